This design comes from an exercise in tuning for small area, a short achievable clock period and few clock cycles per item on the open sky130 flow, not from production work.
RTL that was checked went through simulation tests only; none was proved equivalent to the original.
The runs stand in the order in which they began. Some may have run side by side, so a run need not build on the results above it, and the first need not be the original design.
Not every run is shown, and edits may drop behaviour that the tests do not exercise.
Only the layout flow was run in runs 2 to 5, 9, 13, 16 and 19; the RTL was not checked for function there.

## run.sh

```bash
#!/bin/bash
# synth_recipe.tcl (not shown) runs the flow's synth.tcl, then flattens the netlist and writes it again
# the make line also repeats each setting of config.mk as NAME=value (left out here)
make -C /OpenROAD-flow-scripts/flow DESIGN_CONFIG=/design/flow/config.mk WORK_HOME=/design/flow/orfs CLKGATE_MAP_FILE= SYNTH_SCRIPT=/design/flow/synth_recipe.tcl finish
```

## config.mk

```make
export PLATFORM = sky130hd
export DESIGN_NAME = hw3_0516310
export DESIGN_NICKNAME = hw3_0516310
export VERILOG_FILES = /design/flow/design.v
export SDC_FILE = /design/flow/constraint.sdc
export NUM_CORES = 4
export LEC_CHECK = 0
export CAP_MARGIN = 20
export CORE_MARGIN = 2
export CORE_UTILIZATION = 40
export SLEW_MARGIN = 20
```

## constraint.sdc

```tcl
create_clock -name core_clock -period 5.0 [get_ports {clk}]
set_input_delay 1.0000 -clock core_clock [delete_from_list [all_inputs] [get_ports {clk}]]
set_output_delay 1.0000 -clock core_clock [all_outputs]
set_load 0.01 [all_outputs]
```

## design.v

```verilog
`timescale 1ns / 1ps
module hw3_0516310(
   input clk,
	input enable,
	input [79:0] inbits,
	output reg [34:0] out_text,
	output reg valid);
	reg [12:0] cnt;
	reg [2:0] num;
	localparam [6:0] A = 7'd65;
	reg [79:0] in_bits;
	reg start, Include;
	always @(posedge clk) begin
		if(enable) begin
			if(~valid) begin
				if(Include) begin in_bits = inbits; Include = 0; end
				if(start) begin
					if(in_bits[79]) start = 0;
					else in_bits = in_bits << 1;
				end
				if(in_bits[79:77] == 0 && ~Include && ~start) begin
					out_text  = out_text << 7;
					case(cnt)
						13'b10111 : out_text[6:0] = A;
						13'b111010101 : out_text[6:0] = A+1;
						13'b11101011101 : out_text[6:0] = A+2;
						13'b1110101 : out_text[6:0] = A+3;
						13'b1 : out_text[6:0] = A+4;
						13'b101011101 : out_text[6:0] = A+5;
						13'b111011101 :out_text[6:0] = A+6;
						13'b1010101 : out_text[6:0] = A+7;
						13'b101 : out_text[6:0] = A+8;
						13'b1011101110111 : out_text[6:0] = A+9;
						13'b111010111 : out_text[6:0] = A+10;
						13'b101110101 : out_text[6:0] = A+11;
						13'b1110111 : out_text[6:0] = A+12;
						13'b11101 : out_text[6:0] = A+13;
						13'b11101110111 : out_text[6:0] = A+14;
						13'b10111011101 : out_text[6:0] = A+15;
						13'b1110111010111 : out_text[6:0] = A+16;
						13'b1011101 : out_text[6:0] = A+17;
						13'b10101 : out_text[6:0] = A+18;
						13'b111 : out_text[6:0] = A+19;
						13'b1010111 : out_text[6:0] = A+20;
						13'b101010111 : out_text[6:0] = A+21;
						13'b101110111 : out_text[6:0] = A+22;
						13'b11101010111 : out_text[6:0] = A+23;
						13'b1110101110111 : out_text[6:0] = A+24;
						13'b11101110101 : out_text[6:0] = A+25;
					endcase
					num = num+1;
					cnt = 0;
					in_bits = in_bits << 3;
					end
					else if(~Include && ~start){cnt, in_bits} = {cnt, in_bits} << 1;
					if(num == 5) valid = 1;
			end
		end
		else begin 
			num = 0;
			cnt = 0;
			Include = 1;
			start = 1;
			valid = 0;
			out_text = 0;
		end
	end
endmodule
```

==> summary.txt, run 1 <==
Logic synthesis
  • Sequential share of the synthesized area: 0.504
  • Yosys cell types: 56
  • Yosys warns: 1
  • Syn Inst Count: 669
  • EDFF count, synth: 80
  • FF+latch count, synth: 129
  • Mapped Avg Cell Area: 10.0 µm²
  • Ys async rst share: 0
  • Top_reg_cell synth: edfxtp_1
  • Synthesized area: 6710 µm²

STA
  • Min cycle time layout: 3240 ps
  • Pins Over Slew Limit: 0
  • Slew @ Worst Pin: 1010 ps
  • Final setup fails: 0
  • Final Skew: 7.79 ps
  • Setup TNS: 0 ps
  • Post-route clock period utilization: 0.649
  • Final Hold Viols: 0
  • Slew margin rel.: 0.325
  • RSZ-0062 raised after global routing: false
  • Max Freq: 308 MHz

Placed design
  • DP HPWL: 10.9 mm
  • Port-buffer cells: 112
  • RePlAce Congestion: 0.855

Critical path
  • Worst-path fanout max: 57
  • Setup Crit Path Kind: primary input to flop
  • Worst r2r src: Include
  • Worst Setup End Kind: flop
  • Worst Path Arrival: 3390 ps
  • Critical path launch point: inbits[79]
  • CP startpoint kind: primary input
  • CP required: 5150 ps

Detailed routing
  • Routed WL per cell: 16.7 µm
  • Final WL: 16.3 mm
  • DR DRC count: 0
  • Routed vias: 5292
  • 1st-iter DRT viols: 322
  • Drt first pass iters: 7
  • DRT antenna net count: 0
  • Avg Vias per Cell: 5.39

Min path
  • Worst min path class: flop to flop
  • Critical hold path startpoint: out_text[32]

Final layout
  • Synth-to-layout area growth: 27.1%
  • Antenna cells: 0
  • Fraction of layout cells with a size suffix above 1: 0.0762
  • Most frequent cells in the layout: 114 x a21oi_1, 112 x clkdlybuf4s50_1, 80 x edfxtp_1
  • Nets: 831
  • Fillers: 1518
  • Commonest non-fill, non-tap cell in the layout: a21oi_1

Die
  • Die area: 17800 µm²
  • Initial Util: 0.408
  • Die Ht: 134 µm
  • Die W: 134 µm
  • Ports: 118
  • Core Region: 16500 µm²
  • Number of core rows: 47

Clock tree
  • TritonCTS sink count: 129
  • Hold-fix buffers, CTS: 0
  • H-Tree Depth: 4
  • Post-CTS setup buffers: 0
  • Root Driver: clkbuf_16
  • Clock Latency Late Sink: 410 ps
  • Worst-path clk slew: 60 ps
  • CTS tree: yes
  • Buffer levels on the longest clock path: 2
  • CTS buffer count: 17
  • Cts repair resizes: 0

Global route
  • First-pass GRT wire length: 26.4 mm
  • GRT Overall Usage: 0.185
  • Maximum number of pins on one net before global-route repair: 81
  • Gr ovfl total: 0
  • Initial antenna violation count: 0
  • Vias in the first global route: 5263

Status
  • Status: complete, no violations

Job
  • Max-Cap Viols: 0
sequential cells by signal (all words and copies together), names as in the netlist:
| register | flops |
|---|---|
| in_bits | 80 |
| out_text | 30 |
| cnt | 13 |
| num | 3 |
| Include | 1 |
| start | 1 |
| valid | 1 |
routing by layer:
layer  vias to the layer above  routed length, µm  GRT usage  part of all wire
met4                         0                158     0.0585            0.0097
met3                        14                601     0.0381             0.037
met2                       108               7970      0.305              0.49
met1                      2549               7620      0.244              0.47
met5                         -                  0          0                 0
li1                       2621                  -          -                 -
worst paths after layout:
path	end	depth (start not counted)	slack, ps
worst max-delay path	in_bits[51]	7	1760
worst min-delay path	out_text[32]	2	460
worst max register to register	in_bits[51]	5	2040
worst min register to register	out_text[32]	2	460
logic make-up (layout without fill, tap and decap cells):
family / count (synthesis) / count (layout) / synth area share
AO/OA/AOI/OAI: 161 / 161 / 0.134
flip-flops: 129 / 129 / 0.504
buffers and inverters: 68 / 155 / 0.0528
other: 1 / 6 / 0.000559
XOR/XNOR: 3 / 3 / 0.00392
AND/OR/NAND/NOR: 228 / 228 / 0.184
adder cells (fa/ha/maj): 1 / 1 / 0.00186
multiplexers: 78 / 78 / 0.118
through the flow:
stage	cell area (µm²)	util	instances	hold slack, ps	worst slack [ps]
after floorplan	6730	-	674	454	1210
after global placement	7890	0.479	948	442	1390
after detailed placement	7890	0.479	948	452	1360
after CTS	8510	0.517	980	460	1800
after global routing	8530	0.518	981	471	1560
final	8530	0.518	981	457	1760
Yosys cell counts, types with 2 or more instances:
library cell | n | area (µm²)
and3_1 | 75 | 469
nor3b_1 | 3 | 22.5
nor2b_1 | 5 | 31.3
nand4b_1 | 4 | 35.0
nor3_1 | 6 | 30.0
nor2_1 | 14 | 52.6
nor2_4 | 2 | 22.5
a31oi_1 | 7 | 43.8
nand4_1 | 3 | 18.8
a41oi_1 | 2 | 17.5
nand2_1 | 73 | 274
nand3_1 | 18 | 90.1
dfxtp_1 | 49 | 981
edfxtp_1 | 80 | 2400
nand2b_1 | 2 | 12.5
nor4_1 | 7 | 43.8
o22ai_1 | 2 | 12.5
buf_6 | 3 | 33.8
and2_1 | 3 | 18.8
buf_4 | 5 | 37.5
clkbuf_1 | 36 | 135
o21ai_0 | 14 | 70.1
or2_2 | 3 | 18.8
buf_2 | 17 | 85.1
mux2i_1 | 77 | 771
a21oi_1 | 114 | 571
xnor2_1 | 3 | 26.3
a211oi_1 | 4 | 30.0
clkbuf_8 | 2 | 27.5
o211ai_1 | 2 | 15.0
a21boi_0 | 7 | 52.6
inv_1 | 3 | 11.3
worst max-delay path, stage by stage:
cell and delay (ps):
clkdlybuf4s50_1 450, nor3_1 240, a21oi_1 240, nor2_4 820, buf_4 390, and3_1 190
a21oi_1 40
cell type report:
class | count | area (µm²) | share of cell area
multi-input combinational | 477 | 3020 | 0.353
clock inverter | 9 | 60.1 | 0.00704
tap | 220 | 275 | 0.0323
sequential | 129 | 3390 | 0.397
clock buffer | 23 | 564 | 0.0661
timing repair buffer | 120 | 1220 | 0.143
inverter | 3 | 11.3 | 0.00132
Testbench counts, summed over its fixed seeds: cycles 236,023, items 4,000.
Power of run 1 is not shown: the default activity estimate is doubtful for this run.
==> run 2, diff against run 1 <==
==> design.v (replaced) <==
module hw3_0516310(
	input clk,
	input enable,
	input [79:0] inbits,
	output reg [34:0] out_text,
	output reg valid);
	reg [79:0] sr;        
	reg loaded;           
	reg started;          
	reg [2:0] n;          
	wire [15:0] s = sr[79:64];    
	reg [13:0] gap;
	reg seen;
	integer i;
	always @* begin
		seen = started;
		for (i = 0; i < 14; i = i + 1) begin
			gap[i] = seen & ~(s[15-i] | s[14-i] | s[13-i]);
			seen = seen | s[15-i];
		end
	end
	reg found, one;
	reg [3:0] b, f;
	always @* begin
		found = 1'b0; b = 4'd0;
		for (i = 13; i >= 0; i = i - 1)
			if (gap[i]) begin found = 1'b1; b = i; end
		one = 1'b0; f = 4'd14;
		for (i = 13; i >= 0; i = i - 1)
			if (s[15-i]) begin one = 1'b1; f = i; end
	end
	wire [3:0] am1 = found ? b + 4'd2 : (f == 4'd0 ? 4'd0 : f - 4'd1);
	wire [79:0] nxt = {sr[78:0], 1'b0} << am1;
	wire [12:0] code = s[15:3] >> (4'd13 - b);
	reg [6:0] letter;
	always @* begin
		case (code)
			13'b10111         : letter = 7'd65;
			13'b111010101     : letter = 7'd66;
			13'b11101011101   : letter = 7'd67;
			13'b1110101       : letter = 7'd68;
			13'b1             : letter = 7'd69;
			13'b101011101     : letter = 7'd70;
			13'b111011101     : letter = 7'd71;
			13'b1010101       : letter = 7'd72;
			13'b101           : letter = 7'd73;
			13'b1011101110111 : letter = 7'd74;
			13'b111010111     : letter = 7'd75;
			13'b101110101     : letter = 7'd76;
			13'b1110111       : letter = 7'd77;
			13'b11101         : letter = 7'd78;
			13'b11101110111   : letter = 7'd79;
			13'b10111011101   : letter = 7'd80;
			13'b1110111010111 : letter = 7'd81;
			13'b1011101       : letter = 7'd82;
			13'b10101         : letter = 7'd83;
			13'b111           : letter = 7'd84;
			13'b1010111       : letter = 7'd85;
			13'b101010111     : letter = 7'd86;
			13'b101110111     : letter = 7'd87;
			13'b11101010111   : letter = 7'd88;
			13'b1110101110111 : letter = 7'd89;
			13'b11101110101   : letter = 7'd90;
			default           : letter = 7'd0;
		endcase
	end
	wire emit = loaded & ~valid & found;
	always @(posedge clk) begin
		sr <= loaded ? nxt : inbits;
		if (emit) out_text <= {out_text[27:0], letter};
		if (!enable) begin
			loaded <= 1'b0;
			started <= 1'b0;
			n <= 3'd0;
			valid <= 1'b0;
		end else begin
			loaded <= 1'b1;
			if (loaded) started <= started | found | s[15];
			if (emit) begin
				n <= n + 3'd1;
				if (n == 3'd4) valid <= 1'b1;
			end
		end
	end
endmodule
==> run 2 against run 1 <==
Still clean. Clock skew grew 1.3 ps. Area after synthesis grew 43%. Global-route usage grew 4.0 points. Critical endpoint is now out_text[6].
==> summary.txt, run 2 <==
Critical path
  • CP required: 5150 ps (about the same)
  • Worst-path fanout max: 5 (-91%)
  • Critical path's slowest cell: or4_4
  • Worst Setup End Kind: flop
  • Worst Path Arrival: 4990 ps (+1600 ps)
  • CP cell instances: or4_1 -> or4_4 -> a21oi_4 -> or2b_1 -> a31oi_1 -> nor2_1 -> nor2_2 -> buf_4 -> ha_1 -> clkinv_1 -> o31ai_2 -> o21ai_0 -> and3_1 -> a22o_1 -> a2111oi_4 -> nand4_1
  • Setup Crit Path Kind: flop to flop
  • CP startpoint kind: flop
  • CP max stage delay: 570 ps (-250 ps)
  • FF-to-FF path depth: 16 (+11)

Detailed routing
  • Top Layer Used: met4
  • WL met3: 1.34 mm (+120%)
  • 1st-iter DRT viols: 589 (+83%)
  • Met2 Wirelength: 13.9 mm (+74%)
  • Routed WL per cell: 19.5 µm (+17%)
  • Final WL: 28.9 mm (+77%)
  • DR DRC count: 0 (unchanged)
  • Drt first pass iters: 5 (-2)
  • Avg Vias per Cell: 5.71 (+5.8%)
  • Length of routed wiring on met1: 13.2 mm (+73%)
  • DRT antenna net count: 0 (unchanged)
  • Routed vias: 8437 (+59%)

Clock tree
  • CTS buffer count: 17 (unchanged)
  • TritonCTS sink count: 116 (-10%)
  • Root Driver: clkbuf_16
  • Worst-path clk slew: 60 ps (about the same)
  • Buffer levels on the longest clock path: 2 (unchanged)
  • CTS tree: yes
  • Hold-fix buffers, CTS: 0 (unchanged)
  • Clock Latency Late Sink: 420 ps (about the same)
  • H-Tree Depth: 4 (unchanged)

Final layout
  • Max FFs per register: 80 (unchanged)
  • Antenna cells: 0 (unchanged)
  • Synth-to-layout area growth: 25.0%
  • Final design utilization: 0.510 (-0.00801)
  • Fraction of layout cells with a size suffix above 1: 0.194 (+0.118)
  • Most frequent cells in the layout: 274 x mux2i_1, 112 x clkdlybuf4s50_1, 85 x dfxtp_1
  • Commonest non-fill, non-tap cell in the layout: mux2i_1
  • Nets: 1233 (+48%)

Die
  • Number of core rows: 56 (+19%)
  • Initial Util: 0.408 (+0.000640)
  • Core Region: 23500 µm² (+43%)
  • Ports: 118 (unchanged)
  • Die area: 25300 µm² (+42%)
  • Die Ht: 159 µm (+19%)
  • Die W: 159 µm (+19%)

Logic synthesis
  • Top_reg_cell synth: dfxtp_1
  • Synth area leaders: mux2i_1 29%, dfxtp_1 18%, edfxtp_1 9.4%, mux2_2 8.2%, nand2_1 2.7%
  • Top-count cell post-synth: mux2i_1
  • Syn Inst Count: 1031 (+54%)
  • Yosys cell types: 95 (+70%)
  • FF+latch count, synth: 116 (-10%)
  • Mapped Avg Cell Area: 9.32 µm² (-7.1%)
  • Synth area leader: mux2i_1
  • Yosys warns: 1 (unchanged)
  • Ys async rst share: 0 (unchanged)
  • EDFF count, synth: 30 (-63%)
  • Most frequent cells after synthesis: 275 x mux2i_1, 86 x dfxtp_1, 70 x mux2_2, 68 x nand2_1, 46 x nor2_1
  • Synthesized area: 9610 µm² (+43%)
  • Sequential share of the synthesized area: 0.273 (-0.231)
  • Top cell type's share of synthesized area: 0.286 (-0.0716)

Min path
  • WHS Path Cells: 0 (-2)
  • Worst min path class: flop to flop

STA
  • Slew margin rel.: 0.310 (-0.0152)
  • Slew @ Worst Pin: 1030 ps (+26.0 ps)
  • Post-route clock period utilization: 0.969 (+0.321)
  • Pins Over Slew Limit: 0 (unchanged)
  • Max Freq: 206 MHz (-33%)
  • Final Hold Viols: 0 (unchanged)
  • Final Skew: 9.13 ps (+1.34 ps)
  • Final setup fails: 0 (unchanged)
  • Min cycle time layout: 4850 ps (+1600 ps)

Global route
  • Initial antenna violation count: 0 (unchanged)
  • GRT Overall Usage: 0.225 (+0.0405)
  • Maximum number of pins on one net before global-route repair: 81 (unchanged)
  • Vias in the first global route: 8342 (+59%)
  • First-pass GRT wire length: 46.2 mm (+75%)
  • Gr ovfl total: 0 (unchanged)

Placed design
  • DP HPWL: 21.5 mm (+98%)
  • Port-buffer cells: 112 (unchanged)
  • RePlAce Congestion: 0.949 (+11%)

Status
  • Status: complete, no violations

Job
  • Max-Cap Viols: 0 (unchanged)
==> run 2: cell count changes in the layout (fill, tap and decap cells not counted), moves of 37 or more <==
cell	before	now
a21oi_1	114	39
dfxtp_1	48	85
edfxtp_1	80	30
and3_1	75	7
mux2i_1	77	274
mux2_2	0	70
buf_4	5	55
==> run 2: critical path: cells and delay by family (launching register included) <==
kind,cells,cell delay (ps)
AO/OA/AOI/OAI,6,1700
AND/OR/NAND/NOR,7,2060
flip-flops,1,310
buffers and inverters,2,350
adder cells (fa/ha/maj),1,150
==> run 2: logic make-up (layout without fill, tap and decap cells) <==
logic type	after synthesis	after routing	share of synthesized area
AND/OR/NAND/NOR	237	237	0.129
flip-flops	116	116	0.273
multiplexers	346	346	0.370
buffers and inverters	110	234	0.0501
AO/OA/AOI/OAI	213	213	0.168
XOR/XNOR	3	3	0.00273
other	1	5	0.000390
adder cells (fa/ha/maj)	5	5	0.00651
==> run 2: cell type report <==
| class | instances | area [µm²] |
|---|---|---|
| Multi-Input combinational cell | 809 | 6660 |
| Tap cell | 319 | 399 |
| Sequential cell | 116 | 2630 |
| Fill cell | 2248 | 11500 |
| Clock inverter | 15 | 164 |
| Timing Repair Buffer | 171 | 1610 |
| Clock buffer | 17 | 425 |
| Inverter | 31 | 118 |
==> run 2: repair_timing <==
action / CTS / global route
resized for setup: 1 / 19
pin swaps: 0 / 9
setup buffers: 0 / 5
endpoints found under the hold margin: 0 / 0
setup endpoints to repair: 3 / 6
==> run 2: worst paths after layout <==
kind / from / end / slack, ps
max: started / out_text[6] / 150
max reg2reg: started / out_text[6] / 150
min reg2reg: out_text[2] / out_text[9] / 440
min: out_text[2] / out_text[9] / 440
==> run 2: stage by stage <==
stage          cell area (µm²)  setup slack [ps]  instances  hold slack [ps]  setup TNS (ps)
2_1_floorplan             9620               310       1035              499               0
3_3_place_gp             11300               104       1441              428               0
3_5_place_dp             11300             -8.89       1441              430           -8.89
4_1_cts                  11900               110       1473              444               0
5_1_grt                  12000             -36.4       1478              454           -36.4
6_report                 12000               154       1478              442               0
==> run 2: per-layer routing <==
layer	global-route usage	up-vias
met1	0.304	4032
met2	0.381	260
met5	0	-
met4	0.0566	0
li1	-	4109
met3	0.0300	36
Power of run 2 is left out: the tool's default activity adds up to more than one toggle a clock period on the data nets, which glitch-free logic cannot reach.
==> run 3, diff against run 2 <==
--- a/design.v
+++ b/design.v
@@ -9,5 +9,6 @@
 	reg started;          
+	reg [1:0] ph;         
 	reg [2:0] n;          
-	wire [15:0] s = sr[79:64];    
-	reg [13:0] gap;
+	wire [18:0] s = sr[79:61];    
+	reg [16:0] gap;
 	reg seen;
@@ -16,20 +17,29 @@
 		seen = started;
-		for (i = 0; i < 14; i = i + 1) begin
-			gap[i] = seen & ~(s[15-i] | s[14-i] | s[13-i]);
-			seen = seen | s[15-i];
+		for (i = 0; i < 17; i = i + 1) begin
+			gap[i] = seen & (i >= ph) & ~(s[18-i] | s[17-i] | s[16-i]);
+			seen = seen | s[18-i];
 		end
 	end
-	reg found, one;
-	reg [3:0] b, f;
+	reg found;
+	reg [4:0] b, f;
 	always @* begin
-		found = 1'b0; b = 4'd0;
-		for (i = 13; i >= 0; i = i - 1)
+		found = 1'b0; b = 5'd0;
+		for (i = 16; i >= 0; i = i - 1)
 			if (gap[i]) begin found = 1'b1; b = i; end
-		one = 1'b0; f = 4'd14;
-		for (i = 13; i >= 0; i = i - 1)
-			if (s[15-i]) begin one = 1'b1; f = i; end
+		f = 5'd16;
+		for (i = 15; i >= 0; i = i - 1)
+			if (s[18-i]) f = i;
 	end
-	wire [3:0] am1 = found ? b + 4'd2 : (f == 4'd0 ? 4'd0 : f - 4'd1);
-	wire [79:0] nxt = {sr[78:0], 1'b0} << am1;
-	wire [12:0] code = s[15:3] >> (4'd13 - b);
+	wire [4:0] e = b + 5'd3;
+	wire [2:0] q = found ? e[4:2] : (f[4:2] == 3'd0 ? 3'd1 : f[4:2]);
+	wire ld = ~loaded;
+	wire [4:0] sel = {5{loaded}} & {q == 3'd4, q == 3'd3, q == 3'd2, q == 3'd1, q == 3'd0};
+	wire [79:0] nxt = ({80{ld}} & inbits)
+	                | ({80{sel[0]}} & sr)
+	                | ({80{sel[1]}} & {sr[75:0], 4'b0})
+	                | ({80{sel[2]}} & {sr[71:0], 8'b0})
+	                | ({80{sel[3]}} & {sr[67:0], 12'b0})
+	                | ({80{sel[4]}} & {sr[63:0], 16'b0});
+	wire [15:0] w = s[18:3];
+	wire [12:0] code = w >> (5'd16 - b);
 	reg [6:0] letter;
@@ -68,3 +78,3 @@
 	always @(posedge clk) begin
-		sr <= loaded ? nxt : inbits;
+		sr <= nxt;
 		if (emit) out_text <= {out_text[27:0], letter};
@@ -73,2 +83,3 @@
 			started <= 1'b0;
+			ph <= 2'd0;
 			n <= 3'd0;
@@ -77,3 +88,6 @@
 			loaded <= 1'b1;
-			if (loaded) started <= started | found | s[15];
+			if (loaded) begin
+				started <= started | found | (|s[18:15]);
+				ph <= found ? e[1:0] : 2'd0;
+			end
 			if (emit) begin
==> run 3 against run 2 <==
Largest cell class unchanged. Still clean. Synthesized cell count down 16%. Non-clock buffer count up 12. Sequential share of layout area up 3.9 points. Clock skew up 0.90 ps. Core utilization up 2.5 points. Critical path depth up 2. Clock-buffer cell count unchanged. Hold slack worse by 1.4 ps. First-iteration DRC count down 4.9%. Design area down 14%.
==> summary.txt, run 3 <==
Detailed routing
  • Avg Vias per Cell: 5.79 (+1.3%)
  • 1st-iter DRT viols: 560 (-4.9%)
  • Routed vias: 7440 (-12%)
  • Drt first pass iters: 5 (unchanged)
  • DRT antenna net count: 0 (unchanged)
  • DR DRC count: 0 (unchanged)
  • Final WL: 22.9 mm (-21%)
  • Routed WL per cell: 17.8 µm (-8.7%)

Die
  • Die area: 20700 µm² (-18%)
  • Initial Util: 0.404 (-0.00391)
  • Die W: 144 µm (-9.6%)
  • Number of core rows: 51 (-8.9%)
  • Ports: 118 (unchanged)
  • Die Ht: 144 µm (-9.6%)
  • Core Region: 19300 µm² (-18%)

Final layout
  • Post-route insts no fill: 1286 (-13%)
  • Fillers: 1793 (-20%)
  • Synth-to-layout area growth: 32.3%
  • Antenna cells: 0 (unchanged)
  • Design area: 10300 µm² (-14%)
  • Footprint of the multi-input gates: 5000 µm² (-25%)
  • Most frequent cells in the layout: 112 x clkdlybuf4s50_1, 94 x a21oi_1, 86 x mux2i_1
  • Final design utilization: 0.535 (+0.0246)
  • Fraction of layout cells with a size suffix above 1: 0.184 (-0.0100)
  • Max FFs per register: 80 (unchanged)
  • Nets: 1093 (-11%)
  • Register area: 2670 µm² (+1.6%)
  • Commonest non-fill, non-tap cell in the layout: clkdlybuf4s50_1

Critical path
  • Critical path's slowest cell: or4_1
  • Reg2Reg Setup Slack: 90 ps (-70 ps)
  • Worst path top cell family by delay: simple AND/OR/NAND/NOR gates
  • CP required: 5140 ps (about the same)
  • WP buf/inv: 3 (+1)
  • CP max stage delay: 540 ps (-30 ps)
  • Crit path top cell by count: buf_4
  • CP startpoint kind: flop
  • CP cell instances: buf_4 -> or4_4 -> o22ai_4 -> a211oi_2 -> or2_4 -> nor3_4 -> inv_4 -> ha_4 -> buf_4 -> a31oi_1 -> a2bb2oi_1 -> nand2_1 -> mux2i_4 -> xor2_1 -> o22ai_1 -> a22o_1 -> a211o_1 -> or4_1
  • Setup Crit Path Kind: flop to flop
  • Critical R2R Capture: out_text[6]
  • Worst Path Arrival: 5050 ps (+60 ps)
  • FF-to-FF path depth: 18 (+2)
  • Worst Setup End Kind: flop
  • Worst r2r src: sr[76]
  • Worst-path fanout max: 10 (+5)

STA
  • Final Hold Viols: 0 (unchanged)
  • Post-route clock period utilization: 0.982 (+0.0131)
  • Pins Over Slew Limit: 0 (unchanged)
  • Final setup fails: 0 (unchanged)
  • Slew margin rel.: 0.368 (+0.0578)
  • Slew @ Worst Pin: 944 ps (-90.2 ps)
  • Min cycle time layout: 4910 ps (+65.4 ps)
  • Max Freq: 204 MHz (-1.3%)
  • RSZ-0062 raised after global routing: true
  • Final Skew: 10.0 ps (+0.901 ps)

Clock tree
  • H-Tree Depth: 4 (unchanged)
  • CTS buffer count: 17 (unchanged)
  • CTS tree: yes
  • Worst-path clk slew: 60 ps (about the same)
  • Hold-fix buffers, CTS: 0 (unchanged)
  • TritonCTS sink count: 118 (+1.7%)
  • Root Driver: clkbuf_16
  • Clock Latency Late Sink: 420 ps (about the same)
  • Buffer levels on the longest clock path: 2 (unchanged)

Logic synthesis
  • Synth area leaders: dfxtp_1 23%, edfxtp_1 12%, mux2i_1 11%, o221ai_1 7.3%, nor2b_1 6.2%
  • FF+latch count, synth: 118 (+1.7%)
  • Most frequent cells after synthesis: 94 x a21oi_1, 88 x dfxtp_1, 86 x mux2i_1, 78 x nor2b_1, 65 x o221ai_1
  • Top cell type's share of synthesized area: 0.225 (-0.0611)
  • Yosys warns: 1 (unchanged)
  • EDFF count, synth: 30 (unchanged)
  • Sequential share of the synthesized area: 0.341 (+0.0677)
  • Synthesized area: 7820 µm² (-19%)
  • Ys async rst share: 0 (unchanged)
  • Top_reg_cell synth: dfxtp_1
  • Mapped Avg Cell Area: 8.97 µm² (-3.7%)
  • Yosys cell types: 96 (+1.1%)
  • Synth area leader: dfxtp_1
  • Top-count cell post-synth: a21oi_1
  • Syn Inst Count: 871 (-16%)

Min path
  • WHS Path Cells: 0 (unchanged)
  • Hold Path Sink: out_text[20]
  • Worst min path class: flop to flop
  • Critical hold path startpoint: out_text[13]

Placed design
  • Port-buffer cells: 112 (unchanged)
  • RePlAce Congestion: 0.996 (+5.0%)
  • Area after DPL: 9550 µm² (-15%)
  • DP HPWL: 16.6 mm (-23%)
  • Post-Place Cells: 1250 (-13%)

Global route
  • Initial antenna violation count: 0 (unchanged)
  • Vias in the first global route: 6977 (-16%)
  • GRT Overall Usage: 0.219 (-0.00621)
  • First-pass GRT wire length: 36.0 mm (-22%)
  • Gr ovfl total: 0 (unchanged)
  • Maximum number of pins on one net before global-route repair: 65 (-20%)

Job
  • Max-Cap Viols: 0 (unchanged)

Status
  • Status: complete, no violations
run 3: worst max-delay path by stage:
stage                       from     endpoint  cells after the start
final                     sr[76]  out_text[6]                     18
after global routing      sr[76]  out_text[6]                     19
after CTS                 sr[77]  out_text[6]                     17
after detailed placement  sr[76]  out_text[6]                     19
after global placement    sr[75]  out_text[6]                     17
after floorplan           sr[71]         n[2]                     11
run 3: layout make-up:
type,instances,area share
multi-input cells,670,0.483
flip-flops and latches,118,0.258
repair buffers,183,0.164
clock buffers,17,0.0411
well taps,265,0.0321
clock inverters,15,0.0138
inverters,18,0.00714
run 3: cell families after synthesis:
kind of cell / count (synthesis) / share of synthesized area
other cells: 1 / 0.000480
buf+inv: 87 / 0.0480
compound gates: 285 / 0.258
simple gates: 271 / 0.204
mux: 103 / 0.140
fa+ha+maj: 3 / 0.00480
flops: 118 / 0.341
xor+xnor: 3 / 0.00336
run 3: metrics by stage:
| step | worst slack (ps) | hold slack, ps | TNS, ps |
|---|---|---|---|
| 3_5_place_dp | -36.8 | 434 | -36.8 |
| 4_1_cts | 14.9 | 436 | 0 |
| 6_report | 88.9 | 441 | 0 |
| 5_1_grt | -106 | 448 | -184 |
| 3_3_place_gp | 61.8 | 429 | 0 |
| 2_1_floorplan | 23.4 | 465 | 0 |
run 3: routing by layer:
metal / routed length [µm] / vias up / GRT usage
met5: 0 / - / 0
met4: 408 / 0 / 0.0738
met3: 1040 / 33 / 0.0367
met2: 10900 / 243 / 0.354
met1: 10500 / 3543 / 0.297
li1: - / 3621 / -
run 3: what timing repair did:
action,in CTS,in global routing
pin swaps,0,6
gates resized for setup,5,32
buffers inserted,0,4
hold endpoints to repair,0,0
setup endpoints to repair,2,5
run 3: worst register-to-register path: stages, from the launching register on:
cell       delay (ps)
dfxtp_2           360
buf_4             180
or4_4             470
o22ai_4           220
a211oi_2          100
or2_4             270
nor3_4            230
inv_4              60
ha_4              300
buf_4             170
a31oi_1            60
a2bb2oi_1         490
nand2_1           220
mux2i_4           280
xor2_1            170
o22ai_1            90
a22o_1            210
a211o_1           220
or4_1             540
Power of run 3 is left out for the same reason.
==> run 4, diff against run 3 <==
==> design.v (replaced) <==
module hw3_0516310(
	input clk,
	input enable,
	input [79:0] inbits,
	output reg [34:0] out_text,
	output reg valid);
	reg [79:0] sr;        
	reg loaded;           
	reg started;          
	reg [2:0] ph;         
	reg [2:0] n;          
	reg [12:0] code_r;    
	reg emit_r;           
	wire [22:0] s;
	genvar k;
	generate for (k = 0; k < 23; k = k + 1) begin : g_s
		assign s[k] = sr[79-k];
	end endgenerate
	integer i, j;
	reg [19:0] m;         
	reg [7:0] live;
	always @* begin
		for (i = 0; i < 8; i = i + 1) live[i] = (i >= ph);
		for (i = 0; i < 20; i = i + 1) m[i] = s[i] & (i >= 8 || live[i]);
	end
	reg [20:0] gap, first;
	reg seen, any;
	always @* begin
		seen = started;
		for (i = 0; i <= 20; i = i + 1) begin
			gap[i] = seen & ~(s[i] | s[i+1] | s[i+2]);
			if (i < 8) gap[i] = gap[i] & live[i];
			seen = seen | s[i];
		end
		any = 1'b0;
		for (i = 0; i <= 20; i = i + 1) begin
			first[i] = gap[i] & ~any;
			any = any | gap[i];
		end
	end
	wire found = |gap;
	reg [12:0] code;
	always @* begin
		code = 13'd0;
		for (i = 1; i <= 20; i = i + 1)
			for (j = 0; j < 13; j = j + 1)
				if (j < i) code[j] = code[j] | (first[i] & m[i-1-j]);
	end
	wire st0 = |gap[4:0];
	wire st16 = found ? ~(|gap[12:0]) : ~started & ~(|s[15:0]);
	wire st8 = ~st0 & ~st16;
	reg [2:0] phn;
	always @* begin
		phn = 3'd0;
		for (i = 0; i <= 20; i = i + 1)
			if (first[i]) phn = phn | ((i + 3) % 8);
	end
	wire [79:0] nxt = ({80{~loaded}} & inbits)
	                | ({80{loaded & st0}} & sr)
	                | ({80{loaded & st8}} & {sr[71:0], 8'b0})
	                | ({80{loaded & st16}} & {sr[63:0], 16'b0});
	reg [6:0] letter;
	always @* begin
		case (code_r)
			13'b10111         : letter = 7'd65;
			13'b111010101     : letter = 7'd66;
			13'b11101011101   : letter = 7'd67;
			13'b1110101       : letter = 7'd68;
			13'b1             : letter = 7'd69;
			13'b101011101     : letter = 7'd70;
			13'b111011101     : letter = 7'd71;
			13'b1010101       : letter = 7'd72;
			13'b101           : letter = 7'd73;
			13'b1011101110111 : letter = 7'd74;
			13'b111010111     : letter = 7'd75;
			13'b101110101     : letter = 7'd76;
			13'b1110111       : letter = 7'd77;
			13'b11101         : letter = 7'd78;
			13'b11101110111   : letter = 7'd79;
			13'b10111011101   : letter = 7'd80;
			13'b1110111010111 : letter = 7'd81;
			13'b1011101       : letter = 7'd82;
			13'b10101         : letter = 7'd83;
			13'b111           : letter = 7'd84;
			13'b1010111       : letter = 7'd85;
			13'b101010111     : letter = 7'd86;
			13'b101110111     : letter = 7'd87;
			13'b11101010111   : letter = 7'd88;
			13'b1110101110111 : letter = 7'd89;
			13'b11101110101   : letter = 7'd90;
			default           : letter = 7'd0;
		endcase
	end
	wire emit = loaded & found & (n != 3'd5);
	always @(posedge clk) begin
		sr <= nxt;
		code_r <= code;
		if (emit_r) out_text <= {out_text[27:0], letter};
		if (!enable) begin
			loaded <= 1'b0;
			started <= 1'b0;
			ph <= 3'd0;
			n <= 3'd0;
			emit_r <= 1'b0;
			valid <= 1'b0;
		end else begin
			loaded <= 1'b1;
			if (loaded) begin
				started <= started | found | (|s[7:0]);
				ph <= phn;
			end
			emit_r <= emit;
			if (emit) n <= n + 3'd1;
			if (emit_r && n == 3'd5) valid <= 1'b1;
		end
	end
endmodule
==> run 4 against run 3 <==
Design area down 3.6%. Sequential share of layout area is 4.0 points higher. Flip-flop and latch count up 15. Core utilization fell by 3.9 points. Cell count increased by 3.0%. Global-route usage up 4.8 points. Critical endpoint is now sr[67]. Still clean. Critical path depth down 10. Clock-buffer cell count unchanged.
==> summary.txt, run 4 <==
Detailed routing
  • Routed WL per cell: 22.4 µm (+26%)
  • DR DRC count: 0 (unchanged)
  • DRT antenna net count: 0 (unchanged)
  • Avg Vias per Cell: 6.70 (+16%)
  • 1st-iter DRT viols: 1215 (+120%)
  • Routed vias: 8869 (+19%)
  • Drt first pass iters: 9 (+4)
  • Final WL: 29.7 mm (+29%)

Final layout
  • Commonest non-fill, non-tap cell in the layout: nor2_1
  • Final design utilization: 0.496 (-0.0390)
  • Register area: 2970 µm² (+11%)
  • Fillers: 1896 (+5.7%)
  • Fraction of layout cells with a size suffix above 1: 0.0693 (-0.115)
  • Max FFs per register: 80 (unchanged)
  • Nets: 1125 (+2.9%)
  • Most frequent cells in the layout: 116 x nor2_1, 112 x clkdlybuf4s50_1, 102 x dfxtp_1
  • Antenna cells: 0 (unchanged)
  • Design area: 9970 µm² (-3.6%)
  • Footprint of the multi-input gates: 4710 µm² (-5.8%)
  • Synth-to-layout area growth: 22.0%

Clock tree
  • CTS buffer count: 17 (unchanged)
  • Post-CTS setup buffers: 0 (unchanged)
  • Clock Latency Late Sink: 430 ps (about the same)
  • Root Driver: clkbuf_16
  • Hold-fix buffers, CTS: 0 (unchanged)
  • CTS tree: yes
  • H-Tree Depth: 4 (unchanged)
  • Worst-path clk slew: 70 ps (about the same)
  • TritonCTS sink count: 133 (+13%)
  • Buffer levels on the longest clock path: 2 (unchanged)
  • Cts repair resizes: 0 (-5)

Placed design
  • Area after DPL: 9380 µm² (-1.7%)
  • Port-buffer cells: 112 (unchanged)
  • RePlAce Congestion: 1.00 (+0.34%)
  • DP HPWL: 19.9 mm (+20%)

Die
  • Ports: 118 (unchanged)
  • Number of core rows: 52 (+2.0%)
  • Initial Util: 0.406 (+0.00195)
  • Die area: 21600 µm² (+4.4%)
  • Core Region: 20100 µm² (+4.0%)
  • Die Ht: 147 µm (+2.2%)
  • Die W: 147 µm (+2.2%)

Logic synthesis
  • Ys async rst share: 0 (unchanged)
  • Sequential share of the synthesized area: 0.363 (+0.0222)
  • Synth area leaders: dfxtp_1 25%, edfxtp_1 11%, a221o_1 8.1%, a32oi_1 6.8%, a21oi_1 5.6%
  • Synth area leader: dfxtp_1
  • FF+latch count, synth: 133 (+13%)
  • Synthesized area: 8170 µm² (+4.5%)
  • Mapped Avg Cell Area: 8.26 µm² (-8.0%)
  • Syn Inst Count: 989 (+14%)
  • Most frequent cells after synthesis: 116 x nor2_1, 103 x dfxtp_1, 92 x a21oi_1, 77 x clkbuf_1
  • Top_reg_cell synth: dfxtp_1
  • EDFF count, synth: 30 (unchanged)
  • Top-count cell post-synth: nor2_1
  • Yosys warns: 13 (+12)
  • Yosys cell types: 71 (-26%)
  • Top cell type's share of synthesized area: 0.252 (+0.0271)

Critical path
  • Setup Crit Path Kind: flop to flop
  • Worst Path Arrival: 4370 ps (-680 ps)
  • Worst r2r src: sr[70]
  • Critical path launch point: sr[70]
  • Worst Setup End Kind: flop
  • CP startpoint kind: flop
  • CP required: 5360 ps (+220 ps)
  • Worst-path fanout max: 54 (+44)

STA
  • Slew margin rel.: 0.345 (-0.0229)
  • Max Freq: 250 MHz (+23%)
  • Final Hold Viols: 0 (unchanged)
  • RSZ-0062 raised after global routing: false
  • Slew @ Worst Pin: 981 ps (+36.4 ps)
  • Final Skew: 15.6 ps (+5.62 ps)
  • Pins Over Slew Limit: 0 (unchanged)
  • Post-route clock period utilization: 0.801 (-0.181)
  • Setup TNS: 0 ps (unchanged)
  • Min cycle time layout: 4000 ps (-907 ps)
  • Final setup fails: 0 (unchanged)

Global route
  • Maximum number of pins on one net before global-route repair: 103 (+58%)
  • Vias in the first global route: 8039 (+15%)
  • GRT Overall Usage: 0.267 (+0.0478)
  • First-pass GRT wire length: 45.8 mm (+27%)
  • Gr ovfl total: 0 (unchanged)
  • Initial antenna violation count: 0 (unchanged)

Min path
  • Worst min path class: flop to flop
  • Critical hold path startpoint: out_text[11]

Status
  • Status: complete, no violations

Job
  • Max-Cap Viols: 0 (unchanged)
-- run 4: cell types whose count changed after synthesis, sizes merged, moves of 15 or more --
cell,previous run,this run
o221ai,65,1
nand3,12,36
nor2,43,117
a32oi,4,63
a31oi,5,20
clkbuf,46,77
dfxtp,88,103
mux2i,87,0
nand2,37,66
a221o,1,66
a22oi,9,30
nor2b,78,4
-- run 4: path summary, 6_finish.rpt --
kind / depth (start not counted) / endpoint / slack (ps)
min reg2reg: 0 / out_text[18] / 440
min: 0 / out_text[18] / 440
max: 8 / sr[67] / 1000
max reg2reg: 8 / sr[67] / 1000
-- run 4: final cells by class --
class,instances,share of cell area
multi-input combinational,739,0.472
tap,270,0.0339
timing repair buffer,134,0.132
inverter,16,0.00603
sequential,133,0.298
clock inverter,15,0.0157
clock buffer,17,0.0427
-- run 4: metrics by stage --
stage	instances	hold slack [ps]	setup slack (ps)
CTS	1324	447	1160
global route	1324	457	707
global placement	1292	427	1130
finish	1324	443	996
floorplan	993	477	2150
detailed placement	1292	433	1180
-- run 4: cells by family after synthesis --
kind of cell | synth area share
buffers and inverters | 0.0666
adders and majority gates | 0.00306
DFF | 0.363
xor gates and xnor gates | 0.00215
AOI/OAI and AO/OA | 0.359
other | 0.000459
and+or+nand+nor | 0.206
-- run 4: critical path: stages (launching register included) --
cell	delay (ps)
dfxtp_1	620
nor4_1	610
nand4_1	270
o21ai_1	480
nand2_1	440
o31ai_4	560
and3_2	410
buf_12	290
a221o_1	200
-- run 4: per-layer routing --
| metal | global-route usage | up-vias | share of wire |
|---|---|---|---|
| li1 | - | 4049 | - |
| met1 | 0.353 | 4118 | 0.40 |
| met2 | 0.418 | 599 | 0.46 |
| met3 | 0.0506 | 103 | 0.085 |
| met4 | 0.133 | 0 | 0.047 |
| met5 | 0 | - | 0 |
Power of run 4 is not shown: the default activity estimate is doubtful for this run.
==> run 5, diff against run 4 <==
==> design.v (replaced) <==
module hw3_0516310(
	input clk,
	input enable,
	input [79:0] inbits,
	output reg [34:0] out_text,
	output reg valid);
	reg [79:0] sr;        
	reg loaded;           
	reg started;          
	reg [2:0] ph;         
	reg [2:0] n;          
	wire [22:0] s = sr[79:57];    
	reg [7:0] live;
	integer i;
	always @*
		for (i = 0; i < 8; i = i + 1) live[i] = (i >= ph);
	reg [20:0] gap;
	reg seen;
	always @* begin
		seen = started;
		for (i = 0; i <= 20; i = i + 1) begin
			gap[i] = seen & ~(s[22-i] | s[21-i] | s[20-i]);
			if (i < 8) gap[i] = gap[i] & live[i];
			seen = seen | s[22-i];
		end
	end
	reg found;
	reg [4:0] b;
	reg [4:0] f;
	always @* begin
		found = 1'b0; b = 0;
		for (i = 20; i >= 0; i = i - 1)
			if (gap[i]) begin found = 1'b1; b = i; end
		f = 16;
		for (i = 15; i >= 0; i = i - 1)
			if (s[22-i]) f = i;
	end
	wire [4:0] e = b + 3;
	wire [4:0] fq = f / 8;
	wire [4:0] q = found ? e / 8 : (fq == 0 ? 1 : fq);
	wire [79:0] nxt = ({80{~loaded}} & inbits)
	                | ({80{loaded & (q == 0)}} & sr)
	                | ({80{loaded & (q == 1)}} & {sr[71:0], 8'b0})
	                | ({80{loaded & (q == 2)}} & {sr[63:0], 16'b0});
	reg [19:0] m;
	always @*
		for (i = 0; i < 20; i = i + 1)
			m[19-i] = s[22-i] & (i >= 8 || live[i]);
	wire [19:0] msh = m >> (20 - b);
	wire [12:0] code = msh[12:0];
	reg [6:0] letter;
	always @* begin
		case (code)
			13'b10111         : letter = 7'd65;
			13'b111010101     : letter = 7'd66;
			13'b11101011101   : letter = 7'd67;
			13'b1110101       : letter = 7'd68;
			13'b1             : letter = 7'd69;
			13'b101011101     : letter = 7'd70;
			13'b111011101     : letter = 7'd71;
			13'b1010101       : letter = 7'd72;
			13'b101           : letter = 7'd73;
			13'b1011101110111 : letter = 7'd74;
			13'b111010111     : letter = 7'd75;
			13'b101110101     : letter = 7'd76;
			13'b1110111       : letter = 7'd77;
			13'b11101         : letter = 7'd78;
			13'b11101110111   : letter = 7'd79;
			13'b10111011101   : letter = 7'd80;
			13'b1110111010111 : letter = 7'd81;
			13'b1011101       : letter = 7'd82;
			13'b10101         : letter = 7'd83;
			13'b111           : letter = 7'd84;
			13'b1010111       : letter = 7'd85;
			13'b101010111     : letter = 7'd86;
			13'b101110111     : letter = 7'd87;
			13'b11101010111   : letter = 7'd88;
			13'b1110101110111 : letter = 7'd89;
			13'b11101110101   : letter = 7'd90;
			default           : letter = 7'd0;
		endcase
	end
	wire emit = loaded & ~valid & found;
	always @(posedge clk) begin
		sr <= nxt;
		if (emit) out_text <= {out_text[27:0], letter};
		if (!enable) begin
			loaded <= 1'b0;
			started <= 1'b0;
			ph <= 0;
			n <= 3'd0;
			valid <= 1'b0;
		end else begin
			loaded <= 1'b1;
			if (loaded) begin
				started <= started | found | (|s[22:15]);
				ph <= found ? e % 8 : 0;
			end
			if (emit) begin
				n <= n + 3'd1;
				if (n == 3'd4) valid <= 1'b1;
			end
		end
	end
endmodule
==> run 5 against run 4 <==
Critical path depth up 17. Cell count down 5.7%. Die area down 9.5%. Non-clock buffer count up 68. Area after synthesis down 9.8%. Wire length down 14%. Sequential share of layout area down 3.1 points. Largest cell class unchanged. Highest routed layer unchanged.
==> summary.txt, run 5 <==
Status
  • Status: complete, no violations

Detailed routing
  • Final WL: 25.5 mm (-14%)
  • Drt first pass iters: 13 (+4)
  • Avg Vias per Cell: 6.21 (-7.3%)
  • DR DRC count: 0 (unchanged)
  • Routed WL per cell: 20.5 µm (-8.7%)
  • DRT antenna net count: 0 (unchanged)
  • 1st-iter DRT viols: 1270 (+4.5%)
  • Routed vias: 7749 (-13%)

Logic synthesis
  • Compound-Gate Fraction of Synth Area: 0.278 (-0.0803)
  • Most frequent cells after synthesis: 178 x nand2_1, 89 x dfxtp_1, 64 x a222oi_1, 56 x clkbuf_1, 35 x nor2_1
  • Synth Area in Adders: 0.00510 (+0.00203)
  • Synthesized area: 7370 µm² (-9.8%)
  • Syn Inst Count: 854 (-14%)
  • Yosys warns: 13 (unchanged)
  • EDFF count, synth: 30 (unchanged)
  • Sequential share of the synthesized area: 0.364 (+0.00139)
  • Main combinational cell family by area after synthesis: compound AO/OA/AOI/OAI gates
  • FF+latch count, synth: 119 (-11%)
  • Simple-Gate Fraction of Synth Area: 0.225 (+0.0183)
  • Mapped Avg Cell Area: 8.63 µm² (+4.5%)
  • Xor and xnor area share after synthesis: 0.00238 (+0.000233)
  • Yosys cell types: 89 (+25%)
  • Synth area leader: dfxtp_1
  • Top_reg_cell synth: dfxtp_1
  • Top-count cell post-synth: nand2_1
  • Synth area leaders: dfxtp_1 24%, edfxtp_1 12%, nand2_1 9.1%, a222oi_1 8.7%, mux2i_1 3.1%
  • Ys async rst share: 0 (unchanged)
  • Top cell type's share of synthesized area: 0.242 (-0.0106)
  • Post-synthesis mux area share: 0.0695 (+0.0695)

Clock tree
  • CTS buffer count: 17 (unchanged)
  • TritonCTS sink count: 119 (-11%)
  • CTS tree: yes
  • Root Driver: clkbuf_16
  • H-Tree Depth: 4 (unchanged)
  • Hold-fix buffers, CTS: 0 (unchanged)
  • Worst-path clk slew: 60 ps (about the same)
  • Clock Latency Late Sink: 430 ps (about the same)
  • Buffer levels on the longest clock path: 2 (unchanged)

Critical path
  • Reg2Reg Setup Slack: 90 ps (-910 ps)
  • Worst r2r src: started
  • Crit path top cell by count: buf_4
  • Setup Crit Path Kind: flop to flop
  • Worst-path fanout max: 21 (-61%)
  • CP startpoint kind: flop
  • Critical R2R Capture: out_text[3]
  • Critical path's slowest cell: o32ai_4
  • Worst Path Arrival: 5080 ps (+710 ps)
  • Worst Setup End Kind: flop
  • CP max stage delay: 340 ps (-280 ps)
  • FF-to-FF path depth: 25 (+17)
  • CP required: 5170 ps (-190 ps)

Die
  • Die Ht: 140 µm (-4.9%)
  • Ports: 118 (unchanged)
  • Core Region: 18000 µm² (-10%)
  • Die area: 19500 µm² (-9.5%)
  • Initial Util: 0.409 (+0.00244)
  • Number of core rows: 49 (-5.8%)
  • Die W: 140 µm (-4.9%)

Job
  • Max-Cap Viols: 0 (unchanged)

Min path
  • Worst min path class: flop to flop
  • Critical hold path startpoint: out_text[25]
  • Hold Path Sink: out_text[32]
  • WHS Path Cells: 0 (unchanged)

Global route
  • First-pass GRT wire length: 39.8 mm (-13%)
  • Gr ovfl total: 0 (unchanged)
  • Maximum number of pins on one net before global-route repair: 81 (-21%)
  • GRT Overall Usage: 0.255 (-0.0119)
  • Vias in the first global route: 7052 (-12%)
  • Initial antenna violation count: 0 (unchanged)

STA
  • Final Hold Viols: 0 (unchanged)
  • Pins Over Slew Limit: 0 (unchanged)
  • Setup TNS: 0 ps (unchanged)
  • Worst Hold Slack: 445 ps (+2.38 ps)
  • Slew margin rel.: 0.254 (-0.0915)
  • Max Freq: 204 MHz (-18%)
  • Final Skew: 15.8 ps (+0.186 ps)
  • Slew @ Worst Pin: 1120 ps (+139 ps)
  • Min cycle time layout: 4910 ps (+907 ps)
  • Final setup fails: 0 (unchanged)
  • Post-route clock period utilization: 0.982 (+0.181)

Final layout
  • Fillers: 1689 (-11%)
  • Most frequent cells in the layout: 178 x nand2_1, 112 x clkdlybuf4s50_1, 88 x dfxtp_1
  • Antenna cells: 0 (unchanged)
  • Post-route insts no fill: 1248 (-5.7%)
  • Nets: 1091 (-3.0%)
  • Max FFs per register: 80 (unchanged)
  • Fraction of layout cells with a size suffix above 1: 0.209 (+0.140)
  • Synth-to-layout area growth: 36.5%
  • Commonest non-fill, non-tap cell in the layout: nand2_1

Placed design
  • Port-buffer cells: 112 (unchanged)
  • DP HPWL: 18.1 mm (-9.0%)
  • Post-Place Cells: 1201 (-7.0%)
  • RePlAce Congestion: 0.923 (-7.7%)
-- run 5: changes by cell type after synthesis, moves of 13 or more --
cell      change
a31oi_1      -17
clkbuf_1     -21
a22oi_1      -20
nand2_1     +112
a221o_1      -64
a32oi_1      -63
mux2i_1      +23
nor2_1       -81
a222oi_1     +56
dfxtp_1      -14
a21oi_1      -72
nand3_1      -13
-- run 5: cell families after synthesis --
kind of cell,after synthesis
and+or+nand+nor,344
AOI/OAI and AO/OA,251
DFF,119
buffers and inverters,96
muxes,38
adders and majority gates,3
xor gates and xnor gates,2
other,1
-- run 5: worst max-delay path by stage --
stage	startpoint	to	slack, ps	cells after the start
2_1_floorplan	sr[79]	out_text[3]	20	24
3_3_place_gp	sr[77]	out_text[6]	110	16
3_5_place_dp	sr[77]	out_text[6]	80	16
4_1_cts	sr[77]	out_text[6]	60	16
5_1_grt	started	out_text[3]	-70	25
6_report	started	out_text[3]	90	25
-- run 5: repair_timing --
action                                  4_1_cts  5_1_grt
buffers inserted                              0       15
gates resized for setup                       0       44
endpoints found under the setup margin        0        6
-- run 5: final cells by class --
| cell class | instances | area (µm²) | share of cell area |
|---|---|---|---|
| multi-input cells | 643 | 4560 | 0.454 |
| repair buffers | 202 | 1850 | 0.184 |
| clock buffers | 21 | 493 | 0.0490 |
| clock inverters | 11 | 88.8 | 0.00884 |
| inverters | 23 | 86.3 | 0.00859 |
| well taps | 229 | 287 | 0.0285 |
| flip-flops and latches | 119 | 2680 | 0.267 |
-- run 5: worst max-delay path: cells and delay by family (launching register included) --
family,cells,cell delay (ps)
flip-flops,1,320
adder cells (fa/ha/maj),1,190
AND/OR/NAND/NOR,6,730
AO/OA/AOI/OAI,9,1800
multiplexers,2,450
buffers and inverters,7,1150
-- run 5: routing by layer --
layer,up-vias,GRT usage,part of all wire
met2,396,0.371,0.44
met4,0,0.0600,0.011
met3,25,0.0496,0.082
met5,-,0,0
li1,3609,-,-
met1,3719,0.387,0.47
-- run 5: stage by stage --
stage	util	area, µm²	worst slack (ps)
6_report	0.558	10100	89.4
5_1_grt	0.558	10100	-69.8
4_1_cts	0.540	9730	61.1
3_5_place_dp	0.507	9150	79.5
3_3_place_gp	0.507	9150	113
2_1_floorplan	-	7470	23.7
Power of run 5 is not shown: default switching activity piles up to over one toggle a cycle in this logic, so the estimate is an artifact.
==> run 6, diff against run 5 <==
==> design.v (replaced) <==
module hw3_0516310(
	input clk,
	input enable,
	input [79:0] inbits,
	output [34:0] out_text,
	output reg valid);
	reg [79:0] sr;        
	reg loaded;           
	reg started;          
	reg [2:0] ph;         
	reg [2:0] n;          
	reg [12:0] code_r;    
	reg [27:0] out_hi;    
	wire [22:0] s;
	genvar k;
	generate for (k = 0; k < 23; k = k + 1) begin : g_s
		assign s[k] = sr[79-k];
	end endgenerate
	integer i, j;
	reg [19:0] m;         
	reg [7:0] live;
	always @* begin
		for (i = 0; i < 8; i = i + 1) live[i] = (i >= ph);
		for (i = 0; i < 20; i = i + 1) m[i] = s[i] & (i >= 8 || live[i]);
	end
	reg [20:0] gap, first;
	reg seen, any;
	always @* begin
		seen = started;
		for (i = 0; i <= 20; i = i + 1) begin
			gap[i] = seen & ~(s[i] | s[i+1] | s[i+2]);
			if (i < 8) gap[i] = gap[i] & live[i];
			seen = seen | s[i];
		end
		any = 1'b0;
		for (i = 0; i <= 20; i = i + 1) begin
			first[i] = gap[i] & ~any;
			any = any | gap[i];
		end
	end
	wire found = |gap;
	reg [12:0] code;
	always @* begin
		code = 13'd0;
		for (i = 1; i <= 20; i = i + 1)
			for (j = 0; j < 13; j = j + 1)
				if (j < i) code[j] = code[j] | (first[i] & m[i-1-j]);
	end
	wire st0 = |gap[4:0];
	wire st16 = found ? ~(|gap[12:0]) : ~started & ~(|s[15:0]);
	wire st8 = ~st0 & ~st16;
	reg [2:0] phn;
	always @* begin
		phn = 3'd0;
		for (i = 0; i <= 20; i = i + 1)
			if (first[i]) phn = phn | ((i + 3) % 8);
	end
	wire [79:0] nxt = ({80{~loaded}} & inbits)
	                | ({80{loaded & st0}} & sr)
	                | ({80{loaded & st8}} & {sr[71:0], 8'b0})
	                | ({80{loaded & st16}} & {sr[63:0], 16'b0});
	reg [6:0] letter;
	always @* begin
		case (code_r)
			13'b10111         : letter = 7'd65;
			13'b111010101     : letter = 7'd66;
			13'b11101011101   : letter = 7'd67;
			13'b1110101       : letter = 7'd68;
			13'b1             : letter = 7'd69;
			13'b101011101     : letter = 7'd70;
			13'b111011101     : letter = 7'd71;
			13'b1010101       : letter = 7'd72;
			13'b101           : letter = 7'd73;
			13'b1011101110111 : letter = 7'd74;
			13'b111010111     : letter = 7'd75;
			13'b101110101     : letter = 7'd76;
			13'b1110111       : letter = 7'd77;
			13'b11101         : letter = 7'd78;
			13'b11101110111   : letter = 7'd79;
			13'b10111011101   : letter = 7'd80;
			13'b1110111010111 : letter = 7'd81;
			13'b1011101       : letter = 7'd82;
			13'b10101         : letter = 7'd83;
			13'b111           : letter = 7'd84;
			13'b1010111       : letter = 7'd85;
			13'b101010111     : letter = 7'd86;
			13'b101110111     : letter = 7'd87;
			13'b11101010111   : letter = 7'd88;
			13'b1110101110111 : letter = 7'd89;
			13'b11101110101   : letter = 7'd90;
			default           : letter = 7'd0;
		endcase
	end
	wire emit = loaded & found & (n != 3'd5);
	assign out_text = {out_hi, letter};
	always @(posedge clk) begin
		sr <= nxt;
		if (emit) begin
			code_r <= code;
			out_hi <= {out_hi[20:0], letter};
		end
		if (!enable) begin
			loaded <= 1'b0;
			started <= 1'b0;
			ph <= 3'd0;
			n <= 3'd0;
			valid <= 1'b0;
		end else begin
			loaded <= 1'b1;
			if (loaded) begin
				started <= started | found | (|s[7:0]);
				ph <= phn;
			end
			if (emit) n <= n + 3'd1;
			if (emit && n == 3'd4) valid <= 1'b1;
		end
	end
endmodule
--- a/config.mk
+++ b/config.mk
@@ -7,2 +7,3 @@
 export LEC_CHECK = 0
+export ABC_CLOCK_PERIOD_IN_PS = 3000
 export CAP_MARGIN = 20
@@ -10,2 +11,3 @@
 export CORE_UTILIZATION = 40
+export SETUP_SLACK_MARGIN = 1.5
 export SLEW_MARGIN = 20
==> run 6 against run 5 <==
Still clean on timing, DRC and antenna. Critical path depth down 18. Core utilization decreased by 5.1 points. Design area up 2.1%. Maximum frequency increased by 44%. First-iteration DRC count decreased by 28%. Register-to-register slack improved by 1500 ps. Sequential share of layout area increased by 1.6 points. Non-clock buffer count shrank 57. Critical endpoint is now out_text[1].
==> summary.txt, run 6 <==
Final layout
  • Post-route insts no fill: 1292 (+3.5%)
  • Nets: 1094 (+0.27%)
  • Fillers: 1885 (+12%)
  • Antenna cells: 0 (unchanged)
  • Synth-to-layout area growth: 24.1%
  • Register area: 2900 µm² (+8.0%)
  • Max FFs per register: 80 (unchanged)
  • Fraction of layout cells with a size suffix above 1: 0.155 (-0.0544)
  • Footprint of the multi-input gates: 5040 µm² (+10%)
  • Design area: 10300 µm² (+2.1%)
  • Most frequent cells in the layout: 115 x nand2_1, 106 x clkdlybuf4s50_1, 86 x dfxtp_1
  • Commonest non-fill, non-tap cell in the layout: nand2_1

Die
  • Ports: 118 (unchanged)
  • Die W: 148 µm (+5.8%)
  • Die area: 21800 µm² (+12%)
  • Die Ht: 148 µm (+5.8%)
  • Initial Util: 0.408 (about the same)
  • Number of core rows: 52 (+6.1%)
  • Core Region: 20200 µm² (+12%)

Detailed routing
  • Routed WL per cell: 20.8 µm (+1.5%)
  • Routed vias: 8102 (+4.6%)
  • Final WL: 26.8 mm (+5.0%)
  • 1st-iter DRT viols: 919 (-28%)
  • DRT antenna net count: 0 (unchanged)
  • Avg Vias per Cell: 6.27 (+0.99%)
  • DR DRC count: 0 (unchanged)
  • Drt first pass iters: 5 (-8)

STA
  • Max Freq: 293 MHz (+44%)
  • Pins Over Slew Limit: 0 (unchanged)
  • Final setup fails: 0 (unchanged)
  • Setup TNS: 0 ps (unchanged)
  • Slew @ Worst Pin: 963 ps (-156 ps)
  • Final Hold Viols: 0 (unchanged)
  • Slew margin rel.: 0.358 (+0.104)
  • RSZ-0062 raised after global routing: true
  • Min cycle time layout: 3410 ps (-1500 ps)
  • Post-route clock period utilization: 0.682 (-0.300)
  • Final Skew: 11.4 ps (-4.45 ps)

Min path
  • Worst min path class: flop to flop
  • Hold Path Sink: out_hi[15]
  • Critical hold path startpoint: out_hi[8]
  • WHS Path Cells: 0 (unchanged)

Clock tree
  • Clock Latency Late Sink: 430 ps (about the same)
  • CTS tree: yes
  • H-Tree Depth: 4 (unchanged)
  • Buffer levels on the longest clock path: 2 (unchanged)
  • TritonCTS sink count: 126 (+5.9%)
  • Root Driver: clkbuf_16
  • Worst-path clk slew: 60 ps (about the same)
  • Hold-fix buffers, CTS: 0 (unchanged)
  • CTS buffer count: 17 (unchanged)

Global route
  • Initial antenna violation count: 0 (unchanged)
  • First-pass GRT wire length: 42.5 mm (+6.8%)
  • GRT Overall Usage: 0.245 (-0.0102)
  • Gr ovfl total: 0 (unchanged)
  • Maximum number of pins on one net before global-route repair: 79 (-2.5%)
  • Vias in the first global route: 7691 (+9.1%)

Critical path
  • Critical path's slowest cell: edfxtp_1
  • Critical R2R Capture: code_r[0]
  • Worst Path Arrival: 2410 ps (-2670 ps)
  • CP required: 4000 ps (-1170 ps)
  • CP startpoint kind: flop
  • FF-to-FF path depth: 10 (-60%)
  • CP cell instances: nand2_2 -> nor3b_2 -> and2_1 -> a22o_1 -> nor4_1 -> nand2_1 -> dlygate4sd2_1
  • Reg2Reg Setup Slack: 1610 ps (+1520 ps)
  • Worst-path fanout max: 7 (-67%)
  • Worst r2r src: sr[70]
  • CP max stage delay: 500 ps (+160 ps)
  • Worst Setup End Kind: output pin
  • Setup Crit Path Kind: flop to output pin

Status
  • Status: complete, no violations

Logic synthesis
  • Synth area leaders: dfxtp_1 22%, edfxtp_1 13%, o221ai_2 9.1%, mux2i_1 7.6%, nand2_1 5.3%
  • Synthesized area: 8270 µm² (+12%)
  • Mapped Avg Cell Area: 8.83 µm² (+2.4%)
  • Top_reg_cell synth: dfxtp_1
  • Syn Inst Count: 936 (+9.6%)
  • Sequential share of the synthesized area: 0.350 (-0.0142)
  • Top-count cell post-synth: nand2_1
  • Top cell type's share of synthesized area: 0.216 (-0.0263)
  • Synth area leader: dfxtp_1
  • FF+latch count, synth: 126 (+5.9%)
  • Ys async rst share: 0 (unchanged)
  • EDFF count, synth: 37 (+23%)
  • Yosys cell types: 74 (-17%)
  • Most frequent cells after synthesis: 117 x nand2_1, 89 x dfxtp_1, 80 x o21ai_0, 66 x clkbuf_1, 63 x mux2i_1
  • Yosys warns: 13 (unchanged)

Placed design
  • RePlAce Congestion: 0.936 (+1.5%)
  • DP HPWL: 19.0 mm (+4.8%)
  • Post-Place Cells: 1244 (+3.6%)
  • Port-buffer cells: 112 (unchanged)
  • Area after DPL: 9460 µm² (+3.4%)

Job
  • Max-Cap Viols: 0 (unchanged)
==> run 6: logic make-up after synthesis <==
| group | after synthesis | share of synthesized area |
|---|---|---|
| compound gates | 322 | 0.316 |
| xor+xnor | 1 | 0.00106 |
| fa+ha+maj | 3 | 0.00454 |
| buf+inv | 106 | 0.0593 |
| flops | 126 | 0.350 |
| mux | 63 | 0.0763 |
| other cells | 1 | 0.000454 |
| simple gates | 314 | 0.192 |
==> run 6: how the worst max path moves through the flow <==
stage / startpoint / end / slack [ps]
global route: sr[74] / code_r[0] / 1420
detailed placement: code_r[8] / out_text[6] / 930
CTS: code_r[11] / out_text[6] / 1490
floorplan: sr[71] / code_r[0] / 1700
global placement: code_r[8] / out_text[4] / 930
finish: code_r[4] / out_text[1] / 1590
==> run 6: through the flow <==
stage / hold slack (ps) / utilization / setup WS [ps]
3_5_place_dp: 430 / 0.467 / 933
5_1_grt: 452 / 0.507 / 1420
2_1_floorplan: 442 / - / 1700
6_report: 444 / 0.507 / 1590
3_3_place_gp: 432 / 0.467 / 928
4_1_cts: 445 / 0.501 / 1490
==> run 6: final cells by class <==
cell class,count,share of cell area
Multi-Input combinational cell,708,0.491
Sequential cell,126,0.283
Timing Repair Buffer,145,0.133
Clock buffer,18,0.0439
Tap cell,270,0.0329
Clock inverter,14,0.0127
Inverter,11,0.00402
==> run 6: worst max-delay path: cells and delay by family, from the launching register on <==
kind            cells  cell delay, ps
flops               1             500
compound gates      1             200
simple gates        5             970
buf+inv             1             300
==> run 6: what timing repair did <==
action | 4_1_cts | 5_1_grt
resized for setup | 20 | 23
pin swaps | 2 | 3
setup buffers | 7 | 9
hold endpoints to repair | 0 | 0
endpoints found under the setup margin | 35 | 79
==> run 6: per-layer routing <==
metal	GRT usage	share of wire
met5	0	0
met3	0.0537	0.069
met1	0.323	0.43
met2	0.389	0.47
met4	0.0995	0.034
Testbench counts for the RTL of run 6, summed over its fixed seeds: cycles 29,937, items 4,000.
Power of run 6 is not shown: the default activity estimate is doubtful for this run.
==> run 7, diff against run 6 <==
--- a/config.mk
+++ b/config.mk
@@ -7,3 +7,3 @@
 export LEC_CHECK = 0
-export ABC_CLOCK_PERIOD_IN_PS = 3000
+export ABC_CLOCK_PERIOD_IN_PS = 2500
 export CAP_MARGIN = 20
@@ -11,3 +11,3 @@
 export CORE_UTILIZATION = 40
-export SETUP_SLACK_MARGIN = 1.5
+export SETUP_SLACK_MARGIN = 2.5
 export SLEW_MARGIN = 20
==> run 7 against run 6 <==
Still clean on timing, DRC and antenna. Clock-buffer cell count grew 4. Area after synthesis is the same. Non-clock buffer count grew 141. Sequential share of layout area shrank 6.0 points. Design area grew 29%. Largest cell class unchanged.
==> summary.txt, run 7 <==
Placed design
  • Post-Place Cells: 1237 (-0.56%)
  • RePlAce Congestion: 0.960 (+2.5%)
  • DP HPWL: 19.6 mm (+3.2%)
  • Port-buffer cells: 112 (unchanged)

Critical path
  • Worst Path Arrival: 2380 ps (-30 ps)
  • Critical path's slowest cell: edfxtp_1
  • CP max stage delay: 410 ps (-90 ps)
  • CP cell instances: buf_6 -> nor4_4 -> nor2b_4 -> nand3_2 -> nor2_2 -> buf_4 -> buf_4 -> buf_4 -> buf_6 -> a21boi_2 -> nand4_1 -> buf_2
  • Reg2Reg Setup Slack: 2090 ps (+480 ps)
  • CP startpoint kind: flop
  • Crit path top cell by count: buf_4
  • Critical R2R Capture: code_r[3]
  • Setup Crit Path Kind: flop to output pin
  • FF-to-FF path depth: 10 (unchanged)
  • CP required: 4000 ps (about the same)
  • Worst r2r src: sr[78]
  • Worst Setup End Kind: output pin
  • Worst-path fanout max: 2 (-5)

Logic synthesis
  • Top_reg_cell synth: dfxtp_1
  • Yosys cell types: 74 (unchanged)
  • EDFF count, synth: 37 (unchanged)
  • Ys async rst share: 0 (unchanged)
  • Mapped Avg Cell Area: 8.83 µm² (unchanged)
  • Synth area leader: dfxtp_1
  • Top cell type's share of synthesized area: 0.216 (unchanged)
  • Synthesized area: 8270 µm² (unchanged)
  • Top-count cell post-synth: nand2_1
  • Syn Inst Count: 936 (unchanged)
  • Yosys warns: 13 (unchanged)
  • Synth area leaders: dfxtp_1 22%, edfxtp_1 13%, o221ai_2 9.1%, mux2i_1 7.6%, nand2_1 5.3%
  • Sequential share of the synthesized area: 0.350 (unchanged)
  • FF+latch count, synth: 126 (unchanged)
  • Most frequent cells after synthesis: 117 x nand2_1, 89 x dfxtp_1, 80 x o21ai_0, 66 x clkbuf_1, 63 x mux2i_1

Min path
  • WHS Path Cells: 0 (unchanged)
  • Hold Path Sink: out_hi[27]
  • Critical hold path startpoint: out_hi[20]
  • Worst min path class: flop to flop

Final layout
  • Final design utilization: 0.654 (+0.147)
  • Antenna cells: 0 (unchanged)
  • Footprint of the multi-input gates: 6270 µm² (+24%)
  • Fraction of layout cells with a size suffix above 1: 0.424 (+0.269)
  • Fillers: 1559 (-17%)
  • Register area: 2950 µm² (+1.7%)
  • Commonest non-fill, non-tap cell in the layout: buf_4
  • Most frequent cells in the layout: 111 x buf_4, 106 x clkdlybuf4s50_1, 73 x o21ai_0
  • Nets: 1239 (+13%)
  • Synth-to-layout area growth: 60.2%
  • Max FFs per register: 80 (unchanged)
  • Post-route insts no fill: 1436 (+11%)

STA
  • RSZ-0062 raised after global routing: true
  • Final Skew: 14.1 ps (+2.76 ps)
  • Slew @ Worst Pin: 905 ps (-58.3 ps)
  • Min cycle time layout: 3380 ps (-34.3 ps)
  • Max Freq: 296 MHz (+1.0%)
  • Post-route clock period utilization: 0.675 (-0.00686)
  • Final Hold Viols: 0 (unchanged)
  • Slew margin rel.: 0.395 (+0.0366)
  • Pins Over Slew Limit: 0 (unchanged)
  • Final setup fails: 0 (unchanged)
  • Setup TNS: 0 ps (unchanged)

Clock tree
  • Worst-path clk slew: 60 ps (about the same)
  • Clock Latency Late Sink: 420 ps (about the same)
  • CTS tree: yes
  • H-Tree Depth: 4 (unchanged)
  • CTS buffer count: 17 (unchanged)
  • Root Driver: clkbuf_16
  • Hold-fix buffers, CTS: 0 (unchanged)
  • TritonCTS sink count: 126 (unchanged)
  • Buffer levels on the longest clock path: 2 (unchanged)

Die
  • Initial Util: 0.408 (unchanged)
  • Number of core rows: 52 (unchanged)
  • Die Ht: 148 µm (unchanged)
  • Core Region: 20200 µm² (unchanged)
  • Die W: 148 µm (unchanged)
  • Ports: 118 (unchanged)
  • Die area: 21800 µm² (unchanged)

Detailed routing
  • WL met3: 2.90 mm (+56%)
  • Avg Vias per Cell: 6.51 (+3.8%)
  • Drt first pass iters: 8 (+3)
  • Routed vias: 9347 (+15%)
  • 1st-iter DRT viols: 962 (+4.7%)
  • Top Layer Used: met5
  • Length of routed wiring on met1: 13.2 mm (+15%)
  • Met2 Wirelength: 15.8 mm (+25%)
  • DR DRC count: 0 (unchanged)
  • Routed WL per cell: 23.4 µm (+13%)
  • DRT antenna net count: 0 (unchanged)
  • Final WL: 33.6 mm (+25%)

Job
  • Max-Cap Viols: 0 (unchanged)

Global route
  • Initial antenna violation count: 2 (+2)
  • Vias in the first global route: 8995 (+17%)
  • GRT Overall Usage: 0.301 (+0.0566)
  • Maximum number of pins on one net before global-route repair: 94 (+19%)
  • First-pass GRT wire length: 51.3 mm (+21%)
  • Gr ovfl total: 0 (unchanged)

Status
  • Status: complete, no violations
==> run 7: cell counts after synthesis <==
No cell type changed its count.
==> run 7: logic make-up after synthesis <==
| kind of cell | Yosys count | share of synthesized area |
|---|---|---|
| flops | 126 | 0.350 |
| xor+xnor | 1 | 0.00106 |
| compound gates | 322 | 0.316 |
| mux | 63 | 0.0763 |
| fa+ha+maj | 3 | 0.00454 |
| simple gates | 314 | 0.192 |
| buf+inv | 106 | 0.0593 |
| other cells | 1 | 0.000454 |
==> run 7: per-stage QoR <==
step                cell area [µm²]  worst slack [ps]  hold WS (ps)
finish                        13200              1620           444
global route                  13200              1450           461
CTS                           12800              1620           446
detailed placement             9780              1210           434
global placement               9780              1300           431
floorplan                      8740              2030           442
==> run 7: layout make-up <==
class,instances,area share
Clock buffer,22,0.0390
Clock inverter,9,0.00870
Inverter,11,0.00340
Multi-Input combinational cell,711,0.474
Sequential cell,126,0.223
Tap cell,270,0.0255
Timing Repair Buffer,286,0.227
Timing Repair inverter,1,0.000378
==> run 7: per-layer routing <==
layer / track usage / vias up
met5: 0 / -
met4: 0.141 / 2
met3: 0.0664 / 153
met2: 0.485 / 553
met1: 0.386 / 4530
li1: - / 4109
==> run 7: worst max path at each step <==
stage / startpoint / endpoint / slack (ps) / depth (start not counted)
after floorplan: sr[70] / code_r[0] / 2030 / 7
after global placement: code_r[8] / out_text[6] / 1300 / 8
after detailed placement: sr[72] / sr[48] / 1210 / 10
after CTS: code_r[11] / out_text[6] / 1620 / 11
after global routing: code_r[10] / out_text[6] / 1450 / 12
final: code_r[10] / out_text[6] / 1620 / 12
==> run 7: critical path: cells and delay by family (launching register included) <==
family          cells  cell delay, ps
simple gates        5             830
buf+inv             6             660
flops               1             410
compound gates      1              40
==> run 7: what timing repair did <==
item / 4_1_cts / 5_1_grt
setup buffers: 127 / 23
endpoints found under the setup margin: 144 / 144
pin swaps: 70 / 48
cloned: 18 / 0
gates resized for setup: 262 / 62
Power of run 7 is not shown: the default activity estimate is doubtful for this run.
==> run 8, diff against run 7 <==
--- a/config.mk
+++ b/config.mk
@@ -7,3 +7,4 @@
 export LEC_CHECK = 0
-export ABC_CLOCK_PERIOD_IN_PS = 2500
+export ABC_AREA = 1
+export ABC_CLOCK_PERIOD_IN_PS = 3000
 export CAP_MARGIN = 20
@@ -11,3 +12,3 @@
 export CORE_UTILIZATION = 40
-export SETUP_SLACK_MARGIN = 2.5
+export SETUP_SLACK_MARGIN = 1.5
 export SLEW_MARGIN = 20
==> run 8 against run 7 <==
Global-route usage is 5.3 points lower. Synthesized cell count up 34%. Highest routed layer is now met4. Largest cell class unchanged. Core utilization shrank 15 points. Still clean. Clock skew decreased by 3.0 ps. Hold slack got worse by 2.1 ps.
==> summary.txt, run 8 <==
Status
  • Status: complete, no violations

Detailed routing
  • Avg Vias per Cell: 5.51 (-15%)
  • WL met3: 1.57 mm (-46%)
  • Top Layer Used: met4
  • Met2 Wirelength: 12.8 mm (-19%)
  • DR DRC count: 0 (unchanged)
  • DRT antenna net count: 0 (unchanged)
  • Length of routed wiring on met1: 12.6 mm (-4.2%)
  • Routed vias: 8848 (-5.3%)
  • Drt first pass iters: 6 (-2)
  • Final WL: 27.6 mm (-18%)
  • 1st-iter DRT viols: 694 (-28%)
  • Routed WL per cell: 17.2 µm (-27%)

Die
  • Die Ht: 148 µm (+0.40%)
  • Core Region: 20400 µm² (+0.64%)
  • Number of core rows: 52 (unchanged)
  • Initial Util: 0.409 (+0.000708)
  • Die area: 22000 µm² (+0.79%)
  • Ports: 118 (unchanged)
  • Die W: 148 µm (+0.40%)

Placed design
  • DP HPWL: 19.3 mm (-1.5%)
  • Port-buffer cells: 112 (unchanged)
  • RePlAce Congestion: 0.914 (-4.8%)

Clock tree
  • CTS tree: yes
  • TritonCTS sink count: 126 (unchanged)
  • Buffer levels on the longest clock path: 2 (unchanged)
  • Worst-path clk slew: 60 ps (about the same)
  • Root Driver: clkbuf_16
  • Hold-fix buffers, CTS: 0 (unchanged)
  • H-Tree Depth: 4 (unchanged)
  • Clock Latency Late Sink: 420 ps (about the same)
  • CTS buffer count: 17 (unchanged)

Logic synthesis
  • Top_reg_cell synth: dfxtp_1
  • Sequential share of the synthesized area: 0.347 (-0.00284)
  • Top-count cell post-synth: nand2_1
  • Top cell type's share of synthesized area: 0.214 (-0.00175)
  • Synth area leaders: dfxtp_1 21%, nand2_1 14%, edfxtp_1 13%, nand3_1 12%, nand4_1 8.3%
  • Synth area leader: dfxtp_1
  • Mapped Avg Cell Area: 6.67 µm² (-25%)
  • Ys async rst share: 0 (unchanged)
  • Synthesized area: 8330 µm² (+0.82%)
  • EDFF count, synth: 37 (unchanged)
  • Syn Inst Count: 1250 (+34%)
  • FF+latch count, synth: 126 (unchanged)
  • Yosys cell types: 43 (-42%)
  • Yosys warns: 13 (unchanged)
  • Most frequent cells after synthesis: 316 x nand2_1, 194 x nand3_1, 135 x nor2_1, 110 x nand4_1, 92 x inv_1

Final layout
  • Nets: 1409 (+14%)
  • Max FFs per register: 80 (unchanged)
  • Commonest non-fill, non-tap cell in the layout: nand2_1
  • Fraction of layout cells with a size suffix above 1: 0.0942 (-0.329)
  • Fillers: 2116 (+36%)
  • Synth-to-layout area growth: 23.0%
  • Most frequent cells in the layout: 314 x nand2_1, 194 x nand3_1, 123 x nor2_1
  • Antenna cells: 0 (unchanged)

STA
  • Setup TNS: 0 ps (unchanged)
  • Post-route clock period utilization: 0.709 (+0.0341)
  • Slew margin rel.: 0.297 (-0.0975)
  • Final Skew: 11.1 ps (-2.99 ps)
  • Min cycle time layout: 3550 ps (+171 ps)
  • Pins Over Slew Limit: 0 (unchanged)
  • Slew @ Worst Pin: 1050 ps (+146 ps)
  • Max Freq: 282 MHz (-4.8%)
  • Final Hold Viols: 0 (unchanged)
  • Final setup fails: 0 (unchanged)
  • RSZ-0062 raised after global routing: true

Job
  • Max-Cap Viols: 0 (unchanged)

Critical path
  • CP required: 4000 ps (about the same)
  • Worst Path Arrival: 2550 ps (+170 ps)
  • Setup Crit Path Kind: flop to output pin
  • Worst-path fanout max: 3 (+1)
  • Worst Setup End Kind: output pin
  • CP startpoint kind: flop

Global route
  • Vias in the first global route: 8265 (-8.1%)
  • Maximum number of pins on one net before global-route repair: 84 (-11%)
  • First-pass GRT wire length: 43.4 mm (-15%)
  • Gr ovfl total: 0 (unchanged)
  • GRT Overall Usage: 0.248 (-0.0527)
  • Initial antenna violation count: 0 (-2)

Min path
  • Worst min path class: flop to flop
[run 8: cell types whose count changed in the layout (fill, tap and decap cells not counted), moves of 42 or more]
| cell | before | now |
|---|---|---|
| buf_4 | 111 | 16 |
| inv_1 | 9 | 83 |
| mux2i_1 | 63 | 0 |
| nand2_1 | 53 | 314 |
| nand3_1 | 26 | 194 |
| nand3b_1 | 1 | 66 |
| nand4_1 | 12 | 110 |
| nor2_1 | 39 | 123 |
| o21ai_0 | 73 | 31 |
| o221ai_2 | 63 | 0 |
[run 8: routing by layer]
layer | track usage | vias to the layer above
li1 | - | 4372
met1 | 0.343 | 4122
met2 | 0.397 | 310
met3 | 0.0423 | 44
met4 | 0.0795 | 0
met5 | 0 | -
[run 8: cell families after synthesis]
| group | share of synthesized area |
|---|---|
| adder cells (fa/ha/maj) | 0.00450 |
| AND/OR/NAND/NOR | 0.504 |
| XOR/XNOR | 0.00105 |
| other | 0.000450 |
| AO/OA/AOI/OAI | 0.0395 |
| buffers and inverters | 0.103 |
| flip-flops | 0.347 |
[run 8: layout make-up]
cell class                 count  area [µm²]  share of cell area
tap                          270         338              0.0330
clock inverter                14         119              0.0116
inverter                     111         417              0.0406
timing repair buffer         130        1270               0.124
multi-input combinational    938        4760               0.465
clock buffer                  18         450              0.0439
sequential                   126        2900               0.283
[run 8: timing repair]
item	4_1_cts	5_1_grt
setup buffers	6	4
gates cloned	0	1
setup endpoints to repair	78	118
pin swaps	1	3
resized for setup	25	26
[run 8: worst paths after layout]
path / start / to / slack (ps) / cells after the start
max: code_r[11] / out_text[1] / 1450 / 9
min: out_hi[13] / out_hi[20] / 440 / 0
max reg2reg: sr[75] / code_r[10] / 1760 / 18
min reg2reg: out_hi[13] / out_hi[20] / 440 / 0
[run 8: metrics by stage]
step            util  hold slack, ps  area [µm²]  worst slack, ps  cells
3_5_place_dp   0.464             431        9450             1370   1564
6_report       0.503             442       10300             1450   1607
4_1_cts        0.498             445       10100             1470   1602
3_3_place_gp   0.464             427        9450             1250   1564
5_1_grt        0.503             455       10300             1350   1607
2_1_floorplan      -             460        8350             2230   1254
[run 8: critical path, cell delays in order, from the launching register on]
cell             delay [ps]
edfxtp_1                410
nor2_1                  120
inv_1                   100
nor4_4                  230
buf_4                   180
nand2_2                  80
o31ai_4                 260
nor4_1                   90
nand2_1                 100
clkdlybuf4s50_1         560
Power of run 8 is not shown: the default activity estimate is doubtful for this run.
==> run 9, diff against run 8 <==
--- a/design.v
+++ b/design.v
@@ -9,3 +9,3 @@
 	reg started;          
-	reg [2:0] ph;         
+	reg [3:0] ph;         
 	reg [2:0] n;          
@@ -13,5 +13,5 @@
 	reg [27:0] out_hi;    
-	wire [22:0] s;
+	wire [30:0] s;
 	genvar k;
-	generate for (k = 0; k < 23; k = k + 1) begin : g_s
+	generate for (k = 0; k < 31; k = k + 1) begin : g_s
 		assign s[k] = sr[79-k];
@@ -19,9 +19,9 @@
 	integer i, j;
-	reg [19:0] m;         
-	reg [7:0] live;
+	reg [27:0] m;         
+	reg [15:0] live;
 	always @* begin
-		for (i = 0; i < 8; i = i + 1) live[i] = (i >= ph);
-		for (i = 0; i < 20; i = i + 1) m[i] = s[i] & (i >= 8 || live[i]);
+		for (i = 0; i < 16; i = i + 1) live[i] = (i >= ph);
+		for (i = 0; i < 28; i = i + 1) m[i] = s[i] & (i >= 16 || live[i]);
 	end
-	reg [20:0] gap, first;
+	reg [28:0] gap, first;
 	reg seen, any;
@@ -29,5 +29,5 @@
 		seen = started;
-		for (i = 0; i <= 20; i = i + 1) begin
+		for (i = 0; i <= 28; i = i + 1) begin
 			gap[i] = seen & ~(s[i] | s[i+1] | s[i+2]);
-			if (i < 8) gap[i] = gap[i] & live[i];
+			if (i < 16) gap[i] = gap[i] & live[i];
 			seen = seen | s[i];
@@ -35,3 +35,3 @@
 		any = 1'b0;
-		for (i = 0; i <= 20; i = i + 1) begin
+		for (i = 0; i <= 28; i = i + 1) begin
 			first[i] = gap[i] & ~any;
@@ -44,3 +44,3 @@
 		code = 13'd0;
-		for (i = 1; i <= 20; i = i + 1)
+		for (i = 1; i <= 28; i = i + 1)
 			for (j = 0; j < 13; j = j + 1)
@@ -48,15 +48,12 @@
 	end
-	wire st0 = |gap[4:0];
-	wire st16 = found ? ~(|gap[12:0]) : ~started & ~(|s[15:0]);
-	wire st8 = ~st0 & ~st16;
-	reg [2:0] phn;
+	wire hold = |gap[12:0];
+	reg [3:0] phn;
 	always @* begin
-		phn = 3'd0;
-		for (i = 0; i <= 20; i = i + 1)
-			if (first[i]) phn = phn | ((i + 3) % 8);
+		phn = 4'd0;
+		for (i = 0; i <= 28; i = i + 1)
+			if (first[i]) phn = phn | ((i + 3) % 16);
 	end
 	wire [79:0] nxt = ({80{~loaded}} & inbits)
-	                | ({80{loaded & st0}} & sr)
-	                | ({80{loaded & st8}} & {sr[71:0], 8'b0})
-	                | ({80{loaded & st16}} & {sr[63:0], 16'b0});
+	                | ({80{loaded & hold}} & sr)
+	                | ({80{loaded & ~hold}} & {sr[63:0], 16'b0});
 	reg [6:0] letter;
@@ -104,3 +101,3 @@
 			started <= 1'b0;
-			ph <= 3'd0;
+			ph <= 4'd0;
 			n <= 3'd0;
@@ -110,3 +107,3 @@
 			if (loaded) begin
-				started <= started | found | (|s[7:0]);
+				started <= started | found | (|s[15:0]);
 				ph <= phn;
--- a/config.mk
+++ b/config.mk
@@ -7,3 +7,2 @@
 export LEC_CHECK = 0
-export ABC_AREA = 1
 export ABC_CLOCK_PERIOD_IN_PS = 3000
==> run 9 against run 8 <==
Flip-flop and latch count up 1. Die area increased by 4.2%. Clock skew is 18 ps higher. Via count rose by 9.6%. Critical path depth is 1 lower. Sequential share of layout area decreased by 2.3 points. Area after synthesis grew 4.3%. Worst setup slack worse by 94 ps. First-iteration DRC count is 130% higher. Core utilization is 2.8 points higher. Largest cell class unchanged.
==> summary.txt, run 9 <==
Status
  • Status: complete, no violations

Final layout
  • Antenna cells: 0 (unchanged)
  • Synth-to-layout area growth: 29.2%
  • Fraction of layout cells with a size suffix above 1: 0.155 (+0.0604)
  • Nets: 1275 (-9.5%)
  • Max FFs per register: 80 (unchanged)
  • Footprint of the multi-input gates: 5590 µm² (+17%)
  • Fillers: 2072 (-2.1%)
  • Register area: 2920 µm² (+0.86%)
  • Commonest non-fill, non-tap cell in the layout: nor2_1
  • Most frequent cells in the layout: 121 x nor2_1, 106 x clkdlybuf4s50_1, 97 x a21oi_1

Die
  • Die Ht: 151 µm (+2.1%)
  • Die area: 22900 µm² (+4.2%)
  • Ports: 118 (unchanged)
  • Core Region: 21200 µm² (+3.9%)
  • Die W: 151 µm (+2.1%)
  • Number of core rows: 53 (+1.9%)
  • Initial Util: 0.411 (+0.00182)

Logic synthesis
  • Yosys cell types: 81 (+88%)
  • Ys async rst share: 0 (unchanged)
  • Top cell type's share of synthesized area: 0.207 (-0.00659)
  • Synth area leader: dfxtp_1
  • Syn Inst Count: 1081 (-14%)
  • Most frequent cells after synthesis: 121 x nor2_1, 98 x a21oi_1, 90 x dfxtp_1, 87 x nand2_1, 74 x clkbuf_1
  • Top_reg_cell synth: dfxtp_1
  • EDFF count, synth: 37 (unchanged)
  • Sequential share of the synthesized area: 0.335 (-0.0121)
  • Synth area leaders: dfxtp_1 21%, edfxtp_1 13%, mux2i_1 7.5%, a21oi_1 5.6%, nor2_1 5.2%
  • Yosys warns: 13 (unchanged)
  • Mapped Avg Cell Area: 8.04 µm² (+21%)
  • Synthesized area: 8690 µm² (+4.3%)
  • Top-count cell post-synth: nor2_1
  • FF+latch count, synth: 127 (+0.79%)

Detailed routing
  • DR DRC count: 0 (unchanged)
  • Routed vias: 9695 (+9.6%)
  • 1st-iter DRT viols: 1574 (+130%)
  • Drt first pass iters: 8 (+2)
  • DRT antenna net count: 0 (unchanged)
  • Avg Vias per Cell: 6.56 (+19%)
  • Routed WL per cell: 24.8 µm (+44%)
  • Final WL: 36.6 mm (+32%)

Clock tree
  • TritonCTS sink count: 127 (+0.79%)
  • Worst-path clk slew: 60 ps (about the same)
  • CTS buffer count: 17 (unchanged)
  • Hold-fix buffers, CTS: 0 (unchanged)
  • Clock Latency Late Sink: 440 ps (+20 ps)
  • H-Tree Depth: 4 (unchanged)
  • Root Driver: clkbuf_16
  • CTS tree: yes
  • Buffer levels on the longest clock path: 2 (unchanged)

Global route
  • Initial antenna violation count: 1 (+1)
  • Gr ovfl total: 0 (unchanged)
  • GRT Overall Usage: 0.312 (+0.0634)
  • Maximum number of pins on one net before global-route repair: 119 (+42%)
  • First-pass GRT wire length: 53.4 mm (+23%)
  • Vias in the first global route: 8729 (+5.6%)

STA
  • Setup TNS: 0 ps (unchanged)
  • Final Hold Viols: 0 (unchanged)
  • Final setup fails: 0 (unchanged)
  • Final Skew: 29.0 ps (+17.9 ps)
  • Min cycle time layout: 3640 ps (+93.6 ps)
  • RSZ-0062 raised after global routing: true
  • Slew @ Worst Pin: 1040 ps (-8.08 ps)
  • Post-route clock period utilization: 0.728 (+0.0187)
  • Pins Over Slew Limit: 0 (unchanged)
  • Max Freq: 275 MHz (-2.6%)
  • Slew margin rel.: 0.305 (+0.00798)

Placed design
  • DP HPWL: 26.2 mm (+36%)
  • RePlAce Congestion: 1.05 (+15%)
  • Port-buffer cells: 112 (unchanged)

Critical path
  • CP required: 4000 ps (about the same)
  • Critical path's slowest cell: edfxtp_1
  • CP startpoint kind: flop
  • Worst path top cell family by delay: simple AND/OR/NAND/NOR gates
  • Setup Crit Path Kind: flop to output pin
  • Worst Setup End Kind: output pin
  • Worst Path Arrival: 2640 ps (+90 ps)
  • Crit path top cell by count: or3_4
  • CP max stage delay: 420 ps (-140 ps)
  • Worst-path fanout max: 5 (+2)
  • CP cell instances: or3_4 -> or3_4 -> o21bai_1 -> a31oi_1 -> or3_1 -> buf_4 -> nand3b_1 -> buf_2
  • WP buf/inv: 2 (-1)

Job
  • Max-Cap Viols: 0 (unchanged)

Min path
  • Worst min path class: flop to flop
[run 9: changes by cell type in the layout (fill, tap and decap cells not counted), moves of 60 or more]
| cell | delta |
|---|---|
| nand4_1 | -94 |
| a21oi_1 | +84 |
| mux2i_1 | +65 |
| nand2_1 | -231 |
| nand3b_1 | -60 |
| inv_1 | -62 |
| nand3_1 | -160 |
[run 9: layout make-up]
cell class,instances,area share
clock inverters,13,0.0126
inverters,21,0.00701
multi-input cells,839,0.498
repair buffers,184,0.150
clock buffers,19,0.0413
flip-flops and latches,127,0.260
well taps,275,0.0306
[run 9: timing repair]
item,4_1_cts,5_1_grt
setup buffers,13,20
gates cloned,2,2
endpoints found under the hold margin,0,0
resized for setup,53,33
endpoints found under the setup margin,133,120
pin swaps,13,14
[run 9: kinds of logic after synthesis]
logic type      synth area share
other cells             0.000431
buf+inv                   0.0617
fa+ha+maj                0.00432
flops                      0.335
compound gates             0.265
mux                       0.0761
xor+xnor                 0.00101
simple gates               0.256
[run 9: final timing paths]
check                  start          end  slack, ps  depth (start not counted)
setup / recovery  code_r[12]  out_text[2]       1360                          8
hold / removal     out_hi[9]   out_hi[16]        450                          0
setup reg to reg      sr[72]    code_r[5]       1430                          8
hold reg to reg    out_hi[9]   out_hi[16]        450                          0
[run 9: worst register-to-register path, delay by kind of cell (launching register included)]
| family | cells | cell delay [ps] |
|---|---|---|
| flops | 1 | 460 |
| compound gates | 3 | 870 |
| simple gates | 5 | 1940 |
[run 9: per-layer routing]
layer,routed length (µm),share of wire,track usage
met5,12,0.00033,0
met1,15000,0.41,0.421
met3,4640,0.13,0.103
met2,15500,0.42,0.459
met4,1500,0.041,0.122
[run 9: metrics by stage]
step,instances,instance area (µm²),hold WS [ps],utilization,worst slack [ps]
6_report,1478,11200,448,0.531,1360
5_1_grt,1478,11200,456,0.531,1260
4_1_cts,1456,10900,447,0.516,1270
3_5_place_dp,1409,10000,437,0.475,851
3_3_place_gp,1409,10000,428,0.475,907
2_1_floorplan,1085,8710,444,-,1610
Power of run 9 is not shown: the default activity estimate is doubtful for this run.
==> run 10, diff against run 9 <==
--- a/design.v
+++ b/design.v
@@ -9,3 +9,3 @@
 	reg started;          
-	reg [3:0] ph;         
+	reg [2:0] ph;         
 	reg [2:0] n;          
@@ -13,5 +13,5 @@
 	reg [27:0] out_hi;    
-	wire [30:0] s;
+	wire [22:0] s;
 	genvar k;
-	generate for (k = 0; k < 31; k = k + 1) begin : g_s
+	generate for (k = 0; k < 23; k = k + 1) begin : g_s
 		assign s[k] = sr[79-k];
@@ -19,9 +19,9 @@
 	integer i, j;
-	reg [27:0] m;         
-	reg [15:0] live;
+	reg [19:0] m;         
+	reg [7:0] live;
 	always @* begin
-		for (i = 0; i < 16; i = i + 1) live[i] = (i >= ph);
-		for (i = 0; i < 28; i = i + 1) m[i] = s[i] & (i >= 16 || live[i]);
+		for (i = 0; i < 8; i = i + 1) live[i] = (i >= ph);
+		for (i = 0; i < 20; i = i + 1) m[i] = s[i] & (i >= 8 || live[i]);
 	end
-	reg [28:0] gap, first;
+	reg [20:0] gap, first;
 	reg seen, any;
@@ -29,5 +29,5 @@
 		seen = started;
-		for (i = 0; i <= 28; i = i + 1) begin
+		for (i = 0; i <= 20; i = i + 1) begin
 			gap[i] = seen & ~(s[i] | s[i+1] | s[i+2]);
-			if (i < 16) gap[i] = gap[i] & live[i];
+			if (i < 8) gap[i] = gap[i] & live[i];
 			seen = seen | s[i];
@@ -35,3 +35,3 @@
 		any = 1'b0;
-		for (i = 0; i <= 28; i = i + 1) begin
+		for (i = 0; i <= 20; i = i + 1) begin
 			first[i] = gap[i] & ~any;
@@ -44,3 +44,3 @@
 		code = 13'd0;
-		for (i = 1; i <= 28; i = i + 1)
+		for (i = 1; i <= 20; i = i + 1)
 			for (j = 0; j < 13; j = j + 1)
@@ -48,12 +48,15 @@
 	end
-	wire hold = |gap[12:0];
-	reg [3:0] phn;
+	wire st0 = |gap[4:0];
+	wire st16 = found ? ~(|gap[12:0]) : ~started & ~(|s[15:0]);
+	wire st8 = ~st0 & ~st16;
+	reg [2:0] phn;
 	always @* begin
-		phn = 4'd0;
-		for (i = 0; i <= 28; i = i + 1)
-			if (first[i]) phn = phn | ((i + 3) % 16);
+		phn = 3'd0;
+		for (i = 0; i <= 20; i = i + 1)
+			if (first[i]) phn = phn | ((i + 3) % 8);
 	end
 	wire [79:0] nxt = ({80{~loaded}} & inbits)
-	                | ({80{loaded & hold}} & sr)
-	                | ({80{loaded & ~hold}} & {sr[63:0], 16'b0});
+	                | ({80{loaded & st0}} & sr)
+	                | ({80{loaded & st8}} & {sr[71:0], 8'b0})
+	                | ({80{loaded & st16}} & {sr[63:0], 16'b0});
 	reg [6:0] letter;
@@ -101,3 +104,3 @@
 			started <= 1'b0;
-			ph <= 4'd0;
+			ph <= 3'd0;
 			n <= 3'd0;
@@ -107,3 +110,3 @@
 			if (loaded) begin
-				started <= started | found | (|s[15:0]);
+				started <= started | found | (|s[7:0]);
 				ph <= phn;
==> flow/run.sh (new file) <==
#!/bin/bash
# The standard layout, with the port buffers made from the smallest buffer
# (buf_1) instead of the one buffer_ports picks by itself.
set -euo pipefail
bash standard.sh finish \
  "BUFFER_PORTS_ARGS=-buffer_cell sky130_fd_sc_hd__buf_1" \
  > standard.log 2>&1
==> standard.sh (new file) <==
#!/bin/bash
# synth_recipe.tcl (not shown) runs the flow's synth.tcl, then flattens the netlist and writes it again
# the make line also repeats each setting of config.mk as NAME=value (left out here)
make -C /OpenROAD-flow-scripts/flow DESIGN_CONFIG=/design/flow/config.mk WORK_HOME=/design/flow/orfs CLKGATE_MAP_FILE= SYNTH_SCRIPT=/design/flow/synth_recipe.tcl "${@:-finish}"
removed: run.sh
==> run 10 against run 9 <==
Still clean on timing, DRC and antenna. Register-to-register slack improved by 290 ps. Clock skew fell by 19 ps. Flip-flop and latch count fell by 1. Hold slack lost 3.4 ps. Global-route usage is 7.8 points lower. Sequential share of layout area up 4.5 points. Clock-buffer cell count shrank 1. Critical path type unchanged. Largest cell class unchanged.
==> summary.txt, run 10 <==
Logic synthesis
  • Mapped Avg Cell Area: 8.83 µm² (+9.8%)
  • Synthesized area: 8270 µm² (-4.9%)
  • Top_reg_cell synth: dfxtp_1
  • Yosys cell types: 74 (-8.6%)
  • Synth area leader: dfxtp_1
  • Yosys warns: 13 (unchanged)
  • FF+latch count, synth: 126 (-0.79%)
  • Most frequent cells after synthesis: 117 x nand2_1, 89 x dfxtp_1, 80 x o21ai_0, 66 x clkbuf_1, 63 x mux2i_1
  • EDFF count, synth: 37 (unchanged)
  • Top cell type's share of synthesized area: 0.216 (+0.00834)
  • Sequential share of the synthesized area: 0.350 (+0.0150)
  • Top-count cell post-synth: nand2_1
  • Synth area leaders: dfxtp_1 22%, edfxtp_1 13%, o221ai_2 9.1%, mux2i_1 7.6%, nand2_1 5.3%
  • Syn Inst Count: 936 (-13%)
  • Ys async rst share: 0 (unchanged)

Min path
  • Worst min path class: flop to flop
  • Critical hold path startpoint: out_hi[15]

Final layout
  • Max FFs per register: 80 (unchanged)
  • Synth-to-layout area growth: 15.0%
  • Fillers: 2006 (-3.2%)
  • Most frequent cells in the layout: 116 x nand2_1, 110 x buf_1, 87 x dfxtp_1
  • Commonest non-fill, non-tap cell in the layout: nand2_1
  • Fraction of layout cells with a size suffix above 1: 0.141 (-0.0134)
  • Nets: 1085 (-15%)

STA
  • Pins Over Slew Limit: 0 (unchanged)
  • Min cycle time layout: 3450 ps (-191 ps)
  • Setup TNS: 0 ps (unchanged)
  • Final Hold Viols: 0 (unchanged)
  • RSZ-0062 raised after global routing: true
  • Post-route clock period utilization: 0.690 (-0.0382)
  • Max Freq: 290 MHz (+5.5%)
  • Final Skew: 10.0 ps (-19.0 ps)
  • Slew margin rel.: 0.293 (-0.0118)
  • Slew @ Worst Pin: 1060 ps (+17.7 ps)
  • Final setup fails: 0 (unchanged)

Clock tree
  • Worst-path clk slew: 60 ps (about the same)
  • CTS tree: yes
  • Clock Latency Late Sink: 420 ps (-20 ps)
  • CTS buffer count: 17 (unchanged)
  • Root Driver: clkbuf_16
  • Buffer levels on the longest clock path: 2 (unchanged)
  • TritonCTS sink count: 126 (-0.79%)
  • H-Tree Depth: 4 (unchanged)

Critical path
  • Worst-path fanout max: 9 (+4)
  • Worst r2r src: sr[75]
  • CP startpoint kind: flop
  • Critical R2R Capture: code_r[5]
  • Worst Path Arrival: 2450 ps (-190 ps)
  • CP required: 4000 ps (about the same)
  • FF-to-FF path depth: 7 (-1)
  • Worst Setup End Kind: output pin
  • Setup Crit Path Kind: flop to output pin
  • Critical path launch point: code_r[6]
  • Crit path to: out_text[2]
  • Reg2Reg Setup Slack: 1720 ps (+290 ps)

Detailed routing
  • DRT antenna net count: 0 (unchanged)
  • 1st-iter DRT viols: 905 (-43%)
  • Drt first pass iters: 6 (-2)
  • Routed WL per cell: 20.4 µm (-18%)
  • Avg Vias per Cell: 6.26 (-4.6%)
  • Routed vias: 8038 (-17%)
  • DR DRC count: 0 (unchanged)
  • Final WL: 26.2 mm (-28%)

Placed design
  • RePlAce Congestion: 0.959 (-8.8%)
  • DP HPWL: 18.2 mm (-31%)
  • Port-buffer cells: 112 (unchanged)

Global route
  • Met3 Usage GRT: 0.0515 (-0.0515)
  • Initial antenna violation count: 1 (unchanged)
  • GRT Overall Usage: 0.233 (-0.0784)
  • Maximum number of pins on one net before global-route repair: 91 (-24%)
  • Most Crowded Layer GR: met2
  • M1 GR Usage: 0.302 (-0.119)
  • First-pass GRT wire length: 41.0 mm (-23%)
  • Gr ovfl total: 0 (unchanged)
  • Met2 Use GR: 0.386 (-0.0730)
  • Vias in the first global route: 7551 (-13%)

Die
  • Initial Util: 0.408 (-0.00253)
  • Die Ht: 148 µm (-2.4%)
  • Core Region: 20200 µm² (-4.3%)
  • Ports: 118 (unchanged)
  • Number of core rows: 52 (-1.9%)
  • Die W: 148 µm (-2.4%)
  • Die area: 21800 µm² (-4.8%)

Job
  • Max-Cap Viols: 0 (unchanged)

Status
  • Status: complete, no violations
## run 10: cells by family (layout without fill, tap and decap cells)
group | after synthesis | in the layout | share of synthesized area
mux | 63 | 63 | 0.0763
buf+inv | 106 | 179 | 0.0593
other cells | 1 | 6 | 0.000454
fa+ha+maj | 3 | 3 | 0.00454
simple gates | 314 | 314 | 0.192
flops | 126 | 126 | 0.350
xor+xnor | 1 | 1 | 0.00106
compound gates | 322 | 322 | 0.316
## run 10: layout make-up
| type | instances | area (µm²) | area share |
|---|---|---|---|
| antenna | 1 | 2.50 | 0.000263 |
| clock buffer | 18 | 439 | 0.0462 |
| clock inverter | 14 | 154 | 0.0162 |
| inverter | 11 | 41.3 | 0.00434 |
| multi-input combinational | 708 | 5000 | 0.526 |
| sequential | 126 | 2900 | 0.305 |
| tap | 270 | 338 | 0.0355 |
| timing repair buffer | 136 | 628 | 0.0661 |
## run 10: timing repair
action                                  4_1_cts  5_1_grt
cloned                                        0        1
pin swaps                                     1        0
hold buffers                                  0        0
resized for setup                             9       16
endpoints found under the setup margin       37       99
setup buffers                                 4        4
## run 10: how the worst min path moves through the flow
| stage | to | slack (ps) | depth (start not counted) |
|---|---|---|---|
| floorplan | sr[10] | 440 | 2 |
| global placement | out_hi[20] | 430 | 0 |
| detailed placement | out_hi[10] | 440 | 0 |
| CTS | out_hi[22] | 450 | 0 |
| global route | out_hi[27] | 460 | 0 |
| finish | out_hi[22] | 440 | 0 |
## run 10: critical path, cell delays in order, from the launching register on
cell,delay [ps]
edfxtp_1,550
nand2_2,210
nor3b_2,350
and2_1,250
a22o_1,170
a31oi_1,60
and3_1,180
nand2_1,100
buf_2,150
## run 10: through the flow
step                      area [µm²]  cells  utilization  hold WS, ps  setup slack, ps
after CTS                       9400   1278        0.465          446             1500
after floorplan                 8290    940            -          442             1700
after detailed placement        8740   1242        0.432          438             1320
final                           9500   1284        0.470          444             1550
after global placement          8740   1242        0.432          430             1420
after global routing            9500   1284        0.470          461             1440
## run 10: metal layers
layer,routed length [µm],vias to the layer above,share of wire
li1,-,3776,-
met1,11200,3855,0.43
met2,12500,342,0.48
met3,1780,65,0.068
met4,725,0,0.028
met5,0,-,0
Testbench counts for the RTL of run 10, summed over its fixed seeds: cycles 29,937, items 4,000.
Power of run 10 is not shown: the default activity estimate is doubtful for this run.
==> run 11, diff against run 10 <==
==> flow/run.sh (replaced) <==
#!/bin/bash
# The standard layout, with the port buffers made from the smallest buffer
# (buf_1) instead of the one buffer_ports picks by itself, and power
# recovery (downsizing cells off the critical paths) after global routing.
set -euo pipefail
bash standard.sh finish \
  "BUFFER_PORTS_ARGS=-buffer_cell sky130_fd_sc_hd__buf_1" \
  RECOVER_POWER=100 \
  > standard.log 2>&1
==> run 11 against run 10 <==
Maximum frequency decreased by 15%. Highest routed layer unchanged. Sequential share of layout area increased by 1.4 points. Worst setup slack got worse by 610 ps. Still clean. Die area unchanged. Clock skew about the same. Wire length about the same. Design area decreased by 4.3%.
==> summary.txt, run 11 <==
Status
  • Status: complete, no violations

Die
  • Die W: 148 µm (unchanged)
  • Die area: 21800 µm² (unchanged)
  • Initial Util: 0.408 (unchanged)
  • Ports: 118 (unchanged)
  • Number of core rows: 52 (unchanged)
  • Die Ht: 148 µm (unchanged)
  • Core Region: 20200 µm² (unchanged)

Min path
  • Worst min path class: flop to flop

Final layout
  • Synth-to-layout area growth: 10.1%
  • Most frequent cells in the layout: 117 x nand2_1, 109 x buf_1, 87 x dfxtp_1
  • Commonest non-fill, non-tap cell in the layout: nand2_1
  • Design area: 9100 µm² (-4.3%)
  • Fillers: 2083 (+3.8%)
  • Nets: 1085 (unchanged)
  • Max FFs per register: 80 (unchanged)
  • Fraction of layout cells with a size suffix above 1: 0.0809 (-0.0602)

Placed design
  • DP HPWL: 18.2 mm (unchanged)
  • Area after DPL: 8740 µm² (unchanged)
  • RePlAce Congestion: 0.959 (unchanged)
  • Port-buffer cells: 112 (unchanged)
  • Pre-CTS setup slack: 1320 ps (unchanged)

Critical path
  • Worst Path Arrival: 4370 ps (+1920 ps)
  • Setup Crit Path Kind: flop to flop
  • CP required: 5310 ps (+1310 ps)
  • Worst-path fanout max: 29 (+20)
  • Worst Setup End Kind: flop
  • CP startpoint kind: flop

Logic synthesis
  • Synth area leaders: dfxtp_1 22%, edfxtp_1 13%, o221ai_2 9.1%, mux2i_1 7.6%, nand2_1 5.3%
  • Top-count cell post-synth: nand2_1
  • Sequential share of the synthesized area: 0.350 (unchanged)
  • Mapped Avg Cell Area: 8.83 µm² (unchanged)
  • Xor and xnor area share after synthesis: 0.00106 (unchanged)
  • EDFF count, synth: 37 (unchanged)
  • Main combinational cell family by area after synthesis: compound AO/OA/AOI/OAI gates
  • Ys async rst share: 0 (unchanged)
  • Simple-Gate Fraction of Synth Area: 0.192 (unchanged)
  • Top cell type's share of synthesized area: 0.216 (unchanged)
  • Top_reg_cell synth: dfxtp_1
  • Yosys warns: 13 (unchanged)
  • FF+latch count, synth: 126 (unchanged)
  • Synth Area in Adders: 0.00454 (unchanged)
  • Yosys cell types: 74 (unchanged)
  • Most frequent cells after synthesis: 117 x nand2_1, 89 x dfxtp_1, 80 x o21ai_0, 66 x clkbuf_1, 63 x mux2i_1
  • Synth area leader: dfxtp_1
  • Synthesized area: 8270 µm² (unchanged)
  • Compound-Gate Fraction of Synth Area: 0.316 (unchanged)
  • Syn Inst Count: 936 (unchanged)
  • Post-synthesis mux area share: 0.0763 (unchanged)

Detailed routing
  • Avg Vias per Cell: 6.27 (+0.12%)
  • DR DRC count: 0 (unchanged)
  • Drt first pass iters: 7 (+1)
  • Routed WL per cell: 20.4 µm (about the same)
  • Routed vias: 8048 (+0.12%)
  • 1st-iter DRT viols: 906 (+0.11%)
  • Final WL: 26.2 mm (about the same)
  • DRT antenna net count: 0 (unchanged)

Global route
  • Vias in the first global route: 7551 (unchanged)
  • Initial antenna violation count: 1 (unchanged)
  • First-pass GRT wire length: 41.0 mm (unchanged)
  • Gr ovfl total: 0 (unchanged)
  • Maximum number of pins on one net before global-route repair: 91 (unchanged)
  • GRT Overall Usage: 0.233 (unchanged)

Clock tree
  • Worst-path clk slew: 60 ps (about the same)
  • Clock Latency Late Sink: 430 ps (about the same)
  • H-Tree Depth: 4 (unchanged)
  • Root Driver: clkbuf_16
  • Buffer levels on the longest clock path: 2 (unchanged)
  • CTS tree: yes
  • Hold-fix buffers, CTS: 0 (unchanged)
  • TritonCTS sink count: 126 (unchanged)
  • CTS buffer count: 17 (unchanged)

STA
  • Final Skew: 10.3 ps (+0.242 ps)
  • Post-route clock period utilization: 0.812 (+0.123)
  • Final setup fails: 0 (unchanged)
  • Final Hold Viols: 0 (unchanged)
  • Setup TNS: 0 ps (unchanged)
  • Slew @ Worst Pin: 1050 ps (-11.0 ps)
  • Min cycle time layout: 4060 ps (+613 ps)
  • PnR worst setup slack: 938 ps (-613 ps)
  • RSZ-0062 raised after global routing: true
  • Max Freq: 246 MHz (-15%)
  • Slew margin rel.: 0.301 (+0.00734)
  • Pins Over Slew Limit: 0 (unchanged)
  • Worst Hold Slack: 444 ps (-0.0420 ps)

Job
  • Max-Cap Viols: 0 (unchanged)
[run 11: path summary, 6_finish.rpt]
kind	endpoint	slack, ps	startpoint	cells past startpoint
worst min-delay path	out_hi[22]	440	out_hi[15]	0
worst max register to register	sr[72]	940	sr[70]	10
worst max-delay path	sr[72]	940	sr[70]	10
worst min register to register	out_hi[22]	440	out_hi[15]	0
[run 11: repair_timing]
item,in CTS,in global routing
gates resized for setup,9,16
endpoints found under the setup margin,37,99
hold endpoints to repair,0,0
gates cloned,0,1
pin swaps,1,0
setup buffers,4,4
[run 11: per-layer routing]
layer  GRT usage  vias to the layer above  part of all wire
met5           0                        -                 0
met4      0.0808                        0             0.023
met3      0.0515                       55             0.071
met2       0.386                      347              0.48
met1       0.302                     3875              0.43
li1            -                     3771                 -
[run 11: metrics by stage]
stage / utilization / instances
CTS: 0.465 / 1278
global route: 0.450 / 1284
detailed placement: 0.432 / 1242
global placement: 0.432 / 1242
finish: 0.450 / 1284
floorplan: - / 940
[run 11: cell type report]
class / count / area (µm²) / area share
antenna: 1 / 2.50 / 0.000275
clock buffer: 18 / 439 / 0.0483
clock inverter: 14 / 154 / 0.0169
inverter: 11 / 41.3 / 0.00454
multi-input combinational: 708 / 4610 / 0.507
sequential: 126 / 2900 / 0.318
tap: 270 / 338 / 0.0371
timing repair buffer: 136 / 614 / 0.0675
[run 11: kinds of logic after synthesis]
group / count (synthesis)
compound gates: 322
simple gates: 314
flops: 126
buf+inv: 106
mux: 63
fa+ha+maj: 3
other cells: 1
xor+xnor: 1
[run 11: critical path, stage by stage, from the launching register on]
cell and delay, ps:
dfxtp_1 430, clkbuf_1 280, or2_2 390, or3_1 330, a221oi_1 640, and2_0 280
nand4_1 400, o22ai_1 330, nor2_1 220, clkbuf_16 300, o221ai_1 300
Power of run 11 is not shown: the default activity estimate is doubtful for this run.
==> run 12, diff against run 11 <==
==> flow/run.sh (replaced) <==
#!/bin/bash
# The standard layout, with the port buffers made from the smallest buffer
# (buf_1) instead of the one buffer_ports picks by itself.
set -euo pipefail
bash standard.sh finish \
  "BUFFER_PORTS_ARGS=-buffer_cell sky130_fd_sc_hd__buf_1" \
  > standard.log 2>&1
--- a/config.mk
+++ b/config.mk
@@ -11,2 +11,4 @@
 export CORE_UTILIZATION = 40
+export CTS_BUF_LIST = sky130_fd_sc_hd__clkbuf_4 sky130_fd_sc_hd__clkbuf_8
+export CTS_CLUSTER_SIZE = 30
 export SETUP_SLACK_MARGIN = 1.5
==> run 12 against run 11 <==
Still clean. Global-route usage is essentially flat. Synthesized cell count unchanged. Hold slack better by 7.0 ps. Die area unchanged. Critical path depth stayed put. Clock-buffer cell count unchanged. Register-to-register slack better by 740 ps. Clock skew grew 9.4 ps. Area after synthesis stayed put. Flip-flop and latch count did not move. Cell count about the same. Critical path type is now flop to output pin.
==> summary.txt, run 12 <==
Detailed routing
  • Routed WL per cell: 20.5 µm (+0.23%)
  • Avg Vias per Cell: 6.32 (+0.87%)
  • 1st-iter DRT viols: 945 (+4.3%)
  • Drt first pass iters: 6 (-1)
  • Routed vias: 8124 (+0.94%)
  • DR DRC count: 0 (unchanged)
  • DRT antenna net count: 0 (unchanged)
  • Final WL: 26.3 mm (+0.31%)

Critical path
  • Worst r2r src: sr[77]
  • Reg2Reg Setup Slack: 1680 ps (+740 ps)
  • Worst path top cell family by delay: simple AND/OR/NAND/NOR gates
  • Worst-path fanout max: 3 (-90%)
  • CP startpoint kind: flop
  • Crit path depth: 10 (unchanged)
  • Critical R2R Capture: ph[1]
  • CP required: 4000 ps (-1310 ps)
  • CP max stage delay: 420 ps (-220 ps)
  • Critical path launch point: code_r[12]
  • WP buf/inv: 2 (unchanged)
  • Setup Crit Path Kind: flop to output pin
  • Worst Setup End Kind: output pin
  • FF-to-FF path depth: 8 (-2)
  • Worst Path Arrival: 2410 ps (-1960 ps)
  • CP cell instances: nor4_2 -> buf_4 -> nor2b_4 -> nand3_2 -> nor2_2 -> a22o_1 -> a31oi_1 -> and3_1 -> nand2_1 -> buf_2
  • Crit path to: out_text[2]
  • Critical path's slowest cell: edfxtp_1

Logic synthesis
  • Top-count cell post-synth: nand2_1
  • Syn Inst Count: 936 (unchanged)
  • Yosys warns: 13 (unchanged)
  • Most frequent cells after synthesis: 117 x nand2_1, 89 x dfxtp_1, 80 x o21ai_0, 66 x clkbuf_1, 63 x mux2i_1
  • Sequential share of the synthesized area: 0.350 (unchanged)
  • Synth area leader: dfxtp_1
  • EDFF count, synth: 37 (unchanged)
  • Yosys cell types: 74 (unchanged)
  • FF+latch count, synth: 126 (unchanged)
  • Mapped Avg Cell Area: 8.83 µm² (unchanged)
  • Top_reg_cell synth: dfxtp_1
  • Top cell type's share of synthesized area: 0.216 (unchanged)
  • Synthesized area: 8270 µm² (unchanged)
  • Ys async rst share: 0 (unchanged)
  • Synth area leaders: dfxtp_1 22%, edfxtp_1 13%, o221ai_2 9.1%, mux2i_1 7.6%, nand2_1 5.3%

Min path
  • Worst min path class: flop to flop

Placed design
  • Pre-CTS setup slack: 1320 ps (unchanged)
  • Port-buffer cells: 112 (unchanged)
  • RePlAce Congestion: 0.959 (unchanged)
  • DP HPWL: 18.2 mm (unchanged)

STA
  • RSZ-0062 raised after global routing: true
  • Max Freq: 294 MHz (+19%)
  • Pins Over Slew Limit: 0 (unchanged)
  • Min cycle time layout: 3410 ps (-655 ps)
  • Setup TNS: 0 ps (unchanged)
  • Post-route clock period utilization: 0.681 (-0.131)
  • PnR worst setup slack: 1590 ps (+655 ps)
  • Final setup fails: 0 (unchanged)
  • Final Hold Viols: 0 (unchanged)
  • Slew margin rel.: 0.301 (about the same)
  • Slew @ Worst Pin: 1050 ps (+0.336 ps)
  • Final Skew: 19.7 ps (+9.44 ps)

Final layout
  • Commonest non-fill, non-tap cell in the layout: nand2_1
  • Nets: 1086 (+0.092%)
  • Max FFs per register: 80 (unchanged)
  • Synth-to-layout area growth: 12.9%
  • Fillers: 2044 (-1.9%)
  • Most frequent cells in the layout: 116 x nand2_1, 110 x buf_1, 87 x dfxtp_1
  • Fraction of layout cells with a size suffix above 1: 0.142 (+0.0611)

Clock tree
  • Worst-path clk slew: 80 ps (+20 ps)
  • TritonCTS sink count: 126 (unchanged)
  • Buffer levels on the longest clock path: 2 (unchanged)
  • CTS buffer count: 17 (unchanged)
  • H-Tree Depth: 4 (unchanged)
  • CTS tree: yes
  • Root Driver: clkbuf_8
  • Hold-fix buffers, CTS: 0 (unchanged)
  • Clock Latency Late Sink: 460 ps (+30 ps)

Die
  • Core Region: 20200 µm² (unchanged)
  • Die area: 21800 µm² (unchanged)
  • Die W: 148 µm (unchanged)
  • Die Ht: 148 µm (unchanged)
  • Ports: 118 (unchanged)
  • Initial Util: 0.408 (unchanged)
  • Number of core rows: 52 (unchanged)

Global route
  • Vias in the first global route: 7600 (+0.65%)
  • Maximum number of pins on one net before global-route repair: 91 (unchanged)
  • Gr ovfl total: 0 (unchanged)
  • GRT Overall Usage: 0.234 (+0.000394)
  • Met2 Use GR: 0.390 (+0.00419)
  • Met3 Usage GRT: 0.0506 (-0.000926)
  • Initial antenna violation count: 1 (unchanged)
  • Most Crowded Layer GR: met2
  • First-pass GRT wire length: 41.1 mm (+0.34%)
  • M1 GR Usage: 0.301 (-0.000579)

Job
  • Max-Cap Viols: 0 (unchanged)

Status
  • Status: complete, no violations
run 12: cell types whose count changed in the layout (fill, tap and decap cells not counted), moves of 2 or more:
cell and change:
nor4b_4 +2, and2_1 +3, and2_0 -3, clkbuf_16 -17, o221ai_1 -48, clkbuf_1 -4
clkbuf_8 +17, a221oi_1 -2, buf_4 +6, nor4b_1 -2, o221ai_2 +48
run 12: area by class of cell:
type / count / area (µm²) / area share
clock buffers: 18 / 248 / 0.0266
repair buffers: 137 / 639 / 0.0685
inverters: 11 / 41.3 / 0.00443
clock inverters: 14 / 154 / 0.0165
diodes: 1 / 2.50 / 0.000268
multi-input cells: 708 / 5010 / 0.537
flip-flops and latches: 126 / 2900 / 0.311
well taps: 270 / 338 / 0.0362
run 12: routing by layer:
layer	wire [µm]	part of all wire	vias up
met5	0	0	-
met4	753	0.029	0
met3	1870	0.071	73
met2	12500	0.48	352
met1	11200	0.42	3924
li1	-	-	3775
run 12: how the worst min path moves through the flow:
stage | start | endpoint | depth (start not counted)
after floorplan | sr[2] | sr[10] | 2
after global placement | out_hi[13] | out_hi[20] | 0
after detailed placement | out_hi[3] | out_hi[10] | 0
after CTS | out_hi[15] | out_hi[22] | 0
after global routing | out_hi[15] | out_hi[22] | 0
final | out_hi[15] | out_hi[22] | 0
run 12: cells by family (layout without fill, tap and decap cells):
| kind of cell | Yosys count | in the layout | synth area share |
|---|---|---|---|
| XOR/XNOR | 1 | 1 | 0.00106 |
| multiplexers | 63 | 63 | 0.0763 |
| AND/OR/NAND/NOR | 314 | 314 | 0.192 |
| AO/OA/AOI/OAI | 322 | 322 | 0.316 |
| adder cells (fa/ha/maj) | 3 | 3 | 0.00454 |
| other | 1 | 6 | 0.000454 |
| buffers and inverters | 106 | 180 | 0.0593 |
| flip-flops | 126 | 126 | 0.350 |
run 12: what timing repair did:
action / 4_1_cts / 5_1_grt
endpoints found under the setup margin: 37 / 99
gates resized for setup: 10 / 18
setup buffers: 6 / 3
pin swaps: 1 / 0
gates cloned: 0 / 1
run 12: per-stage QoR:
stage          utilization  std cells  hold slack (ps)  cell area (µm²)
2_1_floorplan            -        940              442             8290
3_3_place_gp         0.432       1242              430             8740
3_5_place_dp         0.432       1242              438             8740
4_1_cts              0.456       1280              446             9230
5_1_grt              0.461       1285              463             9330
6_report             0.461       1285              451             9330
Power of run 12 is not shown: the default activity estimate is doubtful for this run.
==> run 13, diff against run 12 <==
--- a/design.v
+++ b/design.v
@@ -57,3 +57,10 @@
 	end
-	wire [79:0] nxt = ({80{~loaded}} & inbits)
+	wire z8 = ~(|inbits[79:72]);
+	wire z16 = z8 & ~(|inbits[71:64]);
+	wire ld0 = ~loaded & ~z8;
+	wire ld8 = ~loaded & z8 & ~z16;
+	wire ld16 = ~loaded & z16;
+	wire [79:0] nxt = ({80{ld0}} & inbits)
+	                | ({80{ld8}} & {inbits[71:0], 8'b0})
+	                | ({80{ld16}} & {inbits[63:0], 16'b0})
 	                | ({80{loaded & st0}} & sr)
==> run 13 against run 12 <==
Highest routed layer unchanged. Synthesized cell count rose by 33%. First-iteration DRC count up 41%. Register-to-register slack worse by 70 ps. Hold slack gained 5.5 ps. Global-route usage rose by 5.4 points. Core utilization grew 0.19 points. Wire length grew 32%. Area after synthesis increased by 8.5%.
==> summary.txt, run 13 <==
Global route
  • Maximum number of pins on one net before global-route repair: 82 (-9.9%)
  • Gr ovfl total: 0 (unchanged)
  • Vias in the first global route: 9511 (+25%)
  • First-pass GRT wire length: 54.7 mm (+33%)
  • GRT Overall Usage: 0.288 (+0.0537)
  • Initial antenna violation count: 0 (-1)

Logic synthesis
  • Mapped Avg Cell Area: 7.18 µm² (-19%)
  • Top cell type's share of synthesized area: 0.199 (-0.0169)
  • Top_reg_cell synth: dfxtp_1
  • EDFF count, synth: 37 (unchanged)
  • Synth area leader: dfxtp_1
  • Yosys cell types: 74 (unchanged)
  • Yosys warns: 13 (unchanged)
  • Synth area leaders: dfxtp_1 20%, nand2_1 15%, edfxtp_1 12%, a41oi_1 6.2%, a211oi_1 5.3%
  • Sequential share of the synthesized area: 0.323 (-0.0274)
  • Synthesized area: 8970 µm² (+8.5%)
  • Most frequent cells after synthesis: 366 x nand2_1, 93 x a21oi_1, 89 x dfxtp_1, 88 x clkbuf_1
  • FF+latch count, synth: 126 (unchanged)
  • Syn Inst Count: 1249 (+33%)
  • Ys async rst share: 0 (unchanged)
  • Top-count cell post-synth: nand2_1

Clock tree
  • Hold-fix buffers, CTS: 0 (unchanged)
  • Worst-path clk slew: 90 ps (about the same)
  • Root Driver: clkbuf_8
  • TritonCTS sink count: 126 (unchanged)
  • Buffer levels on the longest clock path: 2 (unchanged)
  • CTS tree: yes
  • CTS buffer count: 17 (unchanged)
  • Clock Latency Late Sink: 470 ps (about the same)
  • H-Tree Depth: 4 (unchanged)

Final layout
  • Fillers: 2233 (+9.2%)
  • Antenna cells: 0 (-1)
  • Fraction of layout cells with a size suffix above 1: 0.0939 (-0.0481)
  • Nets: 1392 (+28%)
  • Most frequent cells in the layout: 362 x nand2_1, 111 x buf_1, 93 x a21oi_1
  • Synth-to-layout area growth: 13.0%
  • Post-route insts no fill: 1600 (+25%)
  • Max FFs per register: 80 (unchanged)
  • Commonest non-fill, non-tap cell in the layout: nand2_1

STA
  • Final Skew: 22.4 ps (+2.67 ps)
  • RSZ-0062 raised after global routing: true
  • Final setup fails: 0 (unchanged)
  • Slew margin rel.: 0.281 (-0.0197)
  • Pins Over Slew Limit: 0 (unchanged)
  • Final Hold Viols: 0 (unchanged)
  • Slew @ Worst Pin: 1080 ps (+27.2 ps)
  • PnR worst setup slack: 1480 ps (-109 ps)
  • Post-route clock period utilization: 0.703 (+0.0217)
  • Min cycle time layout: 3520 ps (+109 ps)
  • Max Freq: 284 MHz (-3.1%)
  • Setup TNS: 0 ps (unchanged)

Critical path
  • Critical R2R Capture: sr[70]
  • Worst r2r src: sr[65]
  • Worst-path fanout max: 5 (+2)
  • CP startpoint kind: flop
  • Worst Path Arrival: 2520 ps (+110 ps)
  • FF-to-FF path depth: 9 (+1)
  • CP required: 4000 ps (about the same)
  • Worst Setup End Kind: output pin
  • Setup Crit Path Kind: flop to output pin
  • Critical path launch point: code_r[6]
  • Crit path to: out_text[6]
  • Reg2Reg Setup Slack: 1610 ps (-70 ps)

Detailed routing
  • 1st-iter DRT viols: 1329 (+41%)
  • Drt first pass iters: 9 (+3)
  • Routed vias: 10366 (+28%)
  • DR DRC count: 0 (unchanged)
  • Avg Vias per Cell: 6.48 (+2.5%)
  • DRT antenna net count: 0 (unchanged)
  • Routed WL per cell: 21.7 µm (+6.0%)
  • Final WL: 34.7 mm (+32%)

Placed design
  • DP HPWL: 24.2 mm (+33%)
  • Post-Place Cells: 1554 (+25%)
  • RePlAce Congestion: 1.04 (+8.0%)
  • Port-buffer cells: 112 (unchanged)
  • Pre-CTS setup slack: 1220 ps (-97.7 ps)

Job
  • Max-Cap Viols: 0 (unchanged)

Die
  • Ports: 118 (unchanged)
  • Initial Util: 0.410 (+0.00115)
  • Die Ht: 154 µm (+4.0%)
  • Die W: 154 µm (+4.0%)
  • Number of core rows: 54 (+3.8%)
  • Core Region: 21900 µm² (+8.2%)
  • Die area: 23600 µm² (+8.3%)

Status
  • Status: complete, no violations

Min path
  • Worst min path class: flop to flop
[run 13: what timing repair did]
action | in CTS | in global routing
endpoints found under the setup margin | 120 | 113
buffers inserted | 7 | 7
resized for setup | 19 | 15
pin swaps | 2 | 2
[run 13: cell type report]
cell class,count,area [µm²],area share
timing repair buffer,157,798,0.0788
clock buffer,19,249,0.0246
sequential,126,2900,0.286
clock inverter,13,129,0.0127
tap,280,350,0.0346
multi-input combinational,999,5690,0.561
inverter,6,22.5,0.00222
[run 13: per-stage QoR]
stage | hold WS (ps) | area (µm²) | utilization
after floorplan | 459 | 8980 | -
after global routing | 469 | 10100 | 0.463
final | 457 | 10100 | 0.463
after CTS | 454 | 10000 | 0.458
after detailed placement | 437 | 9510 | 0.434
after global placement | 430 | 9510 | 0.434
[run 13: critical path, cell delays in order (launching register included)]
cell,delay (ps)
edfxtp_1,480
and3_4,240
nand3b_1,180
nor4_2,80
a41o_1,260
a21o_1,160
or4_4,500
buf_6,140
[run 13: kinds of logic after synthesis]
kind of cell    share of synthesized area
simple gates                        0.297
compound gates                      0.312
fa+ha+maj                         0.00419
mux                               0.00223
other cells                      0.000418
buf+inv                            0.0600
xor+xnor                         0.000977
flops                               0.323
[run 13: layer usage]
metal | part of all wire | GRT usage | wire length (µm)
met5 | 0 | 0 | 0
met2 | 0.44 | 0.440 | 15300
met3 | 0.097 | 0.0592 | 3370
met4 | 0.035 | 0.101 | 1220
met1 | 0.43 | 0.403 | 14800
[run 13: worst min path at each step]
stage / depth (start not counted) / slack, ps / start / endpoint
after floorplan: 2 / 460 / n[2] / n[2]
after global placement: 0 / 430 / out_hi[9] / out_hi[16]
after detailed placement: 0 / 440 / out_hi[3] / out_hi[10]
after CTS: 0 / 450 / out_hi[2] / out_hi[9]
after global routing: 0 / 470 / out_hi[11] / out_hi[18]
final: 0 / 460 / out_hi[17] / out_hi[24]
Power of run 13 is not shown: the default activity estimate is doubtful for this run.
==> run 14, diff against run 13 <==
--- a/design.v
+++ b/design.v
@@ -57,10 +57,3 @@
 	end
-	wire z8 = ~(|inbits[79:72]);
-	wire z16 = z8 & ~(|inbits[71:64]);
-	wire ld0 = ~loaded & ~z8;
-	wire ld8 = ~loaded & z8 & ~z16;
-	wire ld16 = ~loaded & z16;
-	wire [79:0] nxt = ({80{ld0}} & inbits)
-	                | ({80{ld8}} & {inbits[71:0], 8'b0})
-	                | ({80{ld16}} & {inbits[63:0], 16'b0})
+	wire [79:0] nxt = ({80{~loaded}} & inbits)
 	                | ({80{loaded & st0}} & sr)
--- a/config.mk
+++ b/config.mk
@@ -13,3 +13,3 @@
 export CTS_CLUSTER_SIZE = 30
-export SETUP_SLACK_MARGIN = 1.5
+export SETUP_SLACK_MARGIN = 2.0
 export SLEW_MARGIN = 20
==> run 14 against run 13 <==
Still clean on timing, DRC and antenna. Sequential share of layout area up 0.75 points. Synthesized cell count down 25%. Die area down 7.6%. Flip-flop and latch count unchanged. Non-clock buffer count up 9. Clock-buffer cell count down 1. Cell count down 18%. Global-route usage down 4.7 points. Clock skew down 6.7 ps. Wire length down 22%. Critical path type unchanged.
==> summary.txt, run 14 <==
Status
  • Status: complete, no violations

Critical path
  • Crit path depth: 10 (+3)
  • Crit path top cell by count: buf_4
  • Crit path to: out_text[1]
  • Worst Setup End Kind: output pin
  • Worst r2r src: sr[71]
  • Worst Path Arrival: 2400 ps (-120 ps)
  • CP startpoint kind: flop
  • Setup Crit Path Kind: flop to output pin
  • Worst-path fanout max: 4 (-1)
  • CP max stage delay: 400 ps (-100 ps)
  • Worst path top cell family by delay: buffers and inverters
  • CP cell instances: buf_4 -> nand2_2 -> nor4b_4 -> buf_4 -> a22o_1 -> buf_4 -> buf_4 -> nor4_1 -> nand2_1 -> buf_2
  • FF-to-FF path depth: 8 (-1)
  • Critical path's slowest cell: edfxtp_1
  • WP buf/inv: 5 (+4)
  • Critical R2R Capture: code_r[11]
  • Critical path launch point: code_r[10]
  • Reg2Reg Setup Slack: 2090 ps (+480 ps)
  • CP required: 4000 ps (about the same)

Final layout
  • Synth-to-layout area growth: 20.2%
  • Most frequent cells in the layout: 111 x nand2_1, 107 x buf_1, 78 x dfxtp_1
  • Antenna cells: 0 (unchanged)
  • Fillers: 1969 (-12%)
  • Design area: 9940 µm² (-2.0%)
  • Commonest non-fill, non-tap cell in the layout: nand2_1
  • Final design utilization: 0.491 (+0.0281)
  • Max FFs per register: 80 (unchanged)
  • Fraction of layout cells with a size suffix above 1: 0.208 (+0.114)
  • Nets: 1116 (-20%)

Detailed routing
  • DR DRC count: 0 (unchanged)
  • Drt first pass iters: 5 (-4)
  • 1st-iter DRT viols: 791 (-40%)
  • DRT antenna net count: 0 (unchanged)
  • Routed vias: 8305 (-20%)
  • Final WL: 26.9 mm (-22%)
  • Avg Vias per Cell: 6.32 (-2.4%)
  • Routed WL per cell: 20.5 µm (-5.5%)

Placed design
  • Pre-CTS setup slack: 1110 ps (-111 ps)
  • DP HPWL: 18.0 mm (-26%)
  • RePlAce Congestion: 0.964 (-6.9%)
  • Port-buffer cells: 112 (unchanged)
  • Area after DPL: 8780 µm² (-7.6%)

Clock tree
  • TritonCTS sink count: 126 (unchanged)
  • H-Tree Depth: 4 (unchanged)
  • Buffer levels on the longest clock path: 2 (unchanged)
  • Clock Latency Late Sink: 460 ps (about the same)
  • Worst-path clk slew: 80 ps (about the same)
  • CTS buffer count: 17 (unchanged)
  • Hold-fix buffers, CTS: 0 (unchanged)
  • CTS tree: yes
  • Root Driver: clkbuf_8

STA
  • RSZ-0062 raised after global routing: true
  • Pins Over Slew Limit: 0 (unchanged)
  • Setup TNS: 0 ps (unchanged)
  • Final Skew: 15.7 ps (-6.66 ps)
  • PnR worst setup slack: 1600 ps (+120 ps)
  • Slew @ Worst Pin: 1090 ps (+9.54 ps)
  • Final Hold Viols: 0 (unchanged)
  • Post-route clock period utilization: 0.679 (-0.0241)
  • Final setup fails: 0 (unchanged)
  • Slew margin rel.: 0.276 (-0.00481)
  • Max Freq: 295 MHz (+3.5%)
  • Min cycle time layout: 3400 ps (-120 ps)

Logic synthesis
  • FF+latch count, synth: 126 (unchanged)
  • Sequential share of the synthesized area: 0.350 (+0.0274)
  • Synthesized area: 8270 µm² (-7.8%)
  • Ys async rst share: 0 (unchanged)
  • Top-count cell post-synth: nand2_1
  • Synth area leader: dfxtp_1
  • Top_reg_cell synth: dfxtp_1
  • EDFF count, synth: 37 (unchanged)
  • Syn Inst Count: 936 (-25%)
  • Synth area leaders: dfxtp_1 22%, edfxtp_1 13%, o221ai_2 9.1%, mux2i_1 7.6%, nand2_1 5.3%
  • Most frequent cells after synthesis: 117 x nand2_1, 89 x dfxtp_1, 80 x o21ai_0, 66 x clkbuf_1, 63 x mux2i_1
  • Mapped Avg Cell Area: 8.83 µm² (+23%)
  • Yosys cell types: 74 (unchanged)
  • Yosys warns: 13 (unchanged)
  • Top cell type's share of synthesized area: 0.216 (+0.0169)

Global route
  • Met3 Usage GRT: 0.0596 (+0.000380)
  • Vias in the first global route: 7859 (-17%)
  • Maximum number of pins on one net before global-route repair: 92 (+12%)
  • GRT Overall Usage: 0.241 (-0.0470)
  • Most Crowded Layer GR: met2
  • First-pass GRT wire length: 42.0 mm (-23%)
  • Initial antenna violation count: 0 (unchanged)
  • Met2 Use GR: 0.396 (-0.0442)
  • M1 GR Usage: 0.301 (-0.101)
  • Gr ovfl total: 0 (unchanged)

Die
  • Ports: 118 (unchanged)
  • Die Ht: 148 µm (-3.9%)
  • Die W: 148 µm (-3.9%)
  • Die area: 21800 µm² (-7.6%)
  • Core Region: 20200 µm² (-7.6%)
  • Number of core rows: 52 (-3.7%)
  • Initial Util: 0.408 (-0.00115)

Min path
  • Worst min path class: flop to flop

Job
  • Max-Cap Viols: 0 (unchanged)
==> run 14: cell types whose count changed in the layout (fill, tap and decap cells not counted), moves of 10 or more <==
cell	previous run	this run
mux2i_1	2	63
a31oi_1	21	9
o21ai_0	32	76
a21oi_1	93	31
o22ai_1	13	23
o221ai_2	0	50
a211oi_1	63	7
nor3_1	34	19
a41oi_1	63	1
a22o_1	2	15
nand2_1	362	111
nor2_1	58	42
dfxtp_1	88	78
o221ai_1	3	15
==> run 14: timing repair <==
| action | in CTS | in global routing |
|---|---|---|
| pin swaps | 22 | 14 |
| gates cloned | 1 | 1 |
| resized for setup | 55 | 34 |
| setup buffers | 33 | 11 |
| endpoints found under the setup margin | 136 | 128 |
==> run 14: worst reg2reg max path, delay by kind of cell (launching register included) <==
family,cells,cell delay (ps)
buffers and inverters,1,170
AND/OR/NAND/NOR,5,1690
AO/OA/AOI/OAI,2,360
flip-flops,1,430
==> run 14: final cells by class <==
type / count / area [µm²] / area share
Sequential cell: 126 / 2910 / 0.293
Multi-Input combinational cell: 709 / 5310 / 0.534
Tap cell: 270 / 338 / 0.0340
Clock inverter: 14 / 145 / 0.0146
Timing Repair Buffer: 166 / 943 / 0.0949
Inverter: 11 / 41.3 / 0.00416
Clock buffer: 18 / 248 / 0.0249
==> run 14: per-stage QoR <==
stage	hold WS, ps	std cells
after global placement	427	1235
after global routing	458	1314
final	449	1314
after detailed placement	431	1235
after CTS	451	1301
after floorplan	442	940
==> run 14: logic make-up after synthesis <==
kind of cell	count (synthesis)	share of synthesized area
other	1	0.000454
XOR/XNOR	1	0.00106
flip-flops	126	0.350
AND/OR/NAND/NOR	314	0.192
buffers and inverters	106	0.0593
adder cells (fa/ha/maj)	3	0.00454
AO/OA/AOI/OAI	322	0.316
multiplexers	63	0.0763
==> run 14: how the worst min path moves through the flow <==
stage / start / slack, ps / cells past startpoint / endpoint
finish: out_hi[16] / 450 / 0 / out_hi[23]
global route: out_hi[16] / 460 / 0 / out_hi[23]
CTS: out_hi[16] / 450 / 0 / out_hi[23]
detailed placement: out_hi[16] / 430 / 0 / out_hi[23]
global placement: out_hi[11] / 430 / 0 / out_hi[18]
floorplan: sr[2] / 440 / 2 / sr[10]
==> run 14: per-layer routing <==
layer	share of wire	wire length (µm)	vias to the layer above
met5	0	0	-
met4	0.041	1100	0
met3	0.070	1900	109
met2	0.48	12900	431
met1	0.41	11100	3928
li1	-	-	3837
Testbench counts for the RTL of run 14, summed over its fixed seeds: cycles 29,937, items 4,000.
Power of run 14 is not shown: the default activity estimate is doubtful for this run.
==> run 15, diff against run 14 <==
--- a/config.mk
+++ b/config.mk
@@ -7,3 +7,2 @@
 export LEC_CHECK = 0
-export ABC_CLOCK_PERIOD_IN_PS = 3000
 export CAP_MARGIN = 20
@@ -13,3 +12,3 @@
 export CTS_CLUSTER_SIZE = 30
-export SETUP_SLACK_MARGIN = 2.0
+export SETUP_SLACK_MARGIN = 1.5
 export SLEW_MARGIN = 20
==> run 15 against run 14 <==
Clock skew up 4.0 ps. Hold slack better by 1.9 ps. Design area is 6.1% lower. Area after synthesis unchanged. Flip-flop and latch count unchanged.
==> summary.txt, run 15 <==
Logic synthesis
  • Mapped Avg Cell Area: 8.83 µm² (unchanged)
  • Yosys warns: 13 (unchanged)
  • Yosys cell types: 74 (unchanged)
  • Ys async rst share: 0 (unchanged)
  • Sequential share of the synthesized area: 0.350 (unchanged)
  • Most frequent cells after synthesis: 117 x nand2_1, 89 x dfxtp_1, 80 x o21ai_0, 66 x clkbuf_1, 63 x mux2i_1
  • FF+latch count, synth: 126 (unchanged)
  • Syn Inst Count: 936 (unchanged)
  • EDFF count, synth: 37 (unchanged)
  • Synthesized area: 8270 µm² (unchanged)
  • Synth area leaders: dfxtp_1 22%, edfxtp_1 13%, o221ai_2 9.1%, mux2i_1 7.6%, nand2_1 5.3%
  • Synth area leader: dfxtp_1
  • Top cell type's share of synthesized area: 0.216 (unchanged)
  • Top-count cell post-synth: nand2_1
  • Top_reg_cell synth: dfxtp_1

Global route
  • GRT Overall Usage: 0.234 (-0.00671)
  • Initial antenna violation count: 1 (+1)
  • Maximum number of pins on one net before global-route repair: 91 (-1.1%)
  • First-pass GRT wire length: 41.1 mm (-2.1%)
  • Gr ovfl total: 0 (unchanged)
  • Vias in the first global route: 7600 (-3.3%)

Status
  • Status: complete, no violations

Critical path
  • FF-to-FF path depth: 8 (unchanged)
  • CP cell instances: nor4_2 -> buf_4 -> nor2b_4 -> nand3_2 -> nor2_2 -> a22o_1 -> a31oi_1 -> and3_1 -> nand2_1 -> buf_2
  • CP required: 4000 ps (about the same)
  • CP max stage delay: 420 ps (+20 ps)
  • Critical path's slowest cell: edfxtp_1
  • Worst path top cell family by delay: simple AND/OR/NAND/NOR gates
  • WP buf/inv: 2 (-3)
  • Worst-path fanout max: 3 (-1)
  • Worst Setup End Kind: output pin
  • Setup Crit Path Kind: flop to output pin
  • Worst r2r src: sr[77]
  • CP startpoint kind: flop
  • Critical R2R Capture: ph[1]
  • Worst Path Arrival: 2410 ps (about the same)
  • Reg2Reg Setup Slack: 1680 ps (-410 ps)

STA
  • Pins Over Slew Limit: 0 (unchanged)
  • Min cycle time layout: 3410 ps (+11.8 ps)
  • RSZ-0062 raised after global routing: true
  • Setup TNS: 0 ps (unchanged)
  • Worst Hold Slack: 451 ps (+1.85 ps)
  • Slew @ Worst Pin: 1050 ps (-36.7 ps)
  • Max Freq: 294 MHz (-0.35%)
  • Slew margin rel.: 0.301 (+0.0245)
  • Post-route clock period utilization: 0.681 (+0.00236)
  • Final setup fails: 0 (unchanged)
  • Final Hold Viols: 0 (unchanged)
  • Final Skew: 19.7 ps (+3.99 ps)

Final layout
  • Fillers: 2044 (+3.8%)
  • Synth-to-layout area growth: 12.9%
  • Fraction of layout cells with a size suffix above 1: 0.142 (-0.0658)
  • Nets: 1086 (-2.7%)
  • Most frequent cells in the layout: 116 x nand2_1, 110 x buf_1, 87 x dfxtp_1
  • Commonest non-fill, non-tap cell in the layout: nand2_1
  • Post-route insts no fill: 1285 (-2.2%)
  • Max FFs per register: 80 (unchanged)
  • Footprint of the multi-input gates: 5010 µm² (-5.6%)
  • Design area: 9330 µm² (-6.1%)
  • Register area: 2900 µm² (-0.56%)

Detailed routing
  • Routed vias: 8124 (-2.2%)
  • Routed WL per cell: 20.5 µm (-0.17%)
  • 1st-iter DRT viols: 945 (+19%)
  • DR DRC count: 0 (unchanged)
  • DRT antenna net count: 0 (unchanged)
  • Final WL: 26.3 mm (-2.4%)
  • Avg Vias per Cell: 6.32 (about the same)
  • Drt first pass iters: 6 (+1)

Placed design
  • Post-Place Cells: 1242 (+0.57%)
  • DP HPWL: 18.2 mm (+1.3%)
  • Area after DPL: 8740 µm² (-0.47%)
  • Port-buffer cells: 112 (unchanged)
  • RePlAce Congestion: 0.959 (-0.57%)

Die
  • Number of core rows: 52 (unchanged)
  • Die Ht: 148 µm (unchanged)
  • Die area: 21800 µm² (unchanged)
  • Core Region: 20200 µm² (unchanged)
  • Initial Util: 0.408 (unchanged)
  • Ports: 118 (unchanged)
  • Die W: 148 µm (unchanged)

Clock tree
  • TritonCTS sink count: 126 (unchanged)
  • CTS buffer count: 17 (unchanged)
  • CTS tree: yes
  • H-Tree Depth: 4 (unchanged)
  • Hold-fix buffers, CTS: 0 (unchanged)
  • Buffer levels on the longest clock path: 2 (unchanged)
  • Root Driver: clkbuf_8
  • Worst-path clk slew: 80 ps (about the same)
  • Clock Latency Late Sink: 460 ps (about the same)

Min path
  • Hold Path Sink: out_hi[22]
  • WHS Path Cells: 0 (unchanged)
  • Worst min path class: flop to flop
  • Critical hold path startpoint: out_hi[15]

Job
  • Max-Cap Viols: 0 (unchanged)
run 15: changes by cell type in the layout (fill, tap and decap cells not counted), sizes merged:
cell / delta
inv: -1
clkdlybuf4s15: -1
bufinv: +1
clkinvlp: -2
buf: -30
clkbuf: +2
clkinv: +2
nor2: -1
diode: +1
run 15: layout make-up:
type                            instances  area share
Multi-Input combinational cell        708       0.537
Sequential cell                       126       0.311
Timing Repair Buffer                  137      0.0685
Tap cell                              270      0.0362
Clock buffer                           18      0.0266
Clock inverter                         14      0.0165
Inverter                               11     0.00443
Antenna cell                            1    0.000268
run 15: metrics by stage:
step / util / setup slack (ps)
2_1_floorplan: - / 1700
3_3_place_gp: 0.432 / 1420
3_5_place_dp: 0.432 / 1320
4_1_cts: 0.456 / 1520
5_1_grt: 0.461 / 1470
6_report: 0.461 / 1590
run 15: per-layer routing:
metal	wire (µm)	GRT usage	vias to the layer above
li1	-	-	3775
met1	11200	0.301	3924
met2	12500	0.390	352
met3	1870	0.0506	73
met4	753	0.0779	0
met5	0	0	-
run 15: cells by family after synthesis:
family,share of synthesized area
compound gates,0.316
xor+xnor,0.00106
fa+ha+maj,0.00454
simple gates,0.192
buf+inv,0.0593
mux,0.0763
flops,0.350
other cells,0.000454
run 15: worst max path at each step:
stage / from / endpoint / slack, ps / depth (start not counted)
2_1_floorplan: sr[71] / code_r[0] / 1700 / 7
3_3_place_gp: sr[79] / sr[72] / 1420 / 10
3_5_place_dp: sr[69] / out_hi[14] / 1320 / 7
4_1_cts: code_r[6] / out_text[6] / 1520 / 8
5_1_grt: code_r[12] / out_text[6] / 1470 / 8
6_report: code_r[12] / out_text[2] / 1590 / 10
run 15: what timing repair did:
item,4_1_cts,5_1_grt
resized for setup,10,18
cloned,0,1
pin swaps,1,0
buffers inserted,6,3
setup endpoints to repair,37,99
Power of run 15 is not shown: the default activity estimate is doubtful for this run.
==> run 16, diff against run 15 <==
--- a/design.v
+++ b/design.v
@@ -57,3 +57,10 @@
 	end
-	wire [79:0] nxt = ({80{~loaded}} & inbits)
+	wire z8 = ~(|inbits[79:72]);
+	wire z16 = z8 & ~(|inbits[71:64]);
+	wire ld0 = ~loaded & ~z8;
+	wire ld8 = ~loaded & z8 & ~z16;
+	wire ld16 = ~loaded & z16;
+	wire [79:0] nxt = ({80{ld0}} & inbits)
+	                | ({80{ld8}} & {inbits[71:0], 8'b0})
+	                | ({80{ld16}} & {inbits[63:0], 16'b0})
 	                | ({80{loaded & st0}} & sr)
--- a/config.mk
+++ b/config.mk
@@ -7,2 +7,3 @@
 export LEC_CHECK = 0
+export ABC_AREA = 1
 export CAP_MARGIN = 20
==> run 16 against run 15 <==
Hold slack better by 5.8 ps. Cell count up 35%. Critical path depth up 3. Core utilization down 0.18 points. Via count up 28%. Die area up 9.4%. Worst setup slack better by 6.0 ps. Sequential share of layout area down 3.0 points. Synthesized cell count up 45%. Register-to-register slack about the same. Global-route usage up 3.9 points. Wire length up 26%.
==> summary.txt, run 16 <==
STA
  • Pins Over Slew Limit: 0 (unchanged)
  • Min cycle time layout: 3400 ps (-5.98 ps)
  • Max Freq: 294 MHz (+0.18%)
  • Final Hold Viols: 0 (unchanged)
  • Slew @ Worst Pin: 1060 ps (+5.88 ps)
  • Final Skew: 18.7 ps (-1.06 ps)
  • Slew margin rel.: 0.292 (-0.00827)
  • Post-route clock period utilization: 0.680 (-0.00120)
  • Setup TNS: 0 ps (unchanged)
  • Final setup fails: 0 (unchanged)
  • RSZ-0062 raised after global routing: true

Critical path
  • Reg2Reg Setup Slack: 1690 ps (about the same)
  • Worst-path fanout max: 3 (unchanged)
  • Critical path launch point: code_r[2]
  • Worst Setup End Kind: output pin
  • CP required: 4000 ps (about the same)
  • CP startpoint kind: flop
  • Critical R2R Capture: sr[72]
  • Worst Path Arrival: 2400 ps (about the same)
  • Setup Crit Path Kind: flop to output pin
  • FF-to-FF path depth: 13 (+5)
  • Worst r2r src: sr[72]

Final layout
  • Antenna cells: 0 (-1)
  • Nets: 1527 (+41%)
  • Max FFs per register: 80 (unchanged)
  • Fillers: 2333 (+14%)
  • Fraction of layout cells with a size suffix above 1: 0.0914 (-0.0506)
  • Synth-to-layout area growth: 13.7%
  • Commonest non-fill, non-tap cell in the layout: nand2_1
  • Post-route insts no fill: 1740 (+35%)
  • Most frequent cells in the layout: 280 x nand2_1, 155 x nor2_1, 139 x nand3_1
  • Final design utilization: 0.459 (-0.00176)

Detailed routing
  • 1st-iter DRT viols: 1152 (+22%)
  • Routed WL per cell: 19.1 µm (-6.9%)
  • Met2 Wirelength: 15.4 mm (+23%)
  • DRT antenna net count: 0 (unchanged)
  • Routed vias: 10378 (+28%)
  • Drt first pass iters: 5 (-1)
  • DR DRC count: 0 (unchanged)
  • Avg Vias per Cell: 5.96 (-5.7%)
  • WL met3: 2.32 mm (+24%)
  • Final WL: 33.2 mm (+26%)
  • Length of routed wiring on met1: 13.8 mm (+23%)
  • Top Layer Used: met5

Placed design
  • Port-buffer cells: 112 (unchanged)
  • Post-Place Cells: 1688 (+36%)
  • DP HPWL: 23.2 mm (+27%)
  • RePlAce Congestion: 0.937 (-2.3%)

Min path
  • Critical hold path startpoint: out_hi[9]
  • Worst min path class: flop to flop
  • Hold Path Sink: out_hi[16]
  • WHS Path Cells: 0 (unchanged)

Clock tree
  • Clock Latency Late Sink: 450 ps (about the same)
  • Worst-path clk slew: 90 ps (about the same)
  • TritonCTS sink count: 126 (unchanged)
  • Buffer levels on the longest clock path: 2 (unchanged)
  • Root Driver: clkbuf_8
  • CTS tree: yes
  • Hold-fix buffers, CTS: 0 (unchanged)
  • H-Tree Depth: 4 (unchanged)
  • CTS buffer count: 17 (unchanged)

Die
  • Die W: 155 µm (+4.6%)
  • Number of core rows: 55 (+5.8%)
  • Die area: 23900 µm² (+9.4%)
  • Core Region: 22400 µm² (+11%)
  • Initial Util: 0.404 (-0.00436)
  • Die Ht: 155 µm (+4.6%)
  • Ports: 118 (unchanged)

Global route
  • Initial antenna violation count: 1 (unchanged)
  • Gr ovfl total: 0 (unchanged)
  • GRT Overall Usage: 0.272 (+0.0386)
  • First-pass GRT wire length: 52.3 mm (+27%)
  • Vias in the first global route: 9479 (+25%)
  • Maximum number of pins on one net before global-route repair: 65 (-29%)

Logic synthesis
  • FF+latch count, synth: 126 (unchanged)
  • Synth area leaders: dfxtp_1 20%, edfxtp_1 12%, nand2_1 12%, nand4_1 8.4%, nand3_1 7.9%
  • EDFF count, synth: 37 (unchanged)
  • Synthesized area: 9070 µm² (+9.7%)
  • Top-count cell post-synth: nand2_1
  • Most frequent cells after synthesis: 280 x nand2_1, 164 x nor2_1, 143 x inv_1, 143 x nand3_1, 122 x nand4_1
  • Ys async rst share: 0 (unchanged)
  • Yosys warns: 13 (unchanged)
  • Yosys cell types: 47 (-36%)
  • Sequential share of the synthesized area: 0.319 (-0.0309)
  • Mapped Avg Cell Area: 6.66 µm² (-25%)
  • Syn Inst Count: 1361 (+45%)
  • Top cell type's share of synthesized area: 0.197 (-0.0190)
  • Synth area leader: dfxtp_1
  • Top_reg_cell synth: dfxtp_1

Job
  • Max-Cap Viols: 0 (unchanged)

Status
  • Status: complete, no violations
run 16: cell types whose count changed in the layout (fill, tap and decap cells not counted), moves of 64 or more:
cell / before / now
nand2_1: 116 / 280
nand3b_1: 1 / 65
nand3_1: 39 / 139
nor2_1: 42 / 155
nand4_1: 12 / 122
inv_1: 11 / 134
run 16: worst max path at each step:
| stage | end | slack (ps) | depth (start not counted) |
|---|---|---|---|
| global placement | out_hi[22] | 1270 | 13 |
| finish | out_text[6] | 1600 | 13 |
| global route | out_text[1] | 1450 | 8 |
| floorplan | code_r[0] | 2070 | 11 |
| detailed placement | out_hi[22] | 1220 | 15 |
| CTS | out_text[6] | 1440 | 11 |
run 16: kinds of logic (layout without fill, tap and decap cells):
group                    count (synthesis)  in the layout  synth area share
AND/OR/NAND/NOR                        829            829             0.444
buffers and inverters                  248            338             0.111
XOR/XNOR                                 1              1          0.000966
flip-flops                             126            126             0.319
adder cells (fa/ha/maj)                  3              3           0.00414
AO/OA/AOI/OAI                          153            153             0.120
other                                    1              5          0.000414
run 16: per-stage QoR:
step                hold slack (ps)  setup slack [ps]  cell area (µm²)
floorplan                       457              2070             9080
global placement                429              1270             9590
detailed placement              437              1220             9590
CTS                             452              1440            10000
global route                    467              1450            10300
finish                          457              1600            10300
run 16: area by class of cell:
class / instances / area [µm²] / area share
multi-input combinational: 991 / 5380 / 0.522
inverter: 159 / 601 / 0.0583
tap: 285 / 357 / 0.0346
timing repair buffer: 146 / 687 / 0.0667
clock buffer: 17 / 234 / 0.0227
sequential: 126 / 2890 / 0.281
clock inverter: 15 / 146 / 0.0142
timing repair inverter: 1 / 7.51 / 0.000729
run 16: per-layer routing:
metal | track usage | vias to the layer above
met1 | 0.353 | 4862
met3 | 0.0465 | 105
met4 | 0.140 | 2
li1 | - | 4888
met2 | 0.438 | 521
met5 | 0 | -
run 16: critical path: stages (launching register included):
cell and delay, ps:
edfxtp_1 400, inv_1 70, nor2_1 30, inv_1 110, nor3_4 60, inv_2 80, nor2_2 50, inv_2 90
nor2_1 60, a21oi_1 150, o21ai_2 120, a2111oi_4 360, nand4_1 190, buf_2 190
run 16: timing repair:
action	4_1_cts	5_1_grt
setup buffers	0	19
pin swaps	0	7
cloned	1	0
endpoints found under the setup margin	77	97
gates resized for setup	9	47
Power of run 16 is not shown: the default activity estimate is doubtful for this run.
==> run 17, diff against run 16 <==
--- a/design.v
+++ b/design.v
@@ -57,10 +57,3 @@
 	end
-	wire z8 = ~(|inbits[79:72]);
-	wire z16 = z8 & ~(|inbits[71:64]);
-	wire ld0 = ~loaded & ~z8;
-	wire ld8 = ~loaded & z8 & ~z16;
-	wire ld16 = ~loaded & z16;
-	wire [79:0] nxt = ({80{ld0}} & inbits)
-	                | ({80{ld8}} & {inbits[71:0], 8'b0})
-	                | ({80{ld16}} & {inbits[63:0], 16'b0})
+	wire [79:0] nxt = ({80{~loaded}} & inbits)
 	                | ({80{loaded & st0}} & sr)
--- a/config.mk
+++ b/config.mk
@@ -7,3 +7,2 @@
 export LEC_CHECK = 0
-export ABC_AREA = 1
 export CAP_MARGIN = 20
@@ -13,3 +12,3 @@
 export CTS_CLUSTER_SIZE = 30
-export SETUP_SLACK_MARGIN = 1.5
+export SETUP_SLACK_MARGIN = 1.0
 export SLEW_MARGIN = 20
==> run 17 against run 16 <==
Worst setup slack worse by 330 ps. Via count shrank 23%. Global-route usage decreased by 4.0 points. Area after synthesis decreased by 8.8%. Cell count shrank 27%. Critical path depth shrank 6. Maximum frequency is 8.8% lower. Clock skew shrank 1.1 ps. Die area shrank 8.6%. Clock-buffer cell count is 1 higher. Design area fell by 11%. Wire length down 23%.
==> summary.txt, run 17 <==
Status
  • Status: complete, no violations

Critical path
  • Setup Crit Path Kind: flop to flop
  • Critical R2R Capture: code_r[7]
  • Worst path top cell family by delay: simple AND/OR/NAND/NOR gates
  • Critical path's slowest cell: dfxtp_1
  • CP required: 5110 ps (+1110 ps)
  • CP cell instances: nor4_1 -> and4_1 -> nor3_1 -> nor4_4 -> and3_1 -> a221oi_4 -> buf_4
  • CP max stage delay: 780 ps (+380 ps)
  • Worst Setup End Kind: flop
  • WP buf/inv: 1 (-4)
  • FF-to-FF path depth: 7 (-6)
  • Worst Path Arrival: 3840 ps (+1440 ps)
  • Reg2Reg Setup Slack: 1270 ps (-420 ps)
  • CP startpoint kind: flop
  • Worst-path fanout max: 30 (+27)
  • Worst r2r src: sr[71]

Final layout
  • Design area: 9160 µm² (-11%)
  • Register area: 2900 µm² (about the same)
  • Most frequent cells in the layout: 117 x nand2_1, 112 x buf_1, 88 x dfxtp_1
  • Footprint of the multi-input gates: 4930 µm² (-8.3%)
  • Nets: 1076 (-30%)
  • Fraction of layout cells with a size suffix above 1: 0.118 (+0.0261)
  • Commonest non-fill, non-tap cell in the layout: nand2_1
  • Max FFs per register: 80 (unchanged)
  • Fillers: 2050 (-12%)
  • Synth-to-layout area growth: 10.8%

Logic synthesis
  • Synth area leaders: dfxtp_1 22%, edfxtp_1 13%, o221ai_2 9.1%, mux2i_1 7.6%, nand2_1 5.3%
  • Syn Inst Count: 936 (-31%)
  • Top cell type's share of synthesized area: 0.216 (+0.0190)
  • EDFF count, synth: 37 (unchanged)
  • FF+latch count, synth: 126 (unchanged)
  • Sequential share of the synthesized area: 0.350 (+0.0309)
  • Top-count cell post-synth: nand2_1
  • Most frequent cells after synthesis: 117 x nand2_1, 89 x dfxtp_1, 80 x o21ai_0, 66 x clkbuf_1, 63 x mux2i_1
  • Synthesized area: 8270 µm² (-8.8%)
  • Yosys cell types: 74 (+57%)
  • Yosys warns: 13 (unchanged)
  • Synth area leader: dfxtp_1
  • Mapped Avg Cell Area: 8.83 µm² (+33%)
  • Ys async rst share: 0 (unchanged)
  • Top_reg_cell synth: dfxtp_1

Detailed routing
  • Drt first pass iters: 6 (+1)
  • DR DRC count: 0 (unchanged)
  • Avg Vias per Cell: 6.27 (+5.1%)
  • Routed WL per cell: 20.1 µm (+5.6%)
  • DRT antenna net count: 0 (unchanged)
  • 1st-iter DRT viols: 967 (-16%)
  • Final WL: 25.7 mm (-23%)
  • Routed vias: 7989 (-23%)

Global route
  • GRT Overall Usage: 0.232 (-0.0404)
  • Vias in the first global route: 7545 (-20%)
  • Gr ovfl total: 0 (unchanged)
  • Initial antenna violation count: 1 (unchanged)
  • First-pass GRT wire length: 40.8 mm (-22%)
  • Maximum number of pins on one net before global-route repair: 91 (+40%)

Die
  • Initial Util: 0.408 (+0.00436)
  • Number of core rows: 52 (-5.5%)
  • Ports: 118 (unchanged)
  • Die Ht: 148 µm (-4.4%)
  • Die area: 21800 µm² (-8.6%)
  • Die W: 148 µm (-4.4%)
  • Core Region: 20200 µm² (-9.8%)

STA
  • Final Skew: 17.6 ps (-1.06 ps)
  • Max Freq: 268 MHz (-8.8%)
  • Setup TNS: 0 ps (unchanged)
  • PnR worst setup slack: 1270 ps (-327 ps)
  • Final setup fails: 0 (unchanged)
  • Pins Over Slew Limit: 0 (unchanged)
  • Slew @ Worst Pin: 1060 ps (+6.43 ps)
  • RSZ-0062 raised after global routing: false
  • Min cycle time layout: 3730 ps (+327 ps)
  • Post-route clock period utilization: 0.746 (+0.0654)
  • Slew margin rel.: 0.292 (about the same)
  • Final Hold Viols: 0 (unchanged)

Clock tree
  • CTS buffer count: 17 (unchanged)
  • Hold-fix buffers, CTS: 0 (unchanged)
  • Root Driver: clkbuf_8
  • TritonCTS sink count: 126 (unchanged)
  • Clock Latency Late Sink: 460 ps (about the same)
  • Post-CTS setup buffers: 0 (unchanged)
  • CTS tree: yes
  • H-Tree Depth: 4 (unchanged)
  • Worst-path clk slew: 80 ps (about the same)
  • Buffer levels on the longest clock path: 2 (unchanged)

Job
  • Max-Cap Viols: 0 (unchanged)

Min path
  • Critical hold path startpoint: out_hi[15]
  • WHS Path Cells: 0 (unchanged)
  • Worst min path class: flop to flop
  • Hold Path Sink: out_hi[22]

Placed design
  • Port-buffer cells: 112 (unchanged)
  • RePlAce Congestion: 0.959 (+2.3%)
  • Pre-CTS setup slack: 1320 ps (+97.1 ps)
  • DP HPWL: 18.2 mm (-21%)
  • Area after DPL: 8740 µm² (-8.8%)
==> run 17: cell count changes in the layout (fill, tap and decap cells not counted), moves of 63 or more <==
cell      delta
nor2_1     -111
nand3b_1    -64
nand4_1    -110
nand3_1     -99
mux2i_1     +63
nand2_1    -163
inv_1      -123
==> run 17: what timing repair did <==
item / 4_1_cts / 5_1_grt
pin swaps: 0 / 0
resized for setup: 1 / 1
hold endpoints to repair: 0 / 0
cloned: 0 / 0
endpoints found under the setup margin: 2 / 3
==> run 17: routing by layer <==
layer  GRT usage  share of wire  vias up
met1       0.301           0.43     3841
met5           0              0        -
met3      0.0512          0.067       62
li1            -              -     3747
met4      0.0760          0.025        0
met2       0.385           0.48      339
==> run 17: cell families (layout without fill, tap and decap cells) <==
family / count (synthesis) / count (layout) / share of synthesized area
flops: 126 / 126 / 0.350
simple gates: 314 / 314 / 0.192
fa+ha+maj: 3 / 3 / 0.00454
buf+inv: 106 / 170 / 0.0593
xor+xnor: 1 / 1 / 0.00106
other cells: 1 / 6 / 0.000454
compound gates: 322 / 322 / 0.316
mux: 63 / 63 / 0.0763
==> run 17: layout make-up <==
cell class,count,share of cell area
multi-input cells,708,0.539
flip-flops and latches,126,0.316
repair buffers,127,0.0596
well taps,270,0.0369
clock buffers,18,0.0270
clock inverters,14,0.0168
inverters,11,0.00451
diodes,1,0.000273
==> run 17: stage by stage <==
step           hold WS [ps]  utilization  std cells
5_1_grt                 463        0.453       1275
3_3_place_gp            430        0.432       1242
3_5_place_dp            438        0.432       1242
4_1_cts                 446        0.452       1274
2_1_floorplan           442            -        940
6_report                449        0.453       1275
==> run 17: worst max path at each step <==
stage               from          end  slack (ps)  cells past startpoint
6_report          sr[71]    code_r[7]        1270                      7
5_1_grt           sr[74]    code_r[7]        1020                      8
4_1_cts        code_r[8]  out_text[6]        1170                      8
3_5_place_dp      sr[69]   out_hi[14]        1320                      7
3_3_place_gp      sr[79]       sr[72]        1420                     10
2_1_floorplan     sr[71]    code_r[0]        1700                      7
Testbench counts for the RTL of run 17, summed over its fixed seeds: cycles 29,937, items 4,000.
Power of run 17 is not shown: the default activity estimate is doubtful for this run.
==> run 18, diff against run 17 <==
--- a/config.mk
+++ b/config.mk
@@ -7,8 +7,9 @@
 export LEC_CHECK = 0
+export ABC_CLOCK_PERIOD_IN_PS = 3000
 export CAP_MARGIN = 20
 export CORE_MARGIN = 2
-export CORE_UTILIZATION = 40
+export CORE_UTILIZATION = 60
 export CTS_BUF_LIST = sky130_fd_sc_hd__clkbuf_4 sky130_fd_sc_hd__clkbuf_8
 export CTS_CLUSTER_SIZE = 30
-export SETUP_SLACK_MARGIN = 1.0
+export SETUP_SLACK_MARGIN = 1.5
 export SLEW_MARGIN = 20
==> run 18 against run 17 <==
Via count up 11%. Worst setup slack better by 300 ps. Design area up 1.9%. Hold slack worse by 3.9 ps. Critical path depth down 1. Clock-buffer cell count up 2. Clock skew about the same. Wire length up 17%. Sequential share of layout area down 0.53 points. Maximum frequency up 8.7%. Global-route usage up 17 points. Core utilization up 25 points.
==> summary.txt, run 18 <==
Min path
  • Worst min path class: flop to flop

STA
  • Min cycle time layout: 3430 ps (-300 ps)
  • Final Skew: 17.7 ps (+0.0659 ps)
  • Setup TNS: 0 ps (unchanged)
  • RSZ-0062 raised after global routing: false
  • Slew @ Worst Pin: 1110 ps (+53.3 ps)
  • Slew margin rel.: 0.257 (-0.0356)
  • Max Freq: 292 MHz (+8.7%)
  • Post-route clock period utilization: 0.686 (-0.0599)
  • Pins Over Slew Limit: 0 (unchanged)
  • Final Hold Viols: 0 (unchanged)
  • Final setup fails: 0 (unchanged)

Detailed routing
  • 1st-iter DRT viols: 1444 (+49%)
  • Final WL: 30.1 mm (+17%)
  • Met2 Wirelength: 14.1 mm (+15%)
  • Routed vias: 8876 (+11%)
  • Top Layer Used: met4
  • Drt first pass iters: 7 (+1)
  • Avg Vias per Cell: 7.46 (+19%)
  • DRT antenna net count: 0 (unchanged)
  • Length of routed wiring on met1: 10.8 mm (-3.1%)
  • DR DRC count: 0 (unchanged)
  • WL met3: 3.41 mm (+99%)
  • Routed WL per cell: 25.3 µm (+26%)

Die
  • Die area: 14700 µm² (-33%)
  • Ports: 118 (unchanged)
  • Die W: 121 µm (-18%)
  • Core Region: 13300 µm² (-34%)
  • Number of core rows: 42 (-19%)
  • Die Ht: 121 µm (-18%)
  • Initial Util: 0.619 (+0.211)

Critical path
  • Setup Crit Path Kind: flop to output pin
  • Worst-path fanout max: 10 (-67%)
  • Worst Path Arrival: 2430 ps (-1410 ps)
  • Critical R2R Capture: code_r[1]
  • Worst Setup End Kind: output pin
  • Crit path to: out_text[6]
  • FF-to-FF path depth: 8 (+1)
  • Reg2Reg Setup Slack: 1590 ps (+320 ps)
  • CP startpoint kind: flop
  • CP required: 4000 ps (-1110 ps)
  • Critical path launch point: code_r[5]
  • Worst r2r src: sr[77]

Final layout
  • Synth-to-layout area growth: 12.9%
  • Max FFs per register: 80 (unchanged)
  • Fraction of layout cells with a size suffix above 1: 0.149 (+0.0314)
  • Nets: 1087 (+1.0%)
  • Commonest non-fill, non-tap cell in the layout: nand2_1
  • Antenna cells: 0 (-1)
  • Most frequent cells in the layout: 116 x nand2_1, 110 x buf_1, 83 x dfxtp_1
  • Fillers: 943 (-54%)

Clock tree
  • Buffer levels on the longest clock path: 2 (unchanged)
  • Hold-fix buffers, CTS: 0 (unchanged)
  • TritonCTS sink count: 126 (unchanged)
  • H-Tree Depth: 4 (unchanged)
  • Root Driver: clkbuf_8
  • Clock Latency Late Sink: 460 ps (about the same)
  • Worst-path clk slew: 70 ps (about the same)
  • CTS buffer count: 17 (unchanged)
  • CTS tree: yes

Logic synthesis
  • Yosys cell types: 74 (unchanged)
  • EDFF count, synth: 37 (unchanged)
  • Yosys warns: 13 (unchanged)
  • Top_reg_cell synth: dfxtp_1
  • Synth area leaders: dfxtp_1 22%, edfxtp_1 13%, o221ai_2 9.1%, mux2i_1 7.6%, nand2_1 5.3%
  • Syn Inst Count: 936 (unchanged)
  • Ys async rst share: 0 (unchanged)
  • Top-count cell post-synth: nand2_1
  • Most frequent cells after synthesis: 117 x nand2_1, 89 x dfxtp_1, 80 x o21ai_0, 66 x clkbuf_1, 63 x mux2i_1
  • Top cell type's share of synthesized area: 0.216 (unchanged)
  • Sequential share of the synthesized area: 0.350 (unchanged)
  • Synthesized area: 8270 µm² (unchanged)
  • Synth area leader: dfxtp_1
  • FF+latch count, synth: 126 (unchanged)
  • Mapped Avg Cell Area: 8.83 µm² (unchanged)

Status
  • Status: complete, no violations

Global route
  • Gr ovfl total: 0 (unchanged)
  • First-pass GRT wire length: 46.1 mm (+13%)
  • Initial antenna violation count: 0 (-1)
  • Vias in the first global route: 8456 (+12%)
  • GRT Overall Usage: 0.403 (+0.171)
  • Maximum number of pins on one net before global-route repair: 78 (-14%)

Placed design
  • DP HPWL: 19.8 mm (+8.9%)
  • Port-buffer cells: 112 (unchanged)
  • RePlAce Congestion: 1.00 (+4.4%)

Job
  • Max-Cap Viols: 0 (unchanged)
## run 18: cell count changes in the layout (fill, tap and decap cells not counted), sizes merged, moves of 4 or more
cell and change:
clkbuf +4, inv -7, buf +8, bufinv +4
## run 18: per-stage QoR
step	cell area, µm²	setup slack (ps)	hold slack [ps]	std cells	utilization
after CTS	9140	1510	444	1181	0.684
after detailed placement	8570	1210	431	1143	0.642
after global routing	9330	1470	458	1190	0.699
after floorplan	8290	1700	442	940	-
after global placement	8570	1300	425	1143	0.642
final	9330	1570	445	1190	0.699
## run 18: worst min-delay path by stage
stage | startpoint | end | slack [ps] | cells after the start
6_report | out_hi[0] | out_hi[7] | 450 | 0
5_1_grt | out_hi[9] | out_hi[16] | 460 | 0
4_1_cts | out_hi[9] | out_hi[16] | 440 | 0
3_5_place_dp | out_hi[9] | out_hi[16] | 430 | 0
3_3_place_gp | out_hi[0] | out_hi[7] | 430 | 0
2_1_floorplan | sr[2] | sr[10] | 440 | 2
## run 18: logic make-up (layout without fill, tap and decap cells)
group,count (synthesis),after routing,share of synthesized area
compound gates,322,322,0.316
xor+xnor,1,1,0.00106
fa+ha+maj,3,3,0.00454
buf+inv,106,179,0.0593
flops,126,126,0.350
mux,63,63,0.0763
other cells,1,5,0.000454
simple gates,314,315,0.192
## run 18: layer usage
layer / track usage / up-vias
met1: 0.485 / 4169
met2: 0.650 / 733
met3: 0.115 / 184
met5: 0 / -
met4: 0.221 / 0
li1: - / 3790
## run 18: timing repair
| action | CTS | global route |
|---|---|---|
| gates resized for setup | 11 | 29 |
| buffers inserted | 6 | 9 |
| cloned | 1 | 0 |
| setup endpoints to repair | 107 | 129 |
| pin swaps | 1 | 4 |
## run 18: layout make-up
cell class	instances	area [µm²]	share of cell area
Timing Repair Buffer	137	631	0.0676
Tap cell	176	220	0.0236
Multi-Input combinational cell	709	5070	0.543
Sequential cell	126	2900	0.311
Clock inverter	11	214	0.0229
Inverter	11	41.3	0.00442
Clock buffer	20	256	0.0275
## run 18: critical path, stage by stage (launching register included)
cell      delay [ps]
edfxtp_1         580
nor3b_4          260
and2_1           190
a32oi_1          320
a21boi_0         310
nand4_1          150
clkbuf_2         150
Power of run 18 is not shown: the default activity estimate is doubtful for this run.
==> run 19, diff against run 18 <==
--- a/design.v
+++ b/design.v
@@ -41,9 +41,14 @@
 	wire found = |gap;
-	reg [12:0] code;
+	reg [4:0] bpos;
 	always @* begin
-		code = 13'd0;
-		for (i = 1; i <= 20; i = i + 1)
-			for (j = 0; j < 13; j = j + 1)
-				if (j < i) code[j] = code[j] | (first[i] & m[i-1-j]);
+		bpos = 5'd0;
+		for (i = 0; i <= 20; i = i + 1)
+			if (first[i]) bpos = bpos | i;
 	end
+	wire [19:0] mr;
+	generate for (k = 0; k < 20; k = k + 1) begin : g_mr
+		assign mr[k] = m[19-k];
+	end endgenerate
+	wire [19:0] msh = mr >> (5'd20 - bpos);
+	wire [12:0] code = msh[12:0];
 	wire st0 = |gap[4:0];
--- a/config.mk
+++ b/config.mk
@@ -10,3 +10,3 @@
 export CORE_MARGIN = 2
-export CORE_UTILIZATION = 60
+export CORE_UTILIZATION = 40
 export CTS_BUF_LIST = sky130_fd_sc_hd__clkbuf_4 sky130_fd_sc_hd__clkbuf_8
==> run 19 against run 18 <==
Global-route usage is 17 points lower. Non-clock buffer count is 41 higher. Maximum frequency is 6.9% lower. Register-to-register slack worse by 270 ps. Critical path depth is 5 higher. Largest cell class unchanged. Critical endpoint is now code_r[4].
==> summary.txt, run 19 <==
Global route
  • Most Crowded Layer GR: met2
  • Met2 Use GR: 0.375 (-0.275)
  • Met3 Usage GRT: 0.0465 (-0.0682)
  • M1 GR Usage: 0.297 (-0.189)
  • Initial antenna violation count: 0 (unchanged)
  • First-pass GRT wire length: 35.8 mm (-22%)
  • Vias in the first global route: 6758 (-20%)
  • Gr ovfl total: 0 (unchanged)
  • Maximum number of pins on one net before global-route repair: 94 (+21%)
  • GRT Overall Usage: 0.229 (-0.175)

Clock tree
  • Worst-path clk slew: 90 ps (+20 ps)
  • Hold-fix buffers, CTS: 0 (unchanged)
  • Root Driver: clkbuf_8
  • CTS tree: yes
  • Clock Latency Late Sink: 460 ps (about the same)
  • CTS buffer count: 17 (unchanged)
  • H-Tree Depth: 4 (unchanged)
  • Buffer levels on the longest clock path: 2 (unchanged)
  • TritonCTS sink count: 126 (unchanged)

Die
  • Initial Util: 0.411 (-0.208)
  • Ports: 118 (unchanged)
  • Core Region: 18100 µm² (+35%)
  • Die W: 140 µm (+16%)
  • Die Ht: 140 µm (+16%)
  • Die area: 19700 µm² (+34%)
  • Number of core rows: 49 (+17%)

Logic synthesis
  • EDFF count, synth: 37 (unchanged)
  • Mapped Avg Cell Area: 8.61 µm² (-2.5%)
  • Sequential share of the synthesized area: 0.389 (+0.0393)
  • Synthesized area: 7430 µm² (-10%)
  • Top-count cell post-synth: nand2_1
  • Synth area leader: dfxtp_1
  • Top cell type's share of synthesized area: 0.240 (+0.0242)
  • Yosys cell types: 83 (+12%)
  • Yosys warns: 13 (unchanged)
  • Most frequent cells after synthesis: 114 x nand2_1, 100 x nor2_1, 89 x dfxtp_1, 81 x o21ai_0, 68 x a221oi_1
  • Top_reg_cell synth: dfxtp_1
  • Syn Inst Count: 863 (-7.8%)
  • Ys async rst share: 0 (unchanged)
  • FF+latch count, synth: 126 (unchanged)
  • Synth area leaders: dfxtp_1 24%, edfxtp_1 15%, a221oi_1 8.0%, nand2_1 5.8%, o21ai_0 5.5%

STA
  • Setup TNS: 0 ps (unchanged)
  • RSZ-0062 raised after global routing: true
  • Slew @ Worst Pin: 924 ps (-191 ps)
  • Post-route clock period utilization: 0.736 (+0.0509)
  • Slew margin rel.: 0.384 (+0.128)
  • Final Skew: 15.3 ps (-2.36 ps)
  • Max Freq: 272 MHz (-6.9%)
  • Min cycle time layout: 3680 ps (+254 ps)
  • Final setup fails: 0 (unchanged)
  • Pins Over Slew Limit: 0 (unchanged)
  • Final Hold Viols: 0 (unchanged)

Detailed routing
  • Routed vias: 7414 (-16%)
  • DRT antenna net count: 0 (unchanged)
  • DR DRC count: 0 (unchanged)
  • Final WL: 23.3 mm (-22%)
  • 1st-iter DRT viols: 532 (-63%)
  • Routed WL per cell: 19.0 µm (-25%)
  • Avg Vias per Cell: 6.05 (-19%)
  • Drt first pass iters: 5 (-2)

Critical path
  • Worst-path fanout max: 7 (-3)
  • CP startpoint kind: flop
  • CP max stage delay: 610 ps (+30 ps)
  • Worst Setup End Kind: flop
  • WP buf/inv: 0 (-1)
  • FF-to-FF path depth: 11 (+3)
  • Worst Path Arrival: 3890 ps (+1460 ps)
  • CP required: 5210 ps (+1210 ps)
  • Critical path's slowest cell: or4_4
  • Crit path depth: 11 (+5)
  • Setup Crit Path Kind: flop to flop
  • Worst path top cell family by delay: simple AND/OR/NAND/NOR gates
  • CP cell instances: or4_4 -> a211oi_4 -> o22ai_4 -> and4bb_2 -> nand3_2 -> and4_4 -> ha_4 -> mux4_2 -> mux2i_2 -> mux2i_1 -> and2_1

Final layout
  • Commonest non-fill, non-tap cell in the layout: nand2_1
  • Synth-to-layout area growth: 22.4%
  • Fraction of layout cells with a size suffix above 1: 0.212 (+0.0627)
  • Max FFs per register: 80 (unchanged)
  • Most frequent cells in the layout: 113 x nand2_1, 109 x buf_1, 99 x nor2_1
  • Antenna cells: 0 (unchanged)
  • Nets: 1070 (-1.6%)
  • Fillers: 1786 (+89%)

Placed design
  • Port-buffer cells: 112 (unchanged)
  • DP HPWL: 15.3 mm (-23%)
  • RePlAce Congestion: 0.934 (-6.7%)

Status
  • Status: complete, no violations

Min path
  • Worst min path class: flop to flop
  • WHS Path Cells: 0 (unchanged)

Job
  • Max-Cap Viols: 0 (unchanged)
==> run 19: cell types whose count changed after synthesis, sizes merged, moves of 7 or more <==
cell,delta
a221oi,+57
o221ai,-65
mux4,+16
mux2i,-50
nor2,+53
o22ai,-18
a22o,-14
nand3b,+7
nand3,-25
o211ai,-7
a2bb2oi,+7
a22oi,-21
nor2b,+7
buf,-10
==> run 19: final timing paths <==
check / start / end / slack [ps]
max reg2reg: sr[79] / code_r[4] / 1320
min: out_hi[6] / out_hi[13] / 450
max: sr[79] / code_r[4] / 1320
min reg2reg: out_hi[6] / out_hi[13] / 450
==> run 19: cells by family (layout without fill, tap and decap cells) <==
kind of cell    after synthesis  in the layout  share of synthesized area
compound gates              265            265                      0.251
xor+xnor                      5              5                    0.00589
fa+ha+maj                     4              4                    0.00674
buf+inv                      90            219                     0.0552
flops                       126            126                      0.389
mux                          34             34                     0.0736
other cells                   1              5                   0.000505
simple gates                338            339                      0.218
==> run 19: per-layer routing <==
layer	part of all wire	vias to the layer above
li1	-	3498
met1	0.42	3515
met2	0.49	339
met3	0.061	62
met4	0.035	0
met5	0	-
==> run 19: layout make-up <==
class / count / area (µm²) / share of cell area
clock inverter: 14 / 144 / 0.0158
clock buffer: 18 / 248 / 0.0272
multi-input combinational: 652 / 4510 / 0.496
tap: 229 / 287 / 0.0315
timing repair buffer: 178 / 945 / 0.104
inverter: 9 / 46.3 / 0.00509
sequential: 126 / 2920 / 0.321
==> run 19: stage by stage <==
stage / hold WS [ps] / util / worst slack (ps) / instances / cell area [µm²]
after detailed placement: 434 / 0.442 / 1080 / 1144 / 7990
after CTS: 450 / 0.485 / 1350 / 1208 / 8780
after floorplan: 443 / - / 1090 / 867 / 7560
after global routing: 457 / 0.503 / 1180 / 1226 / 9100
final: 451 / 0.503 / 1320 / 1226 / 9100
after global placement: 425 / 0.442 / 1090 / 1144 / 7990
==> run 19: timing repair <==
item                                    CTS  global route
cloned                                    1             1
buffers inserted                         31            17
pin swaps                                10            21
gates resized for setup                  39            48
endpoints found under the setup margin   85            90
Power of run 19 is not shown: default switching activity piles up to over one toggle a cycle in this logic, so the estimate is an artifact.
==> run 20, diff against run 19 <==
--- a/design.v
+++ b/design.v
@@ -41,14 +41,9 @@
 	wire found = |gap;
-	reg [4:0] bpos;
+	reg [12:0] code;
 	always @* begin
-		bpos = 5'd0;
-		for (i = 0; i <= 20; i = i + 1)
-			if (first[i]) bpos = bpos | i;
+		code = 13'd0;
+		for (i = 1; i <= 20; i = i + 1)
+			for (j = 0; j < 13; j = j + 1)
+				if (j < i) code[j] = code[j] | (first[i] & m[i-1-j]);
 	end
-	wire [19:0] mr;
-	generate for (k = 0; k < 20; k = k + 1) begin : g_mr
-		assign mr[k] = m[19-k];
-	end endgenerate
-	wire [19:0] msh = mr >> (5'd20 - bpos);
-	wire [12:0] code = msh[12:0];
 	wire st0 = |gap[4:0];
--- a/config.mk
+++ b/config.mk
@@ -7,3 +7,2 @@
 export LEC_CHECK = 0
-export ABC_CLOCK_PERIOD_IN_PS = 3000
 export CAP_MARGIN = 20
@@ -13,2 +12,3 @@
 export CTS_CLUSTER_SIZE = 30
+export PLACE_DENSITY = 0.8
 export SETUP_SLACK_MARGIN = 1.5
==> run 20 against run 19 <==
Hold slack gained 7.9 ps. Clock-buffer cell count grew 2. Critical path depth decreased by 4. Cell count increased by 4.4%.
==> summary.txt, run 20 <==
Critical path
  • CP required: 5160 ps (-50 ps)
  • CP startpoint kind: flop
  • CP max stage delay: 760 ps (+150 ps)
  • Reg2Reg Setup Slack: 1550 ps (+230 ps)
  • CP cell instances: a2111oi_0 -> a21oi_1 -> a21oi_1 -> or4_1 -> a221oi_1 -> a2111oi_0 -> nand3_1
  • Worst-path fanout max: 18 (+11)
  • Worst Setup End Kind: flop
  • Critical path's slowest cell: a2111oi_0
  • Worst Path Arrival: 3610 ps (-280 ps)
  • Setup Crit Path Kind: flop to flop

STA
  • Post-route clock period utilization: 0.690 (-0.0465)
  • Final Skew: 21.6 ps (+6.28 ps)
  • Slew margin rel.: 0.430 (+0.0455)
  • Setup TNS: 0 ps (unchanged)
  • Slew @ Worst Pin: 834 ps (-89.9 ps)
  • Final Hold Viols: 0 (unchanged)
  • RSZ-0062 raised after global routing: true
  • Max Freq: 290 MHz (+6.7%)
  • Worst Hold Slack: 458 ps (+7.95 ps)
  • Pins Over Slew Limit: 0 (unchanged)
  • Final setup fails: 0 (unchanged)
  • Min cycle time layout: 3450 ps (-232 ps)

Clock tree
  • Hold-fix buffers, CTS: 0 (unchanged)
  • CTS tree: yes
  • H-Tree Depth: 4 (unchanged)
  • Buffer levels on the longest clock path: 2 (unchanged)
  • Worst-path clk slew: 90 ps (about the same)
  • CTS buffer count: 17 (unchanged)
  • Root Driver: clkbuf_8
  • TritonCTS sink count: 126 (unchanged)
  • Clock Latency Late Sink: 460 ps (about the same)

Detailed routing
  • Routed vias: 8238 (+11%)
  • 1st-iter DRT viols: 1027 (+93%)
  • Routed WL per cell: 19.9 µm (+4.9%)
  • Final WL: 25.5 mm (+9.5%)
  • Drt first pass iters: 6 (+1)
  • Avg Vias per Cell: 6.44 (+6.4%)
  • DRT antenna net count: 0 (unchanged)
  • DR DRC count: 0 (unchanged)

Final layout
  • Footprint of the multi-input gates: 5020 µm² (+11%)
  • Nets: 1082 (+1.1%)
  • Fillers: 1923 (+7.7%)
  • Register area: 2900 µm² (-0.69%)
  • Commonest non-fill, non-tap cell in the layout: nand2_1
  • Max FFs per register: 80 (unchanged)
  • Fraction of layout cells with a size suffix above 1: 0.139 (-0.0730)
  • Most frequent cells in the layout: 116 x nand2_1, 109 x buf_1, 87 x dfxtp_1
  • Antenna cells: 0 (unchanged)
  • Synth-to-layout area growth: 12.1%

Logic synthesis
  • Yosys warns: 13 (unchanged)
  • Yosys cell types: 74 (-11%)
  • Mapped Avg Cell Area: 8.83 µm² (+2.6%)
  • Top cell type's share of synthesized area: 0.216 (-0.0242)
  • Most frequent cells after synthesis: 117 x nand2_1, 89 x dfxtp_1, 80 x o21ai_0, 66 x clkbuf_1, 63 x mux2i_1
  • Top-count cell post-synth: nand2_1
  • Syn Inst Count: 936 (+8.5%)
  • EDFF count, synth: 37 (unchanged)
  • Synthesized area: 8270 µm² (+11%)
  • Ys async rst share: 0 (unchanged)
  • Sequential share of the synthesized area: 0.350 (-0.0393)
  • Top_reg_cell synth: dfxtp_1
  • FF+latch count, synth: 126 (unchanged)
  • Synth area leaders: dfxtp_1 22%, edfxtp_1 13%, o221ai_2 9.1%, mux2i_1 7.6%, nand2_1 5.3%
  • Synth area leader: dfxtp_1

Global route
  • Met3 Usage GRT: 0.0593 (+0.0128)
  • Gr ovfl total: 0 (unchanged)
  • First-pass GRT wire length: 40.6 mm (+14%)
  • Initial antenna violation count: 0 (unchanged)
  • Maximum number of pins on one net before global-route repair: 101 (+7.4%)
  • Met2 Use GR: 0.382 (+0.00745)
  • GRT Overall Usage: 0.231 (+0.00235)
  • Most Crowded Layer GR: met2
  • M1 GR Usage: 0.282 (-0.0145)
  • Vias in the first global route: 7746 (+15%)

Die
  • Core Region: 20200 µm² (+12%)
  • Die Ht: 148 µm (+5.3%)
  • Number of core rows: 52 (+6.1%)
  • Initial Util: 0.408 (-0.00238)
  • Die area: 21800 µm² (+11%)
  • Ports: 118 (unchanged)
  • Die W: 148 µm (+5.3%)

Placed design
  • DP HPWL: 17.9 mm (+17%)
  • RePlAce Congestion: 0.966 (+3.5%)
  • Port-buffer cells: 112 (unchanged)

Job
  • Max-Cap Viols: 0 (unchanged)

Min path
  • Worst min path class: flop to flop

Status
  • Status: complete, no violations
## run 20: cell types whose count changed in the layout (fill, tap and decap cells not counted), sizes merged, moves of 25 or more
cell    previous run  this run
a221oi            68        11
buf              176       132
mux2i             13        63
nand3             15        40
nor2             100        47
o221ai             0        65
## run 20: kinds of logic after synthesis
group	share of synthesized area
mux	0.0763
flops	0.350
simple gates	0.192
buf+inv	0.0593
compound gates	0.316
xor+xnor	0.00106
fa+ha+maj	0.00454
other cells	0.000454
## run 20: through the flow
| step | utilization | instance area (µm²) | setup WS [ps] | cells |
|---|---|---|---|---|
| final | 0.458 | 9270 | 1550 | 1280 |
| after global routing | 0.458 | 9270 | 1390 | 1280 |
| after detailed placement | 0.431 | 8720 | 1240 | 1239 |
| after floorplan | - | 8290 | 1700 | 940 |
| after CTS | 0.454 | 9180 | 1500 | 1278 |
| after global placement | 0.431 | 8720 | 1340 | 1239 |
## run 20: metal layers
layer  wire length, µm  part of all wire
met2             12000              0.47
met4              1060             0.042
met1              9970              0.39
met5                 0                 0
met3              2460             0.096
## run 20: critical path, delay by kind of cell, from the launching register on
family,cells,cell delay [ps]
AO/OA/AOI/OAI,5,1960
AND/OR/NAND/NOR,2,620
flip-flops,1,560
## run 20: cell type report
type	count	share of cell area
tap	270	0.0364
clock buffer	20	0.0290
clock inverter	12	0.0105
multi-input combinational	708	0.542
timing repair buffer	133	0.0649
sequential	126	0.313
inverter	11	0.00445
## run 20: timing repair
action / CTS / global route
setup buffers: 7 / 2
gates resized for setup: 8 / 21
pin swaps: 1 / 3
endpoints found under the setup margin: 33 / 129
## run 20: path summary, 6_finish.rpt
path / start / endpoint / cells after the start
worst max register to register: sr[72] / code_r[5] / 7
worst min register to register: out_hi[11] / out_hi[18] / 0
worst max-delay path: sr[72] / code_r[5] / 7
worst min-delay path: out_hi[11] / out_hi[18] / 0
Testbench counts for the RTL of run 20, summed over its fixed seeds: cycles 29,937, items 4,000.
Power of run 20 is not shown: the default activity estimate is doubtful for this run.
==> run 21, diff against run 20 <==
--- a/config.mk
+++ b/config.mk
@@ -7,2 +7,3 @@
 export LEC_CHECK = 0
+export ABC_CLOCK_PERIOD_IN_PS = 3000
 export CAP_MARGIN = 20
@@ -12,4 +13,3 @@
 export CTS_CLUSTER_SIZE = 30
-export PLACE_DENSITY = 0.8
-export SETUP_SLACK_MARGIN = 1.5
+export SETUP_SLACK_MARGIN = 1.75
 export SLEW_MARGIN = 20
==> run 21 against run 20 <==
Still clean on timing, DRC and antenna. Critical path depth up 1. Flip-flop and latch count did not move. Die area unchanged. Hold slack got worse by 19 ps.
==> summary.txt, run 21 <==
Detailed routing
  • Routed vias: 8149 (-1.1%)
  • Routed WL per cell: 20.4 µm (+2.1%)
  • 1st-iter DRT viols: 836 (-19%)
  • DRT antenna net count: 0 (unchanged)
  • Drt first pass iters: 5 (-1)
  • Final WL: 26.5 mm (+3.9%)
  • DR DRC count: 0 (unchanged)
  • Avg Vias per Cell: 6.26 (-2.8%)

Logic synthesis
  • Top_reg_cell synth: dfxtp_1
  • FF+latch count, synth: 126 (unchanged)
  • Most frequent cells after synthesis: 117 x nand2_1, 89 x dfxtp_1, 80 x o21ai_0, 66 x clkbuf_1, 63 x mux2i_1
  • Ys async rst share: 0 (unchanged)
  • Sequential share of the synthesized area: 0.350 (unchanged)
  • Yosys warns: 13 (unchanged)
  • Syn Inst Count: 936 (unchanged)
  • Top cell type's share of synthesized area: 0.216 (unchanged)
  • EDFF count, synth: 37 (unchanged)
  • Yosys cell types: 74 (unchanged)
  • Synthesized area: 8270 µm² (unchanged)
  • Synth area leaders: dfxtp_1 22%, edfxtp_1 13%, o221ai_2 9.1%, mux2i_1 7.6%, nand2_1 5.3%
  • Mapped Avg Cell Area: 8.83 µm² (unchanged)
  • Synth area leader: dfxtp_1
  • Top-count cell post-synth: nand2_1

Global route
  • Most Crowded Layer GR: met2
  • Gr ovfl total: 0 (unchanged)
  • Vias in the first global route: 7631 (-1.5%)
  • Initial antenna violation count: 0 (unchanged)
  • Met3 Usage GRT: 0.0512 (-0.00802)
  • Maximum number of pins on one net before global-route repair: 62 (-39%)
  • M1 GR Usage: 0.308 (+0.0257)
  • Met2 Use GR: 0.386 (+0.00326)
  • First-pass GRT wire length: 41.2 mm (+1.4%)
  • GRT Overall Usage: 0.238 (+0.00658)

Die
  • Core Region: 20200 µm² (unchanged)
  • Die area: 21800 µm² (unchanged)
  • Number of core rows: 52 (unchanged)
  • Die W: 148 µm (unchanged)
  • Initial Util: 0.408 (unchanged)
  • Ports: 118 (unchanged)
  • Die Ht: 148 µm (unchanged)

Job
  • Max-Cap Viols: 0 (unchanged)

Clock tree
  • Hold-fix buffers, CTS: 0 (unchanged)
  • Worst-path clk slew: 90 ps (about the same)
  • CTS buffer count: 17 (unchanged)
  • Clock Latency Late Sink: 460 ps (about the same)
  • TritonCTS sink count: 126 (unchanged)
  • Root Driver: clkbuf_8
  • CTS tree: yes
  • H-Tree Depth: 4 (unchanged)
  • Buffer levels on the longest clock path: 2 (unchanged)

STA
  • Final Skew: 19.4 ps (-2.17 ps)
  • Final setup fails: 0 (unchanged)
  • Post-route clock period utilization: 0.682 (-0.00780)
  • Slew margin rel.: 0.439 (+0.00939)
  • Setup TNS: 0 ps (unchanged)
  • Slew @ Worst Pin: 840 ps (+6.55 ps)
  • Max Freq: 293 MHz (+1.1%)
  • RSZ-0062 raised after global routing: true
  • Min cycle time layout: 3410 ps (-39.0 ps)
  • Final Hold Viols: 0 (unchanged)
  • Pins Over Slew Limit: 0 (unchanged)

Critical path
  • CP max stage delay: 490 ps (-270 ps)
  • Worst Setup End Kind: output pin
  • Worst Path Arrival: 2410 ps (-1200 ps)
  • Worst-path fanout max: 5 (-13)
  • CP cell instances: nand2_1 -> nor3b_2 -> and2_1 -> a22o_1 -> a31oi_2 -> and3_4 -> nand4_1 -> buf_2
  • CP startpoint kind: flop
  • Critical path's slowest cell: edfxtp_1
  • Setup Crit Path Kind: flop to output pin
  • CP required: 4000 ps (-1160 ps)

Placed design
  • DP HPWL: 18.2 mm (+1.6%)
  • Port-buffer cells: 112 (unchanged)
  • Post-Place Cells: 1242 (+0.24%)
  • RePlAce Congestion: 0.975 (+0.89%)

Final layout
  • Fraction of layout cells with a size suffix above 1: 0.181 (+0.0428)
  • Nets: 1103 (+1.9%)
  • Post-route insts no fill: 1302 (+1.7%)
  • Synth-to-layout area growth: 16.3%
  • Commonest non-fill, non-tap cell in the layout: nand2_1
  • Most frequent cells in the layout: 114 x nand2_1, 107 x buf_1, 81 x dfxtp_1
  • Max FFs per register: 80 (unchanged)

Min path
  • Worst min path class: flop to flop

Status
  • Status: complete, no violations
## run 21: final cells by class
cell class,count,area [µm²]
Sequential cell,126,2910
Fill cell,2000,10600
Tap cell,270,338
Antenna cell,1,2.50
Clock inverter,15,136
Inverter,11,43.8
Multi-Input combinational cell,709,5130
Timing Repair Buffer,153,821
Clock buffer,17,234
## run 21: per-layer routing
layer  routed length, µm  share of wire  up-vias
met2               12600           0.48      378
met1               11200           0.42     3889
met5                   0              0        -
met3                1910          0.072       63
li1                    -              -     3819
met4                 813          0.031        0
## run 21: cells by family (layout without fill, tap and decap cells)
kind of cell | after synthesis | in the layout | share of synthesized area
buf+inv | 106 | 196 | 0.0593
compound gates | 322 | 322 | 0.316
flops | 126 | 126 | 0.350
xor+xnor | 1 | 1 | 0.00106
other cells | 1 | 6 | 0.000454
fa+ha+maj | 3 | 3 | 0.00454
mux | 63 | 63 | 0.0763
simple gates | 314 | 315 | 0.192
## run 21: what timing repair did
action                     CTS  global route
gates cloned                 0             1
setup endpoints to repair  131           126
pin swaps                    7            12
setup buffers               17             9
gates resized for setup     31            34
## run 21: through the flow
step                      area [µm²]  utilization  hold slack (ps)  setup slack [ps]
after global routing            9610        0.475              462              1440
final                           9620        0.475              440              1590
after floorplan                 8300            -              442              1760
after global placement          8760        0.433              429              1450
after CTS                       9390        0.464              437              1590
after detailed placement        8760        0.433              433              1420
## run 21: worst max-delay path: cells and delay by family, from the launching register on
| family | cells | cell delay [ps] |
|---|---|---|
| flops | 1 | 490 |
| simple gates | 5 | 1040 |
| buf+inv | 1 | 150 |
| compound gates | 2 | 270 |
## run 21: worst paths after layout
kind                       to  slack, ps  cells past startpoint       start
hold reg to reg    out_hi[18]        440                      0  out_hi[11]
setup reg to reg    code_r[3]       1850                      9      sr[72]
setup / recovery  out_text[6]       1590                      8   code_r[0]
hold / removal     out_hi[18]        440                      0  out_hi[11]
Power of run 21 is not shown: the default activity estimate is doubtful for this run.
==> run 22, diff against run 21 <==
--- a/config.mk
+++ b/config.mk
@@ -7,3 +7,2 @@
 export LEC_CHECK = 0
-export ABC_CLOCK_PERIOD_IN_PS = 3000
 export CAP_MARGIN = 20
@@ -13,3 +12,4 @@
 export CTS_CLUSTER_SIZE = 30
-export SETUP_SLACK_MARGIN = 1.75
+export SETUP_SLACK_MARGIN = 1.5
 export SLEW_MARGIN = 20
+export TNS_END_PERCENT = 20
==> run 22 against run 21 <==
Non-clock buffer count fell by 10. Maximum frequency decreased by 1.2%. Core utilization fell by 1.2 points. Clock-buffer cell count rose by 1. Critical path depth rose by 2. Largest cell class unchanged. Synthesized cell count unchanged.
==> summary.txt, run 22 <==
Global route
  • Gr ovfl total: 0 (unchanged)
  • GRT Overall Usage: 0.234 (-0.00369)
  • Vias in the first global route: 7600 (-0.41%)
  • First-pass GRT wire length: 41.1 mm (-0.20%)
  • Maximum number of pins on one net before global-route repair: 91 (+47%)
  • Initial antenna violation count: 1 (+1)

Die
  • Core Region: 20200 µm² (unchanged)
  • Ports: 118 (unchanged)
  • Number of core rows: 52 (unchanged)
  • Die Ht: 148 µm (unchanged)
  • Initial Util: 0.408 (unchanged)
  • Die area: 21800 µm² (unchanged)
  • Die W: 148 µm (unchanged)

Critical path
  • Setup Crit Path Kind: flop to output pin
  • Worst-path fanout max: 3 (-2)
  • CP startpoint kind: flop
  • Worst Setup End Kind: output pin
  • Critical path launch point: code_r[12]
  • Worst r2r src: sr[75]
  • CP required: 4000 ps (about the same)
  • Worst Path Arrival: 2450 ps (+40 ps)

Status
  • Status: complete, no violations

Min path
  • Critical hold path startpoint: out_hi[15]
  • Worst min path class: flop to flop

STA
  • RSZ-0062 raised after global routing: false
  • Final Skew: 18.9 ps (-0.479 ps)
  • Slew margin rel.: 0.303 (-0.137)
  • Min cycle time layout: 3450 ps (+42.5 ps)
  • Pins Over Slew Limit: 0 (unchanged)
  • Post-route clock period utilization: 0.691 (+0.00850)
  • Setup TNS: 0 ps (unchanged)
  • Final Hold Viols: 0 (unchanged)
  • Final setup fails: 0 (unchanged)
  • Worst Hold Slack: 450 ps (+10.0 ps)
  • Max Freq: 290 MHz (-1.2%)
  • Slew @ Worst Pin: 1050 ps (+206 ps)

Logic synthesis
  • Top-count cell post-synth: nand2_1
  • Yosys cell types: 74 (unchanged)
  • Ys async rst share: 0 (unchanged)
  • Syn Inst Count: 936 (unchanged)
  • FF+latch count, synth: 126 (unchanged)
  • Sequential share of the synthesized area: 0.350 (unchanged)
  • Mapped Avg Cell Area: 8.83 µm² (unchanged)
  • Most frequent cells after synthesis: 117 x nand2_1, 89 x dfxtp_1, 80 x o21ai_0, 66 x clkbuf_1, 63 x mux2i_1
  • Synth area leaders: dfxtp_1 22%, edfxtp_1 13%, o221ai_2 9.1%, mux2i_1 7.6%, nand2_1 5.3%
  • EDFF count, synth: 37 (unchanged)
  • Synth area leader: dfxtp_1
  • Top_reg_cell synth: dfxtp_1
  • Synthesized area: 8270 µm² (unchanged)
  • Yosys warns: 13 (unchanged)
  • Top cell type's share of synthesized area: 0.216 (unchanged)

Clock tree
  • CTS buffer count: 17 (unchanged)
  • Root Driver: clkbuf_8
  • Hold-fix buffers, CTS: 0 (unchanged)
  • Worst-path clk slew: 80 ps (about the same)
  • H-Tree Depth: 4 (unchanged)
  • TritonCTS sink count: 126 (unchanged)
  • Buffer levels on the longest clock path: 2 (unchanged)
  • CTS tree: yes
  • Clock Latency Late Sink: 460 ps (about the same)

Detailed routing
  • Drt first pass iters: 6 (+1)
  • DR DRC count: 0 (unchanged)
  • 1st-iter DRT viols: 921 (+10%)
  • DRT antenna net count: 0 (unchanged)
  • Final WL: 26.5 mm (-0.25%)
  • Routed vias: 8134 (-0.18%)
  • Routed WL per cell: 20.5 µm (+0.60%)
  • Avg Vias per Cell: 6.30 (+0.67%)

Final layout
  • Synth-to-layout area growth: 13.4%
  • Post-route insts no fill: 1291 (-0.84%)
  • Most frequent cells in the layout: 116 x nand2_1, 110 x buf_1, 87 x dfxtp_1
  • Fillers: 2041 (+2.1%)
  • Commonest non-fill, non-tap cell in the layout: nand2_1
  • Fraction of layout cells with a size suffix above 1: 0.147 (-0.0343)
  • Nets: 1092 (-1.0%)
  • Max FFs per register: 80 (unchanged)

Placed design
  • Port-buffer cells: 112 (unchanged)
  • Post-Place Cells: 1242 (unchanged)
  • DP HPWL: 18.2 mm (about the same)
  • RePlAce Congestion: 0.959 (-1.6%)

Job
  • Max-Cap Viols: 0 (unchanged)
## run 22: path summary, 6_finish.rpt
| check | to | slack, ps | cells after the start |
|---|---|---|---|
| max | out_text[2] | 1550 | 10 |
| min | out_hi[22] | 450 | 0 |
| max reg2reg | code_r[5] | 1640 | 7 |
| min reg2reg | out_hi[22] | 450 | 0 |
## run 22: area by class of cell
class / instances / area, µm² / area share
Antenna cell: 1 / 2.50 / 0.000267
Timing Repair Buffer: 143 / 684 / 0.0730
Inverter: 11 / 41.3 / 0.00440
Sequential cell: 126 / 2900 / 0.309
Clock buffer: 18 / 248 / 0.0264
Tap cell: 270 / 338 / 0.0360
Clock inverter: 14 / 154 / 0.0164
Multi-Input combinational cell: 708 / 5010 / 0.534
## run 22: per-stage QoR
step | instance area (µm²) | worst slack [ps] | utilization
floorplan | 8290 | 1700 | -
global placement | 8740 | 1420 | 0.432
detailed placement | 8740 | 1320 | 0.432
CTS | 9230 | 1490 | 0.456
global route | 9380 | 1450 | 0.463
finish | 9380 | 1550 | 0.463
## run 22: kinds of logic after synthesis
group                      synth area share
and+or+nand+nor                       0.192
muxes                                0.0763
AOI/OAI and AO/OA                     0.316
other                              0.000454
adders and majority gates           0.00454
DFF                                   0.350
xor gates and xnor gates            0.00106
buffers and inverters                0.0593
## run 22: per-layer routing
| layer | vias up | part of all wire | GRT usage |
|---|---|---|---|
| met1 | 3933 | 0.43 | 0.301 |
| li1 | 3778 | - | - |
| met3 | 59 | 0.070 | 0.0506 |
| met5 | - | 0 | 0 |
| met4 | 0 | 0.024 | 0.0779 |
| met2 | 364 | 0.48 | 0.390 |
## run 22: worst max-delay path, stage by stage, from the launching register on
cell and delay [ps]:
edfxtp_1 420, nor4_2 290, buf_4 170, nor2b_4 170
nand3_2 130, nor2_2 130, a22o_1 190, a31oi_1 70
and3_1 190, nand2_1 100, buf_2 140
## run 22: timing repair
action                                  in CTS  in global routing
setup buffers                                6                  9
gates resized for setup                      9                 19
pin swaps                                    1                  1
gates cloned                                 0                  1
hold endpoints to repair                     0                  0
endpoints found under the setup margin      37                 99
Power of run 22 is not shown: the default activity estimate is doubtful for this run.
==> run 23, diff against run 22 <==
--- a/config.mk
+++ b/config.mk
@@ -14,2 +14,2 @@
 export SLEW_MARGIN = 20
-export TNS_END_PERCENT = 20
+export TNS_END_PERCENT = 0
==> run 23 against run 22 <==
Global-route usage decreased by 0.092 points. Register-to-register slack got worse by 60 ps. Area after synthesis unchanged. Clock skew increased by 0.68 ps. Highest routed layer unchanged. Core utilization decreased by 0.20 points. Design area decreased by 0.44%. Hold slack improved by 0.90 ps. Flip-flop and latch count unchanged. First-iteration DRC count decreased by 12%. Worst setup slack got worse by 7.0 ps. Synthesized cell count unchanged. Critical path depth unchanged.
==> summary.txt, run 23 <==
Logic synthesis
  • Yosys warns: 13 (unchanged)
  • FF+latch count, synth: 126 (unchanged)
  • Top_reg_cell synth: dfxtp_1
  • Top cell type's share of synthesized area: 0.216 (unchanged)
  • Yosys cell types: 74 (unchanged)
  • EDFF count, synth: 37 (unchanged)
  • Top-count cell post-synth: nand2_1
  • Sequential share of the synthesized area: 0.350 (unchanged)
  • Most frequent cells after synthesis: 117 x nand2_1, 89 x dfxtp_1, 80 x o21ai_0, 66 x clkbuf_1, 63 x mux2i_1
  • Ys async rst share: 0 (unchanged)
  • Syn Inst Count: 936 (unchanged)
  • Mapped Avg Cell Area: 8.83 µm² (unchanged)
  • Synth area leader: dfxtp_1
  • Synth area leaders: dfxtp_1 22%, edfxtp_1 13%, o221ai_2 9.1%, mux2i_1 7.6%, nand2_1 5.3%
  • Synthesized area: 8270 µm² (unchanged)

Detailed routing
  • Routed vias: 8142 (+0.098%)
  • DRT antenna net count: 0 (unchanged)
  • Avg Vias per Cell: 6.33 (+0.41%)
  • 1st-iter DRT viols: 808 (-12%)
  • Routed WL per cell: 20.5 µm (+0.23%)
  • Final WL: 26.4 mm (about the same)
  • DR DRC count: 0 (unchanged)
  • Drt first pass iters: 5 (-1)

Global route
  • Initial antenna violation count: 1 (unchanged)
  • Maximum number of pins on one net before global-route repair: 91 (unchanged)
  • Vias in the first global route: 7575 (-0.33%)
  • First-pass GRT wire length: 41.0 mm (-0.34%)
  • GRT Overall Usage: 0.233 (-0.000919)
  • Gr ovfl total: 0 (unchanged)

STA
  • Pins Over Slew Limit: 0 (unchanged)
  • Max Freq: 289 MHz (-0.20%)
  • Min cycle time layout: 3460 ps (+6.99 ps)
  • Slew margin rel.: 0.297 (-0.00530)
  • Slew @ Worst Pin: 1050 ps (+7.96 ps)
  • Post-route clock period utilization: 0.692 (+0.00140)
  • Final Skew: 19.6 ps (+0.680 ps)
  • Final setup fails: 0 (unchanged)
  • RSZ-0062 raised after global routing: true
  • Final Hold Viols: 0 (unchanged)
  • Setup TNS: 0 ps (unchanged)

Clock tree
  • TritonCTS sink count: 126 (unchanged)
  • Root Driver: clkbuf_8
  • Clock Latency Late Sink: 460 ps (about the same)
  • Worst-path clk slew: 80 ps (about the same)
  • CTS buffer count: 17 (unchanged)
  • CTS tree: yes
  • H-Tree Depth: 4 (unchanged)
  • Hold-fix buffers, CTS: 0 (unchanged)
  • Buffer levels on the longest clock path: 2 (unchanged)

Final layout
  • Fraction of layout cells with a size suffix above 1: 0.142 (-0.00533)
  • Final design utilization: 0.461 (-0.00204)
  • Max FFs per register: 80 (unchanged)
  • Synth-to-layout area growth: 12.9%
  • Commonest non-fill, non-tap cell in the layout: nand2_1
  • Most frequent cells in the layout: 116 x nand2_1, 110 x buf_1, 87 x dfxtp_1
  • Nets: 1088 (-0.37%)

Status
  • Status: complete, no violations

Die
  • Initial Util: 0.408 (unchanged)
  • Die area: 21800 µm² (unchanged)
  • Ports: 118 (unchanged)
  • Core Region: 20200 µm² (unchanged)
  • Number of core rows: 52 (unchanged)
  • Die Ht: 148 µm (unchanged)
  • Die W: 148 µm (unchanged)

Critical path
  • Worst Setup End Kind: output pin
  • Reg2Reg Setup Slack: 1580 ps (-60 ps)
  • Worst Path Arrival: 2460 ps (about the same)
  • Setup Crit Path Kind: flop to output pin
  • FF-to-FF path depth: 10 (+3)
  • Worst r2r src: sr[79]
  • CP startpoint kind: flop
  • Worst-path fanout max: 5 (+2)
  • Critical R2R Capture: sr[72]
  • CP required: 4000 ps (about the same)

Job
  • Max-Cap Viols: 0 (unchanged)

Min path
  • WHS Path Cells: 0 (unchanged)
  • Hold Path Sink: out_hi[22]
  • Worst min path class: flop to flop
  • Critical hold path startpoint: out_hi[15]

Placed design
  • RePlAce Congestion: 0.959 (unchanged)
  • Port-buffer cells: 112 (unchanged)
  • DP HPWL: 18.2 mm (unchanged)
## run 23: cells by family after synthesis
family	after synthesis	synth area share
AOI/OAI and AO/OA	322	0.316
xor gates and xnor gates	1	0.00106
adders and majority gates	3	0.00454
buffers and inverters	106	0.0593
DFF	126	0.350
muxes	63	0.0763
other	1	0.000454
and+or+nand+nor	314	0.192
## run 23: metrics by stage
step	setup WS (ps)	std cells	hold WS, ps	cell area, µm²
after global routing	1400	1287	463	9330
after global placement	1420	1242	430	8740
after detailed placement	1320	1242	438	8740
after CTS	1350	1276	446	9180
final	1540	1287	451	9330
after floorplan	1700	940	442	8290
## run 23: critical path, stage by stage (launching register included)
cell and delay, ps:
edfxtp_1 480, nor4_2 250, buf_4 190, nor2b_4 180, nand3_2 130, nor2_2 130, a22o_1 170, a31oi_1 60
and3_1 180, nand2_1 100, clkbuf_2 150
## run 23: worst max-delay path by stage
stage / slack [ps] / start / end
floorplan: 1700 / sr[71] / code_r[0]
finish: 1540 / code_r[11] / out_text[2]
detailed placement: 1320 / sr[69] / out_hi[14]
global route: 1400 / code_r[11] / out_text[6]
global placement: 1420 / sr[79] / sr[72]
CTS: 1350 / code_r[6] / out_text[2]
## run 23: layout make-up
class	instances	area, µm²
fillers	2045	10900
repair buffers	139	654
multi-input cells	708	5000
flip-flops and latches	126	2900
well taps	270	338
clock inverters	14	154
clock buffers	18	248
inverters	11	41.3
diodes	1	2.50
## run 23: per-layer routing
layer,track usage,routed length [µm],part of all wire,vias up
met5,0,0,0,-
met2,0.387,12600,0.48,326
li1,-,-,-,3770
met3,0.0512,1660,0.063,72
met4,0.0760,740,0.028,0
met1,0.302,11400,0.43,3974
## run 23: timing repair
| action | 4_1_cts | 5_1_grt |
|---|---|---|
| setup endpoints to repair | 37 | 99 |
| buffers inserted | 2 | 9 |
| endpoints found under the hold margin | 0 | 0 |
| pin swaps | 1 | 0 |
| gates cloned | 0 | 1 |
| gates resized for setup | 5 | 20 |
Power of run 23 is not shown: the default activity estimate is doubtful for this run.
==> run 24, diff against run 23 <==
--- a/config.mk
+++ b/config.mk
@@ -7,2 +7,3 @@
 export LEC_CHECK = 0
+export ABC_CLOCK_PERIOD_IN_PS = 10000
 export CAP_MARGIN = 20
@@ -14,2 +15 @@
 export SLEW_MARGIN = 20
-export TNS_END_PERCENT = 0
==> run 24 against run 23 <==
Largest cell class unchanged. Still clean. Sequential share of layout area is essentially flat. Synthesized cell count did not move. Cell count decreased by 0.16%. Clock-buffer cell count is the same. Clock skew barely moved. Non-clock buffer count is 2 lower. Flip-flop and latch count unchanged. Critical endpoint unchanged. Via count fell by 0.22%.
==> summary.txt, run 24 <==
Status
  • Status: complete, no violations

Critical path
  • Critical path's slowest cell: edfxtp_1
  • Worst Setup End Kind: output pin
  • CP required: 4000 ps (about the same)
  • Worst Path Arrival: 2410 ps (-50 ps)
  • Worst path top cell family by delay: simple AND/OR/NAND/NOR gates
  • CP cell instances: nor4_2 -> buf_4 -> nor2b_4 -> nand3_2 -> nor2_2 -> a22o_1 -> a31oi_1 -> and3_1 -> nand2_1 -> buf_2
  • CP max stage delay: 420 ps (-60 ps)
  • WP buf/inv: 2 (unchanged)
  • Worst-path fanout max: 3 (-2)
  • CP startpoint kind: flop
  • Setup Crit Path Kind: flop to output pin

Detailed routing
  • Avg Vias per Cell: 6.32 (about the same)
  • Final WL: 26.3 mm (-0.54%)
  • Routed vias: 8124 (-0.22%)
  • 1st-iter DRT viols: 945 (+17%)
  • Drt first pass iters: 6 (+1)
  • Routed WL per cell: 20.5 µm (-0.39%)
  • DRT antenna net count: 0 (unchanged)
  • DR DRC count: 0 (unchanged)

Logic synthesis
  • Syn Inst Count: 936 (unchanged)
  • FF+latch count, synth: 126 (unchanged)
  • Top cell type's share of synthesized area: 0.216 (unchanged)
  • Synthesized area: 8270 µm² (unchanged)
  • Most frequent cells after synthesis: 117 x nand2_1, 89 x dfxtp_1, 80 x o21ai_0, 66 x clkbuf_1, 63 x mux2i_1
  • Sequential share of the synthesized area: 0.350 (unchanged)
  • EDFF count, synth: 37 (unchanged)
  • Synth area leader: dfxtp_1
  • Synth area leaders: dfxtp_1 22%, edfxtp_1 13%, o221ai_2 9.1%, mux2i_1 7.6%, nand2_1 5.3%
  • Yosys cell types: 74 (unchanged)
  • Mapped Avg Cell Area: 8.83 µm² (unchanged)
  • Yosys warns: 13 (unchanged)
  • Top_reg_cell synth: dfxtp_1
  • Top-count cell post-synth: nand2_1
  • Ys async rst share: 0 (unchanged)

Final layout
  • Footprint of the multi-input gates: 5010 µm² (+0.23%)
  • Nets: 1086 (-0.18%)
  • Register area: 2900 µm² (unchanged)
  • Max FFs per register: 80 (unchanged)
  • Post-route insts no fill: 1285 (-0.16%)
  • Synth-to-layout area growth: 12.9% (about the same)
  • Commonest non-fill, non-tap cell in the layout: nand2_1
  • Most frequent cells in the layout: 116 x nand2_1, 110 x buf_1, 87 x dfxtp_1
  • Fraction of layout cells with a size suffix above 1: 0.142 (+0.000280)
  • Fillers: 2044 (-0.049%)

STA
  • Final Hold Viols: 0 (unchanged)
  • Min cycle time layout: 3410 ps (-53.5 ps)
  • Post-route clock period utilization: 0.681 (-0.0107)
  • Max Freq: 294 MHz (+1.6%)
  • Setup TNS: 0 ps (unchanged)
  • Slew @ Worst Pin: 1050 ps (-4.86 ps)
  • Slew margin rel.: 0.301 (+0.00324)
  • RSZ-0062 raised after global routing: true
  • Final Skew: 19.7 ps (+0.105 ps)
  • Pins Over Slew Limit: 0 (unchanged)
  • Final setup fails: 0 (unchanged)

Die
  • Die area: 21800 µm² (unchanged)
  • Die Ht: 148 µm (unchanged)
  • Core Region: 20200 µm² (unchanged)
  • Ports: 118 (unchanged)
  • Number of core rows: 52 (unchanged)
  • Initial Util: 0.408 (unchanged)
  • Die W: 148 µm (unchanged)

Clock tree
  • H-Tree Depth: 4 (unchanged)
  • Clock Latency Late Sink: 460 ps (about the same)
  • CTS tree: yes
  • Root Driver: clkbuf_8
  • Worst-path clk slew: 80 ps (about the same)
  • Hold-fix buffers, CTS: 0 (unchanged)
  • TritonCTS sink count: 126 (unchanged)
  • CTS buffer count: 17 (unchanged)
  • Buffer levels on the longest clock path: 2 (unchanged)

Global route
  • GRT Overall Usage: 0.234 (+0.000919)
  • Maximum number of pins on one net before global-route repair: 91 (unchanged)
  • Vias in the first global route: 7600 (+0.33%)
  • Initial antenna violation count: 1 (unchanged)
  • First-pass GRT wire length: 41.1 mm (+0.34%)
  • Gr ovfl total: 0 (unchanged)

Min path
  • Worst min path class: flop to flop

Placed design
  • DP HPWL: 18.2 mm (unchanged)
  • RePlAce Congestion: 0.959 (unchanged)
  • Port-buffer cells: 112 (unchanged)
  • Post-Place Cells: 1242 (unchanged)

Job
  • Max-Cap Viols: 0 (unchanged)
[run 24: cell counts after synthesis]
Identical to the previous run, type by type.
[run 24: timing repair]
action,in CTS,in global routing
endpoints found under the setup margin,37,99
pin swaps,1,0
gates resized for setup,10,18
setup buffers,6,3
cloned,0,1
[run 24: final timing paths]
path                                  from          end  slack [ps]  depth (start not counted)
worst max register to register      sr[77]        ph[1]        1680                          8
worst min register to register  out_hi[15]   out_hi[22]         450                          0
worst max-delay path            code_r[12]  out_text[2]        1590                         10
worst min-delay path            out_hi[15]   out_hi[22]         450                          0
[run 24: through the flow]
| step | util | instance area, µm² | hold WS [ps] | setup slack (ps) |
|---|---|---|---|---|
| floorplan | - | 8290 | 442 | 1700 |
| CTS | 0.456 | 9230 | 446 | 1520 |
| detailed placement | 0.432 | 8740 | 438 | 1320 |
| finish | 0.461 | 9330 | 451 | 1590 |
| global route | 0.461 | 9330 | 463 | 1470 |
| global placement | 0.432 | 8740 | 430 | 1420 |
[run 24: worst register-to-register path, stage by stage (launching register included)]
cell and delay (ps):
dfxtp_1 410, or3_1 520, o211ai_2 310, nand2_1 200, or4_1 810, nor2_2 400, a22o_1 280, a211oi_1 90
a31oi_1 220
[run 24: per-layer routing]
layer / up-vias / global-route usage / routed length (µm)
li1: 3775 / - / -
met5: - / 0 / 0
met3: 73 / 0.0506 / 1870
met4: 0 / 0.0779 / 753
met2: 352 / 0.390 / 12500
met1: 3924 / 0.301 / 11200
[run 24: cell type report]
| class | instances | area share |
|---|---|---|
| Tap cell | 270 | 0.0362 |
| Antenna cell | 1 | 0.000268 |
| Multi-Input combinational cell | 708 | 0.537 |
| Clock inverter | 14 | 0.0165 |
| Clock buffer | 18 | 0.0266 |
| Timing Repair Buffer | 137 | 0.0685 |
| Inverter | 11 | 0.00443 |
| Sequential cell | 126 | 0.311 |
[run 24: logic make-up (layout without fill, tap and decap cells)]
logic type,count (synthesis),count (layout),share of synthesized area
AOI/OAI and AO/OA,322,322,0.316
xor gates and xnor gates,1,1,0.00106
adders and majority gates,3,3,0.00454
buffers and inverters,106,180,0.0593
DFF,126,126,0.350
muxes,63,63,0.0763
other,1,6,0.000454
and+or+nand+nor,314,314,0.192
Power of run 24 is not shown: the default activity estimate is doubtful for this run.
==> run 25, diff against run 24 <==
--- a/config.mk
+++ b/config.mk
@@ -7,2 +7,3 @@
 export LEC_CHECK = 0
+export ABC_AREA = 1
 export ABC_CLOCK_PERIOD_IN_PS = 10000
==> run 25 against run 24 <==
Global-route usage grew 0.68 points. Highest routed layer unchanged. Still clean on timing, DRC and antenna. Hold slack gained 1.3 ps. Critical path type unchanged. Largest cell class unchanged. Flip-flop and latch count is the same. Critical path depth is the same. Non-clock buffer count shrank 17. Maximum frequency shrank 0.32%. Worst setup slack lost 11 ps. Via count grew 8.8%. Wire length grew 1.8%. Synthesized cell count grew 34%.
==> summary.txt, run 25 <==
Logic synthesis
  • Synth area leader: dfxtp_1
  • Most frequent cells after synthesis: 316 x nand2_1, 194 x nand3_1, 135 x nor2_1, 110 x nand4_1, 92 x inv_1
  • Top cell type's share of synthesized area: 0.214 (-0.00175)
  • Yosys cell types: 43 (-42%)
  • FF+latch count, synth: 126 (unchanged)
  • Yosys warns: 13 (unchanged)
  • Mapped Avg Cell Area: 6.67 µm² (-25%)
  • Synth area leaders: dfxtp_1 21%, nand2_1 14%, edfxtp_1 13%, nand3_1 12%, nand4_1 8.3%
  • Synthesized area: 8330 µm² (+0.82%)
  • Syn Inst Count: 1250 (+34%)
  • Top_reg_cell synth: dfxtp_1
  • Ys async rst share: 0 (unchanged)
  • Top-count cell post-synth: nand2_1
  • Sequential share of the synthesized area: 0.347 (-0.00284)
  • EDFF count, synth: 37 (unchanged)

Final layout
  • Antenna cells: 0 (-1)
  • Nets: 1399 (+29%)
  • Footprint of the multi-input gates: 4690 µm² (-6.3%)
  • Max FFs per register: 80 (unchanged)
  • Fraction of layout cells with a size suffix above 1: 0.0716 (-0.0704)
  • Commonest non-fill, non-tap cell in the layout: nand2_1
  • Synth-to-layout area growth: 10.8%
  • Register area: 2900 µm² (about the same)
  • Design area: 9230 µm² (-1.1%)
  • Final design utilization: 0.453 (-0.00792)
  • Fillers: 2135 (+4.5%)
  • Most frequent cells in the layout: 315 x nand2_1, 194 x nand3_1, 132 x nor2_1

STA
  • Slew margin rel.: 0.354 (+0.0530)
  • Post-route clock period utilization: 0.684 (+0.00219)
  • Max Freq: 293 MHz (-0.32%)
  • PnR worst setup slack: 1580 ps (-11.0 ps)
  • Final setup fails: 0 (unchanged)
  • Final Skew: 13.0 ps (-6.72 ps)
  • Setup TNS: 0 ps (unchanged)
  • Final Hold Viols: 0 (unchanged)
  • Slew @ Worst Pin: 966 ps (-83.0 ps)
  • Min cycle time layout: 3420 ps (+10.9 ps)
  • RSZ-0062 raised after global routing: true
  • Pins Over Slew Limit: 0 (unchanged)

Die
  • Initial Util: 0.409 (+0.000708)
  • Die Ht: 148 µm (+0.40%)
  • Ports: 118 (unchanged)
  • Number of core rows: 52 (unchanged)
  • Die area: 22000 µm² (+0.79%)
  • Die W: 148 µm (+0.40%)
  • Core Region: 20400 µm² (+0.64%)

Detailed routing
  • Avg Vias per Cell: 5.53 (-12%)
  • Drt first pass iters: 5 (-1)
  • Routed vias: 8836 (+8.8%)
  • 1st-iter DRT viols: 781 (-17%)
  • Routed WL per cell: 16.8 µm (-18%)
  • DRT antenna net count: 0 (unchanged)
  • Final WL: 26.8 mm (+1.8%)
  • DR DRC count: 0 (unchanged)

Critical path
  • CP cell instances: nor2_1 -> inv_1 -> nor2_1 -> inv_1 -> nor2_1 -> inv_1 -> nor3_1 -> a211oi_1 -> nand4_1 -> buf_1
  • Worst-path fanout max: 4 (+1)
  • CP max stage delay: 420 ps (about the same)
  • CP required: 4000 ps (about the same)
  • Worst Path Arrival: 2420 ps (about the same)
  • CP startpoint kind: flop
  • Critical path's slowest cell: edfxtp_1
  • Worst Setup End Kind: output pin
  • Setup Crit Path Kind: flop to output pin

Placed design
  • Area after DPL: 8750 µm² (about the same)
  • RePlAce Congestion: 0.897 (-6.5%)
  • Port-buffer cells: 112 (unchanged)
  • Pre-CTS setup slack: 1410 ps (+92.4 ps)
  • DP HPWL: 18.7 mm (+3.0%)

Clock tree
  • Clock Latency Late Sink: 460 ps (about the same)
  • Buffer levels on the longest clock path: 2 (unchanged)
  • TritonCTS sink count: 126 (unchanged)
  • Worst-path clk slew: 80 ps (about the same)
  • Root Driver: clkbuf_8
  • Post-CTS setup buffers: 0 (-6)
  • H-Tree Depth: 4 (unchanged)
  • CTS tree: yes
  • CTS buffer count: 17 (unchanged)

Job
  • Max-Cap Viols: 0 (unchanged)

Global route
  • Initial antenna violation count: 0 (-1)
  • Gr ovfl total: 0 (unchanged)
  • Vias in the first global route: 8305 (+9.3%)
  • Maximum number of pins on one net before global-route repair: 73 (-20%)
  • First-pass GRT wire length: 42.4 mm (+3.3%)
  • GRT Overall Usage: 0.241 (+0.00676)

Status
  • Status: complete, no violations

Min path
  • Worst min path class: flop to flop
[run 25: metrics by stage]
step / hold slack (ps) / instances
floorplan: 460 / 1254
global placement: 425 / 1564
detailed placement: 432 / 1564
CTS: 453 / 1596
global route: 469 / 1597
finish: 453 / 1597
[run 25: per-layer routing]
| layer | part of all wire | global-route usage |
|---|---|---|
| met5 | 0 | 0 |
| met4 | 0.021 | 0.0762 |
| met3 | 0.057 | 0.0383 |
| met2 | 0.47 | 0.395 |
| met1 | 0.45 | 0.326 |
[run 25: final timing paths]
| check | to | cells after the start | slack (ps) | startpoint |
|---|---|---|---|---|
| worst max-delay path | out_text[3] | 10 | 1580 | code_r[3] |
| worst min-delay path | out_hi[18] | 0 | 450 | out_hi[11] |
| worst max register to register | sr[72] | 18 | 1820 | sr[71] |
| worst min register to register | out_hi[18] | 0 | 450 | out_hi[11] |
[run 25: critical path: cells and delay by family (launching register included)]
family,cells,cell delay (ps)
compound gates,1,160
buf+inv,4,450
flops,1,420
simple gates,5,940
[run 25: repair_timing]
item | in CTS | in global routing
gates resized for setup | 4 | 14
pin swaps | 0 | 3
cloned | 0 | 1
hold buffers | 0 | 0
endpoints found under the setup margin | 76 | 118
[run 25: cells by family after synthesis]
logic type | after synthesis | synth area share
buffers and inverters | 191 | 0.103
xor gates and xnor gates | 1 | 0.00105
other | 1 | 0.000450
and+or+nand+nor | 869 | 0.504
DFF | 126 | 0.347
adders and majority gates | 3 | 0.00450
AOI/OAI and AO/OA | 59 | 0.0395
[run 25: layout make-up]
type | count | area share
multi-input cells | 938 | 0.509
clock buffers | 21 | 0.0293
well taps | 270 | 0.0366
inverters | 111 | 0.0451
repair buffers | 120 | 0.0538
flip-flops and latches | 126 | 0.314
clock inverters | 11 | 0.0126
Power of run 25 is not shown: the default activity estimate is doubtful for this run.
==> run 26, diff against run 25 <==
==> flow/run.sh (replaced) <==
#!/bin/bash
# The standard layout, with two changes:
# - synthesis maps with ABC's default script instead of ORFS's abc_speed
#   script (flow/synth_abc.tcl, which then runs synth_recipe.tcl unchanged);
# - the port buffers are made from the smallest buffer (buf_1) instead of
#   the one buffer_ports picks by itself.
set -euo pipefail
bash standard.sh finish \
  "SYNTH_SCRIPT=$PWD/flow/synth_abc.tcl" \
  "BUFFER_PORTS_ARGS=-buffer_cell sky130_fd_sc_hd__buf_1" \
  > standard.log 2>&1
==> flow/synth_abc.tcl (new file) <==
# The standard flow's synthesis script, with ABC's own default mapping script in place of
# ORFS's abc_speed script (no other change: same passes, registers and names).
proc abc {args} {
  set i [lsearch -exact $args -script]
  if {$i >= 0} { set args [lreplace $args $i [expr {$i + 1}]] }
  yosys abc {*}$args
}
source [file join [file dirname [file dirname [file normalize [info script]]]] synth_recipe.tcl]
--- a/config.mk
+++ b/config.mk
@@ -7,4 +7,3 @@
 export LEC_CHECK = 0
-export ABC_AREA = 1
-export ABC_CLOCK_PERIOD_IN_PS = 10000
+export ABC_CLOCK_PERIOD_IN_PS = 3000
 export CAP_MARGIN = 20
==> run 26 against run 25 <==
Still clean. Cell count is 33% lower. Core utilization is 7.5 points higher. Clock-buffer cell count is 2 lower. First-iteration DRC count is 12% higher. Wire length is 7.0% lower. Maximum frequency is 5.1% lower. Sequential share of layout area is 2.0 points higher. Critical path type is now flop to flop. Largest cell class unchanged.
==> summary.txt, run 26 <==
Die
  • Ports: 118 (unchanged)
  • Core Region: 16600 µm² (-19%)
  • Die W: 134 µm (-9.6%)
  • Initial Util: 0.409 (-0.000560)
  • Die Ht: 134 µm (-9.6%)
  • Number of core rows: 47 (-9.6%)
  • Die area: 18000 µm² (-18%)

Critical path
  • CP cell instances: nor3_4 -> nand4_1 -> or3_1 -> or3_4 -> or3_4 -> nor3_4 -> or4_4 -> nand4_1 -> nor3_4 -> a21o_1 -> and3_4 -> clkbuf_16 -> a221o_1
  • Critical path's slowest cell: dfxtp_4
  • CP max stage delay: 380 ps (-40 ps)
  • Worst-path fanout max: 18 (+14)
  • CP required: 5390 ps (+1390 ps)
  • CP startpoint kind: flop
  • Setup Crit Path Kind: flop to flop
  • Worst Setup End Kind: flop
  • Reg2Reg Setup Slack: 1400 ps (-420 ps)
  • Crit path top cell by count: nor3_4
  • Worst Path Arrival: 3990 ps (+1570 ps)

STA
  • Post-route clock period utilization: 0.720 (+0.0366)
  • Final Skew: 16.6 ps (+3.62 ps)
  • Pins Over Slew Limit: 0 (unchanged)
  • Worst Hold Slack: 439 ps (-13.8 ps)
  • Final setup fails: 0 (unchanged)
  • Slew margin rel.: 0.365 (+0.0111)
  • Final Hold Viols: 0 (unchanged)
  • Setup TNS: 0 ps (unchanged)
  • PnR worst setup slack: 1400 ps (-183 ps)
  • RSZ-0062 raised after global routing: true
  • Max Freq: 278 MHz (-5.1%)
  • Slew @ Worst Pin: 951 ps (-15.1 ps)
  • Min cycle time layout: 3600 ps (+183 ps)

Placed design
  • DP HPWL: 15.3 mm (-18%)
  • Port-buffer cells: 112 (unchanged)
  • Area after DPL: 7350 µm² (-16%)
  • Pre-CTS setup slack: 543 ps (-871 ps)
  • RePlAce Congestion: 0.925 (+3.1%)

Logic synthesis
  • Yosys warns: 13 (unchanged)
  • Ys async rst share: 0 (unchanged)
  • EDFF count, synth: 37 (unchanged)
  • Most frequent cells after synthesis: 89 x dfxtp_1, 87 x a221o_1, 73 x a22o_1, 69 x nand2_1, 45 x nor2_1
  • Synthesized area: 6780 µm² (-19%)
  • Synth area leader: dfxtp_1
  • Top_reg_cell synth: dfxtp_1
  • Top-count cell post-synth: dfxtp_1
  • Top cell type's share of synthesized area: 0.263 (+0.0491)
  • Synth area leaders: dfxtp_1 26%, edfxtp_1 16%, a221o_1 13%, a22o_1 9.4%, nand2_1 3.8%
  • Syn Inst Count: 708 (-43%)
  • Sequential share of the synthesized area: 0.427 (+0.0797)
  • Yosys cell types: 53 (+23%)
  • Mapped Avg Cell Area: 9.57 µm² (+44%)
  • FF+latch count, synth: 126 (unchanged)

Global route
  • GRT Overall Usage: 0.251 (+0.0104)
  • Maximum number of pins on one net before global-route repair: 84 (+15%)
  • Vias in the first global route: 6358 (-23%)
  • Gr ovfl total: 0 (unchanged)
  • Initial antenna violation count: 0 (unchanged)
  • First-pass GRT wire length: 35.6 mm (-16%)

Final layout
  • Antenna cells: 0 (unchanged)
  • Fillers: 1524 (-29%)
  • Nets: 924 (-34%)
  • Fraction of layout cells with a size suffix above 1: 0.215 (+0.143)
  • Synth-to-layout area growth: 29.2%
  • Max FFs per register: 80 (unchanged)
  • Commonest non-fill, non-tap cell in the layout: buf_1
  • Most frequent cells in the layout: 110 x buf_1, 87 x a221o_1, 76 x dfxtp_1
  • Design area: 8760 µm² (-5.1%)

Detailed routing
  • Routed vias: 7093 (-20%)
  • DR DRC count: 0 (unchanged)
  • Routed WL per cell: 23.2 µm (+38%)
  • DRT antenna net count: 0 (unchanged)
  • Final WL: 24.9 mm (-7.0%)
  • 1st-iter DRT viols: 875 (+12%)
  • Avg Vias per Cell: 6.62 (+20%)
  • Drt first pass iters: 9 (+4)

Clock tree
  • Worst-path clk slew: 80 ps (about the same)
  • H-Tree Depth: 4 (unchanged)
  • Buffer levels on the longest clock path: 2 (unchanged)
  • TritonCTS sink count: 126 (unchanged)
  • Hold-fix buffers, CTS: 0 (unchanged)
  • Root Driver: clkbuf_8
  • CTS tree: yes
  • Clock Latency Late Sink: 450 ps (about the same)
  • CTS buffer count: 17 (unchanged)

Status
  • Status: complete, no violations

Min path
  • Worst min path class: flop to flop

Job
  • Max-Cap Viols: 0 (unchanged)
==> run 26: cell types whose count changed after synthesis, sizes merged, moves of 13 or more <==
cell / delta
a221o: +87
a221oi: +16
a222oi: +13
a22o: +73
and2: +19
buf: -14
inv: -98
nand2: -253
nand3: -176
nand3b: -65
nand4: -97
nor2: -102
o21ai: -18
==> run 26: per-stage QoR <==
| stage | utilization | cells |
|---|---|---|
| finish | 0.528 | 1072 |
| global route | 0.528 | 1072 |
| CTS | 0.485 | 1037 |
| detailed placement | 0.443 | 990 |
| global placement | 0.443 | 990 |
| floorplan | - | 712 |
==> run 26: path summary, 6_finish.rpt <==
check,start,depth (start not counted),end
worst max-delay path,sr[79],13,sr[36]
worst min-delay path,out_hi[6],0,out_hi[13]
worst max register to register,sr[79],13,sr[36]
worst min register to register,out_hi[6],0,out_hi[13]
==> run 26: cell type report <==
type	instances	area, µm²	area share
multi-input cells	512	3980	0.455
repair buffers	175	1160	0.132
clock buffers	19	255	0.0292
flip-flops and latches	126	2920	0.333
inverters	7	26.3	0.00300
well taps	220	275	0.0314
clock inverters	13	140	0.0160
==> run 26: cell families after synthesis <==
kind of cell | count (synthesis) | synth area share
other | 1 | 0.000553
adder cells (fa/ha/maj) | 3 | 0.00554
flip-flops | 126 | 0.427
AO/OA/AOI/OAI | 246 | 0.315
buffers and inverters | 74 | 0.0499
multiplexers | 1 | 0.00148
XOR/XNOR | 1 | 0.00129
AND/OR/NAND/NOR | 256 | 0.199
==> run 26: per-layer routing <==
metal  track usage  share of wire
met1         0.369           0.43
met2         0.363           0.44
met3        0.0537           0.11
met4        0.0860          0.022
met5             0              0
==> run 26: critical path, delay by kind of cell (launching register included) <==
kind            cells  cell delay, ps
simple gates       10            2560
compound gates      2             350
buf+inv             1             230
flops               1             380
==> run 26: timing repair <==
action,4_1_cts,5_1_grt
pin swaps,15,25
gates resized for setup,40,73
gates cloned,2,13
setup endpoints to repair,136,135
setup buffers,13,22
Power of run 26 is not shown: the default activity estimate is doubtful for this run.
==> run 27, diff against run 26 <==
--- a/config.mk
+++ b/config.mk
@@ -13,3 +13,3 @@
 export CTS_CLUSTER_SIZE = 30
-export SETUP_SLACK_MARGIN = 1.5
+export SETUP_SLACK_MARGIN = 1.75
 export SLEW_MARGIN = 20
==> run 27 against run 26 <==
Critical path type unchanged. Critical endpoint is now sr[44]. Maximum frequency grew 1.4%. Hold slack better by 18 ps. Critical path depth unchanged. Flip-flop and latch count is the same. Worst setup slack improved by 50 ps. Non-clock buffer count increased by 43. Clock skew fell by 2.9 ps. Sequential share of layout area decreased by 2.0 points. Via count increased by 2.4%. Still clean. Synthesized cell count unchanged. Cell count is 4.0% higher. Register-to-register slack improved by 50 ps.
==> summary.txt, run 27 <==
Final layout
  • Antenna cells: 0 (unchanged)
  • Most frequent cells in the layout: 106 x buf_1, 87 x a221o_1, 75 x dfxtp_1
  • Nets: 967 (+4.7%)
  • Fraction of layout cells with a size suffix above 1: 0.266 (+0.0511)
  • Synth-to-layout area growth: 37.4%
  • Commonest non-fill, non-tap cell in the layout: buf_1
  • Max FFs per register: 80 (unchanged)

Logic synthesis
  • Top cell type's share of synthesized area: 0.263 (unchanged)
  • Yosys cell types: 53 (unchanged)
  • Synthesized area: 6780 µm² (unchanged)
  • FF+latch count, synth: 126 (unchanged)
  • Synth Area in Adders: 0.00554 (unchanged)
  • Yosys warns: 13 (unchanged)
  • Synth area leader: dfxtp_1
  • EDFF count, synth: 37 (unchanged)
  • Top-count cell post-synth: dfxtp_1
  • Post-synthesis mux area share: 0.00148 (unchanged)
  • Ys async rst share: 0 (unchanged)
  • Compound-Gate Fraction of Synth Area: 0.315 (unchanged)
  • Xor and xnor area share after synthesis: 0.00129 (unchanged)
  • Sequential share of the synthesized area: 0.427 (unchanged)
  • Syn Inst Count: 708 (unchanged)
  • Top_reg_cell synth: dfxtp_1
  • Main combinational cell family by area after synthesis: compound AO/OA/AOI/OAI gates
  • Most frequent cells after synthesis: 89 x dfxtp_1, 87 x a221o_1, 73 x a22o_1, 69 x nand2_1, 45 x nor2_1
  • Synth area leaders: dfxtp_1 26%, edfxtp_1 16%, a221o_1 13%, a22o_1 9.4%, nand2_1 3.8%
  • Mapped Avg Cell Area: 9.57 µm² (unchanged)
  • Simple-Gate Fraction of Synth Area: 0.199 (unchanged)

Min path
  • Worst min path class: flop to flop
  • Critical hold path startpoint: out_hi[9]

STA
  • Setup TNS: 0 ps (unchanged)
  • Min cycle time layout: 3550 ps (-50.3 ps)
  • Final Hold Viols: 0 (unchanged)
  • Pins Over Slew Limit: 0 (unchanged)
  • RSZ-0062 raised after global routing: true
  • Final Skew: 13.8 ps (-2.85 ps)
  • Slew @ Worst Pin: 940 ps (-11.0 ps)
  • Slew margin rel.: 0.367 (+0.00285)
  • Final setup fails: 0 (unchanged)
  • Max Freq: 282 MHz (+1.4%)
  • Post-route clock period utilization: 0.710 (-0.0101)

Status
  • Status: complete, no violations

Clock tree
  • Root Driver: clkbuf_8
  • Worst-path clk slew: 80 ps (about the same)
  • CTS tree: yes
  • CTS buffer count: 17 (unchanged)
  • TritonCTS sink count: 126 (unchanged)
  • Clock Latency Late Sink: 450 ps (about the same)
  • H-Tree Depth: 4 (unchanged)
  • Buffer levels on the longest clock path: 2 (unchanged)
  • Hold-fix buffers, CTS: 0 (unchanged)

Global route
  • Maximum number of pins on one net before global-route repair: 83 (-1.2%)
  • Initial antenna violation count: 0 (unchanged)
  • Gr ovfl total: 0 (unchanged)
  • Vias in the first global route: 6564 (+3.2%)
  • First-pass GRT wire length: 36.9 mm (+3.8%)
  • GRT Overall Usage: 0.262 (+0.0107)

Critical path
  • Worst Path Arrival: 3880 ps (-110 ps)
  • Setup Crit Path Kind: flop to flop
  • Worst r2r src: started
  • FF-to-FF path depth: 13 (unchanged)
  • Worst-path fanout max: 16 (-2)
  • Critical R2R Capture: sr[44]
  • Critical path launch point: started
  • Reg2Reg Setup Slack: 1450 ps (+50 ps)
  • Crit path to: sr[44]
  • CP startpoint kind: flop
  • Worst Setup End Kind: flop
  • CP required: 5330 ps (-60 ps)

Detailed routing
  • Avg Vias per Cell: 6.52 (-1.5%)
  • Routed WL per cell: 22.7 µm (-2.0%)
  • Routed vias: 7266 (+2.4%)
  • 1st-iter DRT viols: 1147 (+31%)
  • Drt first pass iters: 8 (-1)
  • Final WL: 25.3 mm (+1.9%)
  • DR DRC count: 0 (unchanged)
  • DRT antenna net count: 0 (unchanged)

Die
  • Ports: 118 (unchanged)
  • Core Region: 16600 µm² (unchanged)
  • Die W: 134 µm (unchanged)
  • Number of core rows: 47 (unchanged)
  • Die area: 18000 µm² (unchanged)
  • Initial Util: 0.409 (unchanged)
  • Die Ht: 134 µm (unchanged)

Placed design
  • Port-buffer cells: 112 (unchanged)
  • DP HPWL: 14.9 mm (-3.1%)
  • RePlAce Congestion: 0.965 (+4.3%)

Job
  • Max-Cap Viols: 0 (unchanged)
==> run 27: what timing repair did <==
| action | CTS | global route |
|---|---|---|
| gates resized for setup | 96 | 63 |
| cloned | 12 | 6 |
| pin swaps | 21 | 28 |
| endpoints found under the setup margin | 136 | 136 |
| setup buffers | 48 | 28 |
==> run 27: worst min path at each step <==
stage	cells after the start	to	slack (ps)
final	0	out_hi[16]	460
after global routing	0	out_hi[16]	480
after CTS	0	out_hi[16]	460
after detailed placement	0	out_hi[16]	430
after global placement	0	out_hi[21]	430
after floorplan	1	sr[0]	460
==> run 27: cells by family (layout without fill, tap and decap cells) <==
kind of cell	Yosys count	in the layout
AOI/OAI and AO/OA	246	246
xor gates and xnor gates	1	1
adders and majority gates	3	3
buffers and inverters	74	257
DFF	126	126
muxes	1	1
other	1	5
and+or+nand+nor	256	256
==> run 27: critical path, cell delays in order (launching register included) <==
cell and delay (ps):
dfxtp_2 360, nor3_4 230, nand4_1 190, or3_4 370, or3_4 350, or3_4 380
nor3_4 140, or4_4 160, nand4_1 170, nor3_4 220, a21o_1 200, nor2_4 110
buf_16 230, a221o_1 310
==> run 27: layer usage <==
| layer | up-vias | GRT usage | share of wire |
|---|---|---|---|
| met2 | 466 | 0.389 | 0.45 |
| met4 | 0 | 0.0901 | 0.020 |
| li1 | 3220 | - | - |
| met5 | - | 0 | 0 |
| met1 | 3530 | 0.370 | 0.43 |
| met3 | 50 | 0.0658 | 0.10 |
==> run 27: layout make-up <==
type | instances | area (µm²)
fill | 1429 | 7270
sequential | 126 | 2920
inverter | 7 | 26.3
clock buffer | 22 | 290
multi-input combinational | 512 | 4050
clock inverter | 10 | 111
tap | 220 | 275
timing repair buffer | 218 | 1630
==> run 27: per-stage QoR <==
stage | hold WS (ps) | std cells | area, µm² | setup slack (ps) | utilization
5_1_grt | 476 | 1115 | 9310 | 1280 | 0.561
4_1_cts | 461 | 1081 | 8750 | 1560 | 0.528
3_3_place_gp | 434 | 989 | 7340 | 912 | 0.443
2_1_floorplan | 465 | 712 | 6840 | 1480 | -
3_5_place_dp | 432 | 989 | 7340 | 640 | 0.443
6_report | 457 | 1115 | 9310 | 1450 | 0.561
Power of run 27 is not shown: the default activity estimate is doubtful for this run.
==> run 28, diff against run 27 <==
--- a/config.mk
+++ b/config.mk
@@ -13,3 +13,3 @@
 export CTS_CLUSTER_SIZE = 30
-export SETUP_SLACK_MARGIN = 1.75
+export SETUP_SLACK_MARGIN = 2.0
 export SLEW_MARGIN = 20
==> run 28 against run 27 <==
Flip-flop and latch count unchanged. Via count increased by 4.2%. Largest cell class unchanged. Critical path type unchanged. Cell count increased by 1.5%. Synthesized cell count unchanged. Critical path depth increased by 4. Die area unchanged. Critical endpoint is now sr[19]. Non-clock buffer count increased by 17. Still clean on timing, DRC and antenna. Global-route usage increased by 2.4 points. Maximum frequency decreased by 3.8%. Design area increased by 5.7%.
==> summary.txt, run 28 <==
Status
  • Status: complete, no violations

Placed design
  • DP HPWL: 15.4 mm (+3.5%)
  • Port-buffer cells: 112 (unchanged)
  • RePlAce Congestion: 0.996 (+3.2%)

Final layout
  • Antenna cells: 0 (unchanged)
  • Most frequent cells in the layout: 107 x buf_1, 87 x a221o_1, 76 x dfxtp_1
  • Fraction of layout cells with a size suffix above 1: 0.293 (+0.0268)
  • Nets: 984 (+1.8%)
  • Max FFs per register: 80 (unchanged)
  • Commonest non-fill, non-tap cell in the layout: buf_1
  • Synth-to-layout area growth: 45.2%

STA
  • Final Skew: 16.8 ps (+3.03 ps)
  • Setup TNS: 0 ps (unchanged)
  • Final Hold Viols: 0 (unchanged)
  • Max Freq: 271 MHz (-3.8%)
  • RSZ-0062 raised after global routing: true
  • Final setup fails: 0 (unchanged)
  • Min cycle time layout: 3690 ps (+142 ps)
  • Slew margin rel.: 0.373 (+0.00526)
  • Pins Over Slew Limit: 0 (unchanged)
  • Slew @ Worst Pin: 939 ps (-1.15 ps)
  • Post-route clock period utilization: 0.738 (+0.0283)

Die
  • Ports: 118 (unchanged)
  • Initial Util: 0.409 (unchanged)
  • Die W: 134 µm (unchanged)
  • Die Ht: 134 µm (unchanged)
  • Die area: 18000 µm² (unchanged)
  • Core Region: 16600 µm² (unchanged)
  • Number of core rows: 47 (unchanged)

Logic synthesis
  • Sequential share of the synthesized area: 0.427 (unchanged)
  • Top_reg_cell synth: dfxtp_1
  • Synth area leader: dfxtp_1
  • Yosys warns: 13 (unchanged)
  • Syn Inst Count: 708 (unchanged)
  • Yosys cell types: 53 (unchanged)
  • Most frequent cells after synthesis: 89 x dfxtp_1, 87 x a221o_1, 73 x a22o_1, 69 x nand2_1, 45 x nor2_1
  • FF+latch count, synth: 126 (unchanged)
  • Ys async rst share: 0 (unchanged)
  • Mapped Avg Cell Area: 9.57 µm² (unchanged)
  • Top cell type's share of synthesized area: 0.263 (unchanged)
  • Synthesized area: 6780 µm² (unchanged)
  • Top-count cell post-synth: dfxtp_1
  • EDFF count, synth: 37 (unchanged)
  • Synth area leaders: dfxtp_1 26%, edfxtp_1 16%, a221o_1 13%, a22o_1 9.4%, nand2_1 3.8%

Clock tree
  • H-Tree Depth: 4 (unchanged)
  • Clock Latency Late Sink: 440 ps (about the same)
  • CTS buffer count: 17 (unchanged)
  • Worst-path clk slew: 80 ps (about the same)
  • Buffer levels on the longest clock path: 2 (unchanged)
  • Hold-fix buffers, CTS: 0 (unchanged)
  • TritonCTS sink count: 126 (unchanged)
  • CTS tree: yes
  • Root Driver: clkbuf_8

Critical path
  • CP required: 5330 ps (about the same)
  • Worst Setup End Kind: flop
  • CP max stage delay: 390 ps (about the same)
  • CP cell instances: nor3_4 -> nand4_1 -> buf_4 -> buf_4 -> buf_4 -> buf_4 -> buf_6 -> o21ai_4 -> nand4b_1 -> nor4_2 -> nand4_1 -> nor3_4 -> a21o_1 -> buf_6 -> nor2_4 -> clkbuf_16 -> a221o_1
  • Critical path's slowest cell: dfxtp_4
  • CP startpoint kind: flop
  • Worst Path Arrival: 4020 ps (+140 ps)
  • Setup Crit Path Kind: flop to flop
  • Worst-path fanout max: 8 (-8)
  • Crit path top cell by count: buf_4

Detailed routing
  • Avg Vias per Cell: 6.69 (+2.7%)
  • 1st-iter DRT viols: 1107 (-3.5%)
  • Final WL: 27.3 mm (+7.8%)
  • Drt first pass iters: 9 (+1)
  • DR DRC count: 0 (unchanged)
  • Routed WL per cell: 24.1 µm (+6.2%)
  • Routed vias: 7573 (+4.2%)
  • DRT antenna net count: 0 (unchanged)

Job
  • Max-Cap Viols: 0 (unchanged)

Global route
  • Vias in the first global route: 7125 (+8.5%)
  • Initial antenna violation count: 0 (unchanged)
  • Gr ovfl total: 0 (unchanged)
  • GRT Overall Usage: 0.286 (+0.0242)
  • First-pass GRT wire length: 40.1 mm (+8.7%)
  • Maximum number of pins on one net before global-route repair: 83 (unchanged)

Min path
  • Worst min path class: flop to flop
run 28: cell counts after synthesis:
No cell type changed its count.
run 28: path summary, 6_finish.rpt:
path	from	end	slack (ps)	cells past startpoint
worst min register to register	out_hi[13]	out_hi[20]	450	0
worst max register to register	sr[75]	sr[19]	1310	17
worst max-delay path	sr[75]	sr[19]	1310	17
worst min-delay path	out_hi[13]	out_hi[20]	450	0
run 28: stage by stage:
| step | std cells | hold WS [ps] | utilization | cell area (µm²) | worst slack [ps] |
|---|---|---|---|---|---|
| floorplan | 712 | 465 | - | 6860 | 1480 |
| global placement | 992 | 435 | 0.446 | 7390 | 831 |
| detailed placement | 992 | 436 | 0.446 | 7390 | 757 |
| CTS | 1105 | 450 | 0.562 | 9320 | 1600 |
| global route | 1132 | 460 | 0.593 | 9840 | 1190 |
| finish | 1132 | 450 | 0.593 | 9840 | 1310 |
run 28: worst max-delay path: cells and delay by family, from the launching register on:
kind / cells / cell delay [ps]
DFF: 1 / 390
buffers and inverters: 7 / 1050
AOI/OAI and AO/OA: 3 / 660
and+or+nand+nor: 7 / 1450
run 28: final cells by class:
cell class | instances | area, µm²
fillers | 1350 | 6750
flip-flops and latches | 126 | 2930
multi-input cells | 512 | 4210
clock buffers | 20 | 263
inverters | 7 | 26.3
well taps | 220 | 275
repair buffers | 235 | 1990
clock inverters | 12 | 144
run 28: cells by family (layout without fill, tap and decap cells):
kind of cell,Yosys count,in the layout,synth area share
AO/OA/AOI/OAI,246,246,0.315
XOR/XNOR,1,1,0.00129
multiplexers,1,1,0.00148
flip-flops,126,126,0.427
adder cells (fa/ha/maj),3,3,0.00554
AND/OR/NAND/NOR,256,256,0.199
buffers and inverters,74,274,0.0499
other,1,5,0.000553
run 28: timing repair:
item / 4_1_cts / 5_1_grt
resized for setup: 136 / 76
pin swaps: 27 / 39
endpoints found under the setup margin: 136 / 137
setup buffers: 62 / 22
gates cloned: 19 / 5
run 28: routing by layer:
| metal | GRT usage | part of all wire |
|---|---|---|
| met2 | 0.429 | 0.45 |
| met4 | 0.119 | 0.036 |
| met3 | 0.0722 | 0.11 |
| met5 | 0 | 0 |
| met1 | 0.393 | 0.41 |
Power of run 28 is not shown: the default activity estimate is doubtful for this run.

==> port drivers added, routing unchanged <==
Ports are ideal in the flow. The routed layouts listed here were re-timed in OpenROAD.
Step 1 (the two cells are an assumption about what drives the block):
set clk [get_ports {clk}]
set_driving_cell -lib_cell sky130_fd_sc_hd__clkbuf_16 $clk
set_driving_cell -lib_cell sky130_fd_sc_hd__buf_2 [delete_from_list [all_inputs] $clk]
Step 2 moves the port delays by t, midway between the first and last clock arrival at a register: inputs arrive t later, outputs are due t later. That takes back most of the time a late clock gives input paths.
Slacks: ideal / step 1 / step 2; pairs: ideal / step 1.
| run | t (ns) | setup slack, ns | worst setup path at the end | latest minus earliest clock arrival (ns) | worst slew at a driven data input, ns |
|---|---|---|---|---|---|
| run 1 | 0.452 | 1.757 / 1.772 / 1.320 | input to register | 0.009 / 0.009 | 0.06 |
| run 2 | 0.462 | 0.154 / 0.154 / 0.154 | register to register | 0.009 / 0.009 | 0.06 |
| run 3 | 0.464 | 0.089 / 0.089 / 0.089 | register to register | 0.014 / 0.014 | 0.03 |
| run 4 | 0.472 | 0.996 / 0.996 / 0.996 | register to register | 0.018 / 0.018 | 0.05 |
| run 5 | 0.465 | 0.089 / 0.089 / 0.089 | register to register | 0.016 / 0.016 | 0.06 |
| run 6 | 0.471 | 1.590 / 1.544 / 1.613 | register to register | 0.015 / 0.016 | 0.06 |
| run 7 | 0.464 | 1.624 / 1.576 / 2.040 | register to output | 0.014 / 0.014 | 0.08 |
| run 8 | 0.463 | 1.454 / 1.409 / 1.759 | register to register | 0.013 / 0.013 | 0.06 |
| run 9 | 0.474 | 1.360 / 1.309 / 1.429 | register to register | 0.030 / 0.030 | 0.07 |
| run 10 | 0.463 | 1.551 / 1.508 / 1.716 | register to register | 0.010 / 0.010 | 0.08 |
| run 11 | 0.464 | 0.938 / 0.938 / 0.938 | register to register | 0.011 / 0.010 | 0.07 |
| run 12 | 0.487 | 1.593 / 1.555 / 1.684 | register to register | 0.020 / 0.020 | 0.08 |
| run 13 | 0.502 | 1.484 / 1.439 / 1.469 | input to register | 0.022 / 0.023 | 0.06 |
| run 14 | 0.491 | 1.605 / 1.567 / 2.058 | register to output | 0.016 / 0.016 | 0.06 |
| run 15 | 0.487 | 1.593 / 1.555 / 1.684 | register to register | 0.020 / 0.020 | 0.08 |
| run 16 | 0.488 | 1.599 / 1.556 / 1.350 | input to register | 0.019 / 0.018 | 0.07 |
| run 17 | 0.485 | 1.272 / 1.250 / 1.272 | register to register | 0.018 / 0.018 | 0.08 |
| run 18 | 0.488 | 1.572 / 1.533 / 1.591 | register to register | 0.018 / 0.018 | 0.05 |
| run 19 | 0.485 | 1.318 / 1.318 / 1.318 | register to register | 0.016 / 0.015 | 0.07 |
| run 20 | 0.490 | 1.550 / 1.545 / 1.550 | register to register | 0.022 / 0.022 | 0.07 |
| run 21 | 0.497 | 1.589 / 1.546 / 1.850 | register to register | 0.022 / 0.021 | 0.07 |
| run 22 | 0.485 | 1.547 / 1.508 / 1.643 | register to register | 0.019 / 0.019 | 0.08 |
| run 23 | 0.483 | 1.540 / 1.501 / 1.575 | register to register | 0.020 / 0.019 | 0.08 |
| run 24 | 0.487 | 1.593 / 1.555 / 1.684 | register to register | 0.020 / 0.020 | 0.08 |
| run 25 | 0.495 | 1.582 / 1.541 / 1.823 | register to register | 0.013 / 0.014 | 0.06 |
| run 26 | 0.480 | 1.399 / 1.399 / 1.399 | register to register | 0.017 / 0.017 | 0.06 |
| run 27 | 0.478 | 1.449 / 1.449 / 1.449 | register to register | 0.013 / 0.014 | 0.05 |
| run 28 | 0.474 | 1.308 / 1.308 / 1.308 | register to register | 0.017 / 0.017 | 0.06 |
After both steps setup and hold are still met in every run listed. For run 1, which loses most, drivers alone change the setup slack by +0.015 ns; drivers and shift together by -0.437 ns.
